From an optimization exercise on the open Yosys and OpenROAD flow, aimed at small area, a short achievable clock period and few clock cycles per item; shortcuts taken in it are not production practice.
At most, simulation tests tie the RTL to the original design; equivalence was not proved.
Order is by start time. A run may have started before the one above it ended, and the first run may already hold edits.
Not every run is shown, and edits may drop behaviour that the tests do not exercise.
No functional check of the RTL was part of runs 2, 3 and 11.

===== design.v =====
module multiplier_unit #(
    parameter DATA_WIDTH = 32
) (
    input  wire                      clk,
    input  wire                      rst_n,
    input  wire                      req,
    input  wire [2:0]                funct3,
    input  wire                      funct7_bit5,
    output reg                       ready,
    output reg                       valid,
    input  wire [DATA_WIDTH-1:0]     operand_a,
    input  wire [DATA_WIDTH-1:0]     operand_b,
    output reg  [DATA_WIDTH-1:0]     result
);
    localparam OP_MUL    = 3'b000;   
    localparam OP_MULH   = 3'b001;   
    localparam OP_MULHSU = 3'b010;   
    localparam OP_MULHU  = 3'b011;   
    localparam OP_DIV    = 3'b100;   
    localparam OP_DIVU   = 3'b101;   
    localparam OP_REM    = 3'b110;   
    localparam OP_REMU   = 3'b111;   
    typedef enum logic [2:0] {
        IDLE,
        MUL_EXEC,
        DIV_SETUP,
        DIV_EXEC, 
        RESULT_READY
    } state_t;
    state_t current_state, next_state;
    reg [2:0]  operation;
    reg [63:0] product;
    reg [31:0] dividend, divisor, quotient, remainder;
    reg [5:0]  div_counter;
    reg        div_sign;
    wire signed [31:0] signed_a = $signed(operand_a);
    wire signed [31:0] signed_b = $signed(operand_b);
    wire [31:0] abs_a = (signed_a < 0) ? -signed_a : signed_a;
    wire [31:0] abs_b = (signed_b < 0) ? -signed_b : signed_b;
    wire [63:0] fast_product = operand_a * operand_b;
    wire [63:0] fast_signed_product = signed_a * signed_b;
    wire [63:0] fast_mixed_product = signed_a * $signed({1'b0, operand_b});
    wire [32:0] div_trial = {remainder, dividend[31]} - {1'b0, divisor};
    wire div_by_zero = (operand_b == 32'h0);
    always @(posedge clk or negedge rst_n) begin
        if (!rst_n) begin
            current_state <= IDLE;
        end else begin
            current_state <= next_state;
        end
    end
    always @(*) begin
        next_state = current_state;
        case (current_state)
            IDLE: begin
                if (req) begin
                    case (funct3)
                        OP_MUL, OP_MULH, OP_MULHSU, OP_MULHU: 
                            next_state = MUL_EXEC;
                        OP_DIV, OP_DIVU, OP_REM, OP_REMU:
                            next_state = div_by_zero ? RESULT_READY : DIV_SETUP;
                    endcase
                end
            end
            MUL_EXEC: begin
                next_state = RESULT_READY;   
            end
            DIV_SETUP: begin
                next_state = DIV_EXEC;
            end
            DIV_EXEC: begin
                if (div_counter == 6'd31) begin
                    next_state = RESULT_READY;
                end
            end
            RESULT_READY: begin
                next_state = IDLE;
            end
        endcase
    end
    always @(posedge clk or negedge rst_n) begin
        if (!rst_n) begin
            product <= 64'h0;
            operation <= 3'h0;
        end else if (current_state == IDLE && req) begin
            operation <= funct3;
            case (funct3)
                OP_MUL, OP_MULH: 
                    product <= fast_signed_product;
                OP_MULHSU:
                    product <= fast_mixed_product;
                OP_MULHU:
                    product <= fast_product;
            endcase
        end
    end
    always @(posedge clk or negedge rst_n) begin
        if (!rst_n) begin
            dividend <= 32'h0;
            divisor <= 32'h0;
            quotient <= 32'h0;
            remainder <= 32'h0;
            div_counter <= 6'h0;
            div_sign <= 1'b0;
        end else begin
            case (current_state)
                DIV_SETUP: begin
                    case (funct3)
                        OP_DIV: begin
                            dividend <= abs_a;
                            divisor <= abs_b;
                            div_sign <= (signed_a < 0) ^ (signed_b < 0);
                        end
                        OP_REM: begin
                            dividend <= abs_a;
                            divisor <= abs_b;
                            div_sign <= (signed_a < 0);
                        end
                        OP_DIVU, OP_REMU: begin
                            dividend <= operand_a;
                            divisor <= operand_b;
                            div_sign <= 1'b0;
                        end
                    endcase
                    quotient <= 32'h0;
                    remainder <= 32'h0;
                    div_counter <= 6'h0;
                end
                DIV_EXEC: begin
                    dividend <= dividend << 1;
                    if (!div_trial[32]) begin
                        remainder <= div_trial[31:0];
                        quotient <= (quotient << 1) | 1'b1;
                    end else begin
                        remainder <= (remainder << 1) | dividend[31];
                        quotient <= quotient << 1;
                    end
                    div_counter <= div_counter + 1;
                end
            endcase
        end
    end
    always @(*) begin
        ready = (current_state == IDLE);
        valid = (current_state == RESULT_READY);
        case (operation)
            OP_MUL:    result = product[31:0];
            OP_MULH:   result = product[63:32];
            OP_MULHSU: result = product[63:32];
            OP_MULHU:  result = product[63:32];
            OP_DIV: begin
                if (div_by_zero) begin
                    result = 32'hFFFFFFFF;   
                end else begin
                    result = div_sign ? -quotient : quotient;
                end
            end
            OP_DIVU: begin
                if (div_by_zero) begin
                    result = 32'hFFFFFFFF;   
                end else begin
                    result = quotient;
                end
            end
            OP_REM: begin
                if (div_by_zero) begin
                    result = operand_a;   
                end else begin
                    result = div_sign ? -remainder : remainder;
                end
            end
            OP_REMU: begin
                if (div_by_zero) begin
                    result = operand_a;   
                end else begin
                    result = remainder;
                end
            end
            default: result = 32'h0;
        endcase
    end
endmodule

===== config.mk =====
export PLATFORM = sky130hd
export DESIGN_NAME = multiplier_unit
export DESIGN_NICKNAME = multiplier_unit
export VERILOG_FILES = /design/flow/design.v
export SDC_FILE = /design/flow/constraint.sdc
export NUM_CORES = 4
export LEC_CHECK = 0
export CAP_MARGIN = 20
export CORE_MARGIN = 2
export CORE_UTILIZATION = 40
export SLEW_MARGIN = 20

===== constraint.sdc =====
create_clock -name core_clock -period 15.0 [get_ports {clk}]
set_input_delay 3.0000 -clock core_clock [delete_from_list [all_inputs] [get_ports {clk}]]
set_output_delay 3.0000 -clock core_clock [all_outputs]
set_load 0.01 [all_outputs]

===== run.sh =====
#!/bin/bash
# synth_recipe.tcl (not shown) runs the flow's synth.tcl, then flattens the netlist and writes it again
# the make line also repeats each setting of config.mk as NAME=value (left out here)
make -C /OpenROAD-flow-scripts/flow DESIGN_CONFIG=/design/flow/config.mk WORK_HOME=/design/flow/orfs CLKGATE_MAP_FILE= SYNTH_SCRIPT=/design/flow/synth_recipe.tcl finish

==> notes.md, run 1 <==
cts hold-fix bufs 0; CTS Sinks 205; Avg Vias per Cell about 5.3; Primary FF master, synth dfrtp_1; Placed Cells incl. Taps 13200; outcome complete, no violations; min-delay worst type reg2reg; largest net degree at the start of global routing 103; FMAX ~80 MHz; critical path class in2reg; Routed Wire Length about 300 mm; post-synth top area share 0.475; Mean Syn Cell Area just over 9 µm²; die height between 400 and 500 µm; Skew-Pair Late Insertion Delay ~0.57 ns; Final Critical Period 12.54 ns; highest-delay cell along the critical path a41oi_1; num ports ~110; Post-CTS Setup Inserts 0; gr usage total 0.260; Mapped Area 93900 µm²; starting density of the core 0.403; routed vias about 70000; clk root buf clkbuf_16; share of layout cells above drive strength 1 0.0292; post-layout net count around 13000; Reg2Reg Setup Slack 10.43 ns; placed wire-length estimate 260 mm; fraction of registers with async set/reset 1.00; Synth cell types 105; Multi-input gate area roughly 77000 µm²; final core occ 0.424; die area approximately 240000 µm²; slew of the pin with the lowest slew margin about 1.2 ns; initial DRC count between 5000 and 6000; CTS tree built; CTS H-tree lvls 1; global-route wire length before repair 468 mm; Filler Cells Inserted approximately 23000; cell mode on critical path fa_1; number of antenna violations at the first check in global routing 18; Area Overhead vs Synth 5.12%; Critical Path Max Stage Delay around 0.84 ns; Mapped Cells 10300; Seq/Total Area, Yosys 0.0546; Critical Path RT 15.48 ns; final setup fails 0; CP Capture Type flop; final slew viol count 0; Final Hold Vio Count 0; CTS Buf Count 26; drt wl/cell between 20 and 25 µm; Synth Register Bits approximately 210; Port-buffer cells about 100; cts repair resizes 0; GP Congestion between 0.9 and 1; YS warnings 1; DRC 0; Non-Filler Instances roughly 13000; Core Rows between 150 and 200; antenna viol nets, final 0; Setup Skew roughly 0.020 ns; RSZ-0062 raised after global routing no; Core Area roughly 230000 µm²; EDFF count, synth 0; total global routing overflow 0; Arr. time, crit path roughly 13 ns; Die X roughly 500 µm; max_cap viols 0; clk buf depth 3; Rel. slew slack 0.201; ranking of synthesized cells by area fa_1 48%, inv_1 11%, ha_1 10%; CP startpoint kind input pin; drt pass-1 iters 6; Crit Path Max Fanout 21; syn_nets ~13000; number of global-route vias before repair 76400; storage element area slightly above 5000 µm²; cell taking the most area after synthesis fa_1; fin crit share 0.836; Clock transition at path regs approximately 0.06 ns; setup TNS 0 ns
[metrics by stage]
stage / area [µm²] / hold slack [ns] / setup WS, ns
CTS: 98700 / 0.484 / 2.73
finish: 98700 / 0.480 / 2.46
detailed placement: 97800 / 0.471 / 2.18
global route: 98700 / 0.512 / 2.15
global placement: 97800 / 0.460 / 2.18
floorplan: 93900 / 0.445 / 3.83
[metal layers]
| metal | vias to the layer above | share of wire | track usage |
|---|---|---|---|
| li1 | 30600 | - | - |
| met5 | - | 0.00013 | 0 |
| met1 | 36100 | 0.42 | 0.352 |
| met3 | 482 | 0.068 | 0.0350 |
| met4 | 6 | 0.038 | 0.0824 |
| met2 | 2396 | 0.48 | 0.431 |
[kinds of logic (layout without fill, tap and decap cells)]
| group | after synthesis | count (layout) | share of synthesized area |
|---|---|---|---|
| fa+ha+maj | 2993 | 2993 | 0.577 |
| compound gates | 1295 | 1295 | 0.0882 |
| other cells | 0 | 9 | 0 |
| flops | 205 | 205 | 0.0546 |
| buf+inv | 3154 | 2983 | 0.127 |
| xor+xnor | 388 | 388 | 0.0363 |
| simple gates | 2165 | 2165 | 0.110 |
| mux | 65 | 65 | 0.00700 |
[layout by cell type, fill, tap and decap left out, types with 36 or more instances in the layout]
master,instances
dfrtp_1,205
a31oi_1,59
buf_4,114
xnor2_1,247
inv_1,2714
nand2b_1,47
fa_1,2228
xor2_1,140
or3_1,36
clkdlybuf4s50_1,38
nand3_1,92
nand2_1,931
nand4_1,43
buf_2,64
nor3_1,61
and2_1,475
a21oi_1,325
a22oi_1,37
o21ai_0,272
a211oi_1,48
o21bai_1,49
ha_1,764
mux2i_1,60
o31ai_1,43
a21o_1,118
nor2_1,331
o211ai_1,39
o21ai_1,72
[registers in the layout, summed over array words and instances, names as in the netlist]
name           flops
current_state      3
remainder         32
quotient          32
product           64
div_sign           1
operation          3
div_counter        6
dividend          32
divisor           32
[cells in the mapped netlist (22+ instances only)]
cell and number:
fa_1 2228, xnor2_1 247, clkbuf_1 373, xor2_1 140, nand4_1 43, a31oi_1 59, dfrtp_1 205, nand2b_1 50
o21ai_0 272, o21a_1 34, nor3_1 62, nand2_1 931, ha_1 764, or3_1 36, a21o_1 118, a21oi_1 327
and2_1 475, o21ai_1 72, a211oi_1 48, inv_1 2715, nand3_1 92, buf_1 50, mux2i_1 60, o21bai_1 49
a22oi_1 37, o211ai_1 39, nor2b_1 30, o31ai_1 43, o22ai_1 22, nor2_1 334
[worst paths after layout]
kind                       cells after the start           end    startpoint
max in group asynchronous                      2   product[21]         rst_n
min in group asynchronous                      1  quotient[31]         rst_n
hold reg to reg                                2   divisor[28]   divisor[28]
setup reg to reg                              15  remainder[0]  dividend[31]
hold / removal                                 2   divisor[28]   divisor[28]
setup / recovery                              29   product[55]  operand_a[3]
[critical path, delay by kind of cell]
kind	cells	cell delay (ns)
fa+ha+maj	9	4.22
compound gates	8	3.43
buf+inv	6	1.15
simple gates	4	0.70
xor+xnor	2	0.50
[final cells by class]
class                           instances  area share
Multi-Input combinational cell       6906       0.780
Inverter                             2717       0.103
Sequential cell                       205      0.0520
Tap cell                             3132      0.0397
Timing Repair Buffer                  220      0.0165
Clock buffer                           39     0.00791
Clock inverter                          7    0.000685
Antenna cell                            9    0.000228
Testbench counts, summed over its fixed seeds: cycles 38,207, ops 2,400.
Power of run 1 is left out: the tool's default activity adds up to more than one toggle a clock period on the data nets, which glitch-free logic cannot reach.
==> inputs of run 2 (changes only) <==
==> design.v (replaced) <==
module multiplier_unit #(
    parameter DATA_WIDTH = 32
) (
    input  wire                      clk,
    input  wire                      rst_n,
    input  wire                      req,
    input  wire [2:0]                funct3,
    input  wire                      funct7_bit5,
    output reg                       ready,
    output reg                       valid,
    input  wire [DATA_WIDTH-1:0]     operand_a,
    input  wire [DATA_WIDTH-1:0]     operand_b,
    output reg  [DATA_WIDTH-1:0]     result
);
    localparam [2:0] S_IDLE = 3'd0,
                     S_MUL  = 3'd1,
                     S_MUL9 = 3'd2,
                     S_NEG  = 3'd3,
                     S_DIV  = 3'd4,
                     S_FIX  = 3'd5,
                     S_DONE = 3'd6;
    reg  [2:0]  st;
    reg  [2:0]  op;
    reg  [5:0]  cnt;
    reg         asign;       
    reg         yprev;       
    reg  [32:0] P_hi;        
    reg  [31:0] P_lo;        
    reg  [32:0] M;           
    wire f_div  = funct3[2];
    wire sa_mul = ~funct3[2] & ~(funct3[1] & funct3[0]);    
    wire s_div  = funct3[2] & ~funct3[0];                    
    wire sb     = (~funct3[2] & ~funct3[1]) | s_div;         
    wire is_mul  = (st == S_MUL);
    wire is_mul9 = (st == S_MUL9);
    wire is_div  = (st == S_DIV);
    wire is_negl = (st == S_NEG) | ((st == S_FIX) & ~op[1]);    
    wire is_negh = (st == S_FIX) & op[1];                       
    wire y0 = P_lo[0], y1 = P_lo[1], y2 = P_lo[2], y3 = P_lo[3];
    wire b0_one = y0 ^ yprev;
    wire b0_two = (y1 & ~y0 & ~yprev) | (~y1 & y0 & yprev);
    wire b0_neg = y1;
    wire b1_one = y2 ^ y1;
    wire b1_two = (y3 & ~y2 & ~y1) | (~y3 & y2 & y1);
    wire b1_neg = y3;
    wire nb = M[32];
    wire r1_one = is_mul ? b0_one : (is_mul9 | is_div);
    wire r1_two = is_mul & b0_two;
    wire neg1   = is_mul ? b0_neg : (is_div & ~nb);
    wire r2_one = is_mul & b1_one;
    wire r2_two = is_mul & b1_two;
    wire neg2   = is_mul ? b1_neg : (is_negl | is_negh);
    wire [36:0] Mx = {{4{M[32]}}, M};
    wire [36:0] A  = {{4{P_hi[32]}}, P_hi};
    wire [36:0] r1 = ({37{r1_one}} & Mx) | ({37{r1_two}} & {Mx[35:0], 1'b0});
    wire [36:0] r2 = ({37{r2_one}} & {Mx[34:0], 2'b0}) |
                     ({37{r2_two}} & {Mx[33:0], 3'b0}) |
                     ({37{is_negl}} & {5'b0, P_lo}) |
                     ({37{is_negh}} & {3'b0, P_hi, 1'b0});
    wire [36:0] r1x = r1 ^ {37{neg1}};
    wire [36:0] r2x = r2 ^ {37{neg2}};
    wire [36:0] cs_s = A ^ r1x ^ r2x;
    wire [36:0] cs_c = {(A[35:0] & r1x[35:0]) | (A[35:0] & r2x[35:0]) | (r1x[35:0] & r2x[35:0]), neg1};
    wire [36:0] S = cs_s + cs_c + {36'b0, neg2};
    wire        t_neg = S[32];                        
    wire [31:0] newR  = t_neg ? P_hi[31:0] : S[31:0];
    wire [31:0] X8    = {P_hi[24:0], P_lo[31:25]};
    wire [32:0] cmp   = {1'b0, X8} + r1x[32:0] + {32'b0, neg1};
    wire        skip  = (cnt >= 6'd9) & (P_hi[32:25] == 8'd0) & cmp[32];
    wire        last  = ~skip & (cnt == 6'd1);
    wire bz  = (M[31:0] == 32'd0);
    wire fix = op[1] ? asign : ((asign ^ nb) & ~bz & ~op[0]);
    always @(posedge clk or negedge rst_n) begin
        if (!rst_n)
            st <= S_IDLE;
        else begin
            case (st)
                S_IDLE: if (req) st <= f_div ? ((s_div & operand_a[31]) ? S_NEG : S_DIV) : S_MUL;
                S_MUL:  if (cnt == 6'd1) st <= (~asign & y3) ? S_MUL9 : S_DONE;
                S_MUL9: st <= S_DONE;
                S_NEG:  st <= S_DIV;
                S_DIV:  if (last) st <= fix ? S_FIX : S_DONE;
                S_FIX:  st <= S_DONE;
                default: st <= S_IDLE;
            endcase
        end
    end
    always @(posedge clk) begin
        case (st)
            S_IDLE: begin
                op    <= funct3;
                cnt   <= f_div ? 6'd33 : 6'd8;
                asign <= (f_div ? s_div : sa_mul) & operand_a[31];
                yprev <= 1'b0;
                P_hi  <= 33'd0;
                P_lo  <= operand_a;
                M     <= {sb & operand_b[31], operand_b};
            end
            S_MUL: begin
                cnt   <= cnt - 6'd1;
                yprev <= y3;
                P_hi  <= S[36:4];
                P_lo  <= {S[3:0], P_lo[31:4]};
            end
            S_MUL9: begin
                P_hi  <= S[32:0];
            end
            S_NEG: begin
                P_lo  <= S[31:0];
            end
            S_DIV: begin
                if (skip) begin
                    cnt  <= cnt - 6'd8;
                    P_hi <= {P_hi[24:0], P_lo[31:24]};
                    P_lo <= {P_lo[23:0], 8'd0};
                end else begin
                    cnt  <= cnt - 6'd1;
                    P_lo <= {P_lo[30:0], ~t_neg};
                    if (last)
                        P_hi <= op[1] ? {1'b0, newR} : 33'd0;
                    else
                        P_hi <= {newR, P_lo[31]};
                end
            end
            S_FIX: begin
                if (op[1]) P_hi <= S[32:0];
                else       P_lo <= S[31:0];
            end
            default: ;
        endcase
    end
    wire res_lo = (op == 3'b000) | (op[2:1] == 2'b10);
    always @(*) begin
        ready  = (st == S_IDLE);
        valid  = (st == S_DONE);
        result = res_lo ? P_lo : P_hi[31:0];
    end
endmodule
==> run 2 against run 1 <==
Compared with the run above: first-iteration DRC count shrank 67%; hold slack improved by 0.21 ns; still clean on timing, DRC and antenna; routed wire length down 84%; critical path type is now reg2reg; clock-buffer cell count shrank 30; highest routed layer is now met4; sequential cell count down 93; critical path depth fell by 9; non-clock buffer count fell by 96; area after synthesis is 87% lower; fmax grew 55%; design area down 86%; die area fell by 86%.
==> notes.md, run 2 <==
outcome complete, no violations; Routed Wire Length 49.7 mm; most frequent cells in the layout 178 x nand2_1, 113 x a21oi_1, 109 x edfxtp_1, 103 x clkdlybuf4s50_1, 100 x nor2_1; die area about 33000 µm²; number of antenna violations at the first check in global routing 0; share of layout cells above drive strength 1 0.0619; EDFF count, synth approximately 110; Post-CTS Setup Inserts 0; drt wl/cell roughly 26 µm; Avg Vias per Cell 6.61; Seq/Total Area, Yosys 0.268; main combinational cell family by area after synthesis compound AO/OA/AOI/OAI gates; fin area roughly 14000 µm²; die height roughly 180 µm; drt pass-1 iters 9; Mapped Area approximately 13000 µm²; num ports 105; fin crit share 0.538; most common cell in the synthesized netlist nand2_1; Mean Syn Cell Area 8.59 µm²; top post-synthesis cells by count 178 x nand2_1, 114 x a21oi_1, 109 x edfxtp_1; Filler Cells Inserted 2940; cts repair resizes 0; CP startpoint kind flop; Core Rows between 60 and 70; Port-buffer cells a little over 100; Synth cell types between 80 and 90; Die X between 150 and 200 µm; Synth Register Bits 112; Arr. time, crit path ~8.2 ns; post-layout net count 1675; antenna viol nets, final 0; dpl cell area 13900 µm²; clk buf depth 2; syn_nets ~1600; Setup Skew slightly above 0.02 ns; Final Critical Period slightly above 8 ns; CTS Buf Count 9; CTS Sinks ~110; number of global-route vias before repair ~12000; DRC 0; slew of the pin with the lowest slew margin 1.09 ns; final slew viol count 0; Clock transition at path regs about 0.1 ns; Area Overhead vs Synth 13.3%; ranking of synthesized cells by area edfxtp_1 26%, ha_1 6.9%, xnor2_1 6.3%; Critical Path RT about 15 ns; min-delay worst type reg2reg; max_cap viols 0; Mapped Cells between 1000 and 1500; CTS H-tree lvls 3; routed vias 12500; YS warnings 1; Final Hold Vio Count 0; starting density of the core 0.408; post-synthesis xor/xnor area fraction 0.0755; Crit Path Max Fanout 71; final setup fails 0; RSZ-0062 raised after global routing no; most common cell after layout, fill and taps aside nand2_1; post-synthesis compound-gate area fraction 0.266; critical path class reg2reg; total global routing overflow 0; largest net degree at the start of global routing 74; FMAX around 120 MHz; Skew-Pair Late Insertion Delay around 0.38 ns; CP Capture Type flop; clk root buf clkbuf_16; diodes inserted 0; GP Congestion approximately 0.91; fraction of registers with async set/reset 0.0268; post-synth top area share 0.262; biggest regs M x33, P_hi x33, P_lo x32; placed wire-length estimate about 36 mm; Core Area a little over 30000 µm²; cts hold-fix bufs 0; gr usage total 0.296; Primary FF master, synth edfxtp_1; post-synthesis mux area share 0.0600; Rel. slew slack 0.270; global-route wire length before repair around 74 mm; CTS tree built; simple-gate share of the synthesized area 0.142; cell taking the most area after synthesis edfxtp_1; initial DRC count roughly 1900; Adder-Cell Fraction of Synth Area 0.130; setup TNS 0 ns
==> run 2: changes by cell type after synthesis, moves of 213 or more <==
cell | before | now
inv_1 | 2715 | 91
fa_1 | 2228 | 38
nand2_1 | 931 | 178
ha_1 | 764 | 69
and2_1 | 475 | 3
clkbuf_1 | 373 | 66
nor2_1 | 334 | 105
a21oi_1 | 327 | 114
==> run 2: final timing paths <==
path | depth (start not counted) | end | slack [ns] | start
worst min register to register | 1 | cnt[0] | 0.69 | cnt[0]
min in group asynchronous | 1 | st[2] | 2.79 | rst_n
worst max register to register | 20 | P_hi[30] | 6.93 | st[0]
worst min-delay path | 1 | cnt[0] | 0.69 | cnt[0]
max in group asynchronous | 1 | st[1] | 12.05 | rst_n
worst max-delay path | 20 | P_hi[30] | 6.93 | st[0]
==> run 2: layout make-up <==
cell class	count	area (µm²)	area share
Inverter	93	349	0.0246
Clock inverter	7	93.8	0.00662
Sequential cell	112	3350	0.236
Multi-Input combinational cell	1157	8470	0.598
Timing Repair Buffer	124	1190	0.0839
Tap cell	396	495	0.0350
Clock buffer	9	225	0.0159
==> run 2: stage by stage <==
| step | setup WS, ns | cells | utilization | hold WS (ns) |
|---|---|---|---|---|
| 2_1_floorplan | 9.15 | 1456 | - | 0.590 |
| 3_3_place_gp | 7.24 | 1882 | 0.452 | 0.664 |
| 3_5_place_dp | 7.18 | 1882 | 0.452 | 0.667 |
| 4_1_cts | 7.17 | 1898 | 0.462 | 0.685 |
| 5_1_grt | 6.70 | 1898 | 0.462 | 0.719 |
| 6_report | 6.93 | 1898 | 0.462 | 0.686 |
==> run 2: kinds of logic (layout without fill, tap and decap cells) <==
| kind of cell | Yosys count | after routing |
|---|---|---|
| compound gates | 475 | 475 |
| simple gates | 397 | 397 |
| buf+inv | 187 | 233 |
| flops | 112 | 112 |
| fa+ha+maj | 107 | 107 |
| xor+xnor | 107 | 107 |
| mux | 71 | 71 |
==> run 2: critical path, stage by stage (launching register included) <==
cell	delay, ns
dfrtp_2	0.35
buf_4	0.59
inv_1	0.54
nor2_1	0.66
and3_1	0.87
buf_4	0.37
a222oi_1	0.12
nand2_1	0.12
xnor2_1	0.14
fa_1	0.45
ha_1	0.38
a21oi_1	0.20
o211ai_1	0.16
a211oi_2	0.37
a211oi_4	0.16
a211oi_4	0.45
o31ai_4	0.17
xnor2_1	0.81
o21ai_0	0.49
a22oi_1	0.26
nand3_1	0.11
==> run 2: routing by layer <==
metal | up-vias | GRT usage | routed length, µm
li1 | 5533 | - | -
met1 | 6010 | 0.401 | 20000
met2 | 877 | 0.443 | 21500
met3 | 124 | 0.0752 | 5810
met4 | 0 | 0.137 | 2380
met5 | - | 0 | 0
Power of run 2 is left out for the same reason.
==> inputs of run 3 (changes only) <==
==> design.v (replaced) <==
module multiplier_unit #(
    parameter DATA_WIDTH = 32
) (
    input  wire                      clk,
    input  wire                      rst_n,
    input  wire                      req,
    input  wire [2:0]                funct3,
    input  wire                      funct7_bit5,
    output reg                       ready,
    output reg                       valid,
    input  wire [DATA_WIDTH-1:0]     operand_a,
    input  wire [DATA_WIDTH-1:0]     operand_b,
    output reg  [DATA_WIDTH-1:0]     result
);
    reg s_idle, s_mul, s_mul9, s_neg, s_div, s_fix, s_done;
    reg  [2:0]  op;
    reg  [5:0]  cnt;
    reg         asign;       
    reg         res_lo;      
    reg  [32:0] P_hi;        
    reg  [31:0] P_lo;        
    reg  [32:0] M;           
    reg c1_one, c1_two, c1_neg;      
    reg c2_one, c2_two, c2_neg;      
    reg c2_lo, c2_hi;                
    wire f_div  = funct3[2];
    wire sa_mul = ~funct3[2] & ~(funct3[1] & funct3[0]);    
    wire sdv    = funct3[2] & ~funct3[0];                    
    wire sb     = (~funct3[2] & ~funct3[1]) | sdv;           
    wire [36:0] Mx = {{4{M[32]}}, M};
    wire [36:0] A  = {{4{P_hi[32]}}, P_hi};
    wire [36:0] r1 = ({37{c1_one}} & Mx) | ({37{c1_two}} & {Mx[35:0], 1'b0});
    wire [36:0] r2 = ({37{c2_one}} & {Mx[34:0], 2'b0}) |
                     ({37{c2_two}} & {Mx[33:0], 3'b0}) |
                     ({37{c2_lo}}  & {5'b0, P_lo}) |
                     ({37{c2_hi}}  & {3'b0, P_hi, 1'b0});
    wire [36:0] r1x = r1 ^ {37{c1_neg}};
    wire [36:0] r2x = r2 ^ {37{c2_neg}};
    wire [36:0] cs_s = A ^ r1x ^ r2x;
    wire [36:0] cs_c = {(A[35:0] & r1x[35:0]) | (A[35:0] & r2x[35:0]) | (r1x[35:0] & r2x[35:0]), c1_neg};
    wire [36:0] S = cs_s + cs_c + {36'b0, c2_neg};
    wire        nb    = M[32];
    wire        t_neg = S[32];                        
    wire [31:0] newR  = t_neg ? P_hi[31:0] : S[31:0];
    wire [31:0] X8    = {P_hi[24:0], P_lo[31:25]};
    wire [32:0] cmp   = {1'b0, X8} + r1x[32:0] + {32'b0, c1_neg};
    wire        skip  = (cnt >= 6'd9) & (P_hi[32:25] == 8'd0) & cmp[32];
    wire        last  = ~skip & (cnt == 6'd1);
    wire bz  = (M[31:0] == 32'd0);
    wire fix = op[1] ? asign : ((asign ^ nb) & ~bz & ~op[0]);
    function [2:0] booth;    
        input [2:0] w;
        begin
            booth[2] = w[1] ^ w[0];
            booth[1] = (w[2] & ~w[1] & ~w[0]) | (~w[2] & w[1] & w[0]);
            booth[0] = w[2];
        end
    endfunction
    wire [2:0] bn0_ld = booth({operand_a[1:0], 1'b0});
    wire [2:0] bn1_ld = booth(operand_a[3:1]);
    wire [2:0] bn0    = booth(P_lo[5:3]);
    wire [2:0] bn1    = booth(P_lo[7:5]);
    wire mul_end = s_mul & (cnt == 6'd1);
    wire go_mul9 = mul_end & ~asign & P_lo[3];
    wire div_end = s_div & last;
    wire go_fix  = div_end & fix;
    wire ld     = s_idle | s_done;
    wire dv_one = s_div & ~skip;                  
    wire h_mul  = s_mul;
    wire h_S    = s_mul9 | (s_fix & op[1]);
    wire h_sub  = dv_one & ~last & ~t_neg;
    wire h_rst  = dv_one & ~last & t_neg;
    wire h_lsub = dv_one & last & op[1] & ~t_neg;
    wire h_lrst = dv_one & last & op[1] & t_neg;
    wire h_skip = s_div & skip;
    wire [32:0] hi_nx = ({33{h_mul}}  & S[36:4]) |
                        ({33{h_S}}    & S[32:0]) |
                        ({33{h_sub}}  & {S[31:0], P_lo[31]}) |
                        ({33{h_rst}}  & {P_hi[31:0], P_lo[31]}) |
                        ({33{h_lsub}} & {1'b0, S[31:0]}) |
                        ({33{h_lrst}} & {1'b0, P_hi[31:0]}) |
                        ({33{h_skip}} & {P_hi[24:0], P_lo[31:24]});
    wire l_S    = s_neg | (s_fix & ~op[1]);
    wire [31:0] lo_nx = ({32{ld}}     & operand_a) |
                        ({32{s_mul}}  & {S[3:0], P_lo[31:4]}) |
                        ({32{l_S}}    & S[31:0]) |
                        ({32{dv_one}} & {P_lo[30:0], ~t_neg}) |
                        ({32{h_skip}} & {P_lo[23:0], 8'd0}) |
                        ({32{s_mul9}} & P_lo);
    wire [5:0] cnt_nx = ld ? (f_div ? 6'd33 : 6'd8) :
                        (cnt - (h_skip ? 6'd8 : {5'd0, s_mul | dv_one}));
    always @(posedge clk or negedge rst_n) begin
        if (!rst_n) begin
            s_idle <= 1'b1;
            s_mul  <= 1'b0;
            s_mul9 <= 1'b0;
            s_neg  <= 1'b0;
            s_div  <= 1'b0;
            s_fix  <= 1'b0;
            s_done <= 1'b0;
        end else begin
            s_idle <= (s_idle & ~req) | s_done;
            s_mul  <= (s_idle & req & ~f_div) | (s_mul & ~mul_end);
            s_mul9 <= go_mul9;
            s_neg  <= s_idle & req & sdv & operand_a[31];
            s_div  <= (s_idle & req & f_div & ~(sdv & operand_a[31])) | s_neg | (s_div & ~div_end);
            s_fix  <= go_fix;
            s_done <= (mul_end & ~go_mul9) | s_mul9 | (div_end & ~fix) | s_fix;
        end
    end
    always @(posedge clk) begin
        c1_one <= 1'b0; c1_two <= 1'b0; c1_neg <= 1'b0;
        c2_one <= 1'b0; c2_two <= 1'b0; c2_neg <= 1'b0;
        c2_lo  <= 1'b0; c2_hi  <= 1'b0;
        if (s_idle) begin
            if (f_div) begin
                c1_one <= ~(sdv & operand_a[31]);
                c1_neg <= ~(sb & operand_b[31]);
                c2_lo  <= sdv & operand_a[31];
                c2_neg <= sdv & operand_a[31];
            end else begin
                {c1_one, c1_two, c1_neg} <= bn0_ld;
                {c2_one, c2_two, c2_neg} <= bn1_ld;
            end
        end else if (s_mul) begin
            if (mul_end) begin
                c1_one <= go_mul9;
            end else begin
                {c1_one, c1_two, c1_neg} <= bn0;
                {c2_one, c2_two, c2_neg} <= bn1;
            end
        end else if (s_neg | (s_div & ~div_end)) begin
            c1_one <= 1'b1;
            c1_neg <= ~nb;
        end else if (go_fix) begin
            c2_lo  <= ~op[1];
            c2_hi  <= op[1];
            c2_neg <= 1'b1;
        end
        if (s_idle | s_done) begin
            op     <= funct3;
            res_lo <= (funct3 == 3'b000) | (funct3[2:1] == 2'b10);
            asign  <= (f_div ? sdv : sa_mul) & operand_a[31];
            M      <= {sb & operand_b[31], operand_b};
        end
        cnt  <= cnt_nx;
        P_hi <= hi_nx;
        P_lo <= lo_nx;
    end
    always @(*) begin
        ready  = s_idle;
        valid  = s_done;
        result = res_lo ? P_lo : P_hi[31:0];
    end
endmodule
--- a/config.mk
+++ b/config.mk
@@ -5,7 +5,7 @@
 export SDC_FILE = /design/flow/constraint.sdc
 export NUM_CORES = 4
 export LEC_CHECK = 0
-export CAP_MARGIN = 20
+export CAP_MARGIN = 80
 export CORE_MARGIN = 2
-export CORE_UTILIZATION = 40
-export SLEW_MARGIN = 20
+export CORE_UTILIZATION = 55
+export SLEW_MARGIN = 80
==> run 3 against run 2 <==
Compared with the run above: sequential cell count is 11 higher; critical path depth increased by 2; register-to-register slack improved by 2.4 ns; worst setup slack gained 2.4 ns; routed wire length shrank 5.8%; final cell count decreased by 9.3%; hold slack worse by 0.17 ns; first-iteration DRC count is 21% higher; non-clock buffer count up 90.
==> notes.md, run 3 <==
total global routing overflow 0; final setup fails 0; cts hold-fix bufs 0; GP Congestion roughly 0.9; biggest regs M x33, P_hi x33, P_lo x32; most common cell in the synthesized netlist nand2_1; Mapped Cells 1293; Critical Path RT about 15 ns; Top delay family on crit path buffers and inverters; Final Critical Period 5.63 ns; Seq/Total Area, Yosys 0.251; diodes inserted 0; min-delay worst type reg2reg; top post-synthesis cells by count 136 x nand2_1, 94 x xnor2_1, 79 x dfxtp_1; Skew-Pair Late Insertion Delay ~0.45 ns; antenna viol nets, final 0; Die X roughly 150 µm; drt wl/cell around 27 µm; CTS H-tree lvls 4; Primary FF master, synth dfxtp_1; CTS Buf Count 17; clk buf depth 2; final core occ 0.752; Final Hold Vio Count 0; Setup Skew 0.0162 ns; initial DRC count 2265; Synth Register Bits between 100 and 150; critical path class reg2reg; largest net degree at the start of global routing 42; EDFF count, synth 37; routed vias 12400; post-synth top area share 0.138; die area 22000 µm²; die height roughly 150 µm; Synth cell types 83; Rel. slew slack 0.774; Mapped Area between 10000 and 15000 µm²; placed wire-length estimate 34.3 mm; num ports ~110; Arr. time, crit path approximately 6.0 ns; CTS tree built; cell taking the most area after synthesis dfxtp_1; drt pass-1 iters 12; starting density of the core 0.564; slew of the pin with the lowest slew margin around 0.34 ns; share of layout cells above drive strength 1 0.256; CTS Sinks 123; clk root buf clkbuf_16; fin crit share 0.375; CP Capture Type flop; final slew viol count 0; fraction of registers with async set/reset 0.0569; CP startpoint kind flop; most common cell after layout, fill and taps aside nand2_1; FMAX ~180 MHz; cts repair resizes 0; Post-CTS Setup Inserts 0; Avg Vias per Cell about 7.2; Core Area about 20000 µm²; Mean Syn Cell Area between 8 and 9 µm²; max_cap viols 0; setup TNS 0 ns; global-route wire length before repair 69.1 mm; cells along the critical path buf_8 > a22oi_1 > clkdlybuf4s50_1 > xnor2_2 > inv_1 > fa_1 > inv_1 > ha_1 > and2_1 > a221o_1 > o211ai_1 > buf_1 > clkdlybuf4s25_1 > buf_1 > a211oi_4 > clkdlybuf4s15_2 > o21ai_4 > nor2b_1 > xnor2_2 > buf_1 > a222oi_1 > nand2_1; WP buf/inv 9; Crit Path Max Fanout 34; Clock transition at path regs 0.07 ns; most frequent cells in the layout 134 x nand2_1, 117 x clkdlybuf4s50_1, 60 x a21oi_1, 57 x dfxtp_2, 54 x ha_1; DRC 0; outcome complete, no violations; cell mode on critical path buf_1; syn_nets 1471; Port-buffer cells roughly 100; Core Rows 52; RSZ-0062 raised after global routing no; Critical Path Max Stage Delay between 0.4 and 0.5 ns; Routed Wire Length ~47 mm; ranking of synthesized cells by area dfxtp_1 14%, edfxtp_1 9.7%, ha_1 7.5%; YS warnings 1; number of antenna violations at the first check in global routing 0; Area Overhead vs Synth 33.3%; gr usage total 0.412; highest-delay cell along the critical path clkdlybuf4s50_1; post-layout net count between 1500 and 2000; number of global-route vias before repair ~12000
[run 3: cell types whose count changed after synthesis, sizes merged, moves of 41 or more]
cell / change
a21oi: -42
dfxtp: +79
edfxtp: -72
inv: -42
nand2: -41
nor2: -55
[run 3: worst paths after layout]
kind                       cells after the start   start       end  slack [ns]
max                                           22  c1_one  P_hi[27]        9.37
min                                            2  cnt[2]    cnt[2]        0.52
max reg2reg                                   22  c1_one  P_hi[27]        9.37
min reg2reg                                    2  cnt[2]    cnt[2]        0.52
max in group asynchronous                      1   rst_n    s_idle       12.40
min in group asynchronous                      1   rst_n    s_done        2.36
[run 3: logic make-up after synthesis]
kind of cell,after synthesis,synth area share
adder cells (fa/ha/maj),107,0.142
AO/OA/AOI/OAI,441,0.288
XOR/XNOR,106,0.0834
buffers and inverters,141,0.0513
AND/OR/NAND/NOR,316,0.129
multiplexers,59,0.0552
flip-flops,123,0.251
[run 3: worst register-to-register path, cell delays in order (launching register included)]
cell             delay (ns)
dfxtp_1                0.34
buf_8                  0.28
a22oi_1                0.16
clkdlybuf4s50_1        0.48
xnor2_2                0.19
inv_1                  0.07
fa_1                   0.48
inv_1                  0.04
ha_1                   0.36
and2_1                 0.19
a221o_1                0.37
o211ai_1               0.33
buf_1                  0.21
clkdlybuf4s25_1        0.30
buf_1                  0.14
a211oi_4               0.08
clkdlybuf4s15_2        0.26
o21ai_4                0.30
nor2b_1                0.28
xnor2_2                0.11
buf_1                  0.17
a222oi_1               0.29
nand2_1                0.09
[run 3: stage by stage]
step / instances / area, µm² / setup slack [ns] / hold WS, ns
CTS: 1698 / 14700 / 9.73 / 0.499
finish: 1721 / 15300 / 9.37 / 0.518
detailed placement: 1666 / 14100 / 9.81 / 0.492
global route: 1721 / 15300 / 9.25 / 0.533
global placement: 1595 / 12600 / 9.33 / 0.482
floorplan: 1293 / 11400 / 10.55 / 0.466
[run 3: cell type report]
type                            count  area (µm²)
Multi-Input combinational cell   1029        9080
Fill cell                        1468        5040
Sequential cell                   123        2960
Timing Repair Buffer              214        2070
Clock buffer                       17         425
Tap cell                          270         338
Inverter                           53         206
Clock inverter                     15         176
[run 3: routing by layer]
layer,vias to the layer above,part of all wire,track usage
li1,5277,-,-
met1,5917,0.36,0.510
met2,936,0.45,0.652
met3,246,0.12,0.0939
met4,0,0.071,0.260
met5,-,0,0
Power of run 3 is left out for the same reason.
==> inputs of run 4 (changes only) <==
==> design.v (replaced) <==
module multiplier_unit #(
    parameter DATA_WIDTH = 32
) (
    input  wire                      clk,
    input  wire                      rst_n,
    input  wire                      req,
    input  wire [2:0]                funct3,
    input  wire                      funct7_bit5,
    output reg                       ready,
    output reg                       valid,
    input  wire [DATA_WIDTH-1:0]     operand_a,
    input  wire [DATA_WIDTH-1:0]     operand_b,
    output reg  [DATA_WIDTH-1:0]     result
);
    reg s_idle, s_mul, s_mul9, s_neg, s_div, s_fix, s_done;
    reg  [2:0]  op;
    reg  [5:0]  cnt;
    reg         asign;       
    reg         sub;         
    reg  [32:0] P_hi;        
    reg  [31:0] P_lo;        
    reg  [32:0] M;           
    reg c1_one, c1_two, c1_neg;      
    reg c2_one, c2_two, c2_neg;      
    reg c2_lo, c2_hi;                
    wire f_div  = funct3[2];
    wire sa_mul = ~funct3[2] & ~(funct3[1] & funct3[0]);    
    wire sdv    = funct3[2] & ~funct3[0];                    
    wire sb     = (~funct3[2] & ~funct3[1]) | sdv;           
    wire neg_a  = sdv & operand_a[31];
    wire [36:0] Mx = {{4{M[32]}}, M};
    wire [36:0] A  = {{4{P_hi[32]}}, P_hi};
    wire [36:0] r1 = ({37{c1_one}} & Mx) | ({37{c1_two}} & {Mx[35:0], 1'b0});
    wire [36:0] r2 = ({37{c2_one}} & {Mx[34:0], 2'b0}) |
                     ({37{c2_two}} & {Mx[33:0], 3'b0}) |
                     ({37{c2_lo}}  & {5'b0, P_lo}) |
                     ({37{c2_hi}}  & {3'b0, P_hi, 1'b0});
    wire [36:0] r1x = r1 ^ {37{c1_neg}};
    wire [36:0] r2x = r2 ^ {37{c2_neg}};
    wire [36:0] cs_s = A ^ r1x ^ r2x;
    wire [36:0] cs_c = {(A[35:0] & r1x[35:0]) | (A[35:0] & r2x[35:0]) | (r1x[35:0] & r2x[35:0]), c1_neg};
    wire [36:0] S = cs_s + cs_c + {36'b0, c2_neg};
    wire        nb    = M[32];
    wire        t_neg = S[32];                        
    wire [31:0] X8    = {P_hi[24:0], P_lo[31:25]};
    wire [32:0] cmp   = {1'b0, X8} + r1x[32:0] + {32'b0, c1_neg};    
    wire        skip  = sub & (cnt >= 6'd9) & (P_hi[32:25] == 8'd0) & cmp[32];
    wire        last  = ~skip & (cnt == 6'd1);
    wire bz     = (M[31:0] == 32'd0);
    wire fixdiv = (asign ^ nb) & ~bz & ~op[0];        
    function [2:0] booth;    
        input [2:0] w;
        begin
            booth[2] = w[1] ^ w[0];
            booth[1] = (w[2] & ~w[1] & ~w[0]) | (~w[2] & w[1] & w[0]);
            booth[0] = w[2];
        end
    endfunction
    wire [2:0] bn0_ld = booth({operand_a[1:0], 1'b0});
    wire [2:0] bn1_ld = booth(operand_a[3:1]);
    wire [2:0] bn0    = booth(P_lo[5:3]);
    wire [2:0] bn1    = booth(P_lo[7:5]);
    wire mul_end = s_mul & (cnt == 6'd1);
    wire go_mul9 = mul_end & ~asign & P_lo[3];
    wire mulh_end = mul_end & ~go_mul9 & (op[1:0] != 2'b00);
    wire div_end = s_div & last;
    wire rem_end = div_end & op[1];
    wire go_fix  = div_end & (op[1] ? (asign | t_neg) : fixdiv);
    wire ld     = s_idle | s_done;
    wire dv_one = s_div & ~skip;                  
    wire h_skip = s_div & skip;
    wire [32:0] hi_nx = ({33{s_mul}}               & S[36:4]) |
                        ({33{rem_end}}             & S[32:0]) |
                        ({33{dv_one & ~last}}      & {S[31:0], P_lo[31]}) |
                        ({33{h_skip}}              & {P_hi[24:0], P_lo[31:24]});
    wire l_S = s_neg | s_fix | s_mul9 | rem_end;
    wire [31:0] lo_nx = ({32{ld}}                  & operand_a) |
                        ({32{s_mul & ~mulh_end}}   & {S[3:0], P_lo[31:4]}) |
                        ({32{mulh_end}}            & S[35:4]) |
                        ({32{l_S}}                 & S[31:0]) |
                        ({32{dv_one & ~rem_end}}   & {P_lo[30:0], ~t_neg}) |
                        ({32{h_skip}}              & {P_lo[23:0], 8'd0});
    wire [5:0] cnt_nx = ld ? (f_div ? 6'd33 : 6'd8) :
                        (cnt - (h_skip ? 6'd8 : {5'd0, s_mul | dv_one}));
    always @(posedge clk or negedge rst_n) begin
        if (!rst_n) begin
            s_idle <= 1'b1;
            s_mul  <= 1'b0;
            s_mul9 <= 1'b0;
            s_neg  <= 1'b0;
            s_div  <= 1'b0;
            s_fix  <= 1'b0;
            s_done <= 1'b0;
        end else begin
            s_idle <= (s_idle & ~req) | s_done;
            s_mul  <= (s_idle & req & ~f_div) | (s_mul & ~mul_end);
            s_mul9 <= go_mul9;
            s_neg  <= s_idle & req & neg_a;
            s_div  <= (s_idle & req & f_div & ~neg_a) | s_neg | (s_div & ~div_end);
            s_fix  <= go_fix;
            s_done <= (mul_end & ~go_mul9) | s_mul9 | (div_end & ~go_fix) | s_fix;
        end
    end
    always @(posedge clk) begin
        c1_one <= 1'b0; c1_two <= 1'b0; c1_neg <= 1'b0;
        c2_one <= 1'b0; c2_two <= 1'b0; c2_neg <= 1'b0;
        c2_lo  <= 1'b0; c2_hi  <= 1'b0;
        if (s_idle) begin
            if (f_div) begin
                c1_one <= ~neg_a;
                c1_neg <= ~(sb & operand_b[31]);
                c2_lo  <= neg_a;
                c2_neg <= neg_a;
            end else begin
                {c1_one, c1_two, c1_neg} <= bn0_ld;
                {c2_one, c2_two, c2_neg} <= bn1_ld;
            end
        end else if (s_mul) begin
            if (mul_end) begin
                c1_one <= go_mul9;
            end else begin
                {c1_one, c1_two, c1_neg} <= bn0;
                {c2_one, c2_two, c2_neg} <= bn1;
            end
        end else if (s_neg) begin
            c1_one <= 1'b1;
            c1_neg <= ~nb;
        end else if (s_div) begin
            if (~div_end) begin
                c1_one <= 1'b1;
                c1_neg <= (skip | ~t_neg) ^ nb;
            end else if (op[1]) begin
                c1_one <= t_neg;
                c1_neg <= t_neg & (asign ^ nb);
                c2_hi  <= asign;
                c2_neg <= asign;
            end else begin
                c2_lo  <= 1'b1;
                c2_neg <= 1'b1;
            end
        end
        sub <= ~s_div | skip | ~t_neg;
        if (ld) begin
            op     <= funct3;
            asign  <= (f_div ? sdv : sa_mul) & operand_a[31];
            M      <= {sb & operand_b[31], operand_b};
        end
        cnt  <= cnt_nx;
        P_hi <= hi_nx;
        P_lo <= lo_nx;
    end
    always @(*) begin
        ready  = s_idle;
        valid  = s_done;
        result = P_lo;
    end
endmodule
--- a/config.mk
+++ b/config.mk
@@ -5,7 +5,7 @@
 export SDC_FILE = /design/flow/constraint.sdc
 export NUM_CORES = 4
 export LEC_CHECK = 0
-export CAP_MARGIN = 80
+export CAP_MARGIN = 40
 export CORE_MARGIN = 2
-export CORE_UTILIZATION = 55
-export SLEW_MARGIN = 80
+export CORE_UTILIZATION = 45
+export SLEW_MARGIN = 40
==> run 4 against run 3 <==
Compared with the run above: still clean; design area shrank 18%; area after synthesis shrank 7.2%; final cell count shrank 9.2%; first-iteration DRC count shrank 32%; clock-buffer cell count grew 2; synthesized cell count shrank 8.9%; critical path depth shrank 6; sequential share of layout area grew 3.5 points; non-clock buffer count shrank 94; critical endpoint is now s_done; largest cell class unchanged.
==> notes.md, run 4 <==
outcome complete, no violations; CTS Buf Count 17; CTS tree built; Synth Register Bits between 100 and 150; setup TNS 0 ns; Area Overhead vs Synth 17.7%; Port-buffer cells ~100; final core occ 0.536; syn_nets roughly 1400; FMAX 183 MHz; final slew viol count 0; Primary FF master, synth dfxtp_1; Seq/Total Area, Yosys 0.269; total global routing overflow 0; Top delay family on crit path compound AO/OA/AOI/OAI gates; slew of the pin with the lowest slew margin ~0.90 ns; Routed Wire Length a little over 40 mm; starting density of the core 0.455; fin area roughly 13000 µm²; die height around 160 µm; post-synth top area share 0.151; CP startpoint kind flop; cell taking the most area after synthesis dfxtp_1; drt wl/cell around 26 µm; Setup Skew approximately 0.014 ns; Die X approximately 160 µm; Critical Path RT 15.27 ns; DRC 0; dpl cell area about 12000 µm²; biggest regs M x33, P_hi x33, P_lo x32; highest-delay cell along the critical path xor2_2; cts repair resizes 0; cells along the critical path buf_4 > inv_1 > xnor2_1 > fa_1 > inv_1 > fa_1 > fa_1 > nand2b_1 > a21o_1 > a2111oi_4 > nor2_1 > o211ai_2 > xor2_2 > nand2_1 > a22oi_1 > o211ai_1; global-route wire length before repair roughly 60 mm; Avg Vias per Cell between 6 and 7; antenna viol nets, final 0; drt pass-1 iters 12; EDFF count, synth 36; most common cell in the synthesized netlist nand2_1; Worst R2R Start c1_neg; clk root buf clkbuf_16; share of layout cells above drive strength 1 0.0675; placed wire-length estimate between 30 and 40 mm; gr usage total 0.323; number of global-route vias before repair just under 10000; initial DRC count between 1500 and 2000; final setup fails 0; cell mode on critical path fa_1; clk buf depth 2; Critical Path Start c1_neg; post-layout net count between 1000 and 1500; top post-synthesis cells by count 104 x nand2_1, 93 x xnor2_1, 80 x dfxtp_1; RSZ-0062 raised after global routing no; fin crit share 0.364; largest net degree at the start of global routing just over 70; Hold Crit Start cnt[2]; critical path class reg2reg; CTS Sinks between 100 and 150; ranking of synthesized cells by area dfxtp_1 15%, edfxtp_1 10%, ha_1 8.1%; Synth cell types 83; Non-Filler Instances 1563; YS warnings 1; Mapped Area roughly 11000 µm²; num ports roughly 110; Skew-Pair Late Insertion Delay ~0.42 ns; Placed Cells incl. Taps ~1500; most common cell after layout, fill and taps aside nand2_1; GP Congestion 0.938; Post-CTS Setup Inserts 0; Core Rows 56; Final Critical Period about 5.5 ns; min-delay worst type reg2reg; Mean Syn Cell Area about 9.0 µm²; diodes inserted 0; max_cap viols 0; routed vias ~10000; die area around 25000 µm²; Rel. slew slack 0.394; cts hold-fix bufs 0; Critical Path Max Stage Delay between 0.5 and 0.6 ns; Final Hold Vio Count 0; Arr. time, crit path between 5 and 6 ns; fraction of registers with async set/reset 0.0569; Crit Path Max Fanout 34; Core Area ~23000 µm²; most frequent cells in the layout 104 x nand2_1, 103 x clkdlybuf4s50_1, 90 x xnor2_1, 78 x dfxtp_1, 69 x ha_1; WP buf/inv 3; CTS H-tree lvls 4; CP Capture Type flop; Mapped Cells 1178; Clock transition at path regs around 0.070 ns; number of antenna violations at the first check in global routing 0
## run 4: final cells by class
| cell class | instances | area [µm²] |
|---|---|---|
| Clock buffer | 19 | 454 |
| Tap cell | 319 | 399 |
| Fill cell | 2172 | 10800 |
| Multi-Input combinational cell | 919 | 7270 |
| Timing Repair Buffer | 120 | 1180 |
| Sequential cell | 123 | 2860 |
| Clock inverter | 13 | 153 |
| Inverter | 50 | 188 |
## run 4: logic make-up (layout without fill, tap and decap cells)
kind of cell	count (synthesis)	in the layout	synth area share
AOI/OAI and AO/OA	401	401	0.295
xor gates and xnor gates	106	106	0.0888
adders and majority gates	107	107	0.153
buffers and inverters	136	202	0.0521
DFF	123	123	0.269
muxes	3	3	0.00283
and+or+nand+nor	302	302	0.140
## run 4: path summary, 6_finish.rpt
path,slack (ns),depth (start not counted),endpoint
max in group asynchronous,11.82,1,s_idle
min in group asynchronous,2.87,1,s_neg
hold / removal,0.51,2,cnt[2]
hold reg to reg,0.51,2,cnt[2]
setup reg to reg,9.54,16,s_done
setup / recovery,9.54,16,s_done
## run 4: stage by stage
stage	hold WS (ns)	setup slack [ns]
after global placement	0.487	9.64
after floorplan	0.452	10.56
final	0.507	9.54
after global routing	0.541	9.35
after CTS	0.513	9.57
after detailed placement	0.482	9.61
## run 4: worst reg2reg max path, stage by stage, from the launching register on
cell and delay [ns]:
dfxtp_2 0.31, buf_4 0.47, inv_1 0.32, xnor2_1 0.22, fa_1 0.49, inv_1 0.05
fa_1 0.41, fa_1 0.47, nand2b_1 0.19, a21o_1 0.25, a2111oi_4 0.38, nor2_1 0.18
o211ai_2 0.42, xor2_2 0.57, nand2_1 0.16, a22oi_1 0.25, o211ai_1 0.16
## run 4: layer usage
| metal | vias to the layer above | GRT usage | share of wire |
|---|---|---|---|
| met5 | - | 0.00621 | 0 |
| met4 | 0 | 0.131 | 0.040 |
| met3 | 91 | 0.0682 | 0.10 |
| met2 | 668 | 0.475 | 0.43 |
| met1 | 5052 | 0.460 | 0.43 |
| li1 | 4641 | - | - |
Testbench counts for the RTL of run 4, summed over its fixed seeds: cycles 26,822, ops 2,400.
Power of run 4 is left out for the same reason.
==> inputs of run 5 (changes only) <==
==> flow/run.sh (new file) <==
#!/bin/bash
# The standard layout (standard.sh, unchanged synthesis), with
# repair_timing asked to leave extra setup slack so that the layout is
# optimised below the (loose) constraint period. The SDC is not changed.
set -o pipefail
bash standard.sh SETUP_SLACK_MARGIN=10.8 finish > standard.log 2>&1
==> standard.sh (new file) <==
#!/bin/bash
# synth_recipe.tcl (not shown) runs the flow's synth.tcl, then flattens the netlist and writes it again
# the make line also repeats each setting of config.mk as NAME=value (left out here)
make -C /OpenROAD-flow-scripts/flow DESIGN_CONFIG=/design/flow/config.mk WORK_HOME=/design/flow/orfs CLKGATE_MAP_FILE= SYNTH_SCRIPT=/design/flow/synth_recipe.tcl "${@:-finish}"
--- a/config.mk
+++ b/config.mk
@@ -5,7 +5,7 @@
 export SDC_FILE = /design/flow/constraint.sdc
 export NUM_CORES = 4
 export LEC_CHECK = 0
-export CAP_MARGIN = 40
+export CAP_MARGIN = 20
 export CORE_MARGIN = 2
 export CORE_UTILIZATION = 45
-export SLEW_MARGIN = 40
+export SLEW_MARGIN = 20
removed: run.sh
==> run 5 against run 4 <==
Compared with the run above: sequential share of layout area fell by 1.7 points; critical path depth grew 2; largest cell class unchanged; register-to-register slack improved by 1.0 ns; fmax is 24% higher.
==> notes.md, run 5 <==
outcome complete, no violations; fin crit share 0.294; Final Hold Vio Count 0; highest-delay cell along the critical path fa_1; min-delay worst type reg2reg; DRC 0; Synth cell types between 80 and 90; RSZ-0062 raised after global routing yes; CTS H-tree lvls 4; Filler Cells Inserted about 2000; final slew viol count 0; Synth Register Bits roughly 120; Adder-Cell Fraction of Synth Area 0.153; Crit Path Max Fanout 8; Reg2Reg Setup Slack between 10 and 15 ns; final core occ 0.600; Skew-Pair Late Insertion Delay between 0.4 and 0.5 ns; dpl cell area about 12000 µm²; main combinational cell family by area after synthesis compound AO/OA/AOI/OAI gates; Critical Path Max Stage Delay between 0.5 and 0.6 ns; Worst R2R Start c2_lo; largest net degree at the start of global routing a little over 70; Core Area ~23000 µm²; drt pass-1 iters 8; number of antenna violations at the first check in global routing 0; share of layout cells above drive strength 1 0.211; fraction of registers with async set/reset 0.0569; initial DRC count 1675; Routed Wire Length between 40 and 50 mm; cts hold-fix bufs 0; Primary FF master, synth dfxtp_1; storage element area approximately 3000 µm²; global-route wire length before repair between 60 and 70 mm; Multi-input gate area between 8000 and 9000 µm²; setup TNS 0 ns; capture point of the worst reg-to-reg path P_hi[28]; clk buf depth 2; placed wire-length estimate about 31 mm; Clock transition at path regs around 0.06 ns; post-synth top area share 0.151; post-layout net count around 1500; simple-gate share of the synthesized area 0.140; Core Rows 56; post-synthesis compound-gate area fraction 0.295; GP Congestion between 0.9 and 1; slew of the pin with the lowest slew margin roughly 0.9 ns; fin area between 10000 and 15000 µm²; most frequent cells in the layout 97 x nand2_1, 77 x xnor2_1, 69 x clkdlybuf4s50_1, 57 x a21oi_1, 54 x a22o_1; Reg2Reg Depth 18; diodes inserted 0; Seq/Total Area, Yosys 0.269; final setup fails 0; Mean Syn Cell Area 9.02 µm²; die height about 160 µm; CTS tree built; Setup Skew approximately 0.014 ns; biggest regs M x33, P_hi x33, P_lo x32; max_cap viols 0; gr usage total 0.342; critical path class reg2reg; Mapped Cells approximately 1200; CP startpoint kind flop; Mapped Area about 11000 µm²; Critical Path Sink P_hi[28]; Area Overhead vs Synth 31.7%; number of global-route vias before repair ~10000; num ports 105; post-synthesis xor/xnor area fraction 0.0888; Final Critical Period 4.41 ns; cells along the critical path buf_12 > nand2_4 > xnor2_2 > fa_1 > inv_2 > fa_2 > fa_2 > nand2b_4 > a21o_4 > a2111oi_4 > buf_4 > nor2_4 > o211ai_4 > buf_12 > xor2_4 > buf_4 > a22o_1 > a221o_1; total global routing overflow 0; Critical Path RT ~15 ns; drt wl/cell 27.2 µm; cell taking the most area after synthesis dfxtp_1; YS warnings 1; EDFF count, synth 36; routed vias about 11000; CP Capture Type flop; most common cell in the synthesized netlist nand2_1; FMAX roughly 230 MHz; Rel. slew slack 0.386; syn_nets ~1400; clk root buf clkbuf_16; most common cell after layout, fill and taps aside nand2_1; Non-Filler Instances ~1600; top post-synthesis cells by count 104 x nand2_1, 93 x xnor2_1, 80 x dfxtp_1; Placed Cells incl. Taps 1530; Port-buffer cells 103; ranking of synthesized cells by area dfxtp_1 15%, edfxtp_1 10%, ha_1 8.1%; die area between 20000 and 25000 µm²; Critical Path Start c2_lo; starting density of the core 0.455; Avg Vias per Cell between 6 and 7; post-synthesis mux area share 0.00283; CTS Sinks 123; Arr. time, crit path between 4 and 5 ns; antenna viol nets, final 0; Die X about 160 µm; CTS Buf Count 17
run 5: kinds of logic after synthesis:
family | count (synthesis)
compound gates | 401
simple gates | 302
buf+inv | 136
flops | 123
fa+ha+maj | 107
xor+xnor | 106
mux | 3
run 5: per-stage QoR:
step,worst slack [ns],hold slack [ns]
2_1_floorplan,10.85,0.452
3_3_place_gp,9.68,0.487
3_5_place_dp,9.71,0.479
4_1_cts,10.59,0.505
5_1_grt,10.50,0.516
6_report,10.59,0.509
run 5: layout make-up:
| class | instances | share of cell area |
|---|---|---|
| clock buffer | 19 | 0.0325 |
| clock inverter | 13 | 0.00939 |
| inverter | 50 | 0.0137 |
| multi-input combinational | 919 | 0.578 |
| sequential | 123 | 0.212 |
| tap | 319 | 0.0285 |
| timing repair buffer | 172 | 0.126 |
run 5: routing by layer:
metal | wire, µm | global-route usage | up-vias
met5 | 0 | 0 | -
met4 | 2360 | 0.180 | 0
met3 | 4740 | 0.0553 | 127
met2 | 18900 | 0.491 | 810
met1 | 17900 | 0.491 | 5343
li1 | - | - | 4744
run 5: timing repair:
action	in CTS	in global routing
setup endpoints to repair	102	57
gates resized for setup	181	90
buffers inserted	24	23
pin swaps	32	53
gates cloned	2	4
run 5: worst min-delay path by stage:
stage                     startpoint     end  slack (ns)  cells past startpoint
after global placement        cnt[2]  cnt[2]        0.49                      2
after global routing          s_done  s_idle        0.52                      1
final                         s_done  s_idle        0.51                      1
after CTS                     s_done  s_idle        0.51                      1
after detailed placement      s_done  s_idle        0.48                      1
after floorplan               s_mul9  s_done        0.45                      2
run 5: worst max-delay path, delay by kind of cell (launching register included):
kind	cells	cell delay [ns]
DFF	1	0.45
adders and majority gates	3	1.29
buffers and inverters	5	0.72
AOI/OAI and AO/OA	5	1.31
and+or+nand+nor	3	0.27
xor gates and xnor gates	2	0.24
Power of run 5 is left out for the same reason.
==> inputs of run 6 (changes only) <==
==> flow/run.sh (replaced) <==
#!/bin/bash
# The standard layout (standard.sh, unchanged synthesis), with
# repair_timing asked to leave extra setup slack so that the layout is
# optimised below the (loose) constraint period. The SDC is not changed.
set -o pipefail
bash standard.sh SETUP_SLACK_MARGIN=10.4 finish > standard.log 2>&1
==> run 6 against run 5 <==
Compared with the run above: area after synthesis did not move; design area fell by 7.7%; still clean on timing, DRC and antenna; first-iteration DRC count fell by 12%.
==> notes.md, run 6 <==
outcome complete, no violations; CTS Sinks about 120; min-delay worst type reg2reg; gr usage total 0.329; Core Rows 56; drt pass-1 iters 6; DP Worst Slack between 9 and 10 ns; Area Overhead vs Synth 21.6%; WP buf/inv 1; critical path class reg2out; num ports between 100 and 150; storage element area just under 3000 µm²; diodes inserted 0; hold endpoint cnt[2]; Routed Wire Length between 40 and 50 mm; capture point of the worst reg-to-reg path P_lo[12]; Skew-Pair Late Insertion Delay between 0.4 and 0.5 ns; highest routed layer met4; die height 158 µm; routed vias 10600; EDFF count, synth 36; final worst setup slack about 10 ns; final slew viol count 0; post-synthesis mux area share 0.00283; FMAX ~220 MHz; Synth Register Bits about 120; most common cell in the synthesized netlist nand2_1; Top delay family on crit path buffers and inverters; met2 wire length approximately 18 mm; Mapped Area ~11000 µm²; CTS Buf Count 17; DRC 0; cells along the critical path clkdlybuf4s50_1; simple-gate share of the synthesized area 0.140; post-synth top area share 0.151; Multi-input gate area 7430 µm²; ranking of synthesized cells by area dfxtp_1 15%, edfxtp_1 10%, ha_1 8.1%; Final Critical Period roughly 4.6 ns; CP startpoint kind flop; placed wire-length estimate 30.6 mm; Synth cell types 83; drt wl/cell between 20 and 30 µm; WL met1 approximately 18 mm; most common cell after layout, fill and taps aside nand2_1; Clock transition at path regs roughly 0.060 ns; cts hold-fix bufs 0; fin crit share 0.306; cell taking the most area after synthesis dfxtp_1; Worst R2R Start M[0]; Reg2Reg Depth 14; share of layout cells above drive strength 1 0.110; highest-delay cell along the critical path clkdlybuf4s50_1; Core Area around 23000 µm²; YS warnings 1; fraction of registers with async set/reset 0.0569; Arr. time, crit path 1.59 ns; post-synthesis xor/xnor area fraction 0.0888; biggest regs M x33, P_hi x33, P_lo x32; CTS tree built; number of global-route vias before repair 9711; clk root buf clkbuf_16; Critical Path RT approximately 12 ns; final setup fails 0; starting density of the core 0.455; max_cap viols 0; hold path depth 2; final core occ 0.554; main combinational cell family by area after synthesis compound AO/OA/AOI/OAI gates; post-layout net count between 1000 and 1500; Rel. slew slack 0.215; CP Capture Type output port; Mapped Cells about 1200; clk buf depth 2; Hold Crit Start cnt[2]; antenna viol nets, final 0; Avg Vias per Cell between 6 and 7; Seq/Total Area, Yosys 0.269; post-synthesis compound-gate area fraction 0.295; top post-synthesis cells by count 104 x nand2_1, 93 x xnor2_1, 80 x dfxtp_1; Final Hold Vio Count 0; setup TNS 0 ns; met3 WL post-DR 4.42 mm; Setup Skew between 0.01 and 0.015 ns; Critical Path Max Stage Delay 0.62 ns; slew of the pin with the lowest slew margin approximately 1.2 ns; Port-buffer cells a little over 100; Die X ~160 µm; syn_nets roughly 1400; Mean Syn Cell Area 9.02 µm²; initial DRC count between 1000 and 1500; die area between 20000 and 25000 µm²; GP Congestion ~0.94; CTS H-tree lvls 4; worst hold slack between 0.5 and 0.6 ns; Reg2Reg Setup Slack between 10 and 15 ns; total global routing overflow 0; largest net degree at the start of global routing 71; Primary FF master, synth dfxtp_1; RSZ-0062 raised after global routing no; Adder-Cell Fraction of Synth Area 0.153; most frequent cells in the layout 104 x nand2_1, 103 x clkdlybuf4s50_1, 89 x xnor2_1, 67 x ha_1, 62 x dfxtp_1; number of antenna violations at the first check in global routing 0; Filler Cells Inserted roughly 2100; global-route wire length before repair 60.5 mm; Crit Path Max Fanout 5
run 6: cell types whose count changed in the layout (fill, tap and decap cells not counted), sizes merged:
cell and change:
buf -35, clkbuf -3, dlygate4sd2 -33, clkinv -1, clkinvlp -1, bufinv +1, clkdlybuf4s50 +34, inv +1
run 6: metrics by stage:
step / std cells / cell area, µm²
2_1_floorplan: 1178 / 10600
5_1_grt: 1578 / 12900
6_report: 1578 / 12900
3_5_place_dp: 1530 / 11800
4_1_cts: 1572 / 12700
3_3_place_gp: 1530 / 11800
run 6: final cells by class:
class	count	share of cell area
inverters	50	0.0148
repair buffers	135	0.109
flip-flops and latches	123	0.223
clock inverters	13	0.0119
multi-input cells	919	0.575
clock buffers	19	0.0352
well taps	319	0.0309
run 6: cells by family after synthesis:
family	count (synthesis)
AO/OA/AOI/OAI	401
AND/OR/NAND/NOR	302
buffers and inverters	136
flip-flops	123
adder cells (fa/ha/maj)	107
XOR/XNOR	106
multiplexers	3
run 6: worst max path at each step:
| stage | slack [ns] | start | end | cells after the start |
|---|---|---|---|---|
| 3_3_place_gp | 9.64 | c1_neg | s_done | 16 |
| 6_report | 10.41 | P_lo[20] | result[20] | 1 |
| 2_1_floorplan | 10.56 | c2_neg | P_hi[29] | 16 |
| 4_1_cts | 10.40 | P_lo[25] | result[25] | 1 |
| 3_5_place_dp | 9.62 | c1_neg | s_done | 16 |
| 5_1_grt | 10.37 | c2_lo | P_lo[30] | 16 |
run 6: timing repair:
| item | CTS | global route |
|---|---|---|
| gates cloned | 1 | 2 |
| gates resized for setup | 29 | 38 |
| pin swaps | 9 | 12 |
| endpoints found under the setup margin | 56 | 51 |
| setup buffers | 9 | 4 |
run 6: routing by layer:
layer	vias up	GRT usage
li1	4670	-
met5	-	0
met4	0	0.148
met2	638	0.484
met1	5149	0.455
met3	106	0.0838
Power of run 6 is left out for the same reason.
==> inputs of run 7 (changes only) <==
==> flow/run.sh (replaced) <==
#!/bin/bash
# The standard layout (standard.sh, unchanged synthesis), with
# repair_timing asked to leave extra setup slack so that the layout is
# optimised below the (loose) constraint period. The SDC is not changed.
set -o pipefail
bash standard.sh SETUP_SLACK_MARGIN=10.6 finish > standard.log 2>&1
--- a/config.mk
+++ b/config.mk
@@ -5,6 +5,7 @@
 export SDC_FILE = /design/flow/constraint.sdc
 export NUM_CORES = 4
 export LEC_CHECK = 0
+export ABC_AREA = 1
 export CAP_MARGIN = 20
 export CORE_MARGIN = 2
 export CORE_UTILIZATION = 45
==> run 7 against run 6 <==
Compared with the run above: fmax grew 4.4%; non-clock buffer count shrank 1; sequential cell count is the same; clock skew grew 0.0016 ns; die area grew 1.4%; critical path depth is the same; synthesized cell count grew 18%; first-iteration DRC count shrank 1.5%; utilization grew 1.4 points; design area grew 3.2%; critical endpoint is now result[16].
==> notes.md, run 7 <==
final worst setup slack approximately 11 ns; CP startpoint kind flop; RSZ-0062 raised after global routing yes; number of antenna violations at the first check in global routing 0; Arr. time, crit path between 1 and 1.5 ns; Avg Vias per Cell 6.13; final setup fails 0; largest net degree at the start of global routing 59; setup TNS 0 ns; drt wl/cell between 20 and 25 µm; Routed Wire Length 43.3 mm; Mapped Area approximately 11000 µm²; total global routing overflow 0; die height ~160 µm; DP Worst Slack between 9 and 10 ns; outcome complete, no violations; CP Capture Type output port; global-route wire length before repair 63.9 mm; DRC 0; placed wire-length estimate approximately 32 mm; Final Critical Period between 4 and 5 ns; max_cap viols 0; antenna viol nets, final 0; Non-Filler Instances approximately 1800; ranking of synthesized cells by area dfxtp_1 15%, edfxtp_1 10%, nand2_1 10%; Synth Register Bits 123; cell taking the most area after synthesis dfxtp_1; EDFF count, synth 36; Rel. slew slack 0.316; CTS Buf Count 17; die area around 25000 µm²; Critical Path RT 12.00 ns; Reg2Reg Setup Slack about 11 ns; Crit Path Max Fanout 4; CTS Sinks 123; most common cell in the synthesized netlist nand2_1; Skew-Pair Late Insertion Delay 0.42 ns; Mean Syn Cell Area between 7 and 8 µm²; drt pass-1 iters 6; fraction of registers with async set/reset 0.0569; Core Rows 56; GP Congestion a little under 1; initial DRC count 1460; Critical Path Max Stage Delay ~0.56 ns; highest-delay cell along the critical path clkdlybuf4s50_1; post-layout net count 1672; WP buf/inv 1; share of layout cells above drive strength 1 0.121; Clock transition at path regs roughly 0.060 ns; syn_nets roughly 1600; Die X roughly 160 µm; Core Area approximately 23000 µm²; Placed Cells incl. Taps ~1800; starting density of the core 0.459; number of global-route vias before repair ~11000; slew of the pin with the lowest slew margin 1.02 ns; Final Hold Vio Count 0; Filler Cells Inserted around 2200; final slew viol count 0; Setup Skew 0.0121 ns; CTS H-tree lvls 4; top post-synthesis cells by count 286 x nand2_1, 182 x inv_1, 93 x xor2_1; Seq/Total Area, Yosys 0.265; YS warnings 1; Mapped Cells approximately 1400; biggest regs M x33, P_hi x33, P_lo x32; diodes inserted 0; min-delay worst type reg2reg; gr usage total 0.332; critical path class reg2out; FMAX ~230 MHz; fin crit share 0.293; Port-buffer cells approximately 100; Synth cell types a little over 60; Primary FF master, synth dfxtp_1; post-synth top area share 0.149; routed vias ~11000; CTS tree built; clk root buf clkbuf_16; Top delay family on crit path buffers and inverters; num ports 105; most common cell after layout, fill and taps aside nand2_1; clk buf depth 2; most frequent cells in the layout 279 x nand2_1, 178 x inv_1, 85 x a21oi_1, 80 x xor2_1, 78 x clkdlybuf4s50_1; Area Overhead vs Synth 23.7%; cells along the critical path clkdlybuf4s50_1
==> run 7: final timing paths <==
kind / from / end / cells past startpoint
worst max-delay path: P_lo[16] / result[16] / 1
worst min-delay path: cnt[2] / cnt[2] / 2
worst max register to register: c2_two / P_lo[11] / 18
worst min register to register: cnt[2] / cnt[2] / 2
max in group asynchronous: rst_n / s_idle / 1
min in group asynchronous: rst_n / s_div / 1
==> run 7: logic make-up after synthesis <==
logic type / count (synthesis) / share of synthesized area
xor gates and xnor gates: 102 / 0.0847
adders and majority gates: 107 / 0.151
and+or+nand+nor: 442 / 0.178
DFF: 123 / 0.265
AOI/OAI and AO/OA: 371 / 0.232
buffers and inverters: 241 / 0.0897
==> run 7: per-layer routing <==
metal / wire (µm) / share of wire / GRT usage / vias to the layer above
li1: - / - / - / 5064
met1: 18200 / 0.42 / 0.479 / 5251
met2: 17700 / 0.41 / 0.484 / 763
met3: 5590 / 0.13 / 0.0724 / 116
met4: 1740 / 0.040 / 0.126 / 0
met5: 0 / 0 / 0 / -
==> run 7: tightest hold or removal path, stage by stage (launching register included) <==
cell,delay [ns]
dfxtp_1,0.32
nand2_1,0.06
a21oi_1,0.05
==> run 7: per-stage QoR <==
stage | util | hold slack [ns] | area (µm²)
final | 0.568 | 0.481 | 13300
after global routing | 0.568 | 0.502 | 13300
after CTS | 0.552 | 0.483 | 13000
after detailed placement | 0.512 | 0.463 | 12000
after global placement | 0.512 | 0.455 | 12000
after floorplan | - | 0.443 | 10800
==> run 7: final cells by class <==
cell class              instances  area, µm²  share of cell area
well taps                     319        399              0.0300
repair inverters                3       22.5             0.00169
multi-input cells            1023       7200               0.540
repair buffers                134       1390               0.104
clock buffers                  17        425              0.0319
inverters                     192        739              0.0555
clock inverters                15        213              0.0160
flip-flops and latches        123       2940               0.221
==> run 7: repair_timing <==
action | CTS | global route
cloned | 4 | 1
buffers inserted | 13 | 11
pin swaps | 2 | 4
hold buffers | 0 | 0
gates resized for setup | 77 | 52
endpoints found under the setup margin | 96 | 69
Power of run 7 is left out for the same reason.
==> inputs of run 8 (changes only) <==
--- a/design.v
+++ b/design.v
@@ -22,7 +22,7 @@
     reg  [32:0] M;           
     reg c1_one, c1_two, c1_neg;      
     reg c2_one, c2_two, c2_neg;      
-    reg c2_lo, c2_hi;                
+    reg c2_lo;                       
     wire f_div  = funct3[2];
     wire sa_mul = ~funct3[2] & ~(funct3[1] & funct3[0]);    
     wire sdv    = funct3[2] & ~funct3[0];                    
@@ -33,8 +33,7 @@
     wire [36:0] r1 = ({37{c1_one}} & Mx) | ({37{c1_two}} & {Mx[35:0], 1'b0});
     wire [36:0] r2 = ({37{c2_one}} & {Mx[34:0], 2'b0}) |
                      ({37{c2_two}} & {Mx[33:0], 3'b0}) |
-                     ({37{c2_lo}}  & {5'b0, P_lo}) |
-                     ({37{c2_hi}}  & {3'b0, P_hi, 1'b0});
+                     ({37{c2_lo}}  & {5'b0, P_lo});
     wire [36:0] r1x = r1 ^ {37{c1_neg}};
     wire [36:0] r2x = r2 ^ {37{c2_neg}};
     wire [36:0] cs_s = A ^ r1x ^ r2x;
@@ -70,7 +69,6 @@
     wire dv_one = s_div & ~skip;                  
     wire h_skip = s_div & skip;
     wire [32:0] hi_nx = ({33{s_mul}}               & S[36:4]) |
-                        ({33{rem_end}}             & S[32:0]) |
                         ({33{dv_one & ~last}}      & {S[31:0], P_lo[31]}) |
                         ({33{h_skip}}              & {P_hi[24:0], P_lo[31:24]});
     wire l_S = s_neg | s_fix | s_mul9 | rem_end;
@@ -104,7 +102,7 @@
     always @(posedge clk) begin
         c1_one <= 1'b0; c1_two <= 1'b0; c1_neg <= 1'b0;
         c2_one <= 1'b0; c2_two <= 1'b0; c2_neg <= 1'b0;
-        c2_lo  <= 1'b0; c2_hi  <= 1'b0;
+        c2_lo  <= 1'b0;
         if (s_idle) begin
             if (f_div) begin
                 c1_one <= ~neg_a;
@@ -132,7 +130,7 @@
             end else if (op[1]) begin
                 c1_one <= t_neg;
                 c1_neg <= t_neg & (asign ^ nb);
-                c2_hi  <= asign;
+                c2_lo  <= 1'b1;
                 c2_neg <= asign;
             end else begin
                 c2_lo  <= 1'b1;
==> flow/run.sh (replaced) <==
#!/bin/bash
# The standard layout (standard.sh, unchanged synthesis), with
# repair_timing asked to leave extra setup slack so that the layout is
# optimised below the (loose) constraint period. The SDC is not changed.
set -o pipefail
bash standard.sh SETUP_SLACK_MARGIN=10.4 finish > standard.log 2>&1
--- a/config.mk
+++ b/config.mk
@@ -5,7 +5,6 @@
 export SDC_FILE = /design/flow/constraint.sdc
 export NUM_CORES = 4
 export LEC_CHECK = 0
-export ABC_AREA = 1
 export CAP_MARGIN = 20
 export CORE_MARGIN = 2
 export CORE_UTILIZATION = 45
==> run 8 against run 7 <==
Compared with the run above: still clean; first-iteration DRC count up 2.2%; worst setup slack worse by 0.17 ns; clock-buffer cell count up 1.
==> notes.md, run 8 <==
M3 GR Usage 0.0689; Skew-Pair Late Insertion Delay approximately 0.43 ns; Core Area 22000 µm²; top post-synthesis cells by count 95 x nand2_1, 93 x xnor2_1, 79 x dfxtp_1; share of layout cells above drive strength 1 0.115; Die X around 150 µm; gr usage total 0.319; final core occ 0.561; cts hold-fix bufs 0; CP startpoint kind flop; fin crit share 0.304; highest-delay cell along the critical path clkdlybuf4s50_1; Routed Wire Length 39.0 mm; fraction of registers with async set/reset 0.0574; WP buf/inv 1; starting density of the core 0.463; CTS tree built; setup TNS 0 ns; CP Capture Type output port; min-delay worst type reg2reg; Critical Path RT ~12 ns; most common cell in the synthesized netlist nand2_1; Rel. slew slack 0.198; Core Rows 54; Final Critical Period around 4.6 ns; most common cell after layout, fill and taps aside clkdlybuf4s50_1; Critical Path Max Stage Delay just over 0.6 ns; critical path class reg2out; biggest regs M x33, P_hi x33, P_lo x32; num ports 105; ranking of synthesized cells by area dfxtp_1 16%, edfxtp_1 11%, ha_1 8.5%; CTS Sinks approximately 120; Synth Register Bits 122; number of antenna violations at the first check in global routing 0; GR Util met2 0.496; Filler Cells Inserted a little under 2000; total global routing overflow 0; clk buf depth 2; Synth cell types 87; Arr. time, crit path approximately 1.6 ns; slew of the pin with the lowest slew margin between 1 and 1.5 ns; most frequent cells in the layout 103 x clkdlybuf4s50_1, 95 x nand2_1, 87 x xnor2_1, 75 x a22oi_1, 65 x a21oi_1; drt pass-1 iters 9; met1 Usage GRT 0.444; Mapped Cells between 1000 and 1500; routed vias 9825; cells along the critical path clkdlybuf4s50_1; storage element area about 2900 µm²; Primary FF master, synth dfxtp_1; post-synth top area share 0.156; global-route wire length before repair between 50 and 60 mm; largest net degree at the start of global routing 72; YS warnings 1; diodes inserted 0; final slew viol count 0; syn_nets 1291; Top Usage Layer GRT met2; Top delay family on crit path buffers and inverters; FMAX between 200 and 250 MHz; drt wl/cell 26.3 µm; Final Hold Vio Count 0; antenna viol nets, final 0; Multi-input gate area around 7000 µm²; Setup Skew ~0.013 ns; placed wire-length estimate 28.8 mm; Mapped Area approximately 10000 µm²; Seq/Total Area, Yosys 0.279; die area between 20000 and 25000 µm²; final setup fails 0; max_cap viols 0; Mean Syn Cell Area 9.13 µm²; initial DRC count 1492; post-layout net count 1368; Clock transition at path regs 0.07 ns; Crit Path Max Fanout 5; Avg Vias per Cell 6.63; RSZ-0062 raised after global routing yes; GP Congestion 0.971; outcome complete, no violations; Area Overhead vs Synth 21.2%; number of global-route vias before repair about 9400; die height 154 µm; clk root buf clkbuf_16; Port-buffer cells approximately 100; cell taking the most area after synthesis dfxtp_1; CTS Buf Count 17; EDFF count, synth 36; CTS H-tree lvls 4; DRC 0
-- run 8: cell count changes in the layout (fill, tap and decap cells not counted), sizes merged, moves of 27 or more --
| cell | previous run | this run |
|---|---|---|
| a221o | 0 | 27 |
| a221oi | 39 | 8 |
| a222oi | 0 | 41 |
| a22oi | 15 | 75 |
| inv | 192 | 60 |
| nand2 | 290 | 95 |
| o22ai | 69 | 2 |
| xnor2 | 8 | 94 |
| xor2 | 94 | 18 |
-- run 8: cell type report --
| type | instances | share of cell area |
|---|---|---|
| Clock buffer | 18 | 0.0348 |
| Clock inverter | 14 | 0.0130 |
| Inverter | 54 | 0.0167 |
| Multi-Input combinational cell | 865 | 0.567 |
| Sequential cell | 122 | 0.233 |
| Tap cell | 280 | 0.0284 |
| Timing Repair Buffer | 130 | 0.107 |
-- run 8: path summary, 6_finish.rpt --
check,startpoint,to,slack (ns),depth (start not counted)
max in group asynchronous,rst_n,s_idle,11.86,1
min in group asynchronous,rst_n,s_div,2.84,1
max reg2reg,c1_neg,c1_neg,10.57,17
min,cnt[2],cnt[2],0.49,2
max,P_lo[24],result[24],10.43,1
min reg2reg,cnt[2],cnt[2],0.49,2
-- run 8: logic make-up (layout without fill, tap and decap cells) --
| kind of cell | after synthesis | in the layout | share of synthesized area |
|---|---|---|---|
| fa+ha+maj | 107 | 107 | 0.160 |
| mux | 1 | 1 | 0.000985 |
| compound gates | 385 | 385 | 0.278 |
| xor+xnor | 112 | 112 | 0.0973 |
| simple gates | 260 | 260 | 0.129 |
| flops | 122 | 122 | 0.279 |
| buf+inv | 126 | 216 | 0.0560 |
-- run 8: metal layers --
layer	vias up	wire, µm	part of all wire
met5	-	0	0
met4	0	1290	0.033
met3	95	3760	0.096
met2	592	17500	0.45
met1	4754	16400	0.42
li1	4384	-	-
-- run 8: through the flow --
| stage | cells | setup slack, ns | cell area, µm² | hold slack [ns] |
|---|---|---|---|---|
| 3_3_place_gp | 1434 | 9.76 | 11300 | 0.476 |
| 6_report | 1483 | 10.43 | 12300 | 0.491 |
| 5_1_grt | 1483 | 10.38 | 12300 | 0.515 |
| 3_5_place_dp | 1434 | 9.75 | 11300 | 0.482 |
| 2_1_floorplan | 1113 | 10.52 | 10200 | 0.459 |
| 4_1_cts | 1468 | 10.41 | 12000 | 0.495 |
-- run 8: repair_timing --
item / CTS / global route
gates resized for setup: 33 / 38
pin swaps: 2 / 22
cloned: 0 / 2
endpoints found under the setup margin: 60 / 70
buffers inserted: 2 / 13
Testbench counts for the RTL of run 8, summed over its fixed seeds: cycles 26,822, ops 2,400.
Power of run 8 is left out for the same reason.
==> inputs of run 9 (changes only) <==
==> flow/run.sh (replaced) <==
#!/bin/bash
# The standard layout (standard.sh, unchanged synthesis), with
# repair_timing asked to leave extra setup slack so that the layout is
# optimised below the (loose) constraint period. The SDC is not changed.
set -o pipefail
bash standard.sh SETUP_SLACK_MARGIN=10.5 finish > standard.log 2>&1
--- a/config.mk
+++ b/config.mk
@@ -5,6 +5,7 @@
 export SDC_FILE = /design/flow/constraint.sdc
 export NUM_CORES = 4
 export LEC_CHECK = 0
+export ABC_AREA = 1
 export CAP_MARGIN = 20
 export CORE_MARGIN = 2
 export CORE_UTILIZATION = 45
==> run 9 against run 8 <==
Compared with the run above: still clean; die area about the same; fmax up 1.5%; sequential share of layout area down 0.71 points; critical path depth unchanged; clock-buffer cell count unchanged; global-route usage up 0.94 points; worst setup slack better by 0.069 ns; largest cell class unchanged.
==> notes.md, run 9 <==
outcome complete, no violations; Synth Register Bits approximately 120; Area Overhead vs Synth 24.5%; clk buf depth 2; Mapped Area just over 10000 µm²; CTS tree built; WP buf/inv 1; Rel. slew slack 0.294; num ports ~110; post-layout net count 1596; cells along the critical path clkdlybuf4s50_1; Final Hold Vio Count 0; Multi-input gate area around 6700 µm²; Skew-Pair Late Insertion Delay around 0.44 ns; Critical Path RT approximately 12 ns; most common cell after layout, fill and taps aside nand2_1; clk root buf clkbuf_16; Setup Skew 0.0125 ns; cell taking the most area after synthesis dfxtp_1; CTS Sinks approximately 120; Filler Cells Inserted approximately 2100; RSZ-0062 raised after global routing no; total global routing overflow 0; Synth cell types 52; FMAX roughly 220 MHz; Critical Path Max Stage Delay between 0.5 and 0.6 ns; critical path class reg2out; GP Congestion 0.964; top post-synthesis cells by count 249 x nand2_1, 180 x inv_1, 84 x xor2_1; YS warnings 1; Top delay family on crit path buffers and inverters; die area approximately 24000 µm²; Core Area 22000 µm²; placed wire-length estimate around 31 mm; post-synth top area share 0.156; min-delay worst type reg2reg; Primary FF master, synth dfxtp_1; diodes inserted 0; Avg Vias per Cell 6.10; syn_nets between 1000 and 1500; gr usage total 0.329; EDFF count, synth 36; antenna viol nets, final 0; Mean Syn Cell Area ~7.8 µm²; share of layout cells above drive strength 1 0.0999; biggest regs M x33, P_hi x33, P_lo x32; drt wl/cell around 23 µm; fin area around 13000 µm²; global-route wire length before repair ~58 mm; most frequent cells in the layout 246 x nand2_1, 174 x inv_1, 102 x clkdlybuf4s50_1, 78 x a21oi_1; CP Capture Type output port; Core Rows 54; Seq/Total Area, Yosys 0.280; slew of the pin with the lowest slew margin between 1 and 1.5 ns; final slew viol count 0; CTS Buf Count 17; drt pass-1 iters 6; dpl cell area approximately 11000 µm²; initial DRC count 1187; setup TNS 0 ns; DRC 0; cts hold-fix bufs 0; Mapped Cells ~1300; final setup fails 0; Clock transition at path regs roughly 0.060 ns; ranking of synthesized cells by area dfxtp_1 16%, edfxtp_1 11%, nand2_1 9.2%; max_cap viols 0; Final Critical Period between 4 and 5 ns; Die X between 150 and 200 µm; routed vias 10400; Arr. time, crit path 1.50 ns; number of antenna violations at the first check in global routing 0; CTS H-tree lvls 4; Port-buffer cells just over 100; Routed Wire Length between 30 and 40 mm; Crit Path Max Fanout 4; number of global-route vias before repair ~9800; largest net degree at the start of global routing 57; most common cell in the synthesized netlist nand2_1; highest-delay cell along the critical path clkdlybuf4s50_1; die height between 150 and 200 µm; storage element area ~2900 µm²; starting density of the core 0.462; fraction of registers with async set/reset 0.0574; fin crit share 0.300; CP startpoint kind flop
## run 9: through the flow
step,setup WS (ns),cells,hold slack (ns),util
detailed placement,10.03,1647,0.475,0.519
global route,10.49,1711,0.514,0.576
CTS,10.46,1693,0.485,0.557
global placement,10.00,1647,0.465,0.519
finish,10.50,1711,0.479,0.576
floorplan,11.05,1302,0.443,-
## run 9: worst paths after layout
path	slack [ns]	end	start	cells after the start
worst max-delay path	10.50	result[30]	P_lo[30]	1
worst min-delay path	0.48	cnt[4]	cnt[4]	1
worst max register to register	10.60	P_lo[30]	c2_two	15
worst min register to register	0.48	cnt[4]	cnt[4]	1
max in group asynchronous	11.87	s_idle	rst_n	1
min in group asynchronous	2.83	s_neg	rst_n	1
## run 9: layout make-up
class,count,share of cell area
Multi-Input combinational cell,947,0.527
Sequential cell,122,0.225
Timing Repair Buffer,137,0.111
Inverter,188,0.0580
Clock buffer,18,0.0339
Tap cell,280,0.0277
Clock inverter,14,0.0138
Timing Repair inverter,5,0.00297
## run 9: cells by family after synthesis
logic type | after synthesis | share of synthesized area
compound gates | 345 | 0.222
xor+xnor | 103 | 0.0888
fa+ha+maj | 107 | 0.160
buf+inv | 233 | 0.0886
flops | 122 | 0.280
simple gates | 392 | 0.161
## run 9: metal layers
layer  wire length, µm  GRT usage  vias to the layer above
met1             16900      0.477                     4959
met3              4220     0.0636                       90
met5                 0          0                        -
met4              1460      0.122                        0
li1                  -          -                     4739
met2             17100      0.486                      647
## run 9: worst register-to-register path: cells and delay by family, from the launching register on
kind / cells / cell delay (ns)
AND/OR/NAND/NOR: 3 / 0.36
buffers and inverters: 2 / 0.33
AO/OA/AOI/OAI: 6 / 1.52
XOR/XNOR: 2 / 0.77
flip-flops: 1 / 0.47
adder cells (fa/ha/maj): 2 / 0.79
## run 9: what timing repair did
action,4_1_cts,5_1_grt
endpoints found under the setup margin,65,66
resized for setup,29,52
setup buffers,9,16
gates cloned,5,2
pin swaps,1,5
Power of run 9 is left out for the same reason.
==> inputs of run 10 (changes only) <==
==> flow/run.sh (replaced) <==
#!/bin/bash
# The standard layout (standard.sh, unchanged synthesis and SDC) with
# two changes to how the layout is optimised:
#  - repair_timing is asked to leave extra setup slack, so the layout is
#    optimised below the (loose) constraint period;
#  - every input and output port still gets a buffer, but a plain buf_2
#    instead of the delay buffer that buffer_ports would pick by default.
set -o pipefail
bash standard.sh SETUP_SLACK_MARGIN=10.5 \
    "BUFFER_PORTS_ARGS=-buffer_cell sky130_fd_sc_hd__buf_2" \
    finish > standard.log 2>&1
==> run 10 against run 9 <==
Compared with the run above: sequential cell count is the same; design area shrank 5.3%; critical path type is now reg2reg; utilization shrank 3.1 points; critical endpoint is now P_hi[22]; non-clock buffer count shrank 13; highest routed layer unchanged; clock-buffer cell count grew 2; routed wire length shrank 2.3%; register-to-register slack gained 0.09 ns.
==> notes.md, run 10 <==
Critical Path RT ~15 ns; Worst R2R Start c2_neg; Mean Syn Cell Area between 7 and 8 µm²; starting density of the core 0.462; critical path class reg2reg; placed wire-length estimate 30.6 mm; CTS tree built; number of global-route vias before repair between 9000 and 10000; setup TNS 0 ns; WL met1 around 17 mm; diodes inserted 0; Core Area roughly 22000 µm²; Seq/Total Area, Yosys 0.280; met3 WL post-DR roughly 4.0 mm; Filler Cells Inserted between 2000 and 2500; final setup fails 0; CP Capture Type flop; min-delay worst type reg2reg; Synth cell types between 50 and 60; slew of the pin with the lowest slew margin ~1.1 ns; drt pass-1 iters 5; FMAX roughly 230 MHz; Core Rows 54; RSZ-0062 raised after global routing yes; gr usage total 0.323; cell taking the most area after synthesis dfxtp_1; drt wl/cell 22.9 µm; CTS H-tree lvls 4; most common cell after layout, fill and taps aside nand2_1; initial DRC count approximately 1400; outcome complete, no violations; Primary FF master, synth dfxtp_1; biggest regs M x33, P_hi x33, P_lo x32; Mapped Area just over 10000 µm²; Final Hold Vio Count 0; YS warnings 1; most common cell in the synthesized netlist nand2_1; antenna viol nets, final 0; die height 154 µm; max_cap viols 0; Routed Wire Length 38.8 mm; Mapped Cells 1302; Multi-input gate area roughly 6700 µm²; fraction of registers with async set/reset 0.0574; Rel. slew slack 0.289; hold path depth 1; Reg2Reg Depth 20; storage element area around 2800 µm²; share of layout cells above drive strength 1 0.160; num ports 105; top post-synthesis cells by count 249 x nand2_1, 180 x inv_1, 84 x xor2_1; clk buf depth 2; Synth Register Bits around 120; Die X 154 µm; routed vias just over 10000; Arr. time, crit path 4.67 ns; Clock transition at path regs roughly 0.06 ns; Final Critical Period 4.31 ns; Port-buffer cells between 100 and 150; final core occ 0.545; post-synth top area share 0.156; Skew-Pair Late Insertion Delay roughly 0.43 ns; most frequent cells in the layout 245 x nand2_1, 175 x inv_1, 103 x buf_2, 80 x a21oi_1, 74 x dfxtp_1; post-layout net count 1582; ranking of synthesized cells by area dfxtp_1 16%, edfxtp_1 11%, nand2_1 9.2%; CTS Buf Count 17; CP startpoint kind flop; largest net degree at the start of global routing between 50 and 60; Area Overhead vs Synth 17.9%; CTS Sinks approximately 120; GP Congestion ~1.0; EDFF count, synth 36; global-route wire length before repair slightly below 60 mm; Avg Vias per Cell approximately 6; die area between 20000 and 25000 µm²; cts hold-fix bufs 0; syn_nets 1480; DRC 0; met2 wire length 16.7 mm; fin crit share 0.288; Placed Cells incl. Taps around 1600; clk root buf clkbuf_16; Non-Filler Instances between 1500 and 2000; hold endpoint cnt[4]; capture point of the worst reg-to-reg path P_hi[22]; final slew viol count 0; Reg2Reg Setup Slack roughly 11 ns; Setup Skew 0.0110 ns; total global routing overflow 0; highest routed layer met4; Hold Crit Start cnt[4]; Crit Path Max Fanout 15; number of antenna violations at the first check in global routing 0
==> run 10: logic make-up after synthesis <==
kind of cell | share of synthesized area
AND/OR/NAND/NOR | 0.161
AO/OA/AOI/OAI | 0.222
buffers and inverters | 0.0886
flip-flops | 0.280
adder cells (fa/ha/maj) | 0.160
XOR/XNOR | 0.0888
==> run 10: area by class of cell <==
class                           count  area share
Multi-Input combinational cell    947       0.557
Sequential cell                   122       0.238
Timing Repair Buffer              124      0.0646
Inverter                          188      0.0611
Clock buffer                       20      0.0400
Tap cell                          280      0.0293
Clock inverter                     12     0.00763
Timing Repair inverter              4     0.00251
==> run 10: repair_timing <==
| action | 4_1_cts | 5_1_grt |
|---|---|---|
| endpoints found under the setup margin | 62 | 59 |
| gates resized for setup | 26 | 46 |
| buffers inserted | 8 | 3 |
| pin swaps | 1 | 4 |
| gates cloned | 4 | 2 |
==> run 10: worst max-delay path, cell delays in order (launching register included) <==
cell	delay, ns
dfxtp_2	0.38
buf_12	0.21
inv_6	0.10
xor2_1	0.17
inv_1	0.08
fa_1	0.44
fa_1	0.42
fa_1	0.43
nand3b_1	0.18
nand2_1	0.15
a21oi_1	0.13
o21bai_2	0.21
nand2_1	0.10
nand2_2	0.12
a21boi_1	0.13
o21ai_2	0.26
a21oi_1	0.15
xnor2_2	0.23
buf_4	0.18
nand2_1	0.05
o211ai_1	0.12
==> run 10: metrics by stage <==
stage               cell area (µm²)  setup WS (ns)  hold WS, ns
floorplan                     10200          11.05        0.443
global placement              10900           10.0        0.466
detailed placement            10900           9.94        0.477
CTS                           11700          10.51        0.485
global route                  12000          10.46        0.513
finish                        12000          10.69        0.483
==> run 10: how the worst max path moves through the flow <==
stage	startpoint	end	slack [ns]	depth (start not counted)
after floorplan	c1_neg	P_lo[18]	11.05	19
after global placement	c2_neg	P_hi[27]	10.0	19
after detailed placement	c2_neg	P_hi[27]	9.94	19
after CTS	c1_neg	s_done	10.51	21
after global routing	c1_one	cnt[4]	10.46	23
final	c2_neg	P_hi[22]	10.69	20
==> run 10: per-layer routing <==
layer	GRT usage	vias to the layer above
li1	-	4707
met1	0.466	4728
met2	0.489	635
met3	0.0642	91
met4	0.0997	0
met5	0	-
Power of run 10 is left out for the same reason.
==> inputs of run 11 (changes only) <==
--- a/design.v
+++ b/design.v
@@ -23,6 +23,12 @@
     reg c1_one, c1_two, c1_neg;      
     reg c2_one, c2_two, c2_neg;      
     reg c2_lo;                       
+    reg f_ld;                        
+    reg f_mshift;                    
+    reg f_mulh;                      
+    reg f_lS;                        
+    reg f_dstep;                     
+    reg f_dq;                        
     wire f_div  = funct3[2];
     wire sa_mul = ~funct3[2] & ~(funct3[1] & funct3[0]);    
     wire sdv    = funct3[2] & ~funct3[0];                    
@@ -43,8 +49,7 @@
     wire        t_neg = S[32];                        
     wire [31:0] X8    = {P_hi[24:0], P_lo[31:25]};
     wire [32:0] cmp   = {1'b0, X8} + r1x[32:0] + {32'b0, c1_neg};    
-    wire        skip  = sub & (cnt >= 6'd9) & (P_hi[32:25] == 8'd0) & cmp[32];
-    wire        last  = ~skip & (cnt == 6'd1);
+    wire        skip  = sub & (cnt >= 6'd9) & (P_hi[32:25] == 8'd0) & cmp[32];    
     wire bz     = (M[31:0] == 32'd0);
     wire fixdiv = (asign ^ nb) & ~bz & ~op[0];        
     function [2:0] booth;    
@@ -61,25 +66,30 @@
     wire [2:0] bn1    = booth(P_lo[7:5]);
     wire mul_end = s_mul & (cnt == 6'd1);
     wire go_mul9 = mul_end & ~asign & P_lo[3];
-    wire mulh_end = mul_end & ~go_mul9 & (op[1:0] != 2'b00);
-    wire div_end = s_div & last;
-    wire rem_end = div_end & op[1];
+    wire div_end = s_div & (cnt == 6'd1);
     wire go_fix  = div_end & (op[1] ? (asign | t_neg) : fixdiv);
-    wire ld     = s_idle | s_done;
-    wire dv_one = s_div & ~skip;                  
-    wire h_skip = s_div & skip;
+    wire dv_one = f_dstep & ~skip;                
+    wire h_skip = f_dstep & skip;
     wire [32:0] hi_nx = ({33{s_mul}}               & S[36:4]) |
-                        ({33{dv_one & ~last}}      & {S[31:0], P_lo[31]}) |
+                        ({33{dv_one}}              & {S[31:0], P_lo[31]}) |
                         ({33{h_skip}}              & {P_hi[24:0], P_lo[31:24]});
-    wire l_S = s_neg | s_fix | s_mul9 | rem_end;
-    wire [31:0] lo_nx = ({32{ld}}                  & operand_a) |
-                        ({32{s_mul & ~mulh_end}}   & {S[3:0], P_lo[31:4]}) |
-                        ({32{mulh_end}}            & S[35:4]) |
-                        ({32{l_S}}                 & S[31:0]) |
-                        ({32{dv_one & ~rem_end}}   & {P_lo[30:0], ~t_neg}) |
+    wire [31:0] lo_nx = ({32{f_ld}}                & operand_a) |
+                        ({32{f_mshift}}            & {S[3:0], P_lo[31:4]}) |
+                        ({32{f_mulh}}              & S[35:4]) |
+                        ({32{f_lS}}                & S[31:0]) |
+                        ({32{dv_one | f_dq}}       & {P_lo[30:0], ~t_neg}) |
                         ({32{h_skip}}              & {P_lo[23:0], 8'd0});
-    wire [5:0] cnt_nx = ld ? (f_div ? 6'd33 : 6'd8) :
-                        (cnt - (h_skip ? 6'd8 : {5'd0, s_mul | dv_one}));
+    wire [5:0] cnt_nx = f_ld ? (f_div ? 6'd33 : 6'd8) :
+                        (cnt - (h_skip ? 6'd8 : {5'd0, s_mul | s_div}));
+    wire n_idle = (s_idle & ~req) | s_done;
+    wire n_mul  = (s_idle & req & ~f_div) | (s_mul & ~mul_end);
+    wire n_mul9 = go_mul9;
+    wire n_neg  = s_idle & req & neg_a;
+    wire n_div  = (s_idle & req & f_div & ~neg_a) | s_neg | (s_div & ~div_end);
+    wire n_fix  = go_fix;
+    wire n_done = (mul_end & ~go_mul9) | s_mul9 | (div_end & ~go_fix) | s_fix;
+    wire n_mulh = s_mul & (cnt == 6'd2) & ~(~asign & P_lo[7]) & (op[1:0] != 2'b00);
+    wire n_dlast = s_div & ((cnt == 6'd2 & ~skip) | (cnt == 6'd9 & skip));
     always @(posedge clk or negedge rst_n) begin
         if (!rst_n) begin
             s_idle <= 1'b1;
@@ -89,14 +99,26 @@
             s_div  <= 1'b0;
             s_fix  <= 1'b0;
             s_done <= 1'b0;
+            f_ld     <= 1'b1;
+            f_mshift <= 1'b0;
+            f_mulh   <= 1'b0;
+            f_lS     <= 1'b0;
+            f_dstep  <= 1'b0;
+            f_dq     <= 1'b0;
         end else begin
-            s_idle <= (s_idle & ~req) | s_done;
-            s_mul  <= (s_idle & req & ~f_div) | (s_mul & ~mul_end);
-            s_mul9 <= go_mul9;
-            s_neg  <= s_idle & req & neg_a;
-            s_div  <= (s_idle & req & f_div & ~neg_a) | s_neg | (s_div & ~div_end);
-            s_fix  <= go_fix;
-            s_done <= (mul_end & ~go_mul9) | s_mul9 | (div_end & ~go_fix) | s_fix;
+            s_idle   <= n_idle;
+            s_mul    <= n_mul;
+            s_mul9   <= n_mul9;
+            s_neg    <= n_neg;
+            s_div    <= n_div;
+            s_fix    <= n_fix;
+            s_done   <= n_done;
+            f_ld     <= n_idle | n_done;
+            f_mshift <= n_mul & ~n_mulh;
+            f_mulh   <= n_mulh;
+            f_lS     <= n_neg | n_fix | n_mul9 | (n_dlast & op[1]);
+            f_dstep  <= n_div & ~n_dlast;
+            f_dq     <= n_dlast & ~op[1];
         end
     end
     always @(posedge clk) begin
@@ -137,8 +159,8 @@
                 c2_neg <= 1'b1;
             end
         end
-        sub <= ~s_div | skip | ~t_neg;
-        if (ld) begin
+        sub <= ~f_dstep | skip | ~t_neg;
+        if (f_ld) begin
             op     <= funct3;
             asign  <= (f_div ? sdv : sa_mul) & operand_a[31];
             M      <= {sb & operand_b[31], operand_b};
==> run 11 against run 10 <==
Compared with the run above: synthesized cell count grew 6.8%; sequential cell count grew 6; first-iteration DRC count shrank 6.3%; critical path depth shrank 3; clock skew grew 0.0023 ns; via count grew 7.1%; worst setup slack lost 0.077 ns; non-clock buffer count grew 18; hold slack lost 0.0071 ns; critical path type unchanged; highest routed layer unchanged.
==> notes.md, run 11 <==
outcome complete, no violations; Final Hold Vio Count 0; num ports 105; storage element area around 3000 µm²; clk buf depth 2; setup TNS 0 ns; die height approximately 160 µm; number of global-route vias before repair 10100; highest-delay cell along the critical path fa_1; most common cell after layout, fill and taps aside nand2_1; syn_nets between 1500 and 2000; Core Rows between 50 and 60; Skew-Pair Late Insertion Delay 0.44 ns; Primary FF master, synth dfxtp_1; number of antenna violations at the first check in global routing 0; share of layout cells above drive strength 1 0.161; Rel. slew slack 0.258; CTS tree built; min-delay worst type reg2reg; starting density of the core 0.456; Arr. time, crit path about 4.7 ns; Mapped Area 10700 µm²; CTS Sinks ~130; drt wl/cell ~22 µm; final slew viol count 0; Multi-input gate area just under 7000 µm²; CTS H-tree lvls 4; Filler Cells Inserted 2259; antenna viol nets, final 0; Setup Skew 0.0133 ns; Mapped Cells around 1400; global-route wire length before repair 60.9 mm; Synth cell types 53; Avg Vias per Cell 5.90; Core Area between 20000 and 25000 µm²; fraction of registers with async set/reset 0.102; Final Critical Period 4.39 ns; FMAX between 200 and 250 MHz; most frequent cells in the layout 322 x nand2_1, 182 x inv_1, 103 x buf_2, 83 x xor2_1, 79 x a21oi_1; Seq/Total Area, Yosys 0.281; Crit Path Max Fanout 8; RSZ-0062 raised after global routing no; EDFF count, synth 36; GP Congestion roughly 1.0; post-synth top area share 0.148; ranking of synthesized cells by area dfxtp_1 15%, nand2_1 11%, edfxtp_1 10%; CTS Buf Count 17; placed wire-length estimate about 31 mm; Die X 158 µm; routed vias around 11000; cells along the critical path clkinvlp_4 > buf_4 > o221ai_1 > xor2_1 > fa_1 > ha_1 > a21oi_1 > o21a_1 > o21ai_0 > or2_2 > nand2_1 > nand3_1 > or2_2 > nand3_1 > nand2_1 > a21oi_1 > o221ai_1; clk root buf clkbuf_16; final setup fails 0; die area roughly 25000 µm²; CP startpoint kind flop; Mean Syn Cell Area ~7.7 µm²; Routed Wire Length between 40 and 50 mm; cell taking the most area after synthesis dfxtp_1; initial DRC count around 1300; fin crit share 0.293; CP Capture Type flop; gr usage total 0.331; DRC 0; max_cap viols 0; Critical Path Max Stage Delay ~0.5 ns; top post-synthesis cells by count 325 x nand2_1, 187 x inv_1, 94 x xor2_1; critical path class reg2reg; Critical Path RT about 15 ns; total global routing overflow 0; diodes inserted 0; most common cell in the synthesized netlist nand2_1; drt pass-1 iters 8; slew of the pin with the lowest slew margin around 1.1 ns; Port-buffer cells around 100; biggest regs M x33, P_hi x33, P_lo x32; post-layout net count approximately 1700; Area Overhead vs Synth 17.1%; largest net degree at the start of global routing 50; Synth Register Bits between 100 and 150; YS warnings 1; Clock transition at path regs around 0.060 ns
-- run 11: cell types whose count changed after synthesis, sizes merged, moves of 9 or more --
| cell | change |
|---|---|
| nand3 | +26 |
| nand2 | +78 |
| o21ai | -16 |
| nor2 | -11 |
| o221ai | -25 |
| o2111ai | +9 |
| xnor2 | -9 |
| xor2 | +10 |
-- run 11: logic make-up (layout without fill, tap and decap cells) --
group           after synthesis  in the layout  share of synthesized area
fa+ha+maj                   107            107                      0.152
xor+xnor                    104            104                     0.0855
compound gates              316            316                      0.195
simple gates                494            497                      0.196
flops                       128            128                      0.281
buf+inv                     242            373                     0.0903
-- run 11: path summary, 6_finish.rpt --
path	startpoint	endpoint	slack [ns]	cells past startpoint
worst min register to register	cnt[4]	cnt[4]	0.48	1
min in group asynchronous	rst_n	s_done	2.44	1
worst max register to register	c2_lo	P_lo[29]	10.61	17
worst max-delay path	c2_lo	P_lo[29]	10.61	17
max in group asynchronous	rst_n	f_ld	12.27	1
worst min-delay path	cnt[4]	cnt[4]	0.48	1
-- run 11: final cells by class --
type / instances / share of cell area
clock buffers: 20 / 0.0367
well taps: 319 / 0.0320
multi-input cells: 1024 / 0.548
repair buffers: 142 / 0.0711
clock inverters: 12 / 0.00792
flip-flops and latches: 128 / 0.241
repair inverters: 4 / 0.00241
inverters: 195 / 0.0616
-- run 11: metrics by stage --
| step | std cells | area, µm² | util | worst slack [ns] | hold WS, ns |
|---|---|---|---|---|---|
| 6_report | 1844 | 12500 | 0.535 | 10.61 | 0.476 |
| 2_1_floorplan | 1391 | 10700 | - | 11.14 | 0.441 |
| 5_1_grt | 1844 | 12500 | 0.535 | 10.48 | 0.494 |
| 4_1_cts | 1817 | 12100 | 0.520 | 10.53 | 0.482 |
| 3_3_place_gp | 1770 | 11400 | 0.488 | 9.74 | 0.467 |
| 3_5_place_dp | 1770 | 11400 | 0.488 | 9.74 | 0.472 |
-- run 11: repair_timing --
| action | CTS | global route |
|---|---|---|
| hold buffers | 0 | 0 |
| pin swaps | 3 | 6 |
| resized for setup | 21 | 23 |
| setup buffers | 8 | 26 |
| endpoints found under the setup margin | 54 | 54 |
| gates cloned | 7 | 1 |
-- run 11: per-layer routing --
layer,wire (µm),up-vias,global-route usage
met5,0,-,0
met4,1730,0,0.113
met3,4040,123,0.0561
met2,17900,707,0.506
met1,17800,5044,0.473
li1,-,5004,-
-- run 11: worst max-delay path, delay by kind of cell, from the launching register on --
kind / cells / cell delay, ns
AND/OR/NAND/NOR: 6 / 1.07
AO/OA/AOI/OAI: 6 / 1.14
XOR/XNOR: 1 / 0.35
buffers and inverters: 2 / 0.34
flip-flops: 1 / 0.46
adder cells (fa/ha/maj): 2 / 0.86
Power of run 11 is left out for the same reason.
==> inputs of run 12 (changes only) <==
==> design.v: back to that of run 8 <==
--- a/flow/run.sh
+++ b/flow/run.sh
@@ -6,6 +6,6 @@
 #  - every input and output port still gets a buffer, but a plain buf_2
 #    instead of the delay buffer that buffer_ports would pick by default.
 set -o pipefail
-bash standard.sh SETUP_SLACK_MARGIN=10.5 \
+bash standard.sh SETUP_SLACK_MARGIN=10.75 \
     "BUFFER_PORTS_ARGS=-buffer_cell sky130_fd_sc_hd__buf_2" \
     finish > standard.log 2>&1
==> run 12 against run 11 <==
Compared with the run above: clock-buffer cell count unchanged; synthesized cell count decreased by 6.4%; worst setup slack improved by 0.18 ns; sequential share of layout area decreased by 1.3 points; critical path depth decreased by 16; global-route usage decreased by 0.36 points; non-clock buffer count increased by 4; hold slack improved by 0.0074 ns; via count decreased by 4.5%; first-iteration DRC count increased by 1.2%; fmax increased by 4.2%; highest routed layer unchanged.
==> notes.md, run 12 <==
critical path depth 1; syn_nets between 1000 and 1500; share of layout cells above drive strength 1 0.208; fraction of registers with async set/reset 0.0574; Placed Cells incl. Taps between 1500 and 2000; Rel. slew slack 0.315; diodes inserted 0; Routed Wire Length about 40 mm; Arr. time, crit path approximately 1.2 ns; Reg2Reg Depth 19; CTS Buf Count 17; biggest regs M x33, P_hi x33, P_lo x32; fin crit share 0.281; EDFF count, synth 36; clk root buf clkbuf_16; YS warnings 1; critical path class reg2out; die height 154 µm; antenna viol nets, final 0; Critical Path Start s_idle; top post-synthesis cells by count 249 x nand2_1, 180 x inv_1, 84 x xor2_1; final setup fails 0; Final Critical Period between 4 and 5 ns; Synth cell types 52; Die X 154 µm; clk buf depth 2; min-delay worst type reg2reg; Primary FF master, synth dfxtp_1; Setup Skew approximately 0.013 ns; die area 23800 µm²; Mapped Cells 1302; outcome complete, no violations; post-layout net count 1604; global-route wire length before repair about 58 mm; max_cap viols 0; GP Congestion roughly 1; highest-delay cell along the critical path dfstp_2; drt wl/cell 23.1 µm; Clock transition at path regs ~0.06 ns; Core Rows 54; Critical Path RT 12.00 ns; Seq/Total Area, Yosys 0.280; Top delay family on crit path flip-flops; ranking of synthesized cells by area dfxtp_1 16%, edfxtp_1 11%, nand2_1 9.2%; Non-Filler Instances around 1700; Port-buffer cells 103; dpl cell area around 11000 µm²; Skew-Pair Late Insertion Delay between 0.4 and 0.5 ns; CTS Sinks about 120; CP startpoint kind flop; most common cell after layout, fill and taps aside nand2_1; Synth Register Bits around 120; placed wire-length estimate between 30 and 40 mm; setup TNS 0 ns; cts hold-fix bufs 0; final core occ 0.571; Final Hold Vio Count 0; Mapped Area 10200 µm²; gr usage total 0.328; cells along the critical path buf_2; capture point of the worst reg-to-reg path P_hi[24]; starting density of the core 0.462; routed vias between 10000 and 15000; WP buf/inv 1; CP Capture Type output port; cell taking the most area after synthesis dfxtp_1; Reg2Reg Setup Slack approximately 11 ns; total global routing overflow 0; drt pass-1 iters 6; Area Overhead vs Synth 23.6%; Worst R2R Start c2_two; RSZ-0062 raised after global routing yes; DRC 0; Critical Path Max Stage Delay around 0.62 ns; number of global-route vias before repair roughly 9600; Mean Syn Cell Area approximately 8 µm²; number of antenna violations at the first check in global routing 0; num ports about 110; Critical Path Sink ready; FMAX around 240 MHz; Core Area around 22000 µm²; largest net degree at the start of global routing between 50 and 60; CTS tree built; Crit Path Max Fanout 9; fin area about 13000 µm²; slew of the pin with the lowest slew margin between 1 and 1.5 ns; CTS H-tree lvls 4; initial DRC count ~1300; final slew viol count 0; most frequent cells in the layout 243 x nand2_1, 174 x inv_1, 103 x buf_2, 74 x dfxtp_1, 72 x a21oi_1; most common cell in the synthesized netlist nand2_1; post-synth top area share 0.156; Avg Vias per Cell around 6.0
-- run 12: changes by cell type after synthesis, moves of 6 or more --
cell	before	now
nor2_1	61	72
nand3_1	51	28
xnor2_1	10	19
xor2_1	94	84
nand2_1	325	249
nor4_1	13	7
o221ai_1	36	65
a221oi_1	5	13
inv_1	187	180
o2111ai_1	14	5
o21ai_0	47	62
clkbuf_1	33	26
o211ai_1	28	22
-- run 12: repair_timing --
action	in CTS	in global routing
resized for setup	54	84
endpoints found under the setup margin	73	55
buffers inserted	17	15
gates cloned	6	1
pin swaps	4	21
-- run 12: stage by stage --
stage                     hold WS, ns  worst slack (ns)
after floorplan                 0.443             11.05
after global routing            0.513             10.70
after global placement          0.466              10.0
final                           0.483             10.79
after CTS                       0.485             10.76
after detailed placement        0.477              9.94
-- run 12: routing by layer --
metal | global-route usage | up-vias | wire length, µm | part of all wire
met5 | 0 | - | 0 | 0
met4 | 0.118 | 0 | 1420 | 0.036
met1 | 0.466 | 4912 | 16700 | 0.42
li1 | - | 4748 | - | -
met2 | 0.492 | 633 | 17300 | 0.43
met3 | 0.0689 | 98 | 4320 | 0.11
-- run 12: how the worst min path moves through the flow --
stage	start	end	slack [ns]	cells past startpoint
floorplan	cnt[4]	cnt[4]	0.44	1
global placement	cnt[4]	cnt[4]	0.47	1
detailed placement	cnt[4]	cnt[4]	0.48	1
CTS	cnt[4]	cnt[4]	0.49	1
global route	cnt[2]	cnt[2]	0.51	2
finish	cnt[4]	cnt[4]	0.48	1
-- run 12: logic make-up after synthesis --
kind of cell	Yosys count	share of synthesized area
XOR/XNOR	103	0.0888
adder cells (fa/ha/maj)	107	0.160
buffers and inverters	233	0.0886
AND/OR/NAND/NOR	392	0.161
AO/OA/AOI/OAI	345	0.222
flip-flops	122	0.280
-- run 12: area by class of cell --
cell class | instances | area [µm²]
clock buffers | 20 | 479
flip-flops and latches | 122 | 2850
multi-input cells | 947 | 6990
repair buffers | 146 | 1020
repair inverters | 4 | 30.0
well taps | 280 | 350
fillers | 2019 | 9410
clock inverters | 12 | 91.3
inverters | 188 | 742
Testbench counts for the RTL of run 12, summed over its fixed seeds: cycles 26,822, ops 2,400.
Power of run 12 is left out for the same reason.
==> inputs of run 13 (changes only) <==
--- a/flow/run.sh
+++ b/flow/run.sh
@@ -6,6 +6,6 @@
 #  - every input and output port still gets a buffer, but a plain buf_2
 #    instead of the delay buffer that buffer_ports would pick by default.
 set -o pipefail
-bash standard.sh SETUP_SLACK_MARGIN=10.75 \
+bash standard.sh SETUP_SLACK_MARGIN=10.5 \
     "BUFFER_PORTS_ARGS=-buffer_cell sky130_fd_sc_hd__buf_2" \
     finish > standard.log 2>&1
--- a/config.mk
+++ b/config.mk
@@ -8,5 +8,5 @@
 export ABC_AREA = 1
 export CAP_MARGIN = 20
 export CORE_MARGIN = 2
-export CORE_UTILIZATION = 45
+export CORE_UTILIZATION = 60
 export SLEW_MARGIN = 20
==> run 13 against run 12 <==
Compared with the run above: still clean on timing, DRC and antenna; sequential cell count stayed put; hold slack worse by 0.0015 ns; design area is 7.0% lower.
==> notes.md, run 13 <==
outcome complete, no violations; drt pass-1 iters 6; setup TNS 0 ns; hold endpoint cnt[2]; diodes inserted 0; post-synthesis compound-gate area fraction 0.222; Hold Crit Start cnt[2]; syn_nets approximately 1500; largest net degree at the start of global routing 70; total global routing overflow 0; Non-Filler Instances 1629; top post-synthesis cells by count 249 x nand2_1, 180 x inv_1, 84 x xor2_1; biggest regs M x33, P_hi x33, P_lo x32; critical path class reg2reg; Synth cell types 52; fraction of registers with async set/reset 0.0574; Crit Path Max Fanout 12; fin crit share 0.292; post-synthesis mux area share 0; cell mode on critical path nand2_1; post-layout net count 1574; Critical Path RT 15.27 ns; cts hold-fix bufs 0; EDFF count, synth 36; initial DRC count 1552; clk buf depth 2; most frequent cells in the layout 248 x nand2_1, 176 x inv_1, 103 x buf_2, 81 x a21oi_1, 80 x xor2_1; YS warnings 1; gr usage total 0.407; Multi-input gate area 6570 µm²; Placed Cells incl. Taps about 1600; capture point of the worst reg-to-reg path P_lo[19]; number of global-route vias before repair between 9000 and 10000; Avg Vias per Cell 6.47; final worst setup slack ~11 ns; Worst R2R Start c2_lo; CTS H-tree lvls 4; Mapped Cells 1302; post-synthesis xor/xnor area fraction 0.0888; clk root buf clkbuf_16; number of antenna violations at the first check in global routing 0; cells along the critical path clkinvlp_4 > buf_4 > o221ai_1 > xor2_1 > fa_1 > ha_1 > nand2_1 > nor2_1 > nand2_1 > nor2_1 > nand2_1 > nand3_1 > nand2_1 > nand2_1 > xor2_1 > inv_1 > a221oi_1 > o221ai_1; routed vias 10500; starting density of the core 0.612; final setup fails 0; CTS Sinks roughly 120; cell taking the most area after synthesis dfxtp_1; placed wire-length estimate roughly 29 mm; storage element area 2840 µm²; Clock transition at path regs approximately 0.060 ns; Synth Register Bits approximately 120; Skew-Pair Late Insertion Delay around 0.43 ns; highest-delay cell along the critical path fa_1; Final Hold Vio Count 0; Final Critical Period roughly 4.4 ns; Rel. slew slack 0.292; Die X ~130 µm; die height 134 µm; drt wl/cell between 20 and 25 µm; Area Overhead vs Synth 15.0%; Mapped Area approximately 10000 µm²; die area approximately 18000 µm²; min-delay worst type reg2reg; FMAX 228 MHz; global-route wire length before repair ~55 mm; Critical Path Max Stage Delay 0.50 ns; Routed Wire Length between 30 and 40 mm; ranking of synthesized cells by area dfxtp_1 16%, edfxtp_1 11%, nand2_1 9.2%; Core Area approximately 17000 µm²; most common cell after layout, fill and taps aside nand2_1; CP startpoint kind flop; RSZ-0062 raised after global routing yes; GP Congestion approximately 1.0; CP Capture Type flop; final slew viol count 0; num ports about 110; worst hold slack slightly below 0.5 ns; Reg2Reg Setup Slack 10.61 ns; DRC 0; DP Worst Slack 10.10 ns; Core Rows between 40 and 50; hold path depth 2; Filler Cells Inserted 1405; most common cell in the synthesized netlist nand2_1; CTS tree built; post-synth top area share 0.156; Arr. time, crit path around 4.7 ns; Port-buffer cells slightly above 100; slew of the pin with the lowest slew margin 1.06 ns; max_cap viols 0; Reg2Reg Depth 18; Seq/Total Area, Yosys 0.280; main combinational cell family by area after synthesis compound AO/OA/AOI/OAI gates; WP buf/inv 3; Adder-Cell Fraction of Synth Area 0.160; Setup Skew slightly below 0.008 ns; Primary FF master, synth dfxtp_1; antenna viol nets, final 0; CTS Buf Count 17; Mean Syn Cell Area 7.80 µm²; simple-gate share of the synthesized area 0.161; Top delay family on crit path simple AND/OR/NAND/NOR gates; share of layout cells above drive strength 1 0.143
run 13: cell types whose count changed in the layout (fill, tap and decap cells not counted), moves of 6 or more:
cell,before,now
a21oi_1,72,81
a21oi_2,9,1
buf_12,9,3
buf_4,31,8
clkinvlp_4,16,9
ha_1,62,69
o22ai_1,32,40
o22ai_2,8,0
xor2_1,66,80
xor2_2,17,4
run 13: area by class of cell:
| cell class | instances | share of cell area |
|---|---|---|
| Sequential cell | 122 | 0.244 |
| Timing Repair Buffer | 117 | 0.0585 |
| Inverter | 188 | 0.0622 |
| Clock inverter | 14 | 0.0106 |
| Timing Repair inverter | 3 | 0.00193 |
| Multi-Input combinational cell | 947 | 0.563 |
| Tap cell | 220 | 0.0236 |
| Clock buffer | 18 | 0.0368 |
run 13: logic make-up (layout without fill, tap and decap cells):
logic type | after synthesis | in the layout
XOR/XNOR | 103 | 103
flip-flops | 122 | 122
adder cells (fa/ha/maj) | 107 | 107
AND/OR/NAND/NOR | 392 | 392
buffers and inverters | 233 | 340
AO/OA/AOI/OAI | 345 | 345
run 13: worst min-delay path, stage by stage, from the launching register on:
cell and delay [ns]:
dfxtp_1 0.32, nand2_1 0.06, a21oi_1 0.05
run 13: how the worst max path moves through the flow:
| stage | startpoint | to | slack [ns] | cells past startpoint |
|---|---|---|---|---|
| 2_1_floorplan | c1_neg | P_lo[18] | 11.05 | 19 |
| 3_3_place_gp | c2_neg | P_hi[27] | 10.10 | 19 |
| 3_5_place_dp | c2_neg | P_hi[27] | 10.10 | 19 |
| 4_1_cts | c1_neg | P_lo[20] | 10.52 | 18 |
| 5_1_grt | c2_neg | P_lo[30] | 10.42 | 20 |
| 6_report | c2_lo | P_lo[19] | 10.61 | 18 |
run 13: routing by layer:
metal,part of all wire,wire (µm),GRT usage
met3,0.13,4800,0.0688
met2,0.43,15700,0.620
met4,0.046,1690,0.164
met1,0.40,14700,0.578
met5,0,0,0
run 13: per-stage QoR:
step | utilization | area, µm²
after floorplan | - | 10200
after global placement | 0.652 | 10800
after detailed placement | 0.652 | 10800
after CTS | 0.692 | 11500
after global routing | 0.704 | 11700
final | 0.704 | 11700
run 13: what timing repair did:
action / 4_1_cts / 5_1_grt
endpoints found under the setup margin: 37 / 55
cloned: 2 / 2
gates resized for setup: 19 / 33
setup buffers: 3 / 3
pin swaps: 0 / 1
Power of run 13 is left out for the same reason.
==> inputs of run 14 (changes only) <==
--- a/design.v
+++ b/design.v
@@ -138,11 +138,9 @@
             end
         end
         sub <= ~s_div | skip | ~t_neg;
-        if (ld) begin
-            op     <= funct3;
-            asign  <= (f_div ? sdv : sa_mul) & operand_a[31];
-            M      <= {sb & operand_b[31], operand_b};
-        end
+        op     <= funct3;
+        asign  <= (f_div ? sdv : sa_mul) & operand_a[31];
+        M      <= {sb & operand_b[31], operand_b};
         cnt  <= cnt_nx;
         P_hi <= hi_nx;
         P_lo <= lo_nx;
==> run 14 against run 13 <==
Compared with the run above: via count is 7.2% higher; fmax shrank 0.20%; worst setup slack lost 0.0089 ns; first-iteration DRC count fell by 9.3%; critical endpoint is now P_lo[20]; highest routed layer unchanged.
==> notes.md, run 14 <==
Critical Path RT about 15 ns; CP Capture Type flop; syn_nets approximately 1600; Filler Cells Inserted between 1000 and 1500; cts hold-fix bufs 0; cell mode on critical path nand2_1; placed wire-length estimate 30.8 mm; Mapped Area 10300 µm²; Core Rows 48; outcome complete, no violations; post-synthesis compound-gate area fraction 0.182; biggest regs M x33, P_hi x33, P_lo x32; ranking of synthesized cells by area dfxtp_1 22%, nand2_1 12%, ha_1 8.3%; most common cell in the synthesized netlist nand2_1; Mean Syn Cell Area 7.11 µm²; num ports ~110; met1 Usage GRT 0.595; Port-buffer cells around 100; hold path depth 2; M3 GR Usage 0.114; Area Overhead vs Synth 14.7%; Top delay family on crit path adder cells; EDFF count, synth 0; post-synth top area share 0.223; starting density of the core 0.606; simple-gate share of the synthesized area 0.242; clk root buf clkbuf_16; Synth Register Bits about 120; total global routing overflow 0; Clock transition at path regs 0.06 ns; cell taking the most area after synthesis dfxtp_1; CTS tree built; Setup Skew roughly 0.009 ns; Mapped Cells approximately 1500; most common cell after layout, fill and taps aside nand2_1; slew of the pin with the lowest slew margin roughly 1.0 ns; CTS H-tree lvls 4; antenna viol nets, final 0; min-delay worst type reg2reg; cells along the critical path buf_12 > inv_4 > nand2_2 > nand2_1 > fa_1 > fa_1 > fa_1 > nand3b_1 > nand2_4 > nand2_1 > nand3_1 > nand2_1 > nand2_1 > nand2_1 > o21ai_0 > xor2_2 > buf_4 > nand2_1 > o211ai_1 > a21oi_1 > nand3_1; clk buf depth 2; largest net degree at the start of global routing 35; final slew viol count 0; Skew-Pair Late Insertion Delay around 0.44 ns; post-synthesis xor/xnor area fraction 0.0830; GP Congestion between 1 and 1.5; Arr. time, crit path about 4.7 ns; YS warnings 1; FMAX 228 MHz; final setup fails 0; number of antenna violations at the first check in global routing 0; die area 18300 µm²; RSZ-0062 raised after global routing yes; Rel. slew slack 0.298; worst hold slack 0.508 ns; Critical Path Max Stage Delay between 0.4 and 0.5 ns; Crit Path Max Fanout 13; Final Hold Vio Count 0; Reg2Reg Depth 21; critical path depth 21; setup TNS 0 ns; Synth cell types 58; fraction of registers with async set/reset 0.0574; share of layout cells above drive strength 1 0.139; max_cap viols 0; top post-synthesis cells by count 343 x nand2_1, 197 x inv_1, 115 x dfxtp_1; drt wl/cell roughly 22 µm; Primary FF master, synth dfxtp_1; Adder-Cell Fraction of Synth Area 0.157; number of global-route vias before repair roughly 10000; Top Usage Layer GRT met2; routed vias 11300; CTS Buf Count 17; WP buf/inv 3; critical path class reg2reg; diodes inserted 0; CP startpoint kind flop; post-synthesis mux area share 0; Seq/Total Area, Yosys 0.240; Final Critical Period between 4 and 5 ns; gr usage total 0.438; GR Util met2 0.644; drt pass-1 iters 8; DRC 0; die height 135 µm; main combinational cell family by area after synthesis simple AND/OR/NAND/NOR gates; global-route wire length before repair between 50 and 60 mm; Core Area 17100 µm²; Avg Vias per Cell approximately 6.3; Die X between 100 and 150 µm; most frequent cells in the layout 340 x nand2_1, 191 x inv_1, 109 x dfxtp_1, 103 x buf_2, 100 x nor2_1; initial DRC count approximately 1400; fin crit share 0.293; Routed Wire Length 40.3 mm; highest-delay cell along the critical path fa_1; CTS Sinks approximately 120; post-layout net count approximately 1700
run 14: cell count changes in the layout (fill, tap and decap cells not counted), moves of 15 or more:
cell | before | now
nor2_1 | 72 | 100
nand3_1 | 28 | 74
edfxtp_1 | 36 | 0
dfxtp_1 | 75 | 109
inv_1 | 176 | 191
nand2_1 | 248 | 340
o221ai_1 | 61 | 44
run 14: worst paths after layout:
kind | start | to | slack (ns)
worst min-delay path | P_lo[10] | P_lo[11] | 0.51
max in group asynchronous | rst_n | s_idle | 12.38
worst max register to register | c1_neg | P_lo[20] | 10.61
worst max-delay path | c1_neg | P_lo[20] | 10.61
worst min register to register | P_lo[10] | P_lo[11] | 0.51
min in group asynchronous | rst_n | s_mul | 2.39
run 14: cell families after synthesis:
kind of cell / count (synthesis)
AOI/OAI and AO/OA: 289
DFF: 122
adders and majority gates: 107
and+or+nand+nor: 588
xor gates and xnor gates: 98
buffers and inverters: 251
run 14: worst min-delay path, cell delays in order, from the launching register on:
cell     delay, ns
dfxtp_1       0.33
nand2_1       0.07
nand3_1       0.07
run 14: metal layers:
layer / vias up / part of all wire
met5: - / 0
met4: 0 / 0.060
met3: 193 / 0.14
met2: 850 / 0.41
met1: 5190 / 0.39
li1: 5063 / -
run 14: repair_timing:
action	CTS	global route
endpoints found under the hold margin	0	0
gates cloned	4	1
pin swaps	0	3
endpoints found under the setup margin	45	44
resized for setup	14	21
setup buffers	7	11
run 14: final cells by class:
type	instances	area [µm²]	share of cell area
Clock buffer	20	457	0.0385
Clock inverter	12	140	0.0118
Inverter	203	783	0.0660
Multi-Input combinational cell	1082	6950	0.586
Sequential cell	122	2490	0.210
Tap cell	225	282	0.0237
Timing Repair Buffer	127	738	0.0622
Timing Repair inverter	4	30.0	0.00253
run 14: per-stage QoR:
stage	cell area (µm²)	setup WS, ns	std cells	utilization
after floorplan	10300	11.14	1455	-
after global placement	10900	10.16	1740	0.641
after detailed placement	10900	10.12	1740	0.641
after CTS	11700	10.50	1783	0.684
after global routing	11900	10.47	1795	0.696
final	11900	10.61	1795	0.696
Testbench counts for the RTL of run 14, summed over its fixed seeds: cycles 26,822, ops 2,400.
Power of run 14 is left out for the same reason.
==> inputs of run 15 (changes only) <==
--- a/config.mk
+++ b/config.mk
@@ -8,5 +8,7 @@
 export ABC_AREA = 1
 export CAP_MARGIN = 20
 export CORE_MARGIN = 2
-export CORE_UTILIZATION = 60
+export CORE_UTILIZATION = 70
+export CTS_BUF_LIST = sky130_fd_sc_hd__clkbuf_8
+export CTS_CLUSTER_SIZE = 30
 export SLEW_MARGIN = 20
==> run 15 against run 14 <==
Compared with the run above: still clean; clock skew grew 0.0063 ns; via count grew 3.9%; hold slack lost 0.017 ns; routed wire length shrank 0.44%; largest cell class unchanged; critical path depth shrank 9; die area shrank 14%; final cell count shrank 3.0%; synthesized cell count is the same; sequential cell count is the same; non-clock buffer count shrank 10.
==> notes.md, run 15 <==
outcome complete, no violations; number of antenna violations at the first check in global routing 0; antenna viol nets, final 0; fin area about 12000 µm²; Rel. slew slack 0.192; Placed Cells incl. Taps 1702; placed wire-length estimate 30.0 mm; CTS H-tree lvls 4; Synth cell types 58; Seq/Total Area, Yosys 0.240; starting density of the core 0.714; total global routing overflow 0; GP Congestion between 1 and 1.5; share of layout cells above drive strength 1 0.129; CP startpoint kind flop; Mapped Cells approximately 1500; Primary FF master, synth dfxtp_1; most common cell after layout, fill and taps aside nand2_1; Mean Syn Cell Area 7.11 µm²; most common cell in the synthesized netlist nand2_1; clk buf depth 2; Mapped Area 10300 µm²; CTS tree built; Crit Path Max Fanout 26; Avg Vias per Cell 6.74; RSZ-0062 raised after global routing no; Port-buffer cells approximately 100; fin crit share 0.292; fraction of registers with async set/reset 0.0574; final slew viol count 0; CTS Buf Count 17; global-route wire length before repair ~60 mm; Core Rows 44; most frequent cells in the layout 340 x nand2_1, 194 x inv_1, 111 x dfxtp_1, 103 x buf_2, 100 x nor2_1; clk root buf clkbuf_8; initial DRC count around 2000; Setup Skew 0.0151 ns; top post-synthesis cells by count 343 x nand2_1, 197 x inv_1, 115 x dfxtp_1; cts hold-fix bufs 0; Final Hold Vio Count 0; Final Critical Period ~4.4 ns; routed vias between 10000 and 15000; Skew-Pair Late Insertion Delay roughly 0.48 ns; FMAX 228 MHz; Non-Filler Instances approximately 1700; Critical Path RT 15.35 ns; syn_nets around 1600; Area Overhead vs Synth 11.6%; min-delay worst type reg2reg; setup TNS 0 ns; biggest regs M x33, P_hi x33, P_lo x32; number of global-route vias before repair 11000; Clock transition at path regs about 0.080 ns; worst hold slack between 0.4 and 0.5 ns; diodes inserted 0; Routed Wire Length ~40 mm; CP Capture Type flop; cell taking the most area after synthesis dfxtp_1; die area 15800 µm²; slew of the pin with the lowest slew margin 1.21 ns; EDFF count, synth 0; critical path class reg2reg; YS warnings 1; dpl cell area between 10000 and 15000 µm²; Synth Register Bits roughly 120; max_cap viols 0; Arr. time, crit path around 4.7 ns; DRC 0; CTS Sinks approximately 120; Core Area about 14000 µm²; post-synth top area share 0.223; largest net degree at the start of global routing 35; drt wl/cell between 20 and 25 µm; ranking of synthesized cells by area dfxtp_1 22%, nand2_1 12%, ha_1 8.3%; drt pass-1 iters 11; die height 126 µm; post-layout net count 1722; gr usage total 0.496; num ports ~110; final setup fails 0; Die X 126 µm
[run 15: cell counts after synthesis]
Identical to the previous run, type by type.
[run 15: layout make-up]
type / count / area [µm²]
multi-input combinational: 1082 / 6930
clock buffer: 18 / 248
sequential: 122 / 2490
timing repair inverter: 1 / 7.51
timing repair buffer: 117 / 697
clock inverter: 14 / 170
tap: 184 / 230
fill: 1043 / 2940
inverter: 203 / 773
[run 15: critical path, cell delays in order (launching register included)]
cell,delay [ns]
dfrtp_1,1.16
inv_1,0.88
nor2_1,0.30
inv_1,0.09
a21oi_1,0.14
nand2_1,0.14
inv_2,0.28
nor2_2,0.17
inv_2,0.43
o21ai_0,0.21
o21bai_1,0.21
nor2_1,0.16
nand3_1,0.09
[run 15: per-layer routing]
layer / vias up / global-route usage / share of wire
met5: - / 0 / 0
met4: 0 / 0.261 / 0.082
met3: 325 / 0.167 / 0.16
met2: 1123 / 0.735 / 0.41
met1: 5243 / 0.642 / 0.35
li1: 5043 / - / -
[run 15: worst paths after layout]
path | startpoint | to | slack [ns] | cells past startpoint
min reg2reg | cnt[4] | cnt[4] | 0.49 | 1
max | s_mul | P_lo[29] | 10.62 | 12
min | cnt[4] | cnt[4] | 0.49 | 1
min in group asynchronous | rst_n | s_div | 2.35 | 1
max reg2reg | s_mul | P_lo[29] | 10.62 | 12
max in group asynchronous | rst_n | s_idle | 12.41 | 1
[run 15: stage by stage]
step            util  setup WS [ns]
3_5_place_dp   0.753          10.12
5_1_grt        0.797          10.50
3_3_place_gp   0.753          10.14
6_report       0.797          10.62
2_1_floorplan      -          11.14
4_1_cts        0.787          10.50
[run 15: kinds of logic (layout without fill, tap and decap cells)]
group,Yosys count,count (layout),share of synthesized area
AO/OA/AOI/OAI,289,289,0.182
XOR/XNOR,98,98,0.0830
adder cells (fa/ha/maj),107,107,0.157
buffers and inverters,251,353,0.0968
flip-flops,122,122,0.240
AND/OR/NAND/NOR,588,588,0.242
[run 15: repair_timing]
action / in CTS / in global routing
gates resized for setup: 10 / 24
buffers inserted: 2 / 2
gates cloned: 1 / 2
hold endpoints to repair: 0 / 0
pin swaps: 0 / 1
endpoints found under the setup margin: 30 / 35
Power of run 15 is left out for the same reason.
==> inputs of run 16 (changes only) <==
--- a/config.mk
+++ b/config.mk
@@ -5,10 +5,9 @@
 export SDC_FILE = /design/flow/constraint.sdc
 export NUM_CORES = 4
 export LEC_CHECK = 0
-export ABC_AREA = 1
 export CAP_MARGIN = 20
 export CORE_MARGIN = 2
-export CORE_UTILIZATION = 70
+export CORE_UTILIZATION = 60
 export CTS_BUF_LIST = sky130_fd_sc_hd__clkbuf_8
 export CTS_CLUSTER_SIZE = 30
 export SLEW_MARGIN = 20
==> run 16 against run 15 <==
Compared with the run above: highest routed layer unchanged; hold slack better by 0.0059 ns; first-iteration DRC count down 19%; register-to-register slack about the same; design area down 4.4%; critical path depth down 11; routed wire length down 7.7%; die area up 7.9%; via count down 16%; utilization down 9.7 points; sequential share of layout area up 1.0 points; worst setup slack worse by 0.027 ns.
==> notes.md, run 16 <==
Reg2Reg Depth 14; Core Area 15800 µm²; syn_nets between 1000 and 1500; fraction of registers with async set/reset 0.0574; Seq/Total Area, Yosys 0.259; drt pass-1 iters 10; DP Worst Slack between 9 and 10 ns; die height between 100 and 150 µm; Reg2Reg Setup Slack roughly 11 ns; EDFF count, synth 0; Critical Path Max Stage Delay between 0.7 and 0.8 ns; critical path class reg2out; Port-buffer cells between 100 and 150; Multi-input gate area between 6000 and 7000 µm²; global-route wire length before repair approximately 55 mm; top post-synthesis cells by count 115 x dfxtp_1, 94 x nand2_1, 90 x xnor2_1; Avg Vias per Cell 7.05; FMAX 227 MHz; min-delay worst type reg2reg; antenna viol nets, final 0; DRC 0; outcome complete, no violations; most common cell after layout, fill and taps aside dfxtp_1; CTS tree built; Critical Path RT 12.00 ns; number of global-route vias before repair about 9400; setup TNS 0 ns; clk buf depth 2; total global routing overflow 0; Hold Crit Start cnt[2]; post-synth top area share 0.240; final slew viol count 0; Primary FF master, synth dfxtp_1; Core Rows 46; RSZ-0062 raised after global routing no; Worst R2R Start c1_two; post-layout net count 1350; placed wire-length estimate roughly 27 mm; Arr. time, crit path around 1.4 ns; ranking of synthesized cells by area dfxtp_1 24%, ha_1 9.0%, xnor2_1 8.2%; hold path depth 2; WP buf/inv 1; CTS Buf Count 17; cells along the critical path buf_2; Crit Path Max Fanout 19; Synth cell types 70; capture point of the worst reg-to-reg path cnt[5]; GP Congestion between 0.9 and 1; hold endpoint cnt[2]; largest net degree at the start of global routing 44; most frequent cells in the layout 111 x dfxtp_1, 103 x buf_2, 93 x nand2_1, 85 x xnor2_1, 79 x a22oi_1; final worst setup slack roughly 11 ns; most common cell in the synthesized netlist dfxtp_1; Die X 130 µm; Mapped Area ~9600 µm²; diodes inserted 0; num ports about 110; routed vias ~9900; gr usage total 0.438; Top delay family on crit path flip-flops; cell taking the most area after synthesis dfxtp_1; Mapped Cells 1094; starting density of the core 0.608; number of antenna violations at the first check in global routing 0; Synth Register Bits 122; Rel. slew slack 0.225; storage element area about 2500 µm²; share of layout cells above drive strength 1 0.183; Final Critical Period between 4 and 5 ns; CTS Sinks around 120; final setup fails 0; slew of the pin with the lowest slew margin roughly 1.2 ns; Skew-Pair Late Insertion Delay roughly 0.46 ns; YS warnings 1; CP Capture Type output port; initial DRC count between 1500 and 2000; Final Hold Vio Count 0; clk root buf clkbuf_8; Mean Syn Cell Area ~9 µm²; fin crit share 0.294; CTS H-tree lvls 4; die area approximately 17000 µm²; Area Overhead vs Synth 15.1%; worst hold slack approximately 0.5 ns; max_cap viols 0; Clock transition at path regs roughly 0.09 ns; highest-delay cell along the critical path dfstp_2; Routed Wire Length roughly 37 mm; biggest regs M x33, P_hi x33, P_lo x32; Filler Cells Inserted 1361; drt wl/cell ~26 µm; CP startpoint kind flop; Setup Skew around 0.017 ns
==> run 16: cell types whose count changed after synthesis, sizes merged, moves of 23 or more <==
cell    delta
clkbuf    +25
a22oi     +77
xor2      -68
nand3     -63
a21oi     -24
nor2      -58
inv      -157
a21o      +23
o22ai     -34
o221ai    -45
a222oi    +35
xnor2     +77
nand2    -255
==> run 16: stage by stage <==
stage               instance area (µm²)   util  cells
floorplan                          9590      -   1094
global route                      11000  0.700   1401
global placement                  10200  0.647   1358
detailed placement                10200  0.647   1358
CTS                               10800  0.687   1395
finish                            11000  0.700   1401
==> run 16: final cells by class <==
type                            count  area share
Timing Repair Buffer              126      0.0700
Sequential cell                   122       0.226
Tap cell                          216      0.0245
Clock buffer                       18      0.0224
Inverter                           45      0.0156
Clock inverter                     14      0.0188
Multi-Input combinational cell    860       0.623
==> run 16: how the worst max path moves through the flow <==
stage / start / to / cells past startpoint
3_3_place_gp: c1_two / P_lo[31] / 14
5_1_grt: c2_two / P_hi[24] / 15
2_1_floorplan: c2_neg / P_hi[24] / 14
6_report: s_idle / ready / 1
4_1_cts: c2_one / P_lo[26] / 13
3_5_place_dp: c1_neg / s_done / 15
==> run 16: timing repair <==
action | CTS | global route
pin swaps | 3 | 8
endpoints found under the setup margin | 69 | 50
hold buffers | 0 | 0
gates cloned | 1 | 1
buffers inserted | 4 | 5
gates resized for setup | 26 | 34
hold endpoints to repair | 0 | 0
==> run 16: cells by family after synthesis <==
kind of cell / share of synthesized area
AO/OA/AOI/OAI: 0.296
XOR/XNOR: 0.0977
buffers and inverters: 0.0454
adder cells (fa/ha/maj): 0.169
flip-flops: 0.259
AND/OR/NAND/NOR: 0.133
==> run 16: routing by layer <==
metal / track usage / share of wire / routed length (µm) / vias up
met4: 0.243 / 0.060 / 2240 / 0
li1: - / - / - / 4285
met5: 0 / 0 / 0 / -
met2: 0.659 / 0.43 / 15900 / 761
met3: 0.130 / 0.13 / 4750 / 184
met1: 0.568 / 0.38 / 14200 / 4646
Power of run 16 is left out for the same reason.
==> inputs of run 17 (changes only) <==
--- a/config.mk
+++ b/config.mk
@@ -8,6 +8,7 @@
 export CAP_MARGIN = 20
 export CORE_MARGIN = 2
 export CORE_UTILIZATION = 60
-export CTS_BUF_LIST = sky130_fd_sc_hd__clkbuf_8
-export CTS_CLUSTER_SIZE = 30
+export CTS_BUF_LIST = sky130_fd_sc_hd__clkbuf_4 sky130_fd_sc_hd__clkbuf_8
+export CTS_CLUSTER_DIAMETER = 100
+export CTS_CLUSTER_SIZE = 40
 export SLEW_MARGIN = 20
==> run 17 against run 16 <==
Compared with the run above: sequential share of layout area stayed put; first-iteration DRC count stayed put; global-route usage stayed put; still clean on timing, DRC and antenna; highest routed layer unchanged; largest cell class unchanged; non-clock buffer count stayed put.
==> notes.md, run 17 <==
clk root buf clkbuf_8; drt wl/cell about 26 µm; slew of the pin with the lowest slew margin ~1.2 ns; number of antenna violations at the first check in global routing 0; cells along the critical path buf_2; CP Capture Type output port; Synth cell types 70; starting density of the core 0.608; CTS Sinks approximately 120; global-route wire length before repair approximately 55 mm; EDFF count, synth 0; Mapped Cells approximately 1100; initial DRC count ~1600; Reg2Reg Depth 14; GP Congestion 0.967; highest-delay cell along the critical path dfstp_2; final core occ 0.700; die area approximately 17000 µm²; YS warnings 1; most common cell after layout, fill and taps aside dfxtp_1; final setup fails 0; FMAX 227 MHz; share of layout cells above drive strength 1 0.183; diodes inserted 0; most frequent cells in the layout 111 x dfxtp_1, 103 x buf_2, 93 x nand2_1, 85 x xnor2_1, 79 x a22oi_1; Arr. time, crit path between 1 and 1.5 ns; Critical Path Max Stage Delay ~0.75 ns; CTS tree built; top post-synthesis cells by count 115 x dfxtp_1, 94 x nand2_1, 90 x xnor2_1; CTS Buf Count 17; Final Critical Period 4.41 ns; largest net degree at the start of global routing 44; WP buf/inv 1; CP startpoint kind flop; routed vias approximately 9900; Core Rows 46; number of global-route vias before repair about 9400; most common cell in the synthesized netlist dfxtp_1; drt pass-1 iters 10; clk buf depth 2; hold endpoint cnt[2]; hold path depth 2; total global routing overflow 0; final slew viol count 0; post-synth top area share 0.240; Seq/Total Area, Yosys 0.259; Mean Syn Cell Area about 9 µm²; setup TNS 0 ns; ranking of synthesized cells by area dfxtp_1 24%, ha_1 9.0%, xnor2_1 8.2%; Worst R2R Start c1_two; RSZ-0062 raised after global routing no; Primary FF master, synth dfxtp_1; DRC 0; Core Area 15800 µm²; Clock transition at path regs approximately 0.090 ns; max_cap viols 0; min-delay worst type reg2reg; CTS H-tree lvls 4; Skew-Pair Late Insertion Delay 0.46 ns; Mapped Area roughly 9600 µm²; Top delay family on crit path flip-flops; Setup Skew around 0.017 ns; Avg Vias per Cell 7.05; Synth Register Bits between 100 and 150; num ports approximately 110; Crit Path Max Fanout 19; capture point of the worst reg-to-reg path cnt[5]; Port-buffer cells between 100 and 150; post-layout net count around 1400; syn_nets around 1300; cts hold-fix bufs 0; biggest regs M x33, P_hi x33, P_lo x32; Final Hold Vio Count 0; Reg2Reg Setup Slack 10.63 ns; Die X about 130 µm; Area Overhead vs Synth 15.1%; die height 130 µm; Routed Wire Length about 37 mm; cell taking the most area after synthesis dfxtp_1; Hold Crit Start cnt[2]; Critical Path RT around 12 ns; critical path class reg2out; fraction of registers with async set/reset 0.0574; fin crit share 0.294; antenna viol nets, final 0; placed wire-length estimate around 27 mm; Rel. slew slack 0.225; outcome complete, no violations; gr usage total 0.438
## run 17: cell counts after synthesis
Identical to the previous run, type by type.
## run 17: worst max-delay path by stage
stage / from / end / slack (ns) / depth (start not counted)
final: s_idle / ready / 10.59 / 1
after global routing: c2_two / P_hi[24] / 10.47 / 15
after CTS: c2_one / P_lo[26] / 10.53 / 13
after global placement: c1_two / P_lo[31] / 9.83 / 14
after detailed placement: c1_neg / s_done / 9.80 / 15
after floorplan: c2_neg / P_hi[24] / 10.97 / 14
## run 17: through the flow
stage	setup slack [ns]	cell area [µm²]	std cells	hold slack (ns)
floorplan	10.97	9590	1094	0.450
global placement	9.83	10200	1358	0.471
detailed placement	9.80	10200	1358	0.483
CTS	10.53	10800	1395	0.497
global route	10.47	11000	1401	0.518
finish	10.59	11000	1401	0.497
## run 17: cell families (layout without fill, tap and decap cells)
family                   count (synthesis)  count (layout)  share of synthesized area
buffers and inverters                  112             203                     0.0454
flip-flops                             122             122                      0.259
AND/OR/NAND/NOR                        257             257                      0.133
adder cells (fa/ha/maj)                107             107                      0.169
AO/OA/AOI/OAI                          389             389                      0.296
XOR/XNOR                               107             107                     0.0977
## run 17: cell type report
class | instances | area [µm²]
Clock buffer | 18 | 248
Clock inverter | 14 | 208
Fill cell | 1361 | 4730
Inverter | 45 | 173
Multi-Input combinational cell | 860 | 6880
Sequential cell | 122 | 2490
Tap cell | 216 | 270
Timing Repair Buffer | 126 | 772
## run 17: routing by layer
metal	global-route usage	up-vias	wire length (µm)
li1	-	4285	-
met1	0.568	4646	14200
met2	0.659	761	15900
met3	0.130	184	4750
met4	0.243	0	2240
met5	0	-	0
## run 17: repair_timing
action / 4_1_cts / 5_1_grt
endpoints found under the setup margin: 69 / 50
cloned: 1 / 1
gates resized for setup: 26 / 34
buffers inserted: 4 / 5
pin swaps: 3 / 8
Power of run 17 is left out for the same reason.
==> inputs of run 18 (changes only) <==
--- a/flow/run.sh
+++ b/flow/run.sh
@@ -6,6 +6,6 @@
 #  - every input and output port still gets a buffer, but a plain buf_2
 #    instead of the delay buffer that buffer_ports would pick by default.
 set -o pipefail
-bash standard.sh SETUP_SLACK_MARGIN=10.5 \
+bash standard.sh SETUP_SLACK_MARGIN=10.3 \
     "BUFFER_PORTS_ARGS=-buffer_cell sky130_fd_sc_hd__buf_2" \
     finish > standard.log 2>&1
--- a/config.mk
+++ b/config.mk
@@ -8,7 +8,6 @@
 export CAP_MARGIN = 20
 export CORE_MARGIN = 2
 export CORE_UTILIZATION = 60
-export CTS_BUF_LIST = sky130_fd_sc_hd__clkbuf_4 sky130_fd_sc_hd__clkbuf_8
-export CTS_CLUSTER_DIAMETER = 100
-export CTS_CLUSTER_SIZE = 40
+export CTS_BUF_LIST = sky130_fd_sc_hd__clkbuf_8
+export CTS_CLUSTER_SIZE = 30
 export SLEW_MARGIN = 20
==> run 18 against run 17 <==
Compared with the run above: routed wire length is 2.3% lower; non-clock buffer count shrank 4; die area is the same; area after synthesis unchanged; worst setup slack got worse by 0.14 ns; final cell count down 0.29%; critical path depth increased by 15; sequential cell count unchanged; sequential share of layout area increased by 0.29 points; highest routed layer unchanged.
==> notes.md, run 18 <==
outcome complete, no violations; ranking of synthesized cells by area dfxtp_1 24%, ha_1 9.0%, xnor2_1 8.2%; CTS Buf Count 17; most common cell in the synthesized netlist dfxtp_1; Crit Path Max Fanout 17; post-synth top area share 0.240; Arr. time, crit path around 5 ns; CP Capture Type flop; Mean Syn Cell Area around 8.8 µm²; final slew viol count 0; most common cell after layout, fill and taps aside dfxtp_1; gr usage total 0.431; cell taking the most area after synthesis dfxtp_1; total global routing overflow 0; Top Usage Layer GRT met2; Non-Filler Instances about 1400; slew of the pin with the lowest slew margin ~1.2 ns; Port-buffer cells 103; Routed Wire Length 36.2 mm; drt wl/cell around 26 µm; number of global-route vias before repair between 9000 and 10000; number of antenna violations at the first check in global routing 0; Setup Skew 0.0133 ns; drt pass-1 iters 13; Core Rows 46; YS warnings 1; fin crit share 0.303; RSZ-0062 raised after global routing no; top post-synthesis cells by count 115 x dfxtp_1, 94 x nand2_1, 90 x xnor2_1; placed wire-length estimate around 27 mm; Critical Path RT roughly 15 ns; M3 GR Usage 0.129; Seq/Total Area, Yosys 0.259; global-route wire length before repair between 50 and 60 mm; CTS tree built; routed vias approximately 9800; Avg Vias per Cell ~7.0; cell mode on critical path fa_1; Clock transition at path regs about 0.09 ns; GP Congestion around 0.97; EDFF count, synth 0; die height 130 µm; CTS H-tree lvls 4; syn_nets between 1000 and 1500; Skew-Pair Late Insertion Delay approximately 0.46 ns; max_cap viols 0; met1 Usage GRT 0.560; CP startpoint kind flop; starting density of the core 0.608; setup TNS 0 ns; clk buf depth 2; die area approximately 17000 µm²; cells along the critical path buf_12 > clkinvlp_4 > xnor2_2 > fa_1 > fa_2 > fa_1 > nor2b_1 > o31ai_2 > a211o_2 > a22oi_2 > buf_4 > and3_1 > nor3_1 > nor3_2 > a2bb2oi_1 > o31ai_1; Synth Register Bits 122; diodes inserted 0; Final Hold Vio Count 0; FMAX approximately 220 MHz; Mapped Area between 9000 and 10000 µm²; share of layout cells above drive strength 1 0.169; antenna viol nets, final 0; Critical Path Max Stage Delay 0.48 ns; Core Area about 16000 µm²; Area Overhead vs Synth 13.5%; cts hold-fix bufs 0; largest net degree at the start of global routing 44; Primary FF master, synth dfxtp_1; biggest regs M x33, P_hi x33, P_lo x32; Synth cell types 70; highest-delay cell along the critical path fa_1; fraction of registers with async set/reset 0.0574; post-layout net count between 1000 and 1500; critical path class reg2reg; num ports 105; Placed Cells incl. Taps 1358; DRC 0; Mapped Cells around 1100; Final Critical Period around 4.6 ns; initial DRC count between 1500 and 2000; final setup fails 0; GR Util met2 0.652; most frequent cells in the layout 112 x dfxtp_1, 103 x buf_2, 93 x nand2_1, 86 x xnor2_1, 80 x a22oi_1; Die X 130 µm; Rel. slew slack 0.203; CTS Sinks 122; min-delay worst type reg2reg; clk root buf clkbuf_8
-- run 18: cell counts after synthesis --
Identical to the previous run, type by type.
-- run 18: kinds of logic after synthesis --
family / after synthesis / share of synthesized area
AO/OA/AOI/OAI: 389 / 0.296
AND/OR/NAND/NOR: 257 / 0.133
flip-flops: 122 / 0.259
buffers and inverters: 112 / 0.0454
XOR/XNOR: 107 / 0.0977
adder cells (fa/ha/maj): 107 / 0.169
-- run 18: metal layers --
layer | share of wire | vias to the layer above
li1 | - | 4279
met4 | 0.059 | 0
met2 | 0.43 | 741
met3 | 0.13 | 192
met1 | 0.38 | 4580
met5 | 0 | -
-- run 18: area by class of cell --
type / instances / area, µm²
timing repair buffer: 122 / 698
fill: 1378 / 4890
sequential: 122 / 2480
clock inverter: 14 / 208
tap: 216 / 270
multi-input combinational: 860 / 6800
clock buffer: 18 / 248
inverter: 45 / 173
-- run 18: critical path, delay by kind of cell, from the launching register on --
family          cells  cell delay, ns
compound gates      5            1.07
xor+xnor            1            0.21
fa+ha+maj           3            1.29
buf+inv             3            0.56
flops               1            0.42
simple gates        4            0.85
-- run 18: what timing repair did --
item / in CTS / in global routing
endpoints found under the setup margin: 45 / 49
cloned: 0 / 1
resized for setup: 10 / 28
buffers inserted: 1 / 5
pin swaps: 0 / 4
-- run 18: stage by stage --
step	hold slack (ns)	worst slack, ns	utilization	instance area [µm²]
floorplan	0.450	10.97	-	9590
global placement	0.471	9.83	0.647	10200
finish	0.495	10.45	0.690	10900
detailed placement	0.483	9.80	0.647	10200
global route	0.518	10.25	0.690	10900
CTS	0.497	10.23	0.679	10700
-- run 18: final timing paths --
path / start / endpoint / slack [ns] / depth (start not counted)
min reg2reg: cnt[2] / cnt[2] / 0.49 / 2
max in group asynchronous: rst_n / s_idle / 12.42 / 1
min in group asynchronous: rst_n / s_fix / 2.35 / 1
max reg2reg: c1_neg / s_done / 10.45 / 16
max: c1_neg / s_done / 10.45 / 16
min: cnt[2] / cnt[2] / 0.49 / 2
Power of run 18 is left out for the same reason.
==> inputs of run 19 (changes only) <==
--- a/flow/run.sh
+++ b/flow/run.sh
@@ -6,6 +6,6 @@
 #  - every input and output port still gets a buffer, but a plain buf_2
 #    instead of the delay buffer that buffer_ports would pick by default.
 set -o pipefail
-bash standard.sh SETUP_SLACK_MARGIN=10.3 \
+bash standard.sh SETUP_SLACK_MARGIN=10.7 \
     "BUFFER_PORTS_ARGS=-buffer_cell sky130_fd_sc_hd__buf_2" \
     finish > standard.log 2>&1
==> run 19 against run 18 <==
Compared with the run above: still clean; register-to-register slack better by 0.34 ns; critical endpoint is now result[27]; clock skew is 0.00096 ns higher; hold slack improved by 0.0023 ns; sequential cell count unchanged; global-route usage is 1.3 points higher; synthesized cell count stayed put; worst setup slack better by 0.23 ns; sequential share of layout area decreased by 0.96 points; non-clock buffer count up 19; design area is 5.0% higher; routed wire length grew 5.2%; clock-buffer cell count stayed put.
==> notes.md, run 19 <==
Synth cell types 70; Core Rows 46; Mapped Cells ~1100; Routed Wire Length roughly 38 mm; DRC 0; Arr. time, crit path 1.32 ns; EDFF count, synth 0; Mapped Area 9590 µm²; initial DRC count 1791; syn_nets around 1300; number of global-route vias before repair roughly 9500; Critical Path Max Stage Delay 0.64 ns; critical path depth 1; biggest regs M x33, P_hi x33, P_lo x32; setup TNS 0 ns; Avg Vias per Cell 7.19; CTS H-tree lvls 4; Primary FF master, synth dfxtp_1; YS warnings 1; Final Hold Vio Count 0; final setup fails 0; share of layout cells above drive strength 1 0.223; CP Capture Type output port; largest net degree at the start of global routing between 40 and 50; Seq/Total Area, Yosys 0.259; starting density of the core 0.608; Filler Cells Inserted between 1000 and 1500; Crit Path Max Fanout 6; gr usage total 0.444; clk buf depth 2; highest-delay cell along the critical path dfxtp_1; routed vias 10200; Final Critical Period 4.32 ns; Reg2Reg Depth 16; die area about 17000 µm²; Skew-Pair Late Insertion Delay between 0.4 and 0.5 ns; most common cell after layout, fill and taps aside dfxtp_1; GP Congestion between 0.9 and 1; CTS Sinks 122; WP buf/inv 1; Die X between 100 and 150 µm; CP startpoint kind flop; top post-synthesis cells by count 115 x dfxtp_1, 94 x nand2_1, 90 x xnor2_1; critical path class reg2out; Multi-input gate area 7090 µm²; num ports between 100 and 150; drt pass-1 iters 12; most common cell in the synthesized netlist dfxtp_1; post-synth top area share 0.240; final slew viol count 0; post-layout net count approximately 1400; Core Area ~16000 µm²; most frequent cells in the layout 107 x dfxtp_1, 103 x buf_2, 91 x nand2_1, 84 x xnor2_1, 78 x a22oi_1; fin crit share 0.288; worst hold slack roughly 0.50 ns; outcome complete, no violations; slew of the pin with the lowest slew margin 1.17 ns; Mean Syn Cell Area 8.76 µm²; total global routing overflow 0; placed wire-length estimate between 20 and 30 mm; FMAX around 230 MHz; clk root buf clkbuf_8; drt wl/cell about 27 µm; min-delay worst type reg2reg; Port-buffer cells 103; ranking of synthesized cells by area dfxtp_1 24%, ha_1 9.0%, xnor2_1 8.2%; cells along the critical path buf_2; Rel. slew slack 0.217; antenna viol nets, final 0; cell taking the most area after synthesis dfxtp_1; Area Overhead vs Synth 19.2%; cts hold-fix bufs 0; Setup Skew roughly 0.014 ns; CTS tree built; max_cap viols 0; die height 130 µm; RSZ-0062 raised after global routing yes; number of antenna violations at the first check in global routing 0; Critical Path RT between 10 and 15 ns; CTS Buf Count 17; storage element area approximately 2500 µm²; diodes inserted 0; fraction of registers with async set/reset 0.0574; Clock transition at path regs 0.09 ns; hold path depth 2; Top delay family on crit path flip-flops; global-route wire length before repair about 56 mm; Synth Register Bits approximately 120
==> run 19: cell counts after synthesis <==
Identical to the previous run, type by type.
==> run 19: path summary, 6_finish.rpt <==
kind                          start    endpoint  slack (ns)
max in group asynchronous     rst_n      s_idle       12.42
hold reg to reg              cnt[2]      cnt[2]        0.50
setup / recovery           P_lo[27]  result[27]       10.68
min in group asynchronous     rst_n      s_mul9        2.36
setup reg to reg             c1_one      s_done       10.79
hold / removal               cnt[2]      cnt[2]        0.50
==> run 19: worst reg2reg max path, cell delays in order (launching register included) <==
cell and delay [ns]:
dfxtp_2 0.40, buf_12 0.19, nand2_1 0.12, xnor2_2 0.17, fa_1 0.53, fa_2 0.40
fa_2 0.39, nor2b_4 0.15, o31ai_4 0.09, a211o_4 0.39, a22oi_2 0.19, buf_4 0.17
and3_4 0.24, o21a_4 0.16, nor3_2 0.06, a2bb2oi_1 0.17, o31ai_1 0.29
==> run 19: timing repair <==
action,CTS,global route
endpoints found under the setup margin,77,51
resized for setup,50,65
setup buffers,10,13
pin swaps,9,30
gates cloned,2,1
==> run 19: final cells by class <==
class / count / share of cell area
clock buffer: 18 / 0.0217
clock inverter: 14 / 0.0182
inverter: 45 / 0.0151
multi-input combinational: 860 / 0.621
sequential: 122 / 0.219
tap: 216 / 0.0237
timing repair buffer: 141 / 0.0817
==> run 19: kinds of logic after synthesis <==
kind of cell,Yosys count,share of synthesized area
flops,122,0.259
xor+xnor,107,0.0977
buf+inv,112,0.0454
compound gates,389,0.296
fa+ha+maj,107,0.169
simple gates,257,0.133
==> run 19: per-layer routing <==
metal	wire, µm	vias up	share of wire	GRT usage
met2	16000	824	0.42	0.670
met5	0	-	0	0.00882
met3	5110	260	0.13	0.134
met1	14200	4768	0.37	0.569
li1	-	4323	-	-
met4	2810	0	0.074	0.246
==> run 19: through the flow <==
stage | util | std cells | worst slack [ns] | area [µm²]
global placement | 0.647 | 1358 | 9.83 | 10200
finish | 0.725 | 1416 | 10.68 | 11400
detailed placement | 0.647 | 1358 | 9.80 | 10200
floorplan | - | 1094 | 10.97 | 9590
global route | 0.725 | 1416 | 10.65 | 11400
CTS | 0.699 | 1402 | 10.70 | 11000
Power of run 19 is left out for the same reason.
==> inputs of run 20 (changes only) <==
--- a/flow/run.sh
+++ b/flow/run.sh
@@ -6,6 +6,6 @@
 #  - every input and output port still gets a buffer, but a plain buf_2
 #    instead of the delay buffer that buffer_ports would pick by default.
 set -o pipefail
-bash standard.sh SETUP_SLACK_MARGIN=10.7 \
+bash standard.sh SETUP_SLACK_MARGIN=10.5 \
     "BUFFER_PORTS_ARGS=-buffer_cell sky130_fd_sc_hd__buf_2" \
     finish > standard.log 2>&1
--- a/config.mk
+++ b/config.mk
@@ -10,4 +10,5 @@
 export CORE_UTILIZATION = 60
 export CTS_BUF_LIST = sky130_fd_sc_hd__clkbuf_8
 export CTS_CLUSTER_SIZE = 30
+export PLACE_DENSITY = 0.75
 export SLEW_MARGIN = 20
==> run 20 against run 19 <==
Compared with the run above: sequential share of layout area is 0.86 points higher; worst setup slack got worse by 0.16 ns; critical path type is now reg2reg; register-to-register slack got worse by 0.26 ns; largest cell class unchanged; sequential cell count unchanged; area after synthesis stayed put; fmax fell by 3.5%; design area shrank 4.2%; hold slack improved by 0.0030 ns; clock-buffer cell count is the same; critical endpoint is now P_hi[31].
==> notes.md, run 20 <==
Die X 130 µm; Port-buffer cells slightly above 100; total global routing overflow 0; GP Congestion roughly 1; initial DRC count around 1800; share of layout cells above drive strength 1 0.177; CTS H-tree lvls 4; cts hold-fix bufs 0; RSZ-0062 raised after global routing no; drt pass-1 iters 12; Synth Register Bits about 120; diodes inserted 0; dpl cell area around 10000 µm²; Reg2Reg Depth 15; Synth cell types 70; final setup fails 0; CTS Sinks 122; Worst R2R Start c2_neg; gr usage total 0.421; die height roughly 130 µm; most common cell in the synthesized netlist dfxtp_1; slew of the pin with the lowest slew margin about 1.1 ns; CP startpoint kind flop; post-synth top area share 0.240; Primary FF master, synth dfxtp_1; YS warnings 1; Final Hold Vio Count 0; Seq/Total Area, Yosys 0.259; EDFF count, synth 0; Final Critical Period between 4 and 5 ns; fin crit share 0.298; Setup Skew about 0.017 ns; global-route wire length before repair 53.3 mm; die area roughly 17000 µm²; ranking of synthesized cells by area dfxtp_1 24%, ha_1 9.0%, xnor2_1 8.2%; number of global-route vias before repair a little over 9000; Crit Path Max Fanout 15; Critical Path Start c2_neg; outcome complete, no violations; Mapped Area 9590 µm²; Reg2Reg Setup Slack 10.53 ns; Critical Path RT approximately 15 ns; top post-synthesis cells by count 115 x dfxtp_1, 94 x nand2_1, 90 x xnor2_1; Avg Vias per Cell 7.17; routed vias around 10000; capture point of the worst reg-to-reg path P_hi[31]; num ports about 110; max_cap viols 0; clk root buf clkbuf_8; DRC 0; critical path class reg2reg; drt wl/cell about 26 µm; post-layout net count 1349; Core Rows 46; setup TNS 0 ns; biggest regs M x33, P_hi x33, P_lo x32; final worst setup slack 10.53 ns; clk buf depth 2; CP Capture Type flop; most frequent cells in the layout 111 x dfxtp_1, 103 x buf_2, 93 x nand2_1, 84 x xnor2_1, 80 x a22oi_1; number of antenna violations at the first check in global routing 0; Arr. time, crit path roughly 4.8 ns; min-delay worst type reg2reg; fin area around 11000 µm²; Rel. slew slack 0.246; Mapped Cells approximately 1100; CTS tree built; Routed Wire Length 36.1 mm; fraction of registers with async set/reset 0.0574; Skew-Pair Late Insertion Delay around 0.47 ns; Mean Syn Cell Area approximately 8.8 µm²; most common cell after layout, fill and taps aside dfxtp_1; largest net degree at the start of global routing 44; final slew viol count 0; CTS Buf Count 17; antenna viol nets, final 0; Critical Path Sink P_hi[31]; DP Worst Slack between 9 and 10 ns; Clock transition at path regs roughly 0.09 ns; FMAX ~220 MHz; Core Area 15800 µm²; starting density of the core 0.608; Area Overhead vs Synth 14.2%; syn_nets approximately 1300; cell taking the most area after synthesis dfxtp_1; placed wire-length estimate around 26 mm
run 20: cell counts after synthesis:
No cell type changed its count.
run 20: logic make-up after synthesis:
group / after synthesis / synth area share
buffers and inverters: 112 / 0.0454
and+or+nand+nor: 257 / 0.133
AOI/OAI and AO/OA: 389 / 0.296
xor gates and xnor gates: 107 / 0.0977
DFF: 122 / 0.259
adders and majority gates: 107 / 0.169
run 20: final cells by class:
type / instances / area (µm²)
fill: 1384 / 4820
timing repair buffer: 125 / 767
inverter: 45 / 175
clock buffer: 18 / 248
sequential: 122 / 2490
multi-input combinational: 860 / 6860
tap: 216 / 270
clock inverter: 14 / 135
run 20: per-stage QoR:
step | hold WS, ns | util | cells
global route | 0.537 | 0.694 | 1400
detailed placement | 0.484 | 0.647 | 1357
global placement | 0.475 | 0.647 | 1357
CTS | 0.499 | 0.685 | 1395
floorplan | 0.450 | - | 1094
finish | 0.500 | 0.694 | 1400
run 20: critical path, cell delays in order, from the launching register on:
cell and delay (ns):
dfxtp_2 0.39, buf_12 0.20, inv_4 0.12, xnor2_1 0.21
fa_1 0.45, fa_1 0.40, fa_1 0.42, nor2b_2 0.18
o31ai_2 0.12, a211o_1 0.38, a21oi_2 0.31, o211ai_1 0.20
o21ai_0 0.31, xnor2_2 0.18, a22oi_1 0.27, o21ai_0 0.15
run 20: routing by layer:
layer,vias up,track usage,wire length [µm]
met5,-,0,0
li1,4282,-,-
met1,4725,0.563,13400
met4,0,0.228,2060
met3,169,0.112,5330
met2,862,0.624,15300
run 20: worst min-delay path by stage:
| stage | cells past startpoint | slack (ns) | end | start |
|---|---|---|---|---|
| after global routing | 2 | 0.54 | cnt[2] | cnt[2] |
| final | 2 | 0.50 | cnt[2] | cnt[2] |
| after floorplan | 2 | 0.45 | s_done | s_mul9 |
| after global placement | 2 | 0.48 | cnt[2] | cnt[2] |
| after CTS | 2 | 0.50 | cnt[2] | cnt[2] |
| after detailed placement | 2 | 0.48 | cnt[2] | cnt[2] |
run 20: what timing repair did:
action,4_1_cts,5_1_grt
pin swaps,2,11
setup buffers,4,5
gates cloned,2,0
setup endpoints to repair,73,58
gates resized for setup,29,21
Power of run 20 is left out for the same reason.
==> inputs of run 21 (changes only) <==
==> flow/run.sh (replaced) <==
#!/bin/bash
# The standard layout (standard.sh, unchanged synthesis and SDC) with
# two changes to how the layout is optimised:
#  - repair_timing is asked to leave extra setup slack, so the layout is
#    optimised below the (loose) constraint period;
#  - every input and output port still gets a buffer, but a plain buf_1
#    instead of the delay buffer that buffer_ports would pick by default.
set -o pipefail
bash standard.sh SETUP_SLACK_MARGIN=10.5 \
    "BUFFER_PORTS_ARGS=-buffer_cell sky130_fd_sc_hd__buf_1" \
    finish > standard.log 2>&1
--- a/config.mk
+++ b/config.mk
@@ -10,5 +10,4 @@
 export CORE_UTILIZATION = 60
 export CTS_BUF_LIST = sky130_fd_sc_hd__clkbuf_8
 export CTS_CLUSTER_SIZE = 30
-export PLACE_DENSITY = 0.75
 export SLEW_MARGIN = 20
==> run 21 against run 20 <==
Compared with the run above: synthesized cell count did not move; fmax is 0.69% higher; critical path type unchanged; non-clock buffer count unchanged; register-to-register slack gained 0.03 ns; routed wire length fell by 0.78%; still clean; design area shrank 1.5%; die area did not move; utilization shrank 1.1 points; sequential cell count unchanged; critical endpoint is now s_done; clock skew is 0.0052 ns lower.
==> notes.md, run 21 <==
outcome complete, no violations; largest net degree at the start of global routing 44; Reg2Reg Setup Slack roughly 11 ns; Port-buffer cells a little over 100; cell taking the most area after synthesis dfxtp_1; most common cell after layout, fill and taps aside dfxtp_1; RSZ-0062 raised after global routing yes; worst hold slack ~0.51 ns; Seq/Total Area, Yosys 0.259; placed wire-length estimate roughly 26 mm; M3 GR Usage 0.104; number of global-route vias before repair 9014; final slew viol count 0; YS warnings 1; CTS Buf Count 17; CP Capture Type flop; GP Congestion around 0.97; global-route wire length before repair roughly 53 mm; fin area 10800 µm²; post-layout net count 1349; initial DRC count approximately 1500; num ports around 110; starting density of the core 0.608; syn_nets 1272; CTS H-tree lvls 4; CTS tree built; Mean Syn Cell Area just under 9 µm²; fin crit share 0.296; most frequent cells in the layout 112 x dfxtp_1, 103 x buf_1, 93 x nand2_1, 85 x xnor2_1, 79 x a22oi_1; total global routing overflow 0; Synth cell types 70; FMAX 225 MHz; Routed Wire Length 35.8 mm; die area between 15000 and 20000 µm²; Crit Path Max Fanout 20; slew of the pin with the lowest slew margin between 1 and 1.5 ns; Core Area between 15000 and 20000 µm²; CP startpoint kind flop; Reg2Reg Depth 12; final worst setup slack between 10 and 15 ns; drt wl/cell approximately 26 µm; dpl cell area 10100 µm²; Critical Path Sink s_done; cts hold-fix bufs 0; ranking of synthesized cells by area dfxtp_1 24%, ha_1 9.0%, xnor2_1 8.2%; max_cap viols 0; die height ~130 µm; Critical Path RT 15.35 ns; clk root buf clkbuf_8; Clock transition at path regs around 0.080 ns; EDFF count, synth 0; Synth Register Bits 122; Critical Path Start c2_one; Rel. slew slack 0.295; post-synth top area share 0.240; DP Worst Slack about 10 ns; met1 Usage GRT 0.556; GR Util met2 0.633; routed vias about 9700; Die X 130 µm; Setup Skew around 0.011 ns; Worst R2R Start c2_one; most common cell in the synthesized netlist dfxtp_1; Arr. time, crit path about 4.8 ns; Critical Path Max Stage Delay approximately 0.55 ns; share of layout cells above drive strength 1 0.0895; Avg Vias per Cell roughly 7.0; clk buf depth 2; Final Hold Vio Count 0; Area Overhead vs Synth 12.4%; Mapped Cells approximately 1100; gr usage total 0.421; Final Critical Period 4.44 ns; DRC 0; CTS Sinks between 100 and 150; highest-delay cell along the critical path o21ai_0; final setup fails 0; capture point of the worst reg-to-reg path s_done; antenna viol nets, final 0; Top Usage Layer GRT met2; Primary FF master, synth dfxtp_1; critical path class reg2reg; min-delay worst type reg2reg; diodes inserted 0; fraction of registers with async set/reset 0.0574; cells along the critical path a222oi_1 > xnor2_1 > fa_1 > ha_1 > a21oi_1 > o21ai_0 > a21oi_1 > o311ai_2 > o21a_1 > nor3_2 > a2bb2oi_1 > o31ai_1; cell mode on critical path a21oi_1; drt pass-1 iters 8; biggest regs M x33, P_hi x33, P_lo x32; setup TNS 0 ns; Mapped Area roughly 9600 µm²; top post-synthesis cells by count 115 x dfxtp_1, 94 x nand2_1, 90 x xnor2_1; number of antenna violations at the first check in global routing 0; Skew-Pair Late Insertion Delay 0.46 ns; Core Rows between 40 and 50
## run 21: cell types whose count changed in the layout (fill, tap and decap cells not counted), moves of 2 or more
cell / delta
nor4_4: -2
fa_1: -2
buf_2: -103
clkinv_4: +2
a21oi_4: +2
bufbuf_16: -2
buf_1: +103
fa_2: +2
## run 21: area by class of cell
type                       count  area [µm²]
inverter                      45         169
clock inverter                14         138
clock buffer                  18         248
fill                        1387        4990
tap                          216         270
multi-input combinational    860        6860
sequential                   122        2480
timing repair buffer         125         613
## run 21: worst min-delay path by stage
stage | from | endpoint | slack [ns] | depth (start not counted)
final | cnt[2] | cnt[2] | 0.51 | 2
after global routing | s_done | s_idle | 0.54 | 1
after CTS | cnt[2] | cnt[2] | 0.50 | 2
after detailed placement | cnt[2] | cnt[2] | 0.49 | 2
after global placement | cnt[2] | cnt[2] | 0.47 | 2
after floorplan | s_mul9 | s_done | 0.45 | 2
## run 21: metrics by stage
step            util  cells
5_1_grt        0.684   1400
3_5_place_dp   0.639   1358
4_1_cts        0.671   1392
3_3_place_gp   0.639   1358
2_1_floorplan      -   1094
6_report       0.684   1400
## run 21: timing repair
action | 4_1_cts | 5_1_grt
resized for setup | 22 | 29
endpoints found under the setup margin | 39 | 48
setup buffers | 2 | 7
cloned | 0 | 1
pin swaps | 1 | 12
## run 21: logic make-up (layout without fill, tap and decap cells)
family	after synthesis	in the layout	synth area share
xor gates and xnor gates	107	107	0.0977
buffers and inverters	112	202	0.0454
adders and majority gates	107	107	0.169
DFF	122	122	0.259
and+or+nand+nor	257	257	0.133
AOI/OAI and AO/OA	389	389	0.296
## run 21: critical path: cells and delay by family (launching register included)
kind	cells	cell delay (ns)
AOI/OAI and AO/OA	8	2.64
xor gates and xnor gates	1	0.20
adders and majority gates	2	0.93
DFF	1	0.47
and+or+nand+nor	1	0.09
## run 21: per-layer routing
metal / vias up / share of wire
met5: - / 0
met4: 0 / 0.062
met3: 163 / 0.12
met2: 710 / 0.42
met1: 4589 / 0.39
li1: 4276 / -
Power of run 21 is left out for the same reason.
==> inputs of run 22 (changes only) <==
--- a/config.mk
+++ b/config.mk
@@ -7,7 +7,7 @@
 export LEC_CHECK = 0
 export CAP_MARGIN = 20
 export CORE_MARGIN = 2
-export CORE_UTILIZATION = 60
+export CORE_UTILIZATION = 65
 export CTS_BUF_LIST = sky130_fd_sc_hd__clkbuf_8
 export CTS_CLUSTER_SIZE = 30
 export SLEW_MARGIN = 20
==> run 22 against run 21 <==
Compared with the run above: worst setup slack about the same; global-route usage up 3.4 points; routed wire length up 1.4%; critical endpoint is now P_lo[29]; sequential cell count is the same; critical path depth rose by 2; via count up 3.2%; non-clock buffer count up 1; utilization grew 6.7 points; register-to-register slack is essentially flat; highest routed layer unchanged.
==> notes.md, run 22 <==
Reg2Reg Setup Slack ~11 ns; most common cell in the synthesized netlist dfxtp_1; CTS tree built; Mapped Area around 9600 µm²; CTS Sinks approximately 120; hold endpoint s_done; setup TNS 0 ns; clk buf depth 2; slew of the pin with the lowest slew margin about 1.1 ns; total global routing overflow 0; diodes inserted 0; Avg Vias per Cell about 7.3; dpl cell area between 10000 and 15000 µm²; FMAX 225 MHz; top post-synthesis cells by count 115 x dfxtp_1, 94 x nand2_1, 90 x xnor2_1; RSZ-0062 raised after global routing no; Crit Path Max Fanout 19; ranking of synthesized cells by area dfxtp_1 24%, ha_1 9.0%, xnor2_1 8.2%; GP Congestion 1.00; CTS Buf Count 17; post-layout net count 1350; Port-buffer cells 103; Hold Crit Start s_mul9; fin area 10900 µm²; Area Overhead vs Synth 13.3%; max_cap viols 0; Worst R2R Start c2_one; number of global-route vias before repair 9411; Seq/Total Area, Yosys 0.259; final worst setup slack ~11 ns; Setup Skew 0.0145 ns; Synth cell types 70; CP Capture Type flop; Critical Path RT around 15 ns; Arr. time, crit path around 4.8 ns; outcome complete, no violations; Mean Syn Cell Area slightly below 9 µm²; most frequent cells in the layout 112 x dfxtp_1, 103 x buf_1, 93 x nand2_1, 85 x xnor2_1, 80 x a22oi_1; cts hold-fix bufs 0; num ports 105; Skew-Pair Late Insertion Delay around 0.46 ns; global-route wire length before repair 54.9 mm; final setup fails 0; Clock transition at path regs 0.08 ns; Core Area approximately 14000 µm²; number of antenna violations at the first check in global routing 0; cell taking the most area after synthesis dfxtp_1; Rel. slew slack 0.275; Die X 125 µm; clk root buf clkbuf_8; Placed Cells incl. Taps approximately 1300; post-synth top area share 0.240; Reg2Reg Depth 14; gr usage total 0.455; placed wire-length estimate between 20 and 30 mm; biggest regs M x33, P_hi x33, P_lo x32; final slew viol count 0; starting density of the core 0.662; most common cell after layout, fill and taps aside dfxtp_1; CTS H-tree lvls 4; CP startpoint kind flop; fraction of registers with async set/reset 0.0574; Mapped Cells 1094; routed vias between 10000 and 15000; Routed Wire Length between 30 and 40 mm; DP Worst Slack slightly below 10 ns; Final Critical Period about 4.4 ns; die height around 130 µm; min-delay worst type reg2reg; fin crit share 0.296; drt wl/cell about 27 µm; YS warnings 1; EDFF count, synth 0; Core Rows 44; capture point of the worst reg-to-reg path P_lo[29]; share of layout cells above drive strength 1 0.0945; Primary FF master, synth dfxtp_1; initial DRC count approximately 1800; DRC 0; die area 15700 µm²; critical path class reg2reg; drt pass-1 iters 11; hold path depth 2; syn_nets 1272; Final Hold Vio Count 0; Synth Register Bits between 100 and 150; largest net degree at the start of global routing between 40 and 50; antenna viol nets, final 0; Non-Filler Instances 1369
-- run 22: cell counts after synthesis --
No cell type changed its count.
-- run 22: what timing repair did --
item                                    4_1_cts  5_1_grt
pin swaps                                     4       10
hold endpoints to repair                      0        0
gates cloned                                  2        0
gates resized for setup                      25       35
buffers inserted                              7        3
endpoints found under the setup margin       52       57
-- run 22: worst max-delay path by stage --
stage | startpoint | end | slack [ns] | depth (start not counted)
final | c2_one | P_lo[29] | 10.56 | 14
after global routing | c2_neg | P_lo[24] | 10.48 | 15
after floorplan | c2_neg | P_hi[24] | 10.97 | 14
after global placement | c1_neg | c1_neg | 9.85 | 15
after CTS | c2_two | P_hi[24] | 10.52 | 14
after detailed placement | c1_neg | c1_neg | 9.77 | 15
-- run 22: cells by family (layout without fill, tap and decap cells) --
kind of cell,Yosys count,count (layout),share of synthesized area
AO/OA/AOI/OAI,389,389,0.296
XOR/XNOR,107,107,0.0977
adder cells (fa/ha/maj),107,107,0.169
buffers and inverters,112,203,0.0454
flip-flops,122,122,0.259
AND/OR/NAND/NOR,257,257,0.133
-- run 22: area by class of cell --
type	count	area, µm²
well taps	184	230
fillers	1137	3610
inverters	45	175
clock inverters	14	161
clock buffers	18	248
repair buffers	126	654
multi-input cells	860	6920
flip-flops and latches	122	2480
-- run 22: stage by stage --
step	hold WS [ns]	util
CTS	0.514	0.737
finish	0.510	0.751
detailed placement	0.487	0.693
global route	0.536	0.751
floorplan	0.450	-
global placement	0.478	0.693
-- run 22: per-layer routing --
| layer | part of all wire | vias to the layer above | GRT usage |
|---|---|---|---|
| met5 | 0 | - | 0 |
| met4 | 0.068 | 0 | 0.225 |
| met1 | 0.37 | 4656 | 0.586 |
| met2 | 0.42 | 873 | 0.689 |
| li1 | - | 4290 | - |
| met3 | 0.14 | 227 | 0.147 |
-- run 22: critical path, stage by stage (launching register included) --
cell and delay, ns:
dfxtp_2 0.45, buf_4 0.27, a222oi_1 0.44, xnor2_1 0.20
fa_1 0.45, ha_1 0.46, nand4_1 0.27, nor4_4 0.40
nand2_1 0.19, a21oi_4 0.26, o21ai_0 0.17, nand2b_1 0.10
a21oi_1 0.10, xnor2_2 0.22, a211o_1 0.33
Power of run 22 is left out for the same reason.
==> inputs of run 23 (changes only) <==
--- a/config.mk
+++ b/config.mk
@@ -7,7 +7,8 @@
 export LEC_CHECK = 0
 export CAP_MARGIN = 20
 export CORE_MARGIN = 2
-export CORE_UTILIZATION = 65
+export CORE_UTILIZATION = 60
 export CTS_BUF_LIST = sky130_fd_sc_hd__clkbuf_8
 export CTS_CLUSTER_SIZE = 30
 export SLEW_MARGIN = 20
+export TNS_END_PERCENT = 20
==> run 23 against run 22 <==
Compared with the run above: worst setup slack improved by 0.026 ns; hold slack got worse by 0.0021 ns; area after synthesis unchanged; register-to-register slack improved by 0.03 ns; global-route usage decreased by 3.4 points; clock skew decreased by 0.0023 ns; routed wire length decreased by 1.7%; non-clock buffer count decreased by 4; synthesized cell count unchanged; critical path type unchanged; highest routed layer unchanged.
==> notes.md, run 23 <==
outcome complete, no violations; gr usage total 0.421; Placed Cells incl. Taps between 1000 and 1500; hold path depth 2; Die X 130 µm; diodes inserted 0; Area Overhead vs Synth 11.9%; post-layout net count 1346; max_cap viols 0; worst hold slack just over 0.5 ns; most common cell in the synthesized netlist dfxtp_1; Avg Vias per Cell ~7.0; CP Capture Type flop; die height 130 µm; global-route wire length before repair between 50 and 60 mm; cell mode on critical path a21oi_1; min-delay worst type reg2reg; Non-Filler Instances approximately 1400; CTS H-tree lvls 4; fraction of registers with async set/reset 0.0574; Critical Path Max Stage Delay 0.55 ns; Synth Register Bits around 120; cts hold-fix bufs 0; CTS Sinks roughly 120; Clock transition at path regs around 0.080 ns; clk buf depth 2; YS warnings 1; fin crit share 0.294; Primary FF master, synth dfxtp_1; placed wire-length estimate 26.5 mm; setup TNS 0 ns; Mapped Cells between 1000 and 1500; most common cell after layout, fill and taps aside dfxtp_1; Hold Crit Start cnt[2]; EDFF count, synth 0; FMAX between 200 and 250 MHz; share of layout cells above drive strength 1 0.0838; ranking of synthesized cells by area dfxtp_1 24%, ha_1 9.0%, xnor2_1 8.2%; Synth cell types 70; Skew-Pair Late Insertion Delay between 0.4 and 0.5 ns; Core Rows 46; Core Area about 16000 µm²; capture point of the worst reg-to-reg path s_done; clk root buf clkbuf_8; highest-delay cell along the critical path o21ai_0; critical path class reg2reg; critical path depth 12; largest net degree at the start of global routing 44; slew of the pin with the lowest slew margin 1.06 ns; post-synth top area share 0.240; total global routing overflow 0; initial DRC count around 1500; number of global-route vias before repair 9010; Final Hold Vio Count 0; DRC 0; Reg2Reg Depth 12; most frequent cells in the layout 112 x dfxtp_1, 103 x buf_1, 94 x nand2_1, 85 x xnor2_1, 79 x a22oi_1; number of antenna violations at the first check in global routing 0; CTS tree built; Seq/Total Area, Yosys 0.259; num ports 105; Final Critical Period 4.42 ns; biggest regs M x33, P_hi x33, P_lo x32; WP buf/inv 0; Worst R2R Start c2_one; starting density of the core 0.608; Reg2Reg Setup Slack between 10 and 15 ns; drt wl/cell around 26 µm; syn_nets 1272; Arr. time, crit path between 4 and 5 ns; Rel. slew slack 0.291; routed vias 9740; final setup fails 0; Mapped Area approximately 9600 µm²; top post-synthesis cells by count 115 x dfxtp_1, 94 x nand2_1, 90 x xnor2_1; Setup Skew roughly 0.012 ns; die area ~17000 µm²; Critical Path RT 15.36 ns; CP startpoint kind flop; cells along the critical path a222oi_1 > xnor2_1 > fa_1 > ha_1 > a21oi_1 > o21ai_0 > a21oi_1 > o311ai_2 > o21a_2 > nor3_2 > a2bb2oi_1 > o31ai_1; Crit Path Max Fanout 20; Top delay family on crit path compound AO/OA/AOI/OAI gates; antenna viol nets, final 0; RSZ-0062 raised after global routing yes; final slew viol count 0; Routed Wire Length 35.7 mm; GP Congestion approximately 0.97; drt pass-1 iters 9; CTS Buf Count 17; cell taking the most area after synthesis dfxtp_1; Mean Syn Cell Area slightly below 9 µm²; hold endpoint cnt[2]; Port-buffer cells 103
==> run 23: cell counts after synthesis <==
No cell type changed its count.
==> run 23: through the flow <==
stage / worst slack (ns) / area [µm²] / utilization
6_report: 10.58 / 10700 / 0.680
3_5_place_dp: 9.98 / 10100 / 0.639
5_1_grt: 10.40 / 10700 / 0.680
4_1_cts: 10.48 / 10600 / 0.670
3_3_place_gp: 10.0 / 10100 / 0.639
2_1_floorplan: 10.97 / 9590 / -
==> run 23: how the worst max path moves through the flow <==
| stage | startpoint | end | slack (ns) |
|---|---|---|---|
| after CTS | c1_one | s_done | 10.48 |
| after global placement | c2_one | P_lo[31] | 10.0 |
| final | c2_one | s_done | 10.58 |
| after floorplan | c2_neg | P_hi[24] | 10.97 |
| after detailed placement | c2_one | P_lo[31] | 9.98 |
| after global routing | c1_two | P_lo[11] | 10.40 |
==> run 23: cell families after synthesis <==
logic type / share of synthesized area
fa+ha+maj: 0.169
buf+inv: 0.0454
xor+xnor: 0.0977
compound gates: 0.296
simple gates: 0.133
flops: 0.259
==> run 23: worst min-delay path: stages, from the launching register on <==
cell and delay, ns:
dfxtp_1 0.34, nand2b_1 0.08, a21oi_1 0.05
==> run 23: layout make-up <==
cell class	count	area (µm²)
multi-input cells	860	6840
fillers	1387	5040
flip-flops and latches	122	2480
repair buffers	122	583
well taps	216	270
clock buffers	18	248
inverters	45	169
clock inverters	14	138
==> run 23: layer usage <==
layer  routed length (µm)  vias up  part of all wire  global-route usage
met2                15400      726              0.43               0.634
li1                     -     4271                 -                   -
met4                 2050        0             0.058               0.238
met5                    0        -                 0                   0
met1                14000     4590              0.39               0.556
met3                 4280      153              0.12               0.104
==> run 23: timing repair <==
item | in CTS | in global routing
buffers inserted | 1 | 5
gates cloned | 0 | 1
setup endpoints to repair | 39 | 53
pin swaps | 1 | 8
resized for setup | 20 | 25
Power of run 23 is left out for the same reason.
==> inputs of run 24 (changes only) <==
--- a/flow/run.sh
+++ b/flow/run.sh
@@ -6,6 +6,6 @@
 #  - every input and output port still gets a buffer, but a plain buf_1
 #    instead of the delay buffer that buffer_ports would pick by default.
 set -o pipefail
-bash standard.sh SETUP_SLACK_MARGIN=10.5 \
+bash standard.sh SETUP_SLACK_MARGIN=10.65 \
     "BUFFER_PORTS_ARGS=-buffer_cell sky130_fd_sc_hd__buf_1" \
     finish > standard.log 2>&1
--- a/config.mk
+++ b/config.mk
@@ -11,4 +11,4 @@
 export CTS_BUF_LIST = sky130_fd_sc_hd__clkbuf_8
 export CTS_CLUSTER_SIZE = 30
 export SLEW_MARGIN = 20
-export TNS_END_PERCENT = 20
+export TNS_END_PERCENT = 5
==> run 24 against run 23 <==
Compared with the run above: still clean; sequential cell count did not move; routed wire length rose by 0.92%; non-clock buffer count rose by 6; clock-buffer cell count did not move.
==> notes.md, run 24 <==
outcome complete, no violations; clk buf depth 2; drt pass-1 iters 10; min-delay worst type reg2reg; Final Hold Vio Count 0; Filler Cells Inserted roughly 1400; DRC 0; drt wl/cell approximately 26 µm; CP Capture Type output port; number of global-route vias before repair between 9000 and 10000; cts hold-fix bufs 0; most common cell after layout, fill and taps aside dfxtp_1; fin crit share 0.289; Synth cell types 70; FMAX between 200 and 250 MHz; Synth Register Bits between 100 and 150; die height 130 µm; hold path depth 2; GP Congestion just under 1; initial DRC count approximately 1700; fraction of registers with async set/reset 0.0574; RSZ-0062 raised after global routing yes; YS warnings 1; highest-delay cell along the critical path dfxtp_1; post-synth top area share 0.240; share of layout cells above drive strength 1 0.104; most frequent cells in the layout 111 x dfxtp_1, 103 x buf_1, 92 x nand2_1, 84 x xnor2_1, 79 x a22oi_1; CTS tree built; Skew-Pair Late Insertion Delay about 0.47 ns; Seq/Total Area, Yosys 0.259; cells along the critical path buf_1; Worst R2R Start P_lo[4]; Reg2Reg Depth 14; biggest regs M x33, P_hi x33, P_lo x32; CTS Buf Count 17; final setup fails 0; placed wire-length estimate between 20 and 30 mm; Critical Path RT roughly 12 ns; Avg Vias per Cell 6.98; Setup Skew roughly 0.012 ns; starting density of the core 0.608; CTS Sinks between 100 and 150; Top Usage Layer GRT met2; Reg2Reg Setup Slack 10.72 ns; ranking of synthesized cells by area dfxtp_1 24%, ha_1 9.0%, xnor2_1 8.2%; Core Area between 15000 and 20000 µm²; final slew viol count 0; Routed Wire Length 36.0 mm; critical path class reg2out; Die X ~130 µm; setup TNS 0 ns; Rel. slew slack 0.283; Port-buffer cells slightly above 100; post-layout net count about 1400; Area Overhead vs Synth 14.0%; WP buf/inv 1; routed vias just under 10000; Mapped Area 9590 µm²; CTS H-tree lvls 4; CP startpoint kind flop; M3 GR Usage 0.114; GR Util met2 0.648; slew of the pin with the lowest slew margin between 1 and 1.5 ns; Arr. time, crit path 1.33 ns; Critical Path Max Stage Delay 0.67 ns; clk root buf clkbuf_8; global-route wire length before repair 53.4 mm; EDFF count, synth 0; syn_nets 1272; Top delay family on crit path flip-flops; antenna viol nets, final 0; gr usage total 0.426; Core Rows 46; Final Critical Period 4.33 ns; Crit Path Max Fanout 11; Mean Syn Cell Area about 8.8 µm²; cell taking the most area after synthesis dfxtp_1; number of antenna violations at the first check in global routing 0; diodes inserted 0; Hold Crit Start cnt[2]; die area 17000 µm²; hold endpoint cnt[2]; most common cell in the synthesized netlist dfxtp_1; Mapped Cells roughly 1100; Primary FF master, synth dfxtp_1; total global routing overflow 0; Clock transition at path regs ~0.080 ns; num ports between 100 and 150; largest net degree at the start of global routing between 40 and 50; max_cap viols 0; capture point of the worst reg-to-reg path P_hi[24]; met1 Usage GRT 0.556; top post-synthesis cells by count 115 x dfxtp_1, 94 x nand2_1, 90 x xnor2_1
## run 24: cell count changes in the layout (fill, tap and decap cells not counted), sizes merged
cell	change
bufbuf	+1
clkbuf	+1
buf	+4
## run 24: worst max-delay path by stage
stage,cells past startpoint,to,startpoint
after global routing,15,P_hi[24],c1_neg
after detailed placement,14,P_lo[31],c2_one
after CTS,14,P_hi[24],c2_one
after floorplan,14,P_hi[24],c2_neg
final,1,result[5],P_lo[5]
after global placement,14,P_lo[31],c2_one
## run 24: cell families (layout without fill, tap and decap cells)
kind of cell             Yosys count  count (layout)  share of synthesized area
AO/OA/AOI/OAI                    389             389                      0.296
XOR/XNOR                         107             107                     0.0977
adder cells (fa/ha/maj)          107             107                      0.169
buffers and inverters            112             205                     0.0454
flip-flops                       122             122                      0.259
AND/OR/NAND/NOR                  257             257                      0.133
## run 24: metrics by stage
| step | std cells | worst slack, ns | hold WS, ns | util | cell area (µm²) |
|---|---|---|---|---|---|
| finish | 1403 | 10.67 | 0.506 | 0.693 | 10900 |
| global route | 1403 | 10.58 | 0.543 | 0.693 | 10900 |
| CTS | 1395 | 10.62 | 0.504 | 0.678 | 10700 |
| detailed placement | 1358 | 9.98 | 0.490 | 0.639 | 10100 |
| global placement | 1358 | 10.0 | 0.471 | 0.639 | 10100 |
| floorplan | 1094 | 10.97 | 0.450 | - | 9590 |
## run 24: repair_timing
action                     CTS  global route
setup buffers                4             7
setup endpoints to repair   51            47
gates resized for setup     35            39
gates cloned                 1             1
pin swaps                    6            17
## run 24: area by class of cell
| type | count | area (µm²) | area share |
|---|---|---|---|
| clock buffers | 18 | 248 | 0.0227 |
| clock inverters | 14 | 138 | 0.0126 |
| inverters | 45 | 169 | 0.0155 |
| multi-input cells | 860 | 6950 | 0.636 |
| flip-flops and latches | 122 | 2490 | 0.228 |
| well taps | 216 | 270 | 0.0247 |
| repair buffers | 128 | 664 | 0.0608 |
## run 24: metal layers
metal / up-vias / routed length, µm
met5: - / 0
met4: 0 / 2070
met3: 160 / 4720
met2: 741 / 15600
met1: 4607 / 13700
li1: 4288 / -
Power of run 24 is left out for the same reason.
==> inputs of run 25 (changes only) <==
--- a/flow/run.sh
+++ b/flow/run.sh
@@ -6,6 +6,6 @@
 #  - every input and output port still gets a buffer, but a plain buf_1
 #    instead of the delay buffer that buffer_ports would pick by default.
 set -o pipefail
-bash standard.sh SETUP_SLACK_MARGIN=10.65 \
+bash standard.sh SETUP_SLACK_MARGIN=10.8 \
     "BUFFER_PORTS_ARGS=-buffer_cell sky130_fd_sc_hd__buf_1" \
     finish > standard.log 2>&1
==> run 25 against run 24 <==
Compared with the run above: hold slack got worse by 0.0016 ns; non-clock buffer count rose by 4; clock skew rose by 0.0012 ns; clock-buffer cell count did not move; largest cell class unchanged.
==> notes.md, run 25 <==
WP buf/inv 1; RSZ-0062 raised after global routing yes; Top delay family on crit path flip-flops; antenna viol nets, final 0; global-route wire length before repair ~54 mm; Filler Cells Inserted around 1300; diodes inserted 0; number of global-route vias before repair approximately 9000; largest net degree at the start of global routing 44; initial DRC count between 1500 and 2000; Mapped Area approximately 9600 µm²; clk buf depth 2; critical path class reg2out; Mapped Cells 1094; highest-delay cell along the critical path dfxtp_1; total global routing overflow 0; FMAX roughly 230 MHz; DRC 0; slew of the pin with the lowest slew margin about 1.1 ns; max_cap viols 0; Core Rows between 40 and 50; syn_nets 1272; num ports approximately 110; CTS H-tree lvls 4; Routed Wire Length ~36 mm; setup TNS 0 ns; Crit Path Max Fanout 6; Port-buffer cells between 100 and 150; Area Overhead vs Synth 15.6%; EDFF count, synth 0; cells along the critical path buf_1; ranking of synthesized cells by area dfxtp_1 24%, ha_1 9.0%, xnor2_1 8.2%; fin crit share 0.288; min-delay worst type reg2reg; Avg Vias per Cell around 7.0; top post-synthesis cells by count 115 x dfxtp_1, 94 x nand2_1, 90 x xnor2_1; CP Capture Type output port; clk root buf clkbuf_8; Critical Path RT around 12 ns; Reg2Reg Depth 14; number of antenna violations at the first check in global routing 0; Core Area roughly 16000 µm²; Clock transition at path regs about 0.080 ns; met2 wire length approximately 16 mm; CTS Buf Count 17; die area between 15000 and 20000 µm²; most common cell in the synthesized netlist dfxtp_1; WL met1 ~14 mm; most frequent cells in the layout 110 x dfxtp_1, 103 x buf_1, 91 x nand2_1, 83 x xnor2_1, 79 x a22oi_1; Final Critical Period between 4 and 5 ns; YS warnings 1; Rel. slew slack 0.272; CTS tree built; final setup fails 0; die height approximately 130 µm; most common cell after layout, fill and taps aside dfxtp_1; gr usage total 0.427; critical path depth 1; drt pass-1 iters 9; Setup Skew 0.0132 ns; CTS Sinks about 120; Seq/Total Area, Yosys 0.259; Arr. time, crit path about 1.3 ns; share of layout cells above drive strength 1 0.120; Synth cell types 70; post-synth top area share 0.240; final slew viol count 0; cell taking the most area after synthesis dfxtp_1; cts hold-fix bufs 0; Primary FF master, synth dfxtp_1; Synth Register Bits 122; met3 WL post-DR approximately 4.7 mm; outcome complete, no violations; highest routed layer met4; placed wire-length estimate 26.5 mm; Skew-Pair Late Insertion Delay about 0.48 ns; CP startpoint kind flop; starting density of the core 0.608; fraction of registers with async set/reset 0.0574; Critical Path Max Stage Delay roughly 0.65 ns; Final Hold Vio Count 0; hold path depth 2; Mean Syn Cell Area 8.76 µm²; Die X 130 µm; routed vias approximately 10000; biggest regs M x33, P_hi x33, P_lo x32; post-layout net count between 1000 and 1500; GP Congestion between 0.9 and 1; drt wl/cell about 26 µm
## run 25: cell count changes in the layout (fill, tap and decap cells not counted), sizes merged
cell / before / now
clkbuf: 20 / 19
buf: 125 / 130
## run 25: cell type report
| type | count | area (µm²) | share of cell area |
|---|---|---|---|
| well taps | 216 | 270 | 0.0244 |
| inverters | 45 | 169 | 0.0152 |
| clock inverters | 14 | 138 | 0.0124 |
| flip-flops and latches | 122 | 2490 | 0.225 |
| clock buffers | 18 | 248 | 0.0224 |
| multi-input cells | 860 | 7070 | 0.638 |
| repair buffers | 132 | 699 | 0.0631 |
## run 25: final timing paths
check                      slack, ns     start    endpoint
min                             0.50    cnt[2]      cnt[2]
max                            10.67  P_lo[28]  result[28]
min reg2reg                     0.50    cnt[2]      cnt[2]
min in group asynchronous       2.41     rst_n       s_div
max reg2reg                    10.80    c2_one    P_lo[29]
max in group asynchronous      12.27     rst_n      s_idle
## run 25: what timing repair did
item	CTS	global route
cloned	1	1
resized for setup	42	57
pin swaps	9	29
buffers inserted	6	9
setup endpoints to repair	69	75
## run 25: metal layers
layer  GRT usage  vias to the layer above
met4       0.233                        0
met5           0                        -
met1       0.550                     4595
met3       0.120                      183
met2       0.652                      779
li1            -                     4300
## run 25: stage by stage
step                worst slack, ns  utilization  hold slack (ns)  cell area, µm²  instances
CTS                           10.64        0.680            0.504           10700       1397
global placement               10.0        0.639            0.471           10100       1358
detailed placement             9.98        0.639            0.490           10100       1358
floorplan                     10.97            -            0.450            9590       1094
finish                        10.67        0.703            0.505           11100       1407
global route                  10.65        0.703            0.543           11100       1407
## run 25: kinds of logic after synthesis
kind of cell,synth area share
flops,0.259
simple gates,0.133
buf+inv,0.0454
compound gates,0.296
xor+xnor,0.0977
fa+ha+maj,0.169
Power of run 25 is left out for the same reason.

==> separate check: timing with driven ports <==
In the flow no input, the clock included, has a driving cell. The finished layouts below were timed again as built, in two steps. Step 1: set_driving_cell puts a clkbuf_16 on clk and a buf_2 on each other input, an assumption about the parent block. Step 2 adds t to the input delays and takes it off the output delays; t is the mean of the earliest and latest rising clock arrival at the registers after step 1. Input paths then give back, and output paths get back, about the clock's delay inside the block. Three values: ideal ports, drivers, drivers and shift; two values: the first two.
run | t (ns) | slack for setup (ns) | worst setup path at the end | latest minus earliest clock arrival (ns) | worst register clock-pin slew, ns
run 1 | 0.603 | 2.464 / 2.474 / 1.870 | input to register | 0.021 / 0.021 | 0.06 / 0.06
run 2 | 0.424 | 6.935 / 6.935 / 6.935 | register to register | 0.021 / 0.022 | 0.10 / 0.10
run 3 | 0.494 | 9.371 / 9.371 / 9.371 | register to register | 0.017 / 0.016 | 0.07 / 0.07
run 4 | 0.465 | 9.536 / 9.536 / 9.536 | register to register | 0.013 / 0.014 | 0.07 / 0.07
run 5 | 0.476 | 10.585 / 10.585 / 10.439 | input to register | 0.014 / 0.014 | 0.07 / 0.07
run 6 | 0.469 | 10.409 / 10.363 / 10.399 | input to register | 0.011 / 0.010 | 0.06 / 0.06
run 7 | 0.462 | 10.601 / 10.556 / 10.352 | input to register | 0.012 / 0.012 | 0.07 / 0.07
run 8 | 0.470 | 10.434 / 10.388 / 10.506 | input to register | 0.013 / 0.013 | 0.07 / 0.07
run 9 | 0.475 | 10.503 / 10.458 / 10.290 | input to register | 0.013 / 0.012 | 0.06 / 0.06
run 10 | 0.473 | 10.686 / 10.686 / 10.553 | input to register | 0.011 / 0.011 | 0.07 / 0.07
run 11 | 0.476 | 10.608 / 10.608 / 10.608 | register to register | 0.013 / 0.014 | 0.07 / 0.07
run 12 | 0.475 | 10.785 / 10.742 / 10.512 | input to register | 0.013 / 0.013 | 0.07 / 0.07
run 13 | 0.469 | 10.615 / 10.615 / 10.615 | register to register | 0.008 / 0.008 | 0.06 / 0.06
run 14 | 0.472 | 10.606 / 10.606 / 10.606 | register to register | 0.009 / 0.008 | 0.06 / 0.06
run 15 | 0.508 | 10.617 / 10.617 / 10.617 | register to register | 0.015 / 0.015 | 0.08 / 0.08
run 16 | 0.498 | 10.589 / 10.544 / 10.627 | register to register | 0.016 / 0.017 | 0.09 / 0.09
run 17 | 0.498 | 10.589 / 10.544 / 10.627 | register to register | 0.016 / 0.017 | 0.09 / 0.09
run 18 | 0.502 | 10.450 / 10.450 / 10.450 | register to register | 0.013 / 0.013 | 0.09 / 0.09
run 19 | 0.499 | 10.683 / 10.638 / 10.788 | register to register | 0.014 / 0.014 | 0.09 / 0.09
run 20 | 0.505 | 10.526 / 10.526 / 10.526 | register to register | 0.016 / 0.016 | 0.09 / 0.09
run 21 | 0.499 | 10.556 / 10.556 / 10.556 | register to register | 0.011 / 0.011 | 0.09 / 0.09
run 22 | 0.499 | 10.557 / 10.557 / 10.557 | register to register | 0.014 / 0.015 | 0.09 / 0.09
run 23 | 0.503 | 10.583 / 10.571 / 10.583 | register to register | 0.012 / 0.012 | 0.08 / 0.08
run 24 | 0.502 | 10.667 / 10.626 / 10.723 | register to register | 0.012 / 0.012 | 0.09 / 0.09
run 25 | 0.512 | 10.675 / 10.631 / 10.748 | input to register | 0.013 / 0.013 | 0.09 / 0.09
After both steps setup and hold are still met in every run listed. The setup slack of run 1, which loses most, moves by +0.010 ns with the drivers and by -0.594 ns with both steps.
